This is an optimization exercise on Yosys and OpenROAD, whose aim is small area, not a production implementation. Only simulation tests tie the RTL to the original design; equivalence was not proved. Order is by start time. A run may have started before the one above it ended, and the first run may already hold edits. Some runs may be left out. An edit can pass the tests and still lose a function that they never use. The flow treats the clock pin as an ideal source. Dropping or thinning the clock tree relies on that and would not hold on a real chip.

[flow/constraint.sdc]
create_clock -name core_clock -period 10.0 [get_ports {CLOCK_50}]
set_input_delay 2.0000 -clock core_clock [delete_from_list [all_inputs] [get_ports {CLOCK_50}]]
set_output_delay 2.0000 -clock core_clock [all_outputs]
set_load 0.01 [all_outputs]
[flow/design.v]
module lcd_component(
  input CLOCK_50,
  input rst_n,
  output LCD_ON,
  output LCD_BLON,
  output LCD_RW,
  output LCD_EN,
  output LCD_RS,
  output [7:0] LCD_DATA,
  input [2:0] mess,
  input [1:0] isServer
);
assign LCD_ON   = 1'b1;
assign LCD_BLON = 1'b1;
assign LCD_RW   = 1'b0;
reg [8:0] p;
reg [7:0] k;
reg       F, R;
reg       l1;
reg [2:0] l2;
wire act  = (k < 8'd38);
wire last = (F && k == 8'd0) ? (p == 9'd278) : (p == 9'd257);
wire ld   = (k == 8'd214 || k == 8'd255) && (p == (F ? 9'd62 : 9'd83));
always @(posedge CLOCK_50 or negedge rst_n)
begin
  if (!rst_n) begin
    p <= 9'd318;
    k <= 8'd254;
    F <= 1'b1;
    R <= 1'b0;
  end else begin
    R <= ld;
    if (ld && k == 8'd214) F <= 1'b0;
    if (R) begin
      p <= 9'd0;
      k <= 8'd0;
    end else if (act && last) begin
      p <= 9'd0;
      k <= k + 1'b1;
    end else begin
      p <= p + 1'b1;
      if (&p) k <= k + 1'b1;
    end
  end
end
always @(posedge CLOCK_50)
begin
  if (ld) begin
    if (!isServer[1]) l1 <= isServer[0];
    if (mess < 3'd6)  l2 <= mess;
  end
end
assign LCD_EN = act && p >= 9'd3 && p <= 9'd20;
reg [7:0] c1, c2;
wire [3:0] j1 = k - 8'd5;
wire [3:0] j2 = k - 8'd22;
always @(*) begin
  if (!l1)
    case (j1)
      0: c1 = 8'h67; 1: c1 = 8'h76; 2: c1 = 8'h73; 3: c1 = 8'h69;
      4: c1 = 8'h78; 5: c1 = 8'h84; 6: c1 = 8'h20; 7: c1 = 8'h53;
      8: c1 = 8'h54; 9: c1 = 8'h41; 10: c1 = 8'h54; 11: c1 = 8'h55;
      12: c1 = 8'h53; default: c1 = 8'h20;
    endcase
  else
    case (j1)
      0: c1 = 8'h53; 1: c1 = 8'h45; 2: c1 = 8'h52; 3: c1 = 8'h56;
      4: c1 = 8'h45; 5: c1 = 8'h52; 6: c1 = 8'h20; 7: c1 = 8'h53;
      8: c1 = 8'h54; 9: c1 = 8'h41; 10: c1 = 8'h54; 11: c1 = 8'h55;
      12: c1 = 8'h53; default: c1 = 8'h20;
    endcase
  case (l2)
    3'd0:
      case (j2)
        0: c2 = 8'h73; 1: c2 = 8'h68; 2: c2 = 8'h76; 3: c2 = 8'h69;
        4, 5, 6: c2 = 8'h46; default: c2 = 8'h20;
      endcase
    3'd4:
      case (j2)
        0: c2 = 8'h50; 1: c2 = 8'h61; 2: c2 = 8'h67; 3: c2 = 8'h65;
        5: c2 = 8'h52; 6: c2 = 8'h65; 7: c2 = 8'h63; 8: c2 = 8'h65;
        9: c2 = 8'h69; 10: c2 = 8'h76; 11: c2 = 8'h65; 12: c2 = 8'h64;
        default: c2 = 8'h20;
      endcase
    3'd5:
      case (j2)
        0: c2 = 8'h50; 1: c2 = 8'h61; 2: c2 = 8'h67; 3: c2 = 8'h65;
        5: c2 = 8'h4C; 6: c2 = 8'h6F; 7: c2 = 8'h61; 8: c2 = 8'h64;
        9: c2 = 8'h65; 10: c2 = 8'h64; default: c2 = 8'h20;
      endcase
    default:
      case (j2)
        0: c2 = 8'h50; 1: c2 = 8'h61; 2: c2 = 8'h67; 3: c2 = 8'h65;
        5: c2 = (l2 == 3'd1) ? 8'h49 : (l2 == 3'd2) ? 8'h50 : 8'h51;
        7: c2 = 8'h53; 8: c2 = 8'h65; 9: c2 = 8'h6E; 10: c2 = 8'h74;
        default: c2 = 8'h20;
      endcase
  endcase
end
reg [8:0] lut;
always @(*) begin
  if (k >= 8'd254)      lut = 9'h000;
  else if (k >= 8'd38)  lut = 9'h120;
  else if (k >= 8'd22)  lut = {1'b1, c2};
  else if (k == 8'd21)  lut = 9'h0C0;
  else if (k >= 8'd5)   lut = {1'b1, c1};
  else
    case (k[2:0])
      3'd0: lut = 9'h038; 3'd1: lut = 9'h00C; 3'd2: lut = 9'h001;
      3'd3: lut = 9'h006; default: lut = 9'h080;
    endcase
end
assign LCD_RS   = lut[8];
assign LCD_DATA = lut[7:0];
endmodule
[flow/config.mk]
export PLATFORM = sky130hd
export DESIGN_NAME = lcd_component
export DESIGN_NICKNAME = lcd_component
export VERILOG_FILES = /design/flow/design.v
export SDC_FILE = /design/flow/constraint.sdc
export NUM_CORES = 4
export LEC_CHECK = 0
export CAP_MARGIN = 20
export CORE_MARGIN = 2
export CORE_UTILIZATION = 40
export SLEW_MARGIN = 20
[flow/run.sh]
#!/bin/bash
# synth_recipe.tcl (not shown) runs the flow's synth.tcl, then flattens the netlist and writes it again
# the make line also repeats each setting of config.mk as NAME=value (left out here)
make -C /OpenROAD-flow-scripts/flow DESIGN_CONFIG=/design/flow/config.mk WORK_HOME=/design/flow/orfs CLKGATE_MAP_FILE= SYNTH_SCRIPT=/design/flow/synth_recipe.tcl finish
==> out/metrics.yaml, run 1 <==
outcome:
  run_status: "timing/DRC/antenna clean"
sta:
  holdWs_ps: 482
  drv_slew: 0
  tightest_slew_ps: 836
  setup_tns_ps: 0
  setup_viol: 0
  finClkSkew_ps: 3.44
  worst_slack_ps: 4190
  fin_crit_sh: 0.581
  maxClockFrequency_mhz: 172
  slew_headroom: 0.441
  min_period_ps: 5810
  final_hold_viol_count: 0
  rsz0062_at_grt: "no"
clocking:
  cts_tree: "yes"
  clock-sinks: 23
  cts_buffers: 3
  clk_pin_slew_ps: 80
  clockBufferDepth: 2
  cts_root_buf: "clkbuf_8"
  cts_setup_buffers: 0
  post_cts_resized: 0
  cts_htree_levels: 1
  cts_hold_buffers: 0
  clk_latency_ps: 260
worst_setup_path:
  cp_num_buf_inv: 1
  r2r-end: "k[5]"
  r2r_slack_ps: 7180
  required_ps: 8000
  r2r-start: "k[0]"
  cp_max_fo: 20
  crit_path_max_incr_delay_ps: 810
  crit_path_start_kind: "flip-flop"
  r2r_cells: 7
  worstSetupPathType: "reg -> out"
  worstSetupEndpointType: "output port"
  slowest_stage: "dfstp_2"
  critical_path.top_delay_family: "flip-flops"
  crit_chain: "ha_1, xor2_2, nand2_1, or3_1, a32oi_1, nor2_1, o32ai_1, clkdlybuf4s50_1"
  cp.arrival_ps: 3810
finish:
  antenna_cells: 0
  syn_to_final_growth_pct: 7.59
  finalNetCount: 357
  drive_gt1_frac: 0.0955
  num-fill-cells: 657
place:
  gp_congestion: 0.944
  io_buffer_count: 16
  dp_slack_ps: 4540
  dp.final_hpwl_um: 5050
global_routing:
  grt_max_degree: 23
  grt_pass1_vias: 2244
  grt_pass1_wl_um: 11300
  grt_usage: 0.193
  antenna_found_initial: 0
  grt-ovfl-total: 0
die:
  die_h_um: 83.7
  start_util: 0.407
  design.core.area_um2: 6240
  num_io_pins: 20
  rows: 29
  die_w_um: 83.7
  die-area_um2: 7000
yosys:
  ys_types: 62
  synth_edf_count: 4
  synthCells: 340
  ys_ff_latch: 23
  async_flop_share: 0.826
  syn_avg_cell_area_um2: 7.47
  synth_area_um2: 2540
  ys.flop_type: "dfstp_2"
  synth_seq_area_share: 0.241
  ys_warn_count: 1
route:
  viasPerCell: 6.27
  first_pass_iters: 6
  drt_iter0_markers: 222
  drc: 0
  routed-via-count: 2583
  final_antenna_net_count: 0
  wire_per_inst_um: 16.9
  routed_wl_um: 6970
min_path:
  worstHoldPathType: "reg -> reg"
  hp-start: "F"
  worstHoldEndpoint: "F"
  whs_path_depth: 1
job:
  maxCapViolations: 0
[through the flow]
step / area [um2] / instances / util
after global routing: 2730 / 412 / 0.438
after detailed placement: 2690 / 408 / 0.430
after floorplan: 2540 / 341 / -
after global placement: 2690 / 408 / 0.430
final: 2730 / 412 / 0.438
after CTS: 2730 / 412 / 0.438
[logic make-up (layout without fill, tap and decap cells)]
kind of cell	count (synthesis)	after routing	share of synthesized area
simple gates	137	137	0.267
compound gates	103	103	0.268
buf+inv	41	35	0.0685
flops	23	23	0.241
xor+xnor	15	15	0.0576
fa+ha+maj	14	14	0.0690
mux	5	5	0.0261
other cells	2	3	0.00296
[Yosys cell counts (3+ instances only)]
library cell,n,share of area
nand2_1,36,0.053
nor2_1,36,0.053
a21oi_1,24,0.047
o21ai_0,20,0.039
clkbuf_1,19,0.028
nor3_1,15,0.030
dfstp_2,14,0.14
ha_1,14,0.069
a31oi_1,13,0.032
inv_1,11,0.016
nand3_1,11,0.022
nand4_1,9,0.022
o211ai_1,8,0.024
xor2_1,8,0.028
nor2b_1,7,0.017
or3_1,6,0.015
a211oi_1,5,0.015
and3_1,5,0.012
dfrtp_1,5,0.049
xnor2_1,5,0.017
buf_2,4,0.0079
buf_4,4,0.012
edfxtp_1,4,0.047
a311o_1,3,0.012
inv_2,3,0.0044
mux2i_1,3,0.012
o31ai_1,3,0.0089
[cell usage in the layout, fill, tap and decap left out, types with 4 or more instances in the layout]
cell type        instances
nor2_1                  36
nand2_1                 36
a21oi_1                 24
o21ai_0                 20
clkdlybuf4s50_1         16
nor3_1                  15
dfstp_2                 14
ha_1                    14
a31oi_1                 13
inv_1                   11
nand3_1                 11
nand4_1                  9
xor2_1                   8
o211ai_1                 8
nor2b_1                  7
or3_1                    6
dfrtp_1                  5
a211oi_1                 5
xnor2_1                  5
and3_1                   5
edfxtp_1                 4
[flip-flops by register name, summed over array words and instances, names as in the netlist]
name / flops
F: 1
R: 1
k: 8
l1: 1
l2: 3
p: 9
[area by class of cell]
cell class | instances | area [um2] | share of cell area
inverters | 14 | 52.6 | 0.0192
clock inverters | 1 | 5.00 | 0.00183
clock buffers | 3 | 41.3 | 0.0151
multi-input cells | 277 | 1760 | 0.643
flip-flops and latches | 23 | 613 | 0.224
well taps | 77 | 96.3 | 0.0353
repair buffers | 17 | 168 | 0.0614
[worst max-delay path by stage]
stage	slack, ps	to	start	cells after the start
2_1_floorplan	5570	LCD_DATA[3]	k[1]	8
3_3_place_gp	4500	LCD_DATA[3]	k[2]	8
3_5_place_dp	4540	LCD_DATA[3]	k[2]	8
4_1_cts	4230	LCD_DATA[3]	k[2]	8
5_1_grt	4040	LCD_DATA[3]	k[2]	8
6_report	4190	LCD_DATA[3]	k[2]	8
[layer usage]
metal | GRT usage | share of wire | up-vias
met5 | 0 | 0 | -
met4 | 0.0528 | 0.016 | 0
met3 | 0.0158 | 0.049 | 12
met2 | 0.315 | 0.47 | 113
met1 | 0.275 | 0.47 | 1226
li1 | - | - | 1232
Power of run 1 is not shown: the default activity estimate is doubtful for this run.
==> run 2, diff against run 1 <==
==> flow/design.v (replaced) <==
module lcd_component(
  input CLOCK_50,
  input rst_n,
  output LCD_ON,
  output LCD_BLON,
  output LCD_RW,
  output LCD_EN,
  output LCD_RS,
  output [7:0] LCD_DATA,
  input [2:0] mess,
  input [1:0] isServer
);
assign LCD_ON   = 1'b1;
assign LCD_BLON = 1'b1;
assign LCD_RW   = 1'b0;
reg [8:0] p;
reg [7:0] k;
reg       F;
reg       l1;
reg [2:0] l2;
wire act  = (k[7:6] == 2'd0) && (k[5:4] != 2'd0 || k[3:0] >= 4'd11);
wire last = (F && k[5:0] == 6'd11) ? (p == 9'd278) : (p == 9'd257);
wire ld   = (k == 8'd10) && (p == 9'd510);
always @(posedge CLOCK_50 or negedge rst_n)
begin
  if (!rst_n) begin
    p <= 9'd254;
    k <= 8'd10;
    F <= 1'b1;
  end else begin
    if (act && last) begin
      p <= 9'd0;
      if (k[5:0] == 6'd63) begin
        p <= F ? 9'd448 : 9'd427;
        k <= 8'd90;
        F <= 1'b0;
      end else if (k[5:0] == 6'd31)
        k <= 8'd47;
      else
        k <= k + 1'b1;
    end else begin
      p <= p + 1'b1;
      if (&p) k <= k + 1'b1;
    end
  end
end
always @(posedge CLOCK_50)
begin
  if (ld) begin
    if (!isServer[1]) l1 <= isServer[0];
    if (mess < 3'd6)  l2 <= mess;
  end
end
assign LCD_EN = act && p >= 9'd3 && p <= 9'd20;
reg [7:0] c1, c2;
wire [3:0] j = k[3:0];
always @(*) begin
  if (!l1)
    case (j)
      0: c1 = 8'h67; 1: c1 = 8'h76; 2: c1 = 8'h73; 3: c1 = 8'h69;
      4: c1 = 8'h78; 5: c1 = 8'h84; 6: c1 = 8'h20; 7: c1 = 8'h53;
      8: c1 = 8'h54; 9: c1 = 8'h41; 10: c1 = 8'h54; 11: c1 = 8'h55;
      12: c1 = 8'h53; default: c1 = 8'h20;
    endcase
  else
    case (j)
      0: c1 = 8'h53; 1: c1 = 8'h45; 2: c1 = 8'h52; 3: c1 = 8'h56;
      4: c1 = 8'h45; 5: c1 = 8'h52; 6: c1 = 8'h20; 7: c1 = 8'h53;
      8: c1 = 8'h54; 9: c1 = 8'h41; 10: c1 = 8'h54; 11: c1 = 8'h55;
      12: c1 = 8'h53; default: c1 = 8'h20;
    endcase
  case (l2)
    3'd0:
      case (j)
        0: c2 = 8'h73; 1: c2 = 8'h68; 2: c2 = 8'h76; 3: c2 = 8'h69;
        4, 5, 6: c2 = 8'h46; default: c2 = 8'h20;
      endcase
    3'd4:
      case (j)
        0: c2 = 8'h50; 1: c2 = 8'h61; 2: c2 = 8'h67; 3: c2 = 8'h65;
        5: c2 = 8'h52; 6: c2 = 8'h65; 7: c2 = 8'h63; 8: c2 = 8'h65;
        9: c2 = 8'h69; 10: c2 = 8'h76; 11: c2 = 8'h65; 12: c2 = 8'h64;
        default: c2 = 8'h20;
      endcase
    3'd5:
      case (j)
        0: c2 = 8'h50; 1: c2 = 8'h61; 2: c2 = 8'h67; 3: c2 = 8'h65;
        5: c2 = 8'h4C; 6: c2 = 8'h6F; 7: c2 = 8'h61; 8: c2 = 8'h64;
        9: c2 = 8'h65; 10: c2 = 8'h64; default: c2 = 8'h20;
      endcase
    default:
      case (j)
        0: c2 = 8'h50; 1: c2 = 8'h61; 2: c2 = 8'h67; 3: c2 = 8'h65;
        5: c2 = (l2 == 3'd1) ? 8'h49 : (l2 == 3'd2) ? 8'h50 : 8'h51;
        7: c2 = 8'h53; 8: c2 = 8'h65; 9: c2 = 8'h6E; 10: c2 = 8'h74;
        default: c2 = 8'h20;
      endcase
  endcase
end
reg [8:0] lut;
always @(*) begin
  if (!act)             lut = F ? 9'h000 : 9'h120;
  else
    case (k[5:4])
      2'd3: lut = {1'b1, c2};
      2'd2: lut = 9'h0C0;
      2'd1: lut = {1'b1, c1};
      default:
        case (k[2:0])
          3'd3: lut = 9'h038; 3'd4: lut = 9'h00C; 3'd5: lut = 9'h001;
          3'd6: lut = 9'h006; default: lut = 9'h080;
        endcase
    endcase
end
assign LCD_RS   = lut[8];
assign LCD_DATA = lut[7:0];
endmodule
==> run 2 against run 1 <==
  * Still clean
  * Sequential share of layout area up 0.95 points
  * Worst hold slack worse by 6.6 ps
  * Largest cell class unchanged
  * Design area down 8.7%
==> out/metrics.yaml, run 2 <==
sta:
  setup_tns_ps: 0  # unchanged
  final_hold_viol_count: 0  # unchanged
  setup_viol: 0  # unchanged
  slew_headroom: 0.324  # -0.117
  drv_slew: 0  # unchanged
  rsz0062_at_grt: "no"
  tightest_slew_ps: 989  # +153 ps
  finClkSkew_ps: 6.60  # +3.16 ps
  min_period_ps: 5370  # -434 ps
  fin_crit_sh: 0.537  # -0.0434
  maxClockFrequency_mhz: 186  # +8.1%
yosys:
  synthCells: 306  # -10%
  synth_edf_count: 4  # unchanged
  syn_avg_cell_area_um2: 7.56  # +1.2%
  synth_area_um2: 2310  # -8.9%
  synth_top_area_frac: 0.114  # -0.0313
  async_flop_share: 0.818  # -0.00791
  ys.flop_type: "dfstp_2"
  ys_warn_count: 1  # unchanged
  ys_ff_latch: 22  # -4.3%
  netlist_top_cells_count: "33 x nand2_1, 25 x nor2_1, 24 x a21oi_1, 20 x o21ai_0, 17 x clkbuf_1"
  synth_seq_area_share: 0.252  # +0.0106
  ys_types: 62  # unchanged
  synth_top_area_cell: "dfstp_2"
  synthTopCellsByArea: "dfstp_2 11%, dfrtp_1 8.7%, ha_1 6.5%, nand2_1 5.4%, a21oi_1 5.2%"
  synth.most_common_cell: "nand2_1"
worst_setup_path:
  worstSetupEndpointType: "output port"
  cp.arrival_ps: 3370  # -440 ps
  crit_path_start_kind: "flip-flop"
  required_ps: 8000  # about the same
  cp_max_fo: 17  # -15%
  worstSetupPathType: "reg -> out"
route:
  first_pass_iters: 5  # -1
  final_antenna_net_count: 0  # unchanged
  drt_iter0_markers: 280  # +26%
  wire_per_inst_um: 16.6  # -2.0%
  drc: 0  # unchanged
  viasPerCell: 6.15  # -1.9%
  routed-via-count: 2293  # -11%
  routed_wl_um: 6190  # -11%
finish:
  syn_to_final_growth_pct: 7.79
  biggestRegsByFlops: "p x9, k x8, l2 x3"
  final_common_cell: "nand2_1"
  antenna_cells: 0  # unchanged
  finalNetCount: 321  # -10%
  drive_gt1_frac: 0.0731  # -0.0224
  top_register: "p"
  final_cell_mix: "33 x nand2_1, 25 x nor2_1, 24 x a21oi_1"
  largest_reg_flops: 9  # unchanged
die:
  die_h_um: 80.1  # -4.3%
  num_io_pins: 20  # unchanged
  rows: 27  # -6.9%
  design.core.area_um2: 5540  # -11%
  die-area_um2: 6410  # -8.5%
  start_util: 0.418  # +0.0106
  die_w_um: 80.1  # -4.3%
global_routing:
  grt_usage: 0.205  # +0.0118
  grt_max_degree: 38  # +65%
  grt_pass1_wl_um: 10500  # -7.1%
  grt_pass1_vias: 2102  # -6.3%
  antenna_found_initial: 0  # unchanged
  grt-ovfl-total: 0  # unchanged
clocking:
  clk_pin_slew_ps: 70  # about the same
  cts_buffers: 3  # unchanged
  cts_htree_levels: 1  # unchanged
  clock-sinks: 22  # -4.3%
  cts_tree: "yes"
  cts_root_buf: "clkbuf_8"
  post_cts_resized: 0  # unchanged
  cts_hold_buffers: 0  # unchanged
  cts_setup_buffers: 0  # unchanged
  clk_latency_ps: 260  # about the same
  clockBufferDepth: 2  # unchanged
place:
  dp.final_hpwl_um: 4500  # -11%
  io_buffer_count: 16  # unchanged
  gp_congestion: 0.881  # -6.7%
outcome:
  run_status: "timing/DRC/antenna clean"
min_path:
  worstHoldPathType: "reg -> reg"
job:
  maxCapViolations: 0  # unchanged
run 2: cell count changes in the layout (fill, tap and decap cells not counted), moves of 4 or more:
cell      before  now
nor2_1        36   25
nand4_1        9    4
nand2b_1       2    8
nor3_1        15    9
dfstp_2       14   10
a31oi_1       13    6
a21boi_0       0    4
o21ai_1        1    6
o211ai_1       8    3
run 2: per-stage QoR:
| stage | worst slack, ps | util | instance area (um2) | instances | hold WS, ps |
|---|---|---|---|---|---|
| 3_3_place_gp | 5010 | 0.442 | 2450 | 369 | 463 |
| 5_1_grt | 4350 | 0.450 | 2490 | 373 | 508 |
| 2_1_floorplan | 5610 | - | 2320 | 307 | 446 |
| 6_report | 4630 | 0.450 | 2490 | 373 | 475 |
| 4_1_cts | 4680 | 0.450 | 2490 | 373 | 479 |
| 3_5_place_dp | 4970 | 0.442 | 2450 | 369 | 468 |
run 2: cell families after synthesis:
group | Yosys count | share of synthesized area
and+or+nand+nor | 115 | 0.253
AOI/OAI and AO/OA | 103 | 0.299
buffers and inverters | 40 | 0.0757
DFF | 22 | 0.252
adders and majority gates | 12 | 0.0649
xor gates and xnor gates | 8 | 0.0303
muxes | 4 | 0.0227
other | 2 | 0.00325
run 2: area by class of cell:
cell class	count	area, um2
fill	571	3050
multi-input combinational	245	1560
sequential	22	583
timing repair buffer	17	168
tap	72	90.1
inverter	13	48.8
clock buffer	3	41.3
clock inverter	1	3.75
run 2: final timing paths:
| check | startpoint | to | slack, ps | depth (start not counted) |
|---|---|---|---|---|
| worst max-delay path | k[1] | LCD_DATA[5] | 4630 | 9 |
| worst min-delay path | k[7] | k[7] | 480 | 1 |
| worst max register to register | k[3] | k[0] | 6980 | 6 |
| worst min register to register | k[7] | k[7] | 480 | 1 |
| max in group asynchronous | rst_n | k[2] | 7280 | 1 |
| min in group asynchronous | rst_n | p[0] | 2210 | 1 |
run 2: routing by layer:
metal | vias to the layer above | part of all wire | GRT usage
li1 | 1101 | - | -
met1 | 1084 | 0.45 | 0.288
met2 | 96 | 0.47 | 0.333
met3 | 12 | 0.067 | 0.0270
met4 | 0 | 0.015 | 0.0475
met5 | - | 0 | 0
run 2: critical path, stage by stage, from the launching register on:
cell and delay (ps):
dfstp_2 660, inv_1 140, ha_1 420, nor3_1 460, nor2_1 150, o21ai_0 290, o21ai_0 150, o32ai_1 170
o21a_1 150, clkdlybuf4s50_1 520
Power of run 2 is not shown: the default activity estimate is doubtful for this run.
==> run 3, diff against run 2 <==
==> flow/flow/run.sh (new file) <==
#!/bin/bash
# Own flow: the standard layout, with an area-oriented ABC mapping in synthesis
# and the smallest buffer on the ports.
set -euo pipefail
W=$(pwd)
export FLOW_ABC_SCRIPT=$W/flow/abc_min_area.script
export FLOW_STD_SYNTH=$W/synth_recipe.tcl
bash standard.sh synth SYNTH_SCRIPT=$W/flow/synth_area.tcl > $W/synth.log 2>&1
bash standard.sh finish SYNTH_SCRIPT=$W/flow/synth_area.tcl \
  "BUFFER_PORTS_ARGS=-buffer_cell sky130_fd_sc_hd__buf_1" > $W/layout.log 2>&1
==> flow/flow/abc_min_area.script (new file) <==
strash
&get -n
&deepsyn -T 40
&put
dch -f
map -a
==> flow/flow/synth_area.tcl (new file) <==
# The standard synthesis (synth_recipe.tcl), with the final technology mapping
# done by an area-oriented ABC script instead of ORFS's speed script.
proc abc {args} {
  set i [lsearch -exact $args -script]
  if { $i >= 0 } {
    set args [lreplace $args $i [expr { $i + 1 }] -script $::env(FLOW_ABC_SCRIPT)]
  }
  set j [lsearch -exact $args -D]
  if { $j >= 0 } {
    set args [lreplace $args $j [expr { $j + 1 }]]
  }
  yosys abc {*}$args
}
source $::env(FLOW_STD_SYNTH)
==> flow/standard.sh (new file) <==
#!/bin/bash
# synth_recipe.tcl (not shown) runs the flow's synth.tcl, then flattens the netlist and writes it again
# the make line also repeats each setting of config.mk as NAME=value (left out here)
make -C /OpenROAD-flow-scripts/flow DESIGN_CONFIG=/design/flow/config.mk WORK_HOME=/design/flow/orfs CLKGATE_MAP_FILE= SYNTH_SCRIPT=/design/flow/synth_recipe.tcl "${@:-finish}"
removed: flow/run.sh
==> run 3 against run 2 <==
  * Worst hold slack got worse by 1.5 ps
  * Global-route usage increased by 1.5 points
  * Non-clock buffer count fell by 1
  * Die area down 16%
  * First-iteration DRC count down 17%
  * Wire length down 10%
  * Cell count fell by 5.6%
  * Still clean
  * Critical path depth unchanged
  * Design area is 16% lower
  * Register-to-register slack worse by 350 ps
==> out/metrics.yaml, run 3 <==
sta:
  rsz0062_at_grt: "no"
  setup_tns_ps: 0  # unchanged
  fin_crit_sh: 0.516  # -0.0218
  slew_headroom: 0.560  # +0.237
  maxClockFrequency_mhz: 194  # +4.2%
  min_period_ps: 5160  # -218 ps
  final_hold_viol_count: 0  # unchanged
  drv_slew: 0  # unchanged
  finClkSkew_ps: 1.76  # -4.84 ps
  setup_viol: 0  # unchanged
  tightest_slew_ps: 643  # -346 ps
yosys:
  synth_seq_area_share: 0.301  # +0.0490
  synthCells: 280  # -8.5%
  ys.flop_type: "dfstp_2"
  syn_avg_cell_area_um2: 6.92  # -8.5%
  ys_ff_latch: 22  # unchanged
  synth_area_um2: 1940  # -16%
  synth_top_area_frac: 0.136  # +0.0221
  ys_types: 33  # -47%
  synthTopCellsByArea: "dfstp_2 14%, dfrtp_1 10%, clkinv_1 8.7%, nor2_1 8.7%, ha_1 7.8%"
  async_flop_share: 0.818  # unchanged
  synth_top_area_cell: "dfstp_2"
  ys_warn_count: 1  # unchanged
  netlist_top_cells_count: "45 x clkinv_1, 45 x nor2_1, 39 x nand2_1, 26 x o21ai_0, 14 x nand3_1"
  synth_edf_count: 4  # unchanged
clocking:
  clockBufferDepth: 2  # unchanged
  clock-sinks: 22  # unchanged
  cts_tree: "yes"
  clk_pin_slew_ps: 70  # about the same
  cts_hold_buffers: 0  # unchanged
  post_cts_resized: 0  # unchanged
  cts_root_buf: "clkbuf_8"
  cts_setup_buffers: 0  # unchanged
  cts_buffers: 3  # unchanged
  cts_htree_levels: 1  # unchanged
  clk_latency_ps: 260  # about the same
die:
  die_w_um: 73.6  # -8.1%
  die-area_um2: 5410  # -16%
  rows: 25  # -7.4%
  design.core.area_um2: 4690  # -15%
  num_io_pins: 20  # unchanged
  die_h_um: 73.6  # -8.1%
  start_util: 0.413  # -0.00477
global_routing:
  grt_pass1_wl_um: 9160  # -13%
  grt_usage: 0.220  # +0.0154
  grt_pass1_vias: 1941  # -7.7%
  grt_max_degree: 19  # -50%
  antenna_found_initial: 0  # unchanged
  grt-ovfl-total: 0  # unchanged
route:
  viasPerCell: 5.88  # -4.4%
  drc: 0  # unchanged
  wire_per_inst_um: 15.8  # -4.8%
  first_pass_iters: 5  # unchanged
  routed-via-count: 2068  # -9.8%
  drt_iter0_markers: 232  # -17%
  final_antenna_net_count: 0  # unchanged
  routed_wl_um: 5560  # -10%
min_path:
  whs_path_depth: 1  # unchanged
  worstHoldPathType: "reg -> reg"
  worstHoldEndpoint: "k[7]"
  hp-start: "k[7]"
worst_setup_path:
  r2r_slack_ps: 6630  # -350 ps
  crit_path_max_incr_delay_ps: 660  # about the same
  required_ps: 8000  # about the same
  critPathLaunch: "k[2]"
  r2r-start: "k[3]"
  worstSetupPathType: "reg -> out"
  worstSetupEndpointType: "output port"
  cp_max_fo: 15  # -2
  cpMostUsedCell: "clkinv_1"
  cp_num_buf_inv: 3  # +1
  critical_path.top_delay_family: "buffers and inverters"
  slowest_stage: "dfrtp_1"
  crit_chain: "clkinv_1, nor2_1, clkinv_1, a2111oi_0, a31oi_1, o211ai_1, nand4_1, o311ai_0, buf_1"
  r2r-end: "k[7]"
  cp.arrival_ps: 3160  # -210 ps
  crit_path_start_kind: "flip-flop"
  r2r_cells: 12  # +6
finish:
  syn_to_final_growth_pct: 8.01
  num-fill-cells: 497  # -13%
  final_area_um2: 2090  # -16%
  finalNetCount: 318  # -0.93%
  final_cell_mix: "46 x clkinv_1, 45 x nor2_1, 39 x nand2_1"
  top_register: "p"
  antenna_cells: 0  # unchanged
  largest_reg_flops: 9  # unchanged
  drive_gt1_frac: 0.0671  # -0.00598
  biggestRegsByFlops: "p x9, k x8, l2 x3"
  final_common_cell: "clkinv_1"
place:
  dp.final_hpwl_um: 4360  # -3.1%
  placed_cell_area_um2: 2050  # -16%
  gp_congestion: 0.956  # +8.6%
  io_buffer_count: 16  # unchanged
outcome:
  run_status: "timing/DRC/antenna clean"
job:
  maxCapViolations: 0  # unchanged
## run 3: cell types whose count changed after synthesis, sizes merged, moves of 5 or more
cell    before  now
clkinv       0   45
nor2        25   45
clkbuf      17    0
a21oi       25   12
inv         13    0
nand2b       8    0
nor2b        8    0
buf         10    3
nand2       34   39
## run 3: layout make-up
type / count / area [um2] / share of cell area
repair buffers: 16 / 61.3 / 0.0293
flip-flops and latches: 22 / 583 / 0.279
clock buffers: 3 / 41.3 / 0.0197
well taps: 54 / 67.6 / 0.0323
clock inverters: 1 / 3.75 / 0.00179
inverters: 45 / 169 / 0.0807
multi-input cells: 211 / 1170 / 0.557
## run 3: worst max path at each step
stage,end,slack (ps),cells past startpoint
final,LCD_DATA[2],4840,9
after global routing,LCD_DATA[2],4630,9
after CTS,LCD_DATA[2],4960,9
after detailed placement,LCD_DATA[2],5250,9
after global placement,LCD_DATA[6],5230,12
after floorplan,LCD_DATA[6],5930,11
## run 3: kinds of logic after synthesis
family	synth area share
compound gates	0.227
xor+xnor	0.0226
fa+ha+maj	0.0775
buf+inv	0.0988
flops	0.301
other cells	0.00388
simple gates	0.269
## run 3: stage by stage
stage	hold slack [ps]	cells	worst slack, ps	util
floorplan	442	281	5930	-
global placement	459	348	5230	0.436
detailed placement	461	348	5250	0.436
CTS	476	352	4960	0.446
global route	494	352	4630	0.446
finish	474	352	4840	0.446
## run 3: metal layers
metal,vias up,share of wire,global-route usage
li1,1006,-,-
met1,946,0.42,0.269
met2,95,0.49,0.386
met3,21,0.064,0.0261
met4,0,0.033,0.0970
met5,-,0,0
Power of run 3 is not shown: the default activity estimate is doubtful for this run.
==> run 4, diff against run 3 <==
==> flow/flow/run.sh (replaced) <==
#!/bin/bash
# Own flow: the standard layout, with an area-oriented ABC mapping in synthesis
# (adders left to ABC instead of fixed half-adder cells) and the smallest
# buffer on the ports.
set -euo pipefail
W=$(pwd)
export FLOW_ABC_SCRIPT=$W/flow/abc_min_area.script
export FLOW_STD_SYNTH=$W/synth_recipe.tcl
SYN=(SYNTH_SCRIPT=$W/flow/synth_area.tcl ADDER_MAP_FILE=)
bash standard.sh synth "${SYN[@]}" > $W/synth.log 2>&1
bash standard.sh finish "${SYN[@]}" \
  "BUFFER_PORTS_ARGS=-buffer_cell sky130_fd_sc_hd__buf_1" > $W/layout.log 2>&1
==> flow/flow/abc_min_area.script (replaced) <==
strash
&get -n
&deepsyn -T 40
&put
&get -n
&dch -f
&nf -a -R 1000
&put
==> run 4 against run 3 <==
  * Worst setup slack gained 260 ps
  * Critical path depth increased by 3
  * Design area down 15%
  * Highest routed layer unchanged
  * Global-route usage up 0.33 points
  * Sequential share of layout area rose by 4.8 points
  * Non-clock buffer count increased by 1
  * Worst hold slack gained 9.9 ps
  * Via count down 19%
  * Maximum frequency grew 5.3%
  * Register-to-register slack lost 200 ps
  * Cell count shrank 21%
==> out/metrics.yaml, run 4 <==
yosys:
  async_flop_share: 0.818  # unchanged
  synth_area_um2: 1620  # -16%
  synthMuxAreaShare: 0  # unchanged
  syn_avg_cell_area_um2: 7.80  # +13%
  ys_warn_count: 1  # unchanged
  ys_ff_latch: 22  # unchanged
  synthSimpleGateAreaFrac: 0.306  # +0.0367
  synth_compound_area_frac: 0.256  # +0.0292
  synth.most_common_cell: "nand2_1"
  synthTopCellsByArea: "dfstp_2 16%, dfrtp_1 12%, a21oi_1 7.7%, edfxtp_1 7.4%, nand2_1 6.0%"
  synth_seq_area_share: 0.359  # +0.0583
  synthCells: 208  # -26%
  synth_top_area_frac: 0.162  # +0.0263
  ys_types: 44  # +33%
  synth_top_family_by_area: "simple AND/OR/NAND/NOR gates"
  ys.flop_type: "dfstp_2"
  synth_edf_count: 4  # unchanged
  netlist_top_cells_count: "26 x nand2_1, 25 x a21oi_1, 25 x nor2_1, 13 x o21ai_0, 10 x dfstp_2"
  yosys.area_share.adder: 0  # -0.0775
  synth_top_area_cell: "dfstp_2"
  synth_xor_area_frac: 0.0486  # +0.0260
place:
  dp.final_hpwl_um: 3420  # -22%
  io_buffer_count: 16  # unchanged
  gp_congestion: 0.886  # -7.3%
  dp_slack_ps: 5460  # +208 ps
die:
  die_h_um: 67.7  # -8.0%
  start_util: 0.412  # -0.00118
  die_w_um: 67.7  # -8.0%
  design.core.area_um2: 3940  # -16%
  rows: 23  # -8.0%
  die-area_um2: 4580  # -15%
  num_io_pins: 20  # unchanged
sta:
  finClkSkew_ps: 10.1  # +8.37 ps
  maxClockFrequency_mhz: 204  # +5.3%
  setup_viol: 0  # unchanged
  fin_crit_sh: 0.489  # -0.0261
  worst_slack_ps: 5110  # +261 ps
  final_hold_viol_count: 0  # unchanged
  slew_headroom: 0.346  # -0.214
  rsz0062_at_grt: "no"
  setup_tns_ps: 0  # unchanged
  tightest_slew_ps: 973  # +330 ps
  min_period_ps: 4890  # -261 ps
  drv_slew: 0  # unchanged
worst_setup_path:
  crit_path_start_kind: "flip-flop"
  worstSetupPathType: "reg -> out"
  r2r-start: "k[2]"
  r2r_cells: 11  # -1
  r2r_slack_ps: 6430  # -200 ps
  cp.arrival_ps: 2890  # -270 ps
  cp_max_fo: 6  # -9
  r2r-end: "k[7]"
  critPathLaunch: "l2[2]"
  crit_path_end: "LCD_DATA[1]"
  required_ps: 8000  # about the same
  worstSetupEndpointType: "output port"
clocking:
  cts_setup_buffers: 0  # unchanged
  post_cts_resized: 0  # unchanged
  cts_root_buf: "clkbuf_8"
  cts_buffers: 3  # unchanged
  clockBufferDepth: 2  # unchanged
  clk_pin_slew_ps: 90  # +20 ps
  clk_latency_ps: 260  # about the same
  cts_hold_buffers: 0  # unchanged
  clock-sinks: 22  # unchanged
  cts_htree_levels: 1  # unchanged
  cts_tree: "yes"
global_routing:
  grt_pass1_wl_um: 7730  # -16%
  antenna_found_initial: 0  # unchanged
  grt-ovfl-total: 0  # unchanged
  grt_usage: 0.224  # +0.00331
  grt_max_degree: 22  # +3
  grt_pass1_vias: 1592  # -18%
route:
  final_antenna_net_count: 0  # unchanged
  wire_per_inst_um: 16.7  # +5.6%
  drt_iter0_markers: 250  # +7.8%
  viasPerCell: 6.08  # +3.5%
  first_pass_iters: 5  # unchanged
  routed_wl_um: 4620  # -17%
  routed-via-count: 1684  # -19%
  drc: 0  # unchanged
finish:
  final_cell_mix: "26 x nand2_1, 25 x nor2_1, 25 x a21oi_1"
  syn_to_final_growth_pct: 9.87
  largest_reg_flops: 9  # unchanged
  top_register: "p"
  biggestRegsByFlops: "p x9, k x8, l2 x3"
  finalNetCount: 235  # -26%
  drive_gt1_frac: 0.0617  # -0.00544
  antenna_cells: 0  # unchanged
  num-fill-cells: 398  # -20%
  final_common_cell: "nand2_1"
min_path:
  worstHoldPathType: "reg -> reg"
  whs_path_depth: 1  # unchanged
job:
  maxCapViolations: 0  # unchanged
outcome:
  run_status: "timing/DRC/antenna clean"
[run 4: changes by cell type in the layout (fill, tap and decap cells not counted), moves of 9 or more]
cell / delta
clkinv_1: -40
nor2_1: -20
a21oi_1: +13
nand2_1: -13
o21ai_0: -13
ha_1: -12
nand2b_1: +9
[run 4: routing by layer]
layer	track usage	vias to the layer above	wire [um]
li1	-	808	-
met5	0	-	0
met3	0.0267	10	305
met1	0.311	789	2010
met2	0.362	77	2190
met4	0.0689	0	111
[run 4: metrics by stage]
step	instance area, um2	cells	hold slack, ps	utilization
after floorplan	1630	209	447	-
after global placement	1730	272	469	0.438
after detailed placement	1730	272	467	0.438
after CTS	1770	276	482	0.449
after global routing	1780	277	494	0.452
final	1780	277	484	0.452
[run 4: area by class of cell]
class	count	area, um2	area share
multi-input combinational	179	1000	0.562
sequential	22	583	0.327
timing repair buffer	17	71.3	0.0400
tap	50	62.6	0.0351
clock buffer	3	41.3	0.0232
inverter	5	18.8	0.0105
clock inverter	1	3.75	0.00211
[run 4: logic make-up after synthesis]
group,count (synthesis)
AND/OR/NAND/NOR,100
AO/OA/AOI/OAI,67
flip-flops,22
XOR/XNOR,9
buffers and inverters,8
other,2
[run 4: worst min-delay path by stage]
stage               slack (ps)  start   end
floorplan                  450   k[7]  k[7]
global placement           470   k[7]  k[7]
detailed placement         470   k[7]  k[7]
CTS                        480   k[7]  k[7]
global route               490   k[7]  k[7]
finish                     480   k[7]  k[7]
[run 4: worst max-delay path: stages (launching register included)]
cell and delay [ps]:
edfxtp_1 440, clkinv_1 130, nor2_1 90, nor2_1 220, o21ai_0 190, nand3b_1 270
o22ai_1 420, o21a_1 240, nor3_1 60, nor3_1 180, a21oi_1 50, a31oi_1 150
buf_1 170
Power of run 4 is not shown: the default activity estimate is doubtful for this run.
==> run 5, diff against run 4 <==
--- a/flow/design.v
+++ b/flow/design.v
@@ -48,7 +48,15 @@
 begin
   if (ld) begin
     if (!isServer[1]) l1 <= isServer[0];
-    if (mess < 3'd6)  l2 <= mess;
+    case (mess)
+      3'd0: l2 <= 3'd0;
+      3'd1: l2 <= 3'd7;
+      3'd2: l2 <= 3'd3;
+      3'd3: l2 <= 3'd5;
+      3'd4: l2 <= 3'd1;
+      3'd5: l2 <= 3'd6;
+      default: ;
+    endcase
   end
 end
 assign LCD_EN = act && p >= 9'd3 && p <= 9'd20;
@@ -69,32 +77,104 @@
       8: c1 = 8'h54; 9: c1 = 8'h41; 10: c1 = 8'h54; 11: c1 = 8'h55;
       12: c1 = 8'h53; default: c1 = 8'h20;
     endcase
-  case (l2)
-    3'd0:
-      case (j)
-        0: c2 = 8'h73; 1: c2 = 8'h68; 2: c2 = 8'h76; 3: c2 = 8'h69;
-        4, 5, 6: c2 = 8'h46; default: c2 = 8'h20;
-      endcase
-    3'd4:
-      case (j)
-        0: c2 = 8'h50; 1: c2 = 8'h61; 2: c2 = 8'h67; 3: c2 = 8'h65;
-        5: c2 = 8'h52; 6: c2 = 8'h65; 7: c2 = 8'h63; 8: c2 = 8'h65;
-        9: c2 = 8'h69; 10: c2 = 8'h76; 11: c2 = 8'h65; 12: c2 = 8'h64;
-        default: c2 = 8'h20;
-      endcase
-    3'd5:
-      case (j)
-        0: c2 = 8'h50; 1: c2 = 8'h61; 2: c2 = 8'h67; 3: c2 = 8'h65;
-        5: c2 = 8'h4C; 6: c2 = 8'h6F; 7: c2 = 8'h61; 8: c2 = 8'h64;
-        9: c2 = 8'h65; 10: c2 = 8'h64; default: c2 = 8'h20;
-      endcase
-    default:
-      case (j)
-        0: c2 = 8'h50; 1: c2 = 8'h61; 2: c2 = 8'h67; 3: c2 = 8'h65;
-        5: c2 = (l2 == 3'd1) ? 8'h49 : (l2 == 3'd2) ? 8'h50 : 8'h51;
-        7: c2 = 8'h53; 8: c2 = 8'h65; 9: c2 = 8'h6E; 10: c2 = 8'h74;
-        default: c2 = 8'h20;
-      endcase
+  case ({l2, j})
+    7'd0: c2 = 8'h73;
+    7'd1: c2 = 8'h68;
+    7'd2: c2 = 8'h76;
+    7'd3: c2 = 8'h69;
+    7'd4: c2 = 8'h46;
+    7'd5: c2 = 8'h46;
+    7'd6: c2 = 8'h46;
+    7'd7: c2 = 8'h20;
+    7'd8: c2 = 8'h20;
+    7'd9: c2 = 8'h20;
+    7'd10: c2 = 8'h20;
+    7'd11: c2 = 8'h20;
+    7'd12: c2 = 8'h20;
+    7'd13: c2 = 8'h20;
+    7'd14: c2 = 8'h20;
+    7'd15: c2 = 8'h20;
+    7'd112: c2 = 8'h50;
+    7'd113: c2 = 8'h61;
+    7'd114: c2 = 8'h67;
+    7'd115: c2 = 8'h65;
+    7'd116: c2 = 8'h20;
+    7'd117: c2 = 8'h49;
+    7'd118: c2 = 8'h20;
+    7'd119: c2 = 8'h53;
+    7'd120: c2 = 8'h65;
+    7'd121: c2 = 8'h6E;
+    7'd122: c2 = 8'h74;
+    7'd123: c2 = 8'h20;
+    7'd124: c2 = 8'h20;
+    7'd125: c2 = 8'h20;
+    7'd126: c2 = 8'h20;
+    7'd127: c2 = 8'h20;
+    7'd48: c2 = 8'h50;
+    7'd49: c2 = 8'h61;
+    7'd50: c2 = 8'h67;
+    7'd51: c2 = 8'h65;
+    7'd52: c2 = 8'h20;
+    7'd53: c2 = 8'h50;
+    7'd54: c2 = 8'h20;
+    7'd55: c2 = 8'h53;
+    7'd56: c2 = 8'h65;
+    7'd57: c2 = 8'h6E;
+    7'd58: c2 = 8'h74;
+    7'd59: c2 = 8'h20;
+    7'd60: c2 = 8'h20;
+    7'd61: c2 = 8'h20;
+    7'd62: c2 = 8'h20;
+    7'd63: c2 = 8'h20;
+    7'd80: c2 = 8'h50;
+    7'd81: c2 = 8'h61;
+    7'd82: c2 = 8'h67;
+    7'd83: c2 = 8'h65;
+    7'd84: c2 = 8'h20;
+    7'd85: c2 = 8'h51;
+    7'd86: c2 = 8'h20;
+    7'd87: c2 = 8'h53;
+    7'd88: c2 = 8'h65;
+    7'd89: c2 = 8'h6E;
+    7'd90: c2 = 8'h74;
+    7'd91: c2 = 8'h20;
+    7'd92: c2 = 8'h20;
+    7'd93: c2 = 8'h20;
+    7'd94: c2 = 8'h20;
+    7'd95: c2 = 8'h20;
+    7'd16: c2 = 8'h50;
+    7'd17: c2 = 8'h61;
+    7'd18: c2 = 8'h67;
+    7'd19: c2 = 8'h65;
+    7'd20: c2 = 8'h20;
+    7'd21: c2 = 8'h52;
+    7'd22: c2 = 8'h65;
+    7'd23: c2 = 8'h63;
+    7'd24: c2 = 8'h65;
+    7'd25: c2 = 8'h69;
+    7'd26: c2 = 8'h76;
+    7'd27: c2 = 8'h65;
+    7'd28: c2 = 8'h64;
+    7'd29: c2 = 8'h20;
+    7'd30: c2 = 8'h20;
+    7'd31: c2 = 8'h20;
+    7'd96: c2 = 8'h50;
+    7'd97: c2 = 8'h61;
+    7'd98: c2 = 8'h67;
+    7'd99: c2 = 8'h65;
+    7'd100: c2 = 8'h20;
+    7'd101: c2 = 8'h4C;
+    7'd102: c2 = 8'h6F;
+    7'd103: c2 = 8'h61;
+    7'd104: c2 = 8'h64;
+    7'd105: c2 = 8'h65;
+    7'd106: c2 = 8'h64;
+    7'd107: c2 = 8'h20;
+    7'd108: c2 = 8'h20;
+    7'd109: c2 = 8'h20;
+    7'd110: c2 = 8'h20;
+    7'd111: c2 = 8'h20;
+    default: c2 = 8'h20;
   endcase
 end
 reg [8:0] lut;
==> flow/flow/abc_min_area.script (replaced) <==
strash
&get -n
&deepsyn -T 90
&put
&get -n
&dch -f
&nf -a -R 1000
&put
==> run 5 against run 4 <==
  * Maximum frequency fell by 8.8%
  * Cell count rose by 2.9%
  * Critical path depth rose by 1
  * Synthesized cell count rose by 3.8%
  * Wire length fell by 12%
  * Non-clock buffer count did not move
  * Count of clock-buffer cells in the layout rose by 1
  * Worst hold slack improved by 22 ps
  * Register-to-register slack improved by 710 ps
==> out/metrics.yaml, run 5 <==
yosys:
  ys_types: 39  # -11%
  synth_seq_area_share: 0.360  # +0.000833
  synthTopCellsByArea: "dfstp_2 16%, dfrtp_1 12%, o21ai_0 8.0%, edfxtp_1 7.4%, nor2_1 7.4%"
  ys_ff_latch: 22  # unchanged
  ys_warn_count: 1  # unchanged
  synthCells: 216  # +3.8%
  synth.most_common_cell: "nor2_1"
  synth_top_area_frac: 0.162  # +0.000375
  syn_avg_cell_area_um2: 7.50  # -3.9%
  synth_edf_count: 4  # unchanged
  async_flop_share: 0.818  # unchanged
  synth_area_um2: 1620  # -0.23%
  ys.flop_type: "dfstp_2"
  netlist_top_cells_count: "32 x nor2_1, 27 x nand2_1, 26 x o21ai_0, 18 x a21oi_1, 10 x dfstp_2"
  synth_top_area_cell: "dfstp_2"
finish:
  top_register: "p"
  final_common_cell: "nor2_1"
  biggestRegsByFlops: "p x9, k x8, l2 x3"
  num-fill-cells: 403  # +1.3%
  final_cell_mix: "32 x nor2_1, 27 x nand2_1, 26 x o21ai_0"
  final_area_um2: 1780  # -0.21%
  antenna_cells: 0  # unchanged
  syn_to_final_growth_pct: 9.89  # about the same
  finalNetCount: 243  # +3.4%
  largest_reg_flops: 9  # unchanged
  drive_gt1_frac: 0.0596  # -0.00210
worst_setup_path:
  r2r-start: "k[2]"
  critPathLaunch: "k[1]"
  r2r-end: "k[4]"
  cp_max_fo: 22  # +16
  crit_path_start_kind: "flip-flop"
  required_ps: 8000  # about the same
  cp.arrival_ps: 3360  # +470 ps
  r2r_slack_ps: 7140  # +710 ps
  worstSetupPathType: "reg -> out"
  worstSetupEndpointType: "output port"
  r2r_cells: 11  # unchanged
clocking:
  cts_htree_levels: 1  # unchanged
  clk_latency_ps: 260  # about the same
  cts_setup_buffers: 0  # unchanged
  cts_tree: "yes"
  cts_root_buf: "clkbuf_8"
  post_cts_resized: 0  # unchanged
  cts_hold_buffers: 0  # unchanged
  clock-sinks: 22  # unchanged
  clk_pin_slew_ps: 80  # about the same
  cts_buffers: 3  # unchanged
  clockBufferDepth: 2  # unchanged
die:
  die_h_um: 67.6  # -0.11%
  rows: 23  # unchanged
  num_io_pins: 20  # unchanged
  die_w_um: 67.6  # -0.11%
  start_util: 0.411  # -0.000952
  design.core.area_um2: 3940  # unchanged
  die-area_um2: 4570  # -0.22%
route:
  final_antenna_net_count: 0  # unchanged
  drc: 0  # unchanged
  drt_iter0_markers: 171  # -32%
  viasPerCell: 5.76  # -5.2%
  wire_per_inst_um: 14.3  # -14%
  routed_wl_um: 4070  # -12%
  first_pass_iters: 5  # unchanged
  routed-via-count: 1643  # -2.4%
min_path:
  hp-start: "k[7]"
  whs_path_depth: 1  # unchanged
  worstHoldEndpoint: "k[7]"
  worstHoldPathType: "reg -> reg"
sta:
  finClkSkew_ps: 3.16  # -6.96 ps
  fin_crit_sh: 0.536  # +0.0470
  rsz0062_at_grt: "no"
  setup_tns_ps: 0  # unchanged
  min_period_ps: 5360  # +470 ps
  tightest_slew_ps: 606  # -367 ps
  final_hold_viol_count: 0  # unchanged
  maxClockFrequency_mhz: 186  # -8.8%
  slew_headroom: 0.593  # +0.247
  drv_slew: 0  # unchanged
  setup_viol: 0  # unchanged
global_routing:
  grt_pass1_wl_um: 6810  # -12%
  grt_max_degree: 23  # +4.5%
  grt_pass1_vias: 1485  # -6.7%
  grt-ovfl-total: 0  # unchanged
  antenna_found_initial: 0  # unchanged
  grt_usage: 0.194  # -0.0293
place:
  dp.final_hpwl_um: 3070  # -10%
  gp_congestion: 0.853  # -3.8%
  placed_cell_area_um2: 1720  # -0.22%
  io_buffer_count: 16  # unchanged
job:
  maxCapViolations: 0  # unchanged
outcome:
  run_status: "timing/DRC/antenna clean"
[run 5: cell types whose count changed after synthesis, moves of 3 or more]
cell      before  now
and2_0         0    3
nand2b_1       9    2
a21oi_1       25   18
nor2_1        25   32
o21ai_0       13   26
[run 5: worst max path at each step]
stage               slack (ps)  cells after the start          end
global placement          5180                     13  LCD_DATA[5]
global route              4410                     13  LCD_DATA[5]
detailed placement        5060                     13  LCD_DATA[0]
floorplan                 5490                     12  LCD_DATA[5]
finish                    4640                     13  LCD_DATA[5]
CTS                       4740                     13  LCD_DATA[5]
[run 5: cells by family after synthesis]
logic type	after synthesis	synth area share
compound gates	70	0.254
buf+inv	9	0.0278
other cells	2	0.00464
simple gates	103	0.298
mux	1	0.00618
flops	22	0.360
xor+xnor	9	0.0487
[run 5: final cells by class]
class	instances	area (um2)	share of cell area
timing repair buffer	17	71.3	0.0401
tap	50	62.6	0.0352
inverter	6	22.5	0.0127
clock buffer	4	45.0	0.0253
multi-input combinational	186	995	0.559
sequential	22	583	0.328
[run 5: per-layer routing]
layer,GRT usage,up-vias,routed length [um]
li1,-,816,-
met1,0.255,757,1880
met4,0.0842,0,102
met5,0,-,0
met3,0.0250,10,178
met2,0.319,60,1920
[run 5: critical path, cell delays in order (launching register included)]
cell and delay [ps]:
dfstp_2 750, nand3_1 220, nand3_1 140, nand2_1 140, nor2_1 260, nand2_1 150
nor2b_1 210, a31o_1 200, or2_0 160, nor2_1 80, nor3b_1 380, nor2_1 80
o211ai_1 170, buf_1 170
[run 5: through the flow]
step	instances	worst slack [ps]	utilization	hold slack (ps)
3_3_place_gp	280	5180	0.437	490
2_1_floorplan	217	5490	-	468
5_1_grt	285	4410	0.451	537
4_1_cts	284	4740	0.448	502
6_report	285	4640	0.451	505
3_5_place_dp	280	5060	0.437	494
Power of run 5 is not shown: the default activity estimate is doubtful for this run.
==> run 6, diff against run 5 <==
==> flow/design.v: back to that of run 2 <==
==> flow/flow/abc_min_area.script (replaced) <==
strash
&get -n
&deepsyn -T 10
&put
&get -n
&dch -f
&nf -a -R 1000
&put
--- a/flow/config.mk
+++ b/flow/config.mk
@@ -8,4 +8,6 @@
 export CAP_MARGIN = 20
 export CORE_MARGIN = 2
 export CORE_UTILIZATION = 40
+export CTS_CLUSTER_DIAMETER = 200
+export CTS_CLUSTER_SIZE = 30
 export SLEW_MARGIN = 20
==> run 6 against run 5 <==
  * Wire length up 2.7%
  * Maximum frequency increased by 0.74%
  * Sequential cell count did not move
  * First-iteration DRC count increased by 33%
  * Utilization rose by 0.30 points
  * Via count grew 2.5%
  * Synthesized cell count down 1.9%
  * Critical path type unchanged
  * Worst setup slack better by 39 ps
  * Die area rose by 0.87%
  * Cell count shrank 1.4%
  * Area after synthesis increased by 0.93%
  * Largest cell class unchanged
  * Register-to-register slack worse by 400 ps
==> out/metrics.yaml, run 6 <==
sta:
  min_period_ps: 5320  # -39.5 ps
  slew_headroom: 0.364  # -0.229
  maxClockFrequency_mhz: 188  # +0.74%
  final_hold_viol_count: 0  # unchanged
  setup_viol: 0  # unchanged
  drv_slew: 0  # unchanged
  tightest_slew_ps: 944  # +338 ps
  fin_crit_sh: 0.532  # -0.00395
  finClkSkew_ps: 3.20  # +0.0443 ps
  setup_tns_ps: 0  # unchanged
  rsz0062_at_grt: "no"
yosys:
  synthCells: 212  # -1.9%
  synth_top_area_cell: "dfstp_2"
  synth_top_family_by_area: "simple AND/OR/NAND/NOR gates"
  yosys.area_share.adder: 0  # unchanged
  ys_types: 41  # +5.1%
  synth_xor_area_frac: 0.0429  # -0.00581
  ys_ff_latch: 22  # unchanged
  synth_edf_count: 4  # unchanged
  synth_area_um2: 1630  # +0.93%
  synth_seq_area_share: 0.357  # -0.00331
  synth_compound_area_frac: 0.257  # +0.00302
  synthSimpleGateAreaFrac: 0.307  # +0.00874
  ys_warn_count: 1  # unchanged
  synthTopCellsByArea: "dfstp_2 16%, dfrtp_1 12%, o21ai_0 8.0%, edfxtp_1 7.4%, nor2_1 6.4%"
  syn_avg_cell_area_um2: 7.71  # +2.8%
  ys.flop_type: "dfstp_2"
  netlist_top_cells_count: "28 x nor2_1, 26 x o21ai_0, 19 x nand2_1, 18 x a21oi_1, 11 x nor3_1"
  async_flop_share: 0.818  # unchanged
  synth_top_area_frac: 0.161  # -0.00149
  synthMuxAreaShare: 0.00613  # -0.0000568
  synth.most_common_cell: "nor2_1"
worst_setup_path:
  cp.arrival_ps: 3320  # -40 ps
  r2r_cells: 9  # -2
  slowest_stage: "dfrtp_1"
  crit_path_start_kind: "flip-flop"
  cpMostUsedCell: "nand2_1"
  worstSetupPathType: "reg -> out"
  crit_chain: "clkinv_1, nor2_1, mux2i_1, nor3_1, o21ai_0, a21o_1, a31oi_1, nand2_1, nand2_1, nand2_1, or3_1, nor3b_1, buf_1"
  required_ps: 8000  # about the same
  worstSetupEndpointType: "output port"
  cp_max_fo: 17  # -23%
  r2r_slack_ps: 6740  # -400 ps
  r2r-start: "k[3]"
  r2r-end: "k[7]"
  crit_path_max_incr_delay_ps: 640  # -110 ps
die:
  num_io_pins: 20  # unchanged
  die_w_um: 67.9  # +0.44%
  design.core.area_um2: 3970  # +0.73%
  start_util: 0.411  # +0.000805
  die-area_um2: 4610  # +0.87%
  die_h_um: 67.9  # +0.44%
  rows: 23  # unchanged
finish:
  biggestRegsByFlops: "p x9, k x8, l2 x3"
  final_common_cell: "nor2_1"
  largest_reg_flops: 9  # unchanged
  finalNetCount: 239  # -1.6%
  syn_to_final_growth_pct: 10.4
  drive_gt1_frac: 0.0649  # +0.00536
  top_register: "p"
  final_cell_mix: "28 x nor2_1, 26 x o21ai_0, 19 x nand2_1"
  antenna_cells: 0  # unchanged
  num-fill-cells: 415  # +3.0%
place:
  io_buffer_count: 16  # unchanged
  dp.final_hpwl_um: 3160  # +3.0%
  gp_congestion: 0.959  # +12%
route:
  drc: 0  # unchanged
  viasPerCell: 5.99  # +4.0%
  wire_per_inst_um: 14.9  # +4.2%
  first_pass_iters: 5  # unchanged
  drt_iter0_markers: 228  # +33%
  final_antenna_net_count: 0  # unchanged
  wl_met3_um: 234  # +31%
  met2WireLength_um: 1900  # -0.78%
  routed_wl_um: 4190  # +2.7%
  dr.max_layer_used: "met4"
  routed-via-count: 1684  # +2.5%
  drt-met1-wl_um: 1930  # +2.8%
clocking:
  cts_htree_levels: 1  # unchanged
  cts_buffers: 3  # unchanged
  cts_root_buf: "clkbuf_8"
  clock-sinks: 22  # unchanged
  cts_hold_buffers: 0  # unchanged
  cts_setup_buffers: 0  # unchanged
  post_cts_resized: 0  # unchanged
  clockBufferDepth: 2  # unchanged
  cts_tree: "yes"
  clk_pin_slew_ps: 70  # about the same
  clk_latency_ps: 260  # about the same
min_path:
  hp-start: "F"
  whs_path_depth: 2  # +1
  worstHoldPathType: "reg -> reg"
  worstHoldEndpoint: "F"
global_routing:
  grt_pass1_vias: 1524  # +2.6%
  grt_max_degree: 22  # -4.3%
  grt_pass1_wl_um: 6970  # +2.3%
  grt-ovfl-total: 0  # unchanged
  grt_usage: 0.200  # +0.00511
  antenna_found_initial: 0  # unchanged
outcome:
  run_status: "timing/DRC/antenna clean"
job:
  maxCapViolations: 0  # unchanged
[run 6: changes by cell type in the layout (fill, tap and decap cells not counted), moves of 4 or more]
cell and delta:
a31oi_1 +4, nor3_1 +4, nor2b_1 -4, nor2_1 -4
and3_1 +6, a21o_1 +4, o22ai_1 -5, nand2_1 -8
[run 6: cell families after synthesis]
kind of cell	Yosys count
AOI/OAI and AO/OA	71
xor gates and xnor gates	8
buffers and inverters	8
DFF	22
muxes	1
other	2
and+or+nand+nor	100
[run 6: critical path, delay by kind of cell, from the launching register on]
family	cells	cell delay (ps)
AND/OR/NAND/NOR	7	1170
multiplexers	1	150
buffers and inverters	2	520
flip-flops	1	640
AO/OA/AOI/OAI	3	590
[run 6: routing by layer]
| layer | GRT usage | up-vias |
|---|---|---|
| met5 | 0 | - |
| met4 | 0.105 | 0 |
| met3 | 0.0214 | 13 |
| met2 | 0.309 | 67 |
| met1 | 0.275 | 781 |
| li1 | - | 823 |
[run 6: per-stage QoR]
step / cell area [um2] / cells / worst slack (ps) / util / hold slack (ps)
floorplan: 1640 / 213 / 5460 / - / 450
global placement: 1740 / 276 / 4920 / 0.438 / 488
detailed placement: 1740 / 276 / 5010 / 0.438 / 488
CTS: 1790 / 280 / 4710 / 0.451 / 501
global route: 1800 / 281 / 4300 / 0.454 / 531
finish: 1800 / 281 / 4680 / 0.454 / 498
[run 6: worst max-delay path by stage]
stage / startpoint / to
after global placement: k[2] / LCD_DATA[3]
after global routing: k[2] / LCD_DATA[3]
after floorplan: k[2] / LCD_DATA[3]
after CTS: k[2] / LCD_DATA[1]
after detailed placement: k[2] / LCD_DATA[3]
final: k[2] / LCD_DATA[1]
[run 6: cell type report]
class | count | area (um2) | area share
Multi-Input combinational cell | 183 | 1010 | 0.562
Sequential cell | 22 | 583 | 0.323
Timing Repair Buffer | 17 | 71.3 | 0.0395
Tap cell | 50 | 62.6 | 0.0347
Inverter | 5 | 18.8 | 0.0104
Clock buffer | 4 | 55.1 | 0.0305
Power of run 6 is not shown: the default activity estimate is doubtful for this run.
==> run 7, diff against run 6 <==
--- a/flow/config.mk
+++ b/flow/config.mk
@@ -8,6 +8,7 @@
 export CAP_MARGIN = 20
 export CORE_MARGIN = 2
 export CORE_UTILIZATION = 40
+export CTS_BUF_LIST = sky130_fd_sc_hd__clkbuf_16
 export CTS_CLUSTER_DIAMETER = 200
 export CTS_CLUSTER_SIZE = 30
 export SLEW_MARGIN = 20
==> run 7 against run 6 <==
  * Still clean
  * Worst setup slack better by 180 ps
  * First-iteration DRC count is 35% lower
  * Die area is 0.35% higher
  * Clock skew is 1.2 ps lower
  * Global-route usage is 0.35 points higher
  * Via count is 1.0% higher
  * Register-to-register slack better by 80 ps
  * Wire length is 5.9% higher
  * Count of clock-buffer cells in the layout stayed put
  * Maximum frequency is 3.6% higher
  * Sequential cell count stayed put
  * Critical path type unchanged
==> out/metrics.yaml, run 7 <==
worst_setup_path:
  crit_chain: "nor2b_1, or2_0, a32oi_1, nand2_1, nand2_1, nand2_1, nor3_1, nor2_1, o31a_1, a21oi_1, o21ai_0, o21ai_0, buf_1"
  cpMostUsedCell: "nand2_1"
  crit_path_start_kind: "flip-flop"
  r2r_slack_ps: 6820  # +80 ps
  crit_path_max_incr_delay_ps: 740  # +100 ps
  required_ps: 8000  # about the same
  worstSetupEndpointType: "output port"
  worstSetupPathType: "reg -> out"
  cp.arrival_ps: 3140  # -180 ps
  cp_max_fo: 21  # +4
  r2r-end: "k[7]"
  slowest_stage: "dfrtp_1"
  r2r-start: "k[0]"
  r2r_cells: 11  # +2
finish:
  largest_reg_flops: 9  # unchanged
  drive_gt1_frac: 0.0641  # -0.000833
  num-fill-cells: 403  # -2.9%
  top_register: "p"
  final_common_cell: "nor2_1"
  final_cell_mix: "31 x nor2_1, 28 x nand2_1, 21 x o21ai_0"
  biggestRegsByFlops: "p x9, k x8, l2 x3"
  syn_to_final_growth_pct: 12.5
  antenna_cells: 0  # unchanged
  finalNetCount: 242  # +1.3%
global_routing:
  grt_max_degree: 25  # +14%
  grt-ovfl-total: 0  # unchanged
  met2_usage: 0.294  # -0.0151
  grt_pass1_wl_um: 7130  # +2.3%
  grt_usage: 0.203  # +0.00354
  use_met1: 0.309  # +0.0342
  antenna_found_initial: 0  # unchanged
  use_met3: 0.0313  # +0.00987
  grt_pass1_vias: 1512  # -0.79%
  grt.busiest_layer: "met1"
die:
  die_w_um: 68.0  # +0.18%
  rows: 23  # unchanged
  start_util: 0.413  # +0.00158
  design.core.area_um2: 3970  # unchanged
  die-area_um2: 4630  # +0.35%
  num_io_pins: 20  # unchanged
  die_h_um: 68.0  # +0.18%
clocking:
  clock-sinks: 22  # unchanged
  cts_htree_levels: 1  # unchanged
  clk_pin_slew_ps: 60  # about the same
  cts_hold_buffers: 0  # unchanged
  cts_root_buf: "clkbuf_16"
  cts_setup_buffers: 0  # unchanged
  cts_buffers: 3  # unchanged
  clk_latency_ps: 260  # about the same
  cts_tree: "yes"
  clockBufferDepth: 2  # unchanged
  post_cts_resized: 0  # unchanged
route:
  final_antenna_net_count: 0  # unchanged
  viasPerCell: 5.99  # about the same
  routed-via-count: 1701  # +1.0%
  drt_iter0_markers: 149  # -35%
  drc: 0  # unchanged
  routed_wl_um: 4430  # +5.9%
  first_pass_iters: 5  # unchanged
  wire_per_inst_um: 15.6  # +4.8%
sta:
  min_period_ps: 5140  # -183 ps
  rsz0062_at_grt: "no"
  final_hold_viol_count: 0  # unchanged
  finClkSkew_ps: 2.00  # -1.21 ps
  setup_tns_ps: 0  # unchanged
  drv_slew: 0  # unchanged
  setup_viol: 0  # unchanged
  slew_headroom: 0.422  # +0.0581
  maxClockFrequency_mhz: 195  # +3.6%
  holdWs_ps: 504  # +5.48 ps
  tightest_slew_ps: 860  # -83.7 ps
  fin_crit_sh: 0.514  # -0.0183
yosys:
  yosys.area_share.adder: 0  # unchanged
  synthTopCellsByArea: "dfstp_2 16%, dfrtp_1 12%, edfxtp_1 7.3%, nor2_1 7.1%, nand2_1 6.4%"
  ys_warn_count: 1  # unchanged
  ys.flop_type: "dfstp_2"
  synth_xor_area_frac: 0.0374  # -0.00550
  synth_seq_area_share: 0.355  # -0.00136
  synthSimpleGateAreaFrac: 0.325  # +0.0179
  synthCells: 216  # +1.9%
  synth_compound_area_frac: 0.255  # -0.00251
  synth_edf_count: 4  # unchanged
  synth_top_area_frac: 0.160  # -0.000613
  synth_top_area_cell: "dfstp_2"
  async_flop_share: 0.818  # unchanged
  synth_area_um2: 1640  # +0.38%
  synth_top_family_by_area: "simple AND/OR/NAND/NOR gates"
  synthMuxAreaShare: 0  # -0.00613
  synth.most_common_cell: "nor2_1"
  ys_types: 41  # unchanged
  ys_ff_latch: 22  # unchanged
  netlist_top_cells_count: "31 x nor2_1, 28 x nand2_1, 21 x o21ai_0, 20 x a21oi_1, 12 x nor3_1"
  syn_avg_cell_area_um2: 7.59  # -1.5%
min_path:
  worstHoldPathType: "reg -> reg"
  worstHoldEndpoint: "k[7]"
  hp-start: "k[7]"
  whs_path_depth: 1  # -1
place:
  io_buffer_count: 16  # unchanged
  dp.final_hpwl_um: 3220  # +1.9%
  gp_congestion: 1.03  # +7.3%
outcome:
  run_status: "timing/DRC/antenna clean"
job:
  maxCapViolations: 0  # unchanged
==> run 7: worst max path at each step <==
stage               slack [ps]     endpoint  start  cells past startpoint
finish                    4860  LCD_DATA[5]   k[0]                     13
CTS                       4940  LCD_DATA[5]   k[0]                     13
detailed placement        5240  LCD_DATA[5]   k[0]                     13
global placement          5230  LCD_DATA[5]   k[0]                     13
global route              4700  LCD_DATA[5]   k[0]                     13
floorplan                 5840  LCD_DATA[5]   k[1]                     12
==> run 7: per-stage QoR <==
stage,std cells,area [um2],util,setup slack [ps]
floorplan,217,1640,-,5840
finish,284,1850,0.465,4860
detailed placement,280,1740,0.439,5240
global route,284,1850,0.465,4700
CTS,284,1840,0.464,4940
global placement,280,1740,0.439,5230
==> run 7: per-layer routing <==
metal | wire length (um) | share of wire | up-vias
met5 | 0 | 0 | -
met4 | 51 | 0.012 | 0
met3 | 388 | 0.088 | 10
met2 | 1920 | 0.43 | 106
met1 | 2070 | 0.47 | 757
li1 | - | - | 828
==> run 7: layout make-up <==
cell class / instances / area (um2) / share of cell area
clock buffer: 4 / 100 / 0.0542
inverter: 4 / 15.0 / 0.00814
multi-input combinational: 188 / 1020 / 0.555
sequential: 22 / 583 / 0.316
timing repair buffer: 16 / 61.3 / 0.0332
tap: 50 / 62.6 / 0.0339
==> run 7: kinds of logic after synthesis <==
group           count (synthesis)
buf+inv                         7
compound gates                 68
other cells                     2
xor+xnor                        7
flops                          22
simple gates                  110
==> run 7: critical path: cells and delay by family, from the launching register on <==
| family | cells | cell delay (ps) |
|---|---|---|
| simple gates | 7 | 1280 |
| flops | 1 | 740 |
| compound gates | 5 | 710 |
| buf+inv | 1 | 140 |
Power of run 7 is not shown: the default activity estimate is doubtful for this run.
==> run 8, diff against run 7 <==
==> flow/design.v: back to that of run 5 <==
--- a/flow/flow/run.sh
+++ b/flow/flow/run.sh
@@ -5,6 +5,7 @@
 set -euo pipefail
 W=$(pwd)
 export FLOW_ABC_SCRIPT=$W/flow/abc_min_area.script
+export FLOW_ABC_SEEDS="0 1 2 3 4 5 6 7"
 export FLOW_STD_SYNTH=$W/synth_recipe.tcl
 SYN=(SYNTH_SCRIPT=$W/flow/synth_area.tcl ADDER_MAP_FILE=)
 bash standard.sh synth "${SYN[@]}" > $W/synth.log 2>&1
==> flow/flow/abc_min_area.script (replaced) <==
strash
&get -n
&deepsyn -T 30 -S @SEED@
&put
&get -n
&dch -f
&nf -a -R 1000
&put
==> flow/flow/synth_area.tcl (replaced) <==
# The standard synthesis (synth_recipe.tcl), with the final technology mapping
# done by an area-oriented ABC script instead of ORFS's speed script. The
# mapping is tried with several random seeds of ABC's &deepsyn and the
# smallest result is kept.
proc abc {args} {
  set i [lsearch -exact $args -script]
  if { $i >= 0 } {
    set args [lreplace $args $i [expr { $i + 1 }]]
  }
  set j [lsearch -exact $args -D]
  if { $j >= 0 } {
    set args [lreplace $args $j [expr { $j + 1 }]]
  }
  set lib [lindex $args [expr { [lsearch -exact $args -liberty] + 1 }]]
  set tmpl [read [open $::env(FLOW_ABC_SCRIPT)]]
  yosys design -save my_pre_abc
  set best -1
  foreach seed $::env(FLOW_ABC_SEEDS) {
    yosys design -load my_pre_abc
    set f $::env(RESULTS_DIR)/abc_seed_$seed.script
    set fh [open $f w]
    puts -nonewline $fh [string map [list @SEED@ $seed] $tmpl]
    close $fh
    yosys abc {*}$args -script $f
    set st $::env(RESULTS_DIR)/abc_seed_$seed.stat
    yosys tee -q -o $st stat -liberty $lib
    set area 0
    regexp {Chip area for module [^:]*:\s*([0-9.]+)} [read [open $st]] -> area
    puts "abc seed $seed: area $area"
    if { $best < 0 || $area < $best } {
      set best $area
      yosys design -save my_best_abc
    }
  }
  puts "abc best area $best"
  yosys design -load my_best_abc
}
source $::env(FLOW_STD_SYNTH)
--- a/flow/config.mk
+++ b/flow/config.mk
@@ -8,7 +8,4 @@
 export CAP_MARGIN = 20
 export CORE_MARGIN = 2
 export CORE_UTILIZATION = 40
-export CTS_BUF_LIST = sky130_fd_sc_hd__clkbuf_16
-export CTS_CLUSTER_DIAMETER = 200
-export CTS_CLUSTER_SIZE = 30
 export SLEW_MARGIN = 20
==> run 8 against run 7 <==
  * Still clean on timing, DRC and antenna
  * Via count down 3.1%
  * Count of clock-buffer cells in the layout unchanged
  * Global-route usage is 0.14 points lower
  * Die area decreased by 2.4%
  * Critical path depth is 4 lower
==> out/metrics.yaml, run 8 <==
sta:
  slew_headroom: 0.353  # -0.0688
  tightest_slew_ps: 970  # +110 ps
  setup_viol: 0  # unchanged
  setup_tns_ps: 0  # unchanged
  finClkSkew_ps: 6.15  # +4.15 ps
  final_hold_viol_count: 0  # unchanged
  min_period_ps: 4690  # -451 ps
  rsz0062_at_grt: "no"
  fin_crit_sh: 0.469  # -0.0451
  maxClockFrequency_mhz: 213  # +9.6%
  drv_slew: 0  # unchanged
  holdWs_ps: 474  # -29.8 ps
clocking:
  post_cts_resized: 0  # unchanged
  clockBufferDepth: 2  # unchanged
  cts_setup_buffers: 0  # unchanged
  clock-sinks: 22  # unchanged
  cts_htree_levels: 1  # unchanged
  clk_pin_slew_ps: 80  # +20 ps
  clk_latency_ps: 270  # about the same
  cts_buffers: 3  # unchanged
  cts_tree: "yes"
  cts_root_buf: "clkbuf_8"
  cts_hold_buffers: 0  # unchanged
yosys:
  synth_edf_count: 4  # unchanged
  async_flop_share: 0.818  # unchanged
  ys.flop_type: "dfstp_2"
  synthTopCellsByArea: "dfstp_2 16%, dfrtp_1 13%, a21oi_1 7.5%, edfxtp_1 7.5%, nand2_1 6.6%"
  synth_compound_area_frac: 0.286  # +0.0316
  synth_top_area_frac: 0.164  # +0.00414
  synth.most_common_cell: "nand2_1"
  synth_seq_area_share: 0.365  # +0.00918
  ys_warn_count: 1  # unchanged
  synth_top_family_by_area: "compound AO/OA/AOI/OAI gates"
  syn_avg_cell_area_um2: 7.84  # +3.2%
  synthMuxAreaShare: 0  # unchanged
  synth_area_um2: 1600  # -2.5%
  synthSimpleGateAreaFrac: 0.271  # -0.0542
  synthCells: 204  # -5.6%
  ys_types: 43  # +4.9%
  yosys.area_share.adder: 0  # unchanged
  synth_top_area_cell: "dfstp_2"
  synth_xor_area_frac: 0.0548  # +0.0174
  netlist_top_cells_count: "28 x nand2_1, 24 x a21oi_1, 22 x nor2_1, 21 x o21ai_0, 10 x dfstp_2"
  ys_ff_latch: 22  # unchanged
global_routing:
  grt_max_degree: 26  # +4.0%
  use_met1: 0.287  # -0.0224
  grt_usage: 0.202  # -0.00136
  grt_pass1_vias: 1502  # -0.66%
  grt-ovfl-total: 0  # unchanged
  grt.busiest_layer: "met2"
  use_met3: 0.0383  # +0.00708
  met2_usage: 0.316  # +0.0219
  antenna_found_initial: 0  # unchanged
  grt_pass1_wl_um: 7010  # -1.6%
worst_setup_path:
  crit_path_max_incr_delay_ps: 560  # -180 ps
  required_ps: 8000  # about the same
  cpMostUsedCell: "a21oi_1"
  slowest_stage: "dfrtp_1"
  critPathLaunch: "k[0]"
  crit_path_start_kind: "flip-flop"
  critical_path.top_delay_family: "compound AO/OA/AOI/OAI gates"
  worstSetupPathType: "reg -> out"
  cp.arrival_ps: 2690  # -450 ps
  cp_num_buf_inv: 1  # unchanged
  cp_max_fo: 17  # -19%
  crit_chain: "and2_0, o21ai_0, a21oi_1, a21oi_1, nand2b_1, nor3_1, o21bai_1, a21oi_1, buf_1"
  r2r-start: "k[1]"
  worstSetupEndpointType: "output port"
route:
  routed-via-count: 1648  # -3.1%
  routed_wl_um: 4170  # -6.0%
  final_antenna_net_count: 0  # unchanged
  wire_per_inst_um: 15.4  # -1.5%
  viasPerCell: 6.08  # +1.5%
  first_pass_iters: 5  # unchanged
  drc: 0  # unchanged
  drt_iter0_markers: 188  # +26%
finish:
  largest_reg_flops: 9  # unchanged
  antenna_cells: 0  # unchanged
  drive_gt1_frac: 0.0673  # +0.00316
  syn_to_final_growth_pct: 11.0
  finalNetCount: 231  # -4.5%
  final_common_cell: "nand2_1"
  num-fill-cells: 383  # -5.0%
  top_register: "p"
  biggestRegsByFlops: "p x9, k x8, l2 x3"
  multiInputGateArea_um2: 990  # -3.3%
  final_cell_mix: "28 x nand2_1, 24 x a21oi_1, 22 x nor2_1"
  seqCellArea_um2: 583  # unchanged
min_path:
  hp-start: "k[7]"
  worstHoldPathType: "reg -> reg"
job:
  maxCapViolations: 0  # unchanged
outcome:
  run_status: "timing/DRC/antenna clean"
place:
  io_buffer_count: 16  # unchanged
  gp_congestion: 0.912  # -11%
  dp.final_hpwl_um: 3040  # -5.5%
die:
  rows: 22  # -4.3%
  num_io_pins: 20  # unchanged
  die_w_um: 67.2  # -1.2%
  die-area_um2: 4520  # -2.4%
  start_util: 0.427  # +0.0141
  design.core.area_um2: 3740  # -5.7%
  die_h_um: 67.2  # -1.2%
[run 8: cell types whose count changed after synthesis, moves of 4 or more]
cell	delta
nor2b_1	-5
nor3_1	-5
nor2_1	-9
a21oi_1	+4
[run 8: area by class of cell]
class,instances,area share
clock buffers,4,0.0374
inverters,2,0.00423
multi-input cells,178,0.558
flip-flops and latches,22,0.329
well taps,48,0.0339
repair buffers,17,0.0381
[run 8: worst reg2reg max path: stages (launching register included)]
cell       delay [ps]
dfstp_2           690
and2_0            360
o21ai_0           210
nand2_1           130
nand2_1           160
a2111oi_0         350
buf_4             220
a21o_1            150
and3_1            270
nand2_1           110
nor2_1            250
nand2_1           110
xnor2_1           130
[run 8: kinds of logic after synthesis]
logic type | Yosys count
compound gates | 75
flops | 22
buf+inv | 5
other cells | 2
xor+xnor | 10
simple gates | 90
[run 8: metal layers]
metal	vias to the layer above	wire (um)
met1	748	1960
met3	12	307
met2	89	1850
met5	-	0
li1	799	-
met4	0	51
[run 8: final timing paths]
check	endpoint	slack, ps	cells after the start
max	LCD_DATA[4]	5310	9
min	k[7]	470	1
max reg2reg	k[7]	6750	12
min reg2reg	k[7]	470	1
max in group asynchronous	k[5]	7550	1
min in group asynchronous	k[0]	1860	1
[run 8: through the flow]
stage	cell area [um2]	std cells	utilization	setup WS, ps
5_1_grt	1770	271	0.474	5120
6_report	1770	271	0.474	5310
3_5_place_dp	1710	267	0.456	5720
2_1_floorplan	1600	205	-	6060
4_1_cts	1770	271	0.474	5410
3_3_place_gp	1710	267	0.456	5690
Power of run 8 is not shown: the default activity estimate is doubtful for this run.
==> run 9, diff against run 8 <==
--- a/flow/config.mk
+++ b/flow/config.mk
@@ -5,7 +5,7 @@
 export SDC_FILE = /design/flow/constraint.sdc
 export NUM_CORES = 4
 export LEC_CHECK = 0
-export CAP_MARGIN = 20
+export CAP_MARGIN = 0
 export CORE_MARGIN = 2
 export CORE_UTILIZATION = 40
-export SLEW_MARGIN = 20
+export SLEW_MARGIN = 0
==> run 9 against run 8 <==
  * Sequential share of layout area unchanged
  * Register-to-register slack barely moved
  * First-iteration DRC count unchanged
  * Critical path depth stayed put
  * Area after synthesis is the same
  * Maximum frequency stayed put
  * Global-route usage unchanged
  * Clock skew unchanged
  * Largest cell class unchanged
  * Wire length is the same
  * Critical path type unchanged
  * Worst hold slack stayed put
  * Critical endpoint unchanged
==> out/metrics.yaml, run 9 <==
yosys:
  ys_types: 43  # unchanged
  syn_avg_cell_area_um2: 7.84  # unchanged
  synth_top_area_cell: "dfstp_2"
  ys_warn_count: 1  # unchanged
  ys_ff_latch: 22  # unchanged
  synth_top_area_frac: 0.164  # unchanged
  synth.most_common_cell: "nand2_1"
  synth_edf_count: 4  # unchanged
  ys.flop_type: "dfstp_2"
  synthTopCellsByArea: "dfstp_2 16%, dfrtp_1 13%, a21oi_1 7.5%, edfxtp_1 7.5%, nand2_1 6.6%"
  netlist_top_cells_count: "28 x nand2_1, 24 x a21oi_1, 22 x nor2_1, 21 x o21ai_0, 10 x dfstp_2"
  synth_area_um2: 1600  # unchanged
  async_flop_share: 0.818  # unchanged
  synthCells: 204  # unchanged
  synth_seq_area_share: 0.365  # unchanged
finish:
  final_area_um2: 1770  # unchanged
  drive_gt1_frac: 0.0673  # unchanged
  final_cell_count_no_fill: 271  # unchanged
  largest_reg_flops: 9  # unchanged
  antenna_cells: 0  # unchanged
  syn_to_final_growth_pct: 11.0  # unchanged
  biggestRegsByFlops: "p x9, k x8, l2 x3"
  final_cell_mix: "28 x nand2_1, 24 x a21oi_1, 22 x nor2_1"
  finalNetCount: 231  # unchanged
  final_common_cell: "nand2_1"
  top_register: "p"
worst_setup_path:
  crit_path_end: "LCD_DATA[4]"
  worstSetupPathType: "reg -> out"
  worstSetupEndpointType: "output port"
  r2r-start: "k[1]"
  required_ps: 8000  # about the same
  critPathLaunch: "k[0]"
  r2r-end: "k[7]"
  r2r_slack_ps: 6750  # about the same
  cp_max_fo: 17  # unchanged
  crit_path_start_kind: "flip-flop"
  r2r_cells: 12  # unchanged
  cp.arrival_ps: 2690  # about the same
place:
  io_buffer_count: 16  # unchanged
  gp_congestion: 0.912  # unchanged
  dp.final_hpwl_um: 3040  # unchanged
  dpl.cell_count: 267  # unchanged
  placed_cell_area_um2: 1710  # unchanged
clocking:
  clk_latency_ps: 270  # about the same
  cts_buffers: 3  # unchanged
  cts_htree_levels: 1  # unchanged
  clk_pin_slew_ps: 80  # about the same
  clockBufferDepth: 2  # unchanged
  cts_root_buf: "clkbuf_8"
  cts_tree: "yes"
  cts_setup_buffers: 0  # unchanged
  clock-sinks: 22  # unchanged
  cts_hold_buffers: 0  # unchanged
  post_cts_resized: 0  # unchanged
global_routing:
  antenna_found_initial: 0  # unchanged
  grt_pass1_wl_um: 7010  # unchanged
  grt_usage: 0.202  # unchanged
  grt-ovfl-total: 0  # unchanged
  grt_max_degree: 26  # unchanged
  grt_pass1_vias: 1502  # unchanged
route:
  viasPerCell: 6.08  # unchanged
  routed-via-count: 1648  # unchanged
  routed_wl_um: 4170  # unchanged
  drt_iter0_markers: 188  # unchanged
  wire_per_inst_um: 15.4  # unchanged
  drc: 0  # unchanged
  final_antenna_net_count: 0  # unchanged
  first_pass_iters: 5  # unchanged
sta:
  maxClockFrequency_mhz: 213  # unchanged
  rsz0062_at_grt: "no"
  final_hold_viol_count: 0  # unchanged
  fin_crit_sh: 0.469  # unchanged
  holdWs_ps: 474  # unchanged
  drv_slew: 0  # unchanged
  finClkSkew_ps: 6.15  # unchanged
  setup_viol: 0  # unchanged
  setup_tns_ps: 0  # unchanged
  slew_headroom: 0.353  # unchanged
  tightest_slew_ps: 970  # unchanged
  min_period_ps: 4690  # unchanged
die:
  rows: 22  # unchanged
  num_io_pins: 20  # unchanged
  die_h_um: 67.2  # unchanged
  design.core.area_um2: 3740  # unchanged
  start_util: 0.427  # unchanged
  die_w_um: 67.2  # unchanged
  die-area_um2: 4520  # unchanged
min_path:
  worstHoldPathType: "reg -> reg"
job:
  maxCapViolations: 0  # unchanged
outcome:
  run_status: "timing/DRC/antenna clean"
## run 9: cell counts in the layout (fill, tap and decap cells not counted)
No cell type changed its count.
## run 9: kinds of logic (layout without fill, tap and decap cells)
group / count (synthesis) / after routing / synth area share
buf+inv: 5 / 23 / 0.0188
flops: 22 / 22 / 0.365
xor+xnor: 10 / 10 / 0.0548
compound gates: 75 / 75 / 0.286
simple gates: 90 / 90 / 0.271
other cells: 2 / 3 / 0.00470
## run 9: worst min path at each step
| stage | cells after the start | slack (ps) | startpoint | end |
|---|---|---|---|---|
| after global routing | 1 | 490 | k[7] | k[7] |
| final | 1 | 470 | k[7] | k[7] |
| after CTS | 1 | 480 | k[7] | k[7] |
| after global placement | 1 | 460 | k[7] | k[7] |
| after floorplan | 1 | 450 | k[7] | k[7] |
| after detailed placement | 1 | 460 | k[7] | k[7] |
## run 9: per-layer routing
layer  up-vias  wire (um)  track usage
li1        799          -            -
met4         0         51       0.0510
met1       748       1960        0.287
met2        89       1850        0.316
met5         -          0            0
met3        12        307       0.0383
## run 9: layout make-up
| type | count | area [um2] |
|---|---|---|
| Clock buffer | 4 | 66.3 |
| Fill cell | 383 | 1970 |
| Inverter | 2 | 7.51 |
| Multi-Input combinational cell | 178 | 990 |
| Sequential cell | 22 | 583 |
| Tap cell | 48 | 60.1 |
| Timing Repair Buffer | 17 | 67.6 |
## run 9: per-stage QoR
step	setup WS, ps	util
after floorplan	6060	-
after global placement	5690	0.456
after detailed placement	5720	0.456
after CTS	5410	0.474
after global routing	5120	0.474
final	5310	0.474
## run 9: critical path: stages, from the launching register on
cell      delay (ps)
dfrtp_1          560
and2_0           350
o21ai_0          360
a21oi_1          170
a21oi_1          280
nand2b_1         110
nor3_1           190
o21bai_1          90
a21oi_1          140
buf_1            160
Power of run 9 is not shown: the default activity estimate is doubtful for this run.
==> run 10, diff against run 9 <==
==> flow/flow/run.sh (replaced) <==
#!/bin/bash
# Own flow: the standard layout, with an area-oriented ABC mapping in synthesis
# (adders left to ABC instead of fixed half-adder cells) and the smallest
# buffer on the ports; the clock tree is built without dummy loads.
set -euo pipefail
W=$(pwd)
export FLOW_ABC_SCRIPT=$W/flow/abc_min_area.script
export FLOW_ABC_SEEDS="0 1 2 3 4 5 6 7 8 9 10 11 12 13 14 15"
export FLOW_STD_SYNTH=$W/synth_recipe.tcl
SYN=(SYNTH_SCRIPT=$W/flow/synth_area.tcl ADDER_MAP_FILE=)
bash standard.sh synth "${SYN[@]}" > $W/synth.log 2>&1
bash standard.sh finish "${SYN[@]}" \
  "BUFFER_PORTS_ARGS=-buffer_cell sky130_fd_sc_hd__buf_1" \
  "CTS_ARGS=-sink_clustering_enable -repair_clock_nets -dont_use_dummy_load" > $W/layout.log 2>&1
--- a/flow/config.mk
+++ b/flow/config.mk
@@ -5,7 +5,7 @@
 export SDC_FILE = /design/flow/constraint.sdc
 export NUM_CORES = 4
 export LEC_CHECK = 0
-export CAP_MARGIN = 0
+export CAP_MARGIN = 20
 export CORE_MARGIN = 2
 export CORE_UTILIZATION = 40
-export SLEW_MARGIN = 0
+export SLEW_MARGIN = 20
==> run 10 against run 9 <==
  * Clock skew grew 13 ps
  * Design area shrank 2.1%
  * Still clean on timing, DRC and antenna
  * First-iteration DRC count shrank 4.3%
  * Maximum frequency shrank 10%
  * Die area shrank 0.37%
  * Worst hold slack gained 47 ps
  * Wire length shrank 2.2%
  * Highest routed layer unchanged
  * Synthesized cell count is the same
  * Sequential share of layout area grew 0.71 points
  * Largest cell class unchanged
==> out/metrics.yaml, run 10 <==
sta:
  final_hold_viol_count: 0  # unchanged
  tightest_slew_ps: 843  # -127 ps
  setup_tns_ps: 0  # unchanged
  finClkSkew_ps: 18.8  # +12.6 ps
  fin_crit_sh: 0.523  # +0.0535
  slew_headroom: 0.433  # +0.0796
  drv_slew: 0  # unchanged
  maxClockFrequency_mhz: 191  # -10%
  min_period_ps: 5230  # +535 ps
  worst_slack_ps: 4770  # -535 ps
  setup_viol: 0  # unchanged
  rsz0062_at_grt: "no"
global_routing:
  grt_pass1_vias: 1424  # -5.2%
  grt-ovfl-total: 0  # unchanged
  grt_pass1_wl_um: 7030  # +0.30%
  antenna_found_initial: 0  # unchanged
  grt_usage: 0.203  # +0.00164
  grt_max_degree: 20  # -23%
job:
  maxCapViolations: 0  # unchanged
route:
  first_pass_iters: 8  # +3
  drt_iter0_markers: 180  # -4.3%
  routed-via-count: 1663  # +0.91%
  wire_per_inst_um: 15.1  # -1.5%
  viasPerCell: 6.18  # +1.7%
  final_antenna_net_count: 0  # unchanged
  drc: 0  # unchanged
  routed_wl_um: 4080  # -2.2%
clocking:
  cts_buffers: 3  # unchanged
  clk_pin_slew_ps: 80  # about the same
  clk_latency_ps: 270  # about the same
  clock-sinks: 22  # unchanged
  post_cts_resized: 0  # unchanged
  cts_htree_levels: 1  # unchanged
  cts_hold_buffers: 0  # unchanged
  clockBufferDepth: 2  # unchanged
  cts_setup_buffers: 0  # unchanged
  cts_root_buf: "clkbuf_8"
  cts_tree: "yes"
yosys:
  synth_edf_count: 4  # unchanged
  synth_seq_area_share: 0.366  # +0.00143
  async_flop_share: 0.818  # unchanged
  netlist_top_cells_count: "32 x nor2_1, 21 x nand2_1, 20 x a21oi_1, 15 x o21ai_0, 10 x dfstp_2"
  synth_top_area_cell: "dfstp_2"
  syn_avg_cell_area_um2: 7.81  # -0.39%
  ys_ff_latch: 22  # unchanged
  synthTopCellsByArea: "dfstp_2 16%, dfrtp_1 13%, edfxtp_1 7.5%, nor2_1 7.5%, a21oi_1 6.3%"
  synth_area_um2: 1590  # -0.39%
  synth.most_common_cell: "nor2_1"
  ys_warn_count: 1  # unchanged
  ys_types: 45  # +4.7%
  synth_top_area_frac: 0.165  # +0.000645
  synthCells: 204  # unchanged
  ys.flop_type: "dfstp_2"
place:
  io_buffer_count: 16  # unchanged
  dp_slack_ps: 5150  # -567 ps
  dp.final_hpwl_um: 3050  # +0.24%
  gp_congestion: 0.963  # +5.6%
worst_setup_path:
  r2r_slack_ps: 6450  # -300 ps
  crit_path_max_incr_delay_ps: 570  # about the same
  r2r-end: "k[7]"
  crit_path_start_kind: "flip-flop"
  crit_path_end: "LCD_DATA[1]"
  r2r-start: "k[5]"
  slowest_stage: "dfrtp_1"
  cp_num_buf_inv: 2  # +1
  crit_chain: "clkinv_1, nor2_1, o21bai_1, nor2b_1, or3_1, mux2_1, o32ai_1, o211ai_1, o21ai_0, buf_1"
  path_depth: 10  # +1
  r2r_cells: 10  # -2
  critPathLaunch: "k[0]"
  required_ps: 8000  # about the same
  cp.arrival_ps: 3230  # +540 ps
  cp_max_fo: 12  # -5
  worstSetupPathType: "reg -> out"
  worstSetupEndpointType: "output port"
  critical_path.top_delay_family: "simple AND/OR/NAND/NOR gates"
finish:
  final_common_cell: "nor2_1"
  syn_to_final_growth_pct: 9.03
  antenna_cells: 0  # unchanged
  drive_gt1_frac: 0.0633  # -0.00392
  largest_reg_flops: 9  # unchanged
  biggestRegsByFlops: "p x9, k x8, l2 x3"
  final_cell_mix: "32 x nor2_1, 21 x nand2_1, 20 x a21oi_1"
  top_register: "p"
  utilization: 0.464  # -0.0100
  finalNetCount: 230  # -0.43%
outcome:
  run_status: "timing/DRC/antenna clean"
die:
  design.core.area_um2: 3740  # unchanged
  die-area_um2: 4500  # -0.37%
  die_w_um: 67.1  # -0.19%
  start_util: 0.425  # -0.00167
  num_io_pins: 20  # unchanged
  die_h_um: 67.1  # -0.19%
  rows: 22  # unchanged
min_path:
  whs_path_depth: 1  # unchanged
  worstHoldPathType: "reg -> reg"
==> run 10: worst min-delay path by stage <==
stage | from | to | slack [ps]
after floorplan | k[7] | k[7] | 470
after global placement | k[7] | k[7] | 500
after detailed placement | k[7] | k[7] | 500
after CTS | k[7] | k[7] | 520
after global routing | k[7] | k[7] | 540
final | k[7] | k[7] | 520
==> run 10: per-layer routing <==
layer,share of wire,vias to the layer above,global-route usage
li1,-,803,-
met1,0.46,749,0.317
met2,0.42,96,0.281
met3,0.092,15,0.0287
met4,0.023,0,0.0740
met5,0,-,0
==> run 10: cell families after synthesis <==
group                  after synthesis  synth area share
flip-flops                          22             0.366
other                                2           0.00472
multiplexers                         1           0.00707
buffers and inverters                8            0.0259
XOR/XNOR                             7            0.0385
AND/OR/NAND/NOR                     94             0.278
AO/OA/AOI/OAI                       70             0.280
==> run 10: metrics by stage <==
step	cell area (um2)	hold WS, ps	std cells
global route	1740	539	269
detailed placement	1690	498	266
CTS	1740	516	269
finish	1740	521	269
global placement	1690	505	266
floorplan	1600	469	205
==> run 10: layout make-up <==
cell class | count | area (um2)
Fill cell | 390 | 2010
Multi-Input combinational cell | 175 | 972
Sequential cell | 22 | 583
Timing Repair Buffer | 16 | 61.3
Tap cell | 48 | 60.1
Clock buffer | 3 | 41.3
Inverter | 5 | 18.8
Power of run 10 is not shown: the default activity estimate is doubtful for this run.
==> run 11, diff against run 10 <==
==> flow/flow/run.sh (replaced) <==
#!/bin/bash
# Own flow: the standard layout, with an area-oriented ABC mapping in synthesis
# (adders left to ABC instead of fixed half-adder cells) and the smallest
# buffer on the ports; the clock tree is built without dummy loads.
set -euo pipefail
W=$(pwd)
export FLOW_ABC_SCRIPT=$W/flow/abc_min_area.script
export FLOW_ABC_SEEDS="5"
export FLOW_STD_SYNTH=$W/synth_recipe.tcl
SYN=(SYNTH_SCRIPT=$W/flow/synth_area.tcl ADDER_MAP_FILE=)
bash standard.sh synth "${SYN[@]}" > $W/synth.log 2>&1
bash standard.sh finish "${SYN[@]}" \
  "BUFFER_PORTS_ARGS=-buffer_cell sky130_fd_sc_hd__buf_1" \
  "CTS_ARGS=-repair_clock_nets -dont_use_dummy_load -buf_list sky130_fd_sc_hd__clkbuf_8" > $W/layout.log 2>&1
==> run 11 against run 10 <==
  * Register-to-register slack better by 300 ps
  * Via count shrank 2.7%
  * Design area rose by 0.72%
  * Maximum frequency rose by 11%
  * Area after synthesis rose by 0.39%
  * Critical path type unchanged
==> out/metrics.yaml, run 11 <==
outcome:
  run_status: "timing/DRC/antenna clean"
clocking:
  cts_setup_buffers: 0  # unchanged
  post_cts_resized: 0  # unchanged
  cts_root_buf: "clkbuf_8"
  clockBufferDepth: 2  # unchanged
  cts_buffers: 3  # unchanged
  clk_latency_ps: 270  # about the same
  cts_tree: "yes"
  cts_htree_levels: 1  # unchanged
  clock-sinks: 22  # unchanged
  clk_pin_slew_ps: 90  # about the same
  cts_hold_buffers: 0  # unchanged
worst_setup_path:
  required_ps: 8000  # about the same
  cp_max_fo: 17  # +5
  r2r_cells: 12  # +2
  worstSetupEndpointType: "output port"
  worstSetupPathType: "reg -> out"
  cp.arrival_ps: 2690  # -540 ps
  crit_path_start_kind: "flip-flop"
sta:
  finClkSkew_ps: 20.7  # +2.00 ps
  tightest_slew_ps: 953  # +110 ps
  final_hold_viol_count: 0  # unchanged
  rsz0062_at_grt: "no"
  setup_viol: 0  # unchanged
  setup_tns_ps: 0  # unchanged
  min_period_ps: 4690  # -535 ps
  fin_crit_sh: 0.469  # -0.0535
  slew_headroom: 0.365  # -0.0681
  drv_slew: 0  # unchanged
  maxClockFrequency_mhz: 213  # +11%
yosys:
  ys_warn_count: 1  # unchanged
  async_flop_share: 0.818  # unchanged
  synth.most_common_cell: "nand2_1"
  ys_ff_latch: 22  # unchanged
  synthTopCellsByArea: "dfstp_2 16%, dfrtp_1 13%, a21oi_1 7.5%, edfxtp_1 7.5%, nand2_1 6.6%"
  synth_top_area_frac: 0.164  # -0.000645
  ys.flop_type: "dfstp_2"
  synthCells: 204  # unchanged
  synth_edf_count: 4  # unchanged
  synth_area_um2: 1600  # +0.39%
  synth_seq_area_share: 0.365  # -0.00143
  synth_top_area_cell: "dfstp_2"
  ys_types: 43  # -4.4%
  syn_avg_cell_area_um2: 7.84  # +0.39%
  netlist_top_cells_count: "28 x nand2_1, 24 x a21oi_1, 22 x nor2_1, 21 x o21ai_0, 10 x dfstp_2"
die:
  start_util: 0.427  # +0.00167
  num_io_pins: 20  # unchanged
  die_h_um: 67.2  # +0.19%
  die_w_um: 67.2  # +0.19%
  rows: 22  # unchanged
  die-area_um2: 4520  # +0.37%
  design.core.area_um2: 3740  # unchanged
finish:
  syn_to_final_growth_pct: 9.39
  drive_gt1_frac: 0.0631  # -0.000285
  final_common_cell: "nand2_1"
  top_register: "p"
  final_cell_mix: "28 x nand2_1, 24 x a21oi_1, 22 x nor2_1"
  finalNetCount: 231  # +0.43%
  antenna_cells: 0  # unchanged
  largest_reg_flops: 9  # unchanged
  biggestRegsByFlops: "p x9, k x8, l2 x3"
global_routing:
  grt-ovfl-total: 0  # unchanged
  grt_max_degree: 26  # +30%
  grt_usage: 0.201  # -0.00213
  grt_pass1_vias: 1501  # +5.4%
  grt_pass1_wl_um: 6960  # -0.98%
  antenna_found_initial: 0  # unchanged
place:
  io_buffer_count: 16  # unchanged
  gp_congestion: 0.912  # -5.3%
  dp.final_hpwl_um: 3040  # -0.24%
route:
  routed_wl_um: 4130  # +1.3%
  routed-via-count: 1618  # -2.7%
  first_pass_iters: 4  # -4
  wire_per_inst_um: 15.3  # +0.95%
  drt_iter0_markers: 185  # +2.8%
  drc: 0  # unchanged
  final_antenna_net_count: 0  # unchanged
  viasPerCell: 5.99  # -3.1%
min_path:
  whs_path_depth: 1  # unchanged
  worstHoldPathType: "reg -> reg"
job:
  maxCapViolations: 0  # unchanged
-- run 11: worst max-delay path: stages, from the launching register on --
cell and delay, ps:
dfrtp_1 550, and2_0 340, o21ai_0 360, a21oi_1 170, a21oi_1 280, nand2b_1 110, nor3_1 190, o21bai_1 90
a21oi_1 140, buf_1 160
-- run 11: stage by stage --
step	utilization	worst slack (ps)	instances	hold WS, ps	area [um2]
after floorplan	-	6060	205	446	1600
after global placement	0.456	5690	267	461	1710
after detailed placement	0.456	5720	267	465	1710
after CTS	0.467	5410	270	476	1750
after global routing	0.467	5120	270	484	1750
final	0.467	5310	270	472	1750
-- run 11: layout make-up --
| class | count | area, um2 |
|---|---|---|
| fill | 384 | 1990 |
| multi-input combinational | 178 | 990 |
| sequential | 22 | 583 |
| timing repair buffer | 17 | 67.6 |
| tap | 48 | 60.1 |
| clock buffer | 3 | 41.3 |
| inverter | 2 | 7.51 |
-- run 11: cell families (layout without fill, tap and decap cells) --
logic type,Yosys count,after routing,share of synthesized area
buffers and inverters,5,22,0.0188
XOR/XNOR,10,10,0.0548
AO/OA/AOI/OAI,75,75,0.286
flip-flops,22,22,0.365
other,2,3,0.00470
AND/OR/NAND/NOR,90,90,0.271
-- run 11: final timing paths --
| check | startpoint | slack (ps) | to |
|---|---|---|---|
| worst max-delay path | k[0] | 5310 | LCD_DATA[4] |
| worst min-delay path | k[7] | 470 | k[7] |
| worst max register to register | k[1] | 6750 | k[7] |
| worst min register to register | k[7] | 470 | k[7] |
| max in group asynchronous | rst_n | 7550 | k[5] |
| min in group asynchronous | rst_n | 1850 | k[0] |
-- run 11: routing by layer --
layer	wire length, um	GRT usage	vias to the layer above
li1	-	-	797
met1	1970	0.282	737
met2	1820	0.308	78
met3	300	0.0483	6
met4	37	0.0587	0
met5	0	0	-
Power of run 11 is not shown: the default activity estimate is doubtful for this run.
==> run 12, diff against run 11 <==
--- a/flow/flow/run.sh
+++ b/flow/flow/run.sh
@@ -11,4 +11,4 @@
 bash standard.sh synth "${SYN[@]}" > $W/synth.log 2>&1
 bash standard.sh finish "${SYN[@]}" \
   "BUFFER_PORTS_ARGS=-buffer_cell sky130_fd_sc_hd__buf_1" \
-  "CTS_ARGS=-repair_clock_nets -dont_use_dummy_load -buf_list sky130_fd_sc_hd__clkbuf_8" > $W/layout.log 2>&1
+  "CTS_ARGS=-sink_clustering_enable -sink_clustering_size 32 -sink_clustering_max_diameter 1000 -sink_clustering_levels 1 -repair_clock_nets -dont_use_dummy_load -buf_list sky130_fd_sc_hd__clkbuf_8" > $W/layout.log 2>&1
==> run 12 against run 11 <==
  * Worst hold slack stayed put
  * Global-route usage unchanged
  * Still clean
  * Critical path type unchanged
  * Cell count unchanged
  * Largest cell class unchanged
==> out/metrics.yaml, run 12 <==
worst_setup_path:
  cpMostUsedCell: "a21oi_1"
  crit_chain: "and2_0, o21ai_0, a21oi_1, a21oi_1, nand2b_1, nor3_1, o21bai_1, a21oi_1, buf_1"
  crit_path_start_kind: "flip-flop"
  required_ps: 8000  # about the same
  critPathLaunch: "k[0]"
  worstSetupEndpointType: "output port"
  cp_num_buf_inv: 1  # unchanged
  critical_path.top_delay_family: "compound AO/OA/AOI/OAI gates"
  r2r-start: "k[1]"
  slowest_stage: "dfrtp_1"
  worstSetupPathType: "reg -> out"
  cp.arrival_ps: 2690  # about the same
  cp_max_fo: 17  # unchanged
  crit_path_max_incr_delay_ps: 550  # about the same
global_routing:
  grt_max_degree: 26  # unchanged
  grt_pass1_vias: 1501  # unchanged
  grt_usage: 0.201  # unchanged
  grt_pass1_wl_um: 6960  # unchanged
  grt-ovfl-total: 0  # unchanged
  antenna_found_initial: 0  # unchanged
yosys:
  synth_top_area_cell: "dfstp_2"
  synth.most_common_cell: "nand2_1"
  synthCells: 204  # unchanged
  ys_types: 43  # unchanged
  ys.flop_type: "dfstp_2"
  synthTopCellsByArea: "dfstp_2 16%, dfrtp_1 13%, a21oi_1 7.5%, edfxtp_1 7.5%, nand2_1 6.6%"
  synth_top_area_frac: 0.164  # unchanged
  ys_ff_latch: 22  # unchanged
  synth_seq_area_share: 0.365  # unchanged
  syn_avg_cell_area_um2: 7.84  # unchanged
  synth_edf_count: 4  # unchanged
  async_flop_share: 0.818  # unchanged
  synth_area_um2: 1600  # unchanged
  ys_warn_count: 1  # unchanged
  netlist_top_cells_count: "28 x nand2_1, 24 x a21oi_1, 22 x nor2_1, 21 x o21ai_0, 10 x dfstp_2"
finish:
  finalNetCount: 231  # unchanged
  num-fill-cells: 384  # unchanged
  drive_gt1_frac: 0.0631  # unchanged
  biggestRegsByFlops: "p x9, k x8, l2 x3"
  antenna_cells: 0  # unchanged
  final_common_cell: "nand2_1"
  largest_reg_flops: 9  # unchanged
  top_register: "p"
  syn_to_final_growth_pct: 9.39  # unchanged
  final_cell_mix: "28 x nand2_1, 24 x a21oi_1, 22 x nor2_1"
sta:
  min_period_ps: 4690  # unchanged
  rsz0062_at_grt: "no"
  maxClockFrequency_mhz: 213  # unchanged
  setup_viol: 0  # unchanged
  tightest_slew_ps: 953  # unchanged
  drv_slew: 0  # unchanged
  fin_crit_sh: 0.469  # unchanged
  finClkSkew_ps: 20.7  # unchanged
  final_hold_viol_count: 0  # unchanged
  setup_tns_ps: 0  # unchanged
  holdWs_ps: 472  # unchanged
  slew_headroom: 0.365  # unchanged
clocking:
  clk_pin_slew_ps: 90  # about the same
  clock-sinks: 22  # unchanged
  post_cts_resized: 0  # unchanged
  cts_buffers: 3  # unchanged
  cts_tree: "yes"
  clockBufferDepth: 2  # unchanged
  cts_setup_buffers: 0  # unchanged
  cts_hold_buffers: 0  # unchanged
  clk_latency_ps: 270  # about the same
  cts_htree_levels: 1  # unchanged
  cts_root_buf: "clkbuf_8"
die:
  num_io_pins: 20  # unchanged
  die-area_um2: 4520  # unchanged
  start_util: 0.427  # unchanged
  design.core.area_um2: 3740  # unchanged
  die_w_um: 67.2  # unchanged
  rows: 22  # unchanged
  die_h_um: 67.2  # unchanged
route:
  final_antenna_net_count: 0  # unchanged
  drt_iter0_markers: 185  # unchanged
  viasPerCell: 5.99  # unchanged
  routed_wl_um: 4130  # unchanged
  routed-via-count: 1618  # unchanged
  first_pass_iters: 4  # unchanged
  drc: 0  # unchanged
  wire_per_inst_um: 15.3  # unchanged
min_path:
  worstHoldPathType: "reg -> reg"
  hp-start: "k[7]"
place:
  dp.final_hpwl_um: 3040  # unchanged
  io_buffer_count: 16  # unchanged
  gp_congestion: 0.912  # unchanged
job:
  maxCapViolations: 0  # unchanged
outcome:
  run_status: "timing/DRC/antenna clean"
[run 12: cell counts after synthesis]
No cell type changed its count.
[run 12: worst paths after layout]
kind                            slack, ps          end  cells past startpoint
worst min-delay path                  470         k[7]                      1
min in group asynchronous            1850         k[0]                      1
worst max-delay path                 5310  LCD_DATA[4]                      9
worst min register to register        470         k[7]                      1
worst max register to register       6750         k[7]                     12
max in group asynchronous            7550         k[5]                      1
[run 12: area by class of cell]
class | instances | area [um2] | share of cell area
clock buffers | 3 | 41.3 | 0.0236
inverters | 2 | 7.51 | 0.00429
multi-input cells | 178 | 990 | 0.566
flip-flops and latches | 22 | 583 | 0.333
well taps | 48 | 60.1 | 0.0343
repair buffers | 17 | 67.6 | 0.0386
[run 12: through the flow]
step | cell area (um2) | std cells | setup slack (ps) | utilization
after global placement | 1710 | 267 | 5690 | 0.456
final | 1750 | 270 | 5310 | 0.467
after detailed placement | 1710 | 267 | 5720 | 0.456
after CTS | 1750 | 270 | 5410 | 0.467
after floorplan | 1600 | 205 | 6060 | -
after global routing | 1750 | 270 | 5120 | 0.467
[run 12: cells by family (layout without fill, tap and decap cells)]
family | Yosys count | after routing | synth area share
XOR/XNOR | 10 | 10 | 0.0548
flip-flops | 22 | 22 | 0.365
AO/OA/AOI/OAI | 75 | 75 | 0.286
buffers and inverters | 5 | 22 | 0.0188
AND/OR/NAND/NOR | 90 | 90 | 0.271
other | 2 | 3 | 0.00470
[run 12: metal layers]
layer	vias to the layer above	global-route usage	wire length, um
met1	737	0.282	1970
met2	78	0.308	1820
met4	0	0.0587	37
met5	-	0	0
met3	6	0.0483	300
li1	797	-	-
Power of run 12 is not shown: the default activity estimate is doubtful for this run.
==> run 13, diff against run 12 <==
==> flow/flow/run.sh (replaced) <==
#!/bin/bash
# Own flow: the standard layout, with an area-oriented ABC mapping in synthesis
# (adders left to ABC instead of fixed half-adder cells) and the smallest
# buffer on the ports; the clock tree is collapsed to one buffer (its root)
# after CTS, without dummy loads.
set -euo pipefail
W=$(pwd)
export FLOW_ABC_SCRIPT=$W/flow/abc_min_area.script
export FLOW_ABC_SEEDS="5"
export FLOW_STD_SYNTH=$W/synth_recipe.tcl
SYN=(SYNTH_SCRIPT=$W/flow/synth_area.tcl ADDER_MAP_FILE=)
bash standard.sh synth "${SYN[@]}" > $W/synth.log 2>&1
LAY=("${SYN[@]}" "BUFFER_PORTS_ARGS=-buffer_cell sky130_fd_sc_hd__buf_1"
  "CTS_ARGS=-sink_clustering_enable -repair_clock_nets -dont_use_dummy_load")
bash standard.sh cts "${LAY[@]}" > $W/layout.log 2>&1
CTS_DB=$W/orfs/results/$FLOW_PLATFORM/lcd_component/base/4_cts.odb CLOCK_PORT=CLOCK_50 \
  openroad -no_init -exit $W/flow/flatten_clock.tcl > $W/flatten_clock.log 2>&1
bash standard.sh finish "${LAY[@]}" > $W/layout_finish.log 2>&1
==> flow/flow/flatten_clock.tcl (new file) <==
# Collapse the clock tree to its root buffer: every clock buffer driven by the
# root buffer is removed and its sinks are moved onto the root buffer's net.
read_db $::env(CTS_DB)
set block [ord::get_db_block]
set root ""
foreach it [[$block findNet $::env(CLOCK_PORT)] getITerms] {
  if { [$it isInputSignal] && [string match "*clkbuf*" [[[$it getInst] getMaster] getName]] } {
    set root [$it getInst]
  }
}
if { $root eq "" } { error "no root clock buffer" }
set rootnet [[$root findITerm X] getNet]
set n 0
foreach it [$rootnet getITerms] {
  set inst [$it getInst]
  if { $inst eq $root || ![string match "*clkbuf*" [[$inst getMaster] getName]] } { continue }
  if { [[$it getMTerm] getName] ne "A" } { continue }
  set leafnet [[$inst findITerm X] getNet]
  foreach sink [$leafnet getITerms] {
    if { [$sink getInst] eq $inst } { continue }
    $sink disconnect
    $sink connect $rootnet
  }
  $it disconnect
  [$inst findITerm X] disconnect
  odb::dbInst_destroy $inst
  odb::dbNet_destroy $leafnet
  incr n
}
puts "removed $n clock buffers below [$root getName]"
write_db $::env(CTS_DB)
==> run 13 against run 12 <==
  * Still clean
  * Sequential share of layout area increased by 0.53 points
  * Design area decreased by 1.6%
  * Worst hold slack improved by 10 ps
  * Largest cell class unchanged
==> out/metrics.yaml, run 13 <==
clocking:
  clk_pin_slew_ps: 130  # +40 ps
  cts_hold_buffers: 0  # unchanged
  clk_latency_ps: 180  # -90 ps
  clock-sinks: 22  # unchanged
  post_cts_resized: 0  # unchanged
  cts_setup_buffers: 0  # unchanged
global_routing:
  grt.busiest_layer: "met2"
  grt_pass1_vias: 1489  # -0.80%
  use_met3: 0.0333  # -0.0150
  grt_usage: 0.215  # +0.0137
  grt_max_degree: 26  # unchanged
  antenna_found_initial: 0  # unchanged
  met2_usage: 0.340  # +0.0322
  grt-ovfl-total: 0  # unchanged
  use_met1: 0.314  # +0.0324
  grt_pass1_wl_um: 6930  # -0.40%
finish:
  final_cell_mix: "28 x nand2_1, 24 x a21oi_1, 22 x nor2_1"
  final_cell_count_no_fill: 268  # -0.74%
  finalNetCount: 229  # -0.87%
  seqCellArea_um2: 583  # unchanged
  final_area_um2: 1720  # -1.6%
  biggestRegsByFlops: "p x9, k x8, l2 x3"
  multiInputGateArea_um2: 990  # unchanged
  antenna_cells: 0  # unchanged
  num-fill-cells: 385  # +0.26%
  top_register: "p"
  largest_reg_flops: 9  # unchanged
  syn_to_final_growth_pct: 7.67
  final_common_cell: "nand2_1"
  drive_gt1_frac: 0.0545  # -0.00852
yosys:
  syn_avg_cell_area_um2: 7.84  # unchanged
  synthCells: 204  # unchanged
  ys_warn_count: 1  # unchanged
  synth_top_area_frac: 0.164  # unchanged
  ys_ff_latch: 22  # unchanged
  synth_edf_count: 4  # unchanged
  synth_top_area_cell: "dfstp_2"
  synth_area_um2: 1600  # unchanged
  ys_types: 43  # unchanged
  async_flop_share: 0.818  # unchanged
  synth_seq_area_share: 0.365  # unchanged
  ys.flop_type: "dfstp_2"
  synthTopCellsByArea: "dfstp_2 16%, dfrtp_1 13%, a21oi_1 7.5%, edfxtp_1 7.5%, nand2_1 6.6%"
  netlist_top_cells_count: "28 x nand2_1, 24 x a21oi_1, 22 x nor2_1, 21 x o21ai_0, 10 x dfstp_2"
  synth.most_common_cell: "nand2_1"
worst_setup_path:
  r2r_slack_ps: 6770  # +20 ps
  required_ps: 8000  # about the same
  r2r-end: "k[7]"
  cp_max_fo: 17  # unchanged
  worstSetupEndpointType: "output port"
  r2r-start: "k[1]"
  crit_path_start_kind: "flip-flop"
  worstSetupPathType: "reg -> out"
  r2r_cells: 12  # unchanged
  cp.arrival_ps: 2610  # -80 ps
place:
  io_buffer_count: 16  # unchanged
  gp_congestion: 0.912  # unchanged
  placed_cell_area_um2: 1710  # unchanged
  dpl.cell_count: 267  # unchanged
  dp.final_hpwl_um: 3040  # unchanged
die:
  die_w_um: 67.2  # unchanged
  rows: 22  # unchanged
  num_io_pins: 20  # unchanged
  die-area_um2: 4520  # unchanged
  die_h_um: 67.2  # unchanged
  start_util: 0.427  # unchanged
  design.core.area_um2: 3740  # unchanged
sta:
  tightest_slew_ps: 942  # -10.1 ps
  holdWs_ps: 482  # +10.1 ps
  slew_headroom: 0.372  # +0.00676
  final_hold_viol_count: 0  # unchanged
  fin_crit_sh: 0.461  # -0.00765
  min_period_ps: 4610  # -76.5 ps
  rsz0062_at_grt: "no"
  drv_slew: 0  # unchanged
  setup_viol: 0  # unchanged
  setup_tns_ps: 0  # unchanged
  maxClockFrequency_mhz: 217  # +1.7%
  finClkSkew_ps: 1.47  # -19.3 ps
route:
  drc: 0  # unchanged
  wire_per_inst_um: 15.5  # +1.6%
  routed_wl_um: 4160  # +0.82%
  routed-via-count: 1642  # +1.5%
  drt_iter0_markers: 233  # +26%
  first_pass_iters: 7  # +3
  final_antenna_net_count: 0  # unchanged
  viasPerCell: 6.13  # +2.2%
min_path:
  hp-start: "k[7]"
  worstHoldPathType: "reg -> reg"
  whs_path_depth: 1  # unchanged
  worstHoldEndpoint: "k[7]"
outcome:
  run_status: "timing/DRC/antenna clean"
job:
  maxCapViolations: 0  # unchanged
==> run 13: worst max-delay path by stage <==
stage,startpoint,to,slack (ps),depth (start not counted)
2_1_floorplan,l2[0],LCD_DATA[4],6060,8
3_5_place_dp,k[0],LCD_DATA[4],5720,9
6_report,k[0],LCD_DATA[4],5390,9
4_1_cts,k[0],LCD_DATA[4],5410,9
3_3_place_gp,k[1],LCD_DATA[4],5690,9
5_1_grt,k[0],LCD_DATA[4],5180,9
==> run 13: cells by family after synthesis <==
kind of cell	Yosys count	synth area share
XOR/XNOR	10	0.0548
buffers and inverters	5	0.0188
flip-flops	22	0.365
other	2	0.00470
AND/OR/NAND/NOR	90	0.271
AO/OA/AOI/OAI	75	0.286
==> run 13: layout make-up <==
type	count	share of cell area
tap	48	0.0349
clock buffer	1	0.00799
multi-input combinational	178	0.575
timing repair buffer	17	0.0392
inverter	2	0.00436
sequential	22	0.339
==> run 13: per-layer routing <==
metal	share of wire	vias up
li1	-	795
met4	0.0065	0
met3	0.086	4
met1	0.46	745
met5	0	-
met2	0.45	98
==> run 13: critical path, cell delays in order, from the launching register on <==
cell and delay, ps:
dfrtp_1 570, and2_0 340, o21ai_0 350, a21oi_1 170, a21oi_1 290, nand2b_1 120, nor3_1 190, o21bai_1 90
a21oi_1 140, buf_1 160
==> run 13: through the flow <==
stage | worst slack, ps | util
after global routing | 5180 | 0.460
after global placement | 5690 | 0.456
final | 5390 | 0.460
after floorplan | 6060 | -
after CTS | 5410 | 0.467
after detailed placement | 5720 | 0.456
Power of run 13 is not shown: the default activity estimate is doubtful for this run.
==> run 14, diff against run 13 <==
--- a/flow/flow/run.sh
+++ b/flow/flow/run.sh
@@ -11,7 +11,7 @@
 SYN=(SYNTH_SCRIPT=$W/flow/synth_area.tcl ADDER_MAP_FILE=)
 bash standard.sh synth "${SYN[@]}" > $W/synth.log 2>&1
 LAY=("${SYN[@]}" "BUFFER_PORTS_ARGS=-buffer_cell sky130_fd_sc_hd__buf_1"
-  "CTS_ARGS=-sink_clustering_enable -repair_clock_nets -dont_use_dummy_load")
+  "CTS_ARGS=-sink_clustering_enable -repair_clock_nets -dont_use_dummy_load -root_buf sky130_fd_sc_hd__clkbuf_16")
 bash standard.sh cts "${LAY[@]}" > $W/layout.log 2>&1
 CTS_DB=$W/orfs/results/$FLOW_PLATFORM/lcd_component/base/4_cts.odb CLOCK_PORT=CLOCK_50 \
   openroad -no_init -exit $W/flow/flatten_clock.tcl > $W/flatten_clock.log 2>&1
==> run 14 against run 13 <==
  * Worst hold slack got worse by 6.2 ps
  * Design area rose by 0.65%
  * Sequential share of layout area fell by 0.22 points
  * Sequential cell count did not move
  * Area after synthesis did not move
  * Utilization rose by 0.30 points
  * Worst setup slack improved by 50 ps
  * Count of clock-buffer cells in the layout did not move
  * Register-to-register slack barely moved
  * Clock skew rose by 3.9 ps
  * Critical endpoint unchanged
==> out/metrics.yaml, run 14 <==
die:
  num_io_pins: 20  # unchanged
  die_h_um: 67.2  # unchanged
  rows: 22  # unchanged
  start_util: 0.427  # unchanged
  die-area_um2: 4520  # unchanged
  die_w_um: 67.2  # unchanged
  design.core.area_um2: 3740  # unchanged
sta:
  maxClockFrequency_mhz: 219  # +1.1%
  setup_viol: 0  # unchanged
  slew_headroom: 0.365  # -0.00654
  final_hold_viol_count: 0  # unchanged
  fin_crit_sh: 0.456  # -0.00499
  rsz0062_at_grt: "no"
  tightest_slew_ps: 952  # +9.81 ps
  drv_slew: 0  # unchanged
  setup_tns_ps: 0  # unchanged
  min_period_ps: 4560  # -49.9 ps
  finClkSkew_ps: 5.36  # +3.89 ps
worst_setup_path:
  worstSetupPathType: "reg -> out"
  cp_max_fo: 17  # unchanged
  cpMostUsedCell: "a21oi_1"
  required_ps: 8000  # about the same
  crit_chain: "and2_0, o21ai_0, a21oi_1, a21oi_1, nand2b_1, nor3_1, o21bai_1, a21oi_1, buf_1"
  slowest_stage: "dfrtp_1"
  worstSetupEndpointType: "output port"
  crit_path_start_kind: "flip-flop"
  crit_path_max_incr_delay_ps: 560  # about the same
  cp.arrival_ps: 2560  # -50 ps
place:
  io_buffer_count: 16  # unchanged
  dp.final_hpwl_um: 3040  # unchanged
  gp_congestion: 0.912  # unchanged
global_routing:
  grt-ovfl-total: 0  # unchanged
  grt_pass1_wl_um: 6960  # +0.40%
  grt_usage: 0.216  # +0.000705
  antenna_found_initial: 0  # unchanged
  grt_pass1_vias: 1501  # +0.81%
  grt_max_degree: 26  # unchanged
route:
  routed_wl_um: 4170  # about the same
  drt_iter0_markers: 203  # -13%
  wire_per_inst_um: 15.5  # about the same
  drc: 0  # unchanged
  first_pass_iters: 5  # -2
  viasPerCell: 6.16  # +0.49%
  routed-via-count: 1650  # +0.49%
  final_antenna_net_count: 0  # unchanged
finish:
  syn_to_final_growth_pct: 8.37
  num-fill-cells: 383  # -0.52%
  final_cell_mix: "28 x nand2_1, 24 x a21oi_1, 22 x nor2_1"
  final_common_cell: "nand2_1"
  top_register: "p"
  largest_reg_flops: 9  # unchanged
  finalNetCount: 229  # unchanged
  drive_gt1_frac: 0.0545  # unchanged
  antenna_cells: 0  # unchanged
  biggestRegsByFlops: "p x9, k x8, l2 x3"
yosys:
  ys.flop_type: "dfstp_2"
  synth_seq_area_share: 0.365  # unchanged
  synthCells: 204  # unchanged
  synthTopCellsByArea: "dfstp_2 16%, dfrtp_1 13%, a21oi_1 7.5%, edfxtp_1 7.5%, nand2_1 6.6%"
  synth.most_common_cell: "nand2_1"
  synth_edf_count: 4  # unchanged
  ys_warn_count: 1  # unchanged
  syn_avg_cell_area_um2: 7.84  # unchanged
  ys_types: 43  # unchanged
  ys_ff_latch: 22  # unchanged
  netlist_top_cells_count: "28 x nand2_1, 24 x a21oi_1, 22 x nor2_1, 21 x o21ai_0, 10 x dfstp_2"
  synth_top_area_cell: "dfstp_2"
  synth_top_area_frac: 0.164  # unchanged
  synth_area_um2: 1600  # unchanged
  async_flop_share: 0.818  # unchanged
min_path:
  worstHoldPathType: "reg -> reg"
outcome:
  run_status: "timing/DRC/antenna clean"
clocking:
  clk_pin_slew_ps: 90  # -40 ps
  cts_setup_buffers: 0  # unchanged
  clock-sinks: 22  # unchanged
  post_cts_resized: 0  # unchanged
  clk_latency_ps: 150  # -30 ps
  cts_hold_buffers: 0  # unchanged
job:
  maxCapViolations: 0  # unchanged
## run 14: kinds of logic after synthesis
group | synth area share
other cells | 0.00470
flops | 0.365
xor+xnor | 0.0548
buf+inv | 0.0188
simple gates | 0.271
compound gates | 0.286
## run 14: worst paths after layout
check | from | to | slack, ps | cells past startpoint
max | k[0] | LCD_DATA[4] | 5440 | 9
max in group asynchronous | rst_n | k[0] | 7460 | 1
max reg2reg | k[1] | k[7] | 6770 | 12
min | k[7] | k[7] | 480 | 1
min reg2reg | k[7] | k[7] | 480 | 1
min in group asynchronous | rst_n | k[6] | 1970 | 1
## run 14: metrics by stage
step / hold WS, ps / cells / area (um2) / utilization / setup slack (ps)
CTS: 474 / 270 / 1780 / 0.476 / 5430
global placement: 461 / 267 / 1710 / 0.456 / 5690
finish: 475 / 268 / 1730 / 0.463 / 5440
detailed placement: 465 / 267 / 1710 / 0.456 / 5720
global route: 488 / 268 / 1730 / 0.463 / 5240
floorplan: 446 / 205 / 1600 / - / 6060
## run 14: routing by layer
layer / GRT usage / wire length, um / vias up
li1: - / - / 797
met1: 0.311 / 1920 / 755
met2: 0.342 / 1870 / 88
met3: 0.0367 / 316 / 10
met4: 0.0408 / 53 / 0
met5: 0 / 0 / -
## run 14: worst max-delay path, delay by kind of cell, from the launching register on
| family | cells | cell delay, ps |
|---|---|---|
| compound gates | 5 | 1040 |
| buf+inv | 1 | 160 |
| flops | 1 | 560 |
| simple gates | 3 | 640 |
## run 14: final cells by class
type,count,area [um2],area share
Timing Repair Buffer,17,67.6,0.0390
Inverter,2,7.51,0.00433
Sequential cell,22,583,0.336
Multi-Input combinational cell,178,990,0.571
Clock buffer,1,25.0,0.0144
Tap cell,48,60.1,0.0347
Power of run 14 is not shown: the default activity estimate is doubtful for this run.
==> run 15, diff against run 14 <==
--- a/flow/flow/run.sh
+++ b/flow/flow/run.sh
@@ -5,8 +5,8 @@
 # after CTS, without dummy loads.
 set -euo pipefail
 W=$(pwd)
-export FLOW_ABC_SCRIPT=$W/flow/abc_min_area.script
-export FLOW_ABC_SEEDS="5"
+export FLOW_ABC_SCRIPTS="$W/flow/abc_nf.script $W/flow/abc_amap.script"
+export FLOW_ABC_SEEDS="0 1 2 3 4 5 6 7 8 9 10 11"
 export FLOW_STD_SYNTH=$W/synth_recipe.tcl
 SYN=(SYNTH_SCRIPT=$W/flow/synth_area.tcl ADDER_MAP_FILE=)
 bash standard.sh synth "${SYN[@]}" > $W/synth.log 2>&1
==> flow/flow/abc_amap.script (new file) <==
strash
&get -n
&deepsyn -T 30 -S @SEED@
&put
dch -f
amap
==> flow/flow/abc_nf.script (new file) <==
strash
&get -n
&deepsyn -T 30 -S @SEED@
&put
&get -n
&dch -f
&nf -a -R 1000
&put
==> flow/flow/synth_area.tcl (replaced) <==
# The standard synthesis (synth_recipe.tcl), with the final technology mapping
# done by an area-oriented ABC script instead of ORFS's speed script. The
# mapping is tried with several scripts and random seeds of ABC's &deepsyn,
# and the smallest result is kept.
proc abc {args} {
  set i [lsearch -exact $args -script]
  if { $i >= 0 } {
    set args [lreplace $args $i [expr { $i + 1 }]]
  }
  set j [lsearch -exact $args -D]
  if { $j >= 0 } {
    set args [lreplace $args $j [expr { $j + 1 }]]
  }
  set lib [lindex $args [expr { [lsearch -exact $args -liberty] + 1 }]]
  yosys design -save my_pre_abc
  set best -1
  foreach script $::env(FLOW_ABC_SCRIPTS) {
    set tmpl [read [open $script]]
    set name [file rootname [file tail $script]]
    foreach seed $::env(FLOW_ABC_SEEDS) {
      yosys design -load my_pre_abc
      set f $::env(RESULTS_DIR)/${name}_$seed.script
      set fh [open $f w]
      puts -nonewline $fh [string map [list @SEED@ $seed] $tmpl]
      close $fh
      yosys abc {*}$args -script $f
      set st $::env(RESULTS_DIR)/${name}_$seed.stat
      yosys tee -q -o $st stat -liberty $lib
      set area 0
      regexp {Chip area for module [^:]*:\s*([0-9.]+)} [read [open $st]] -> area
      puts "abc $name seed $seed: area $area"
      if { $best < 0 || $area < $best } {
        set best $area
        yosys design -save my_best_abc
      }
    }
  }
  puts "abc best area $best"
  yosys design -load my_best_abc
}
source $::env(FLOW_STD_SYNTH)
removed: flow/flow/abc_min_area.script
==> run 15 against run 14 <==
  * Sequential share of layout area grew 0.097 points
  * Register-to-register slack lost 820 ps
  * Cell count grew 10%
  * Area after synthesis shrank 0.55%
  * Via count grew 7.4%
  * First-iteration DRC count grew 62%
  * Sequential cell count is the same
  * Maximum frequency shrank 19%
  * Non-clock buffer count is the same
  * Utilization shrank 0.13 points
  * Highest routed layer unchanged
  * Global-route usage grew 1.4 points
  * Worst setup slack lost 1100 ps
  * Critical path type unchanged
==> out/metrics.yaml, run 15 <==
yosys:
  ys_warn_count: 1  # unchanged
  synth_edf_count: 4  # unchanged
  syn_avg_cell_area_um2: 6.85  # -13%
  ys_types: 34  # -21%
  ys_ff_latch: 22  # unchanged
  synthCells: 232  # +14%
  synthTopCellsByArea: "dfstp_2 17%, nor2_1 14%, dfrtp_1 13%, edfxtp_1 7.6%, o21ai_0 7.2%"
  async_flop_share: 0.818  # unchanged
  synth_seq_area_share: 0.367  # +0.00201
  synth_area_um2: 1590  # -0.55%
  synth_top_area_cell: "dfstp_2"
  synth_top_area_frac: 0.165  # +0.000905
  netlist_top_cells_count: "58 x nor2_1, 30 x clkinv_1, 23 x nand2_1, 23 x o21ai_0, 15 x a21oi_1"
  synth.most_common_cell: "nor2_1"
  ys.flop_type: "dfstp_2"
sta:
  fin_crit_sh: 0.567  # +0.110
  rsz0062_at_grt: "no"
  drv_slew: 0  # unchanged
  setup_viol: 0  # unchanged
  final_hold_viol_count: 0  # unchanged
  slew_headroom: 0.309  # -0.0558
  maxClockFrequency_mhz: 177  # -19%
  tightest_slew_ps: 1030  # +74.2 ps
  setup_tns_ps: 0  # unchanged
  finClkSkew_ps: 7.01  # +1.66 ps
  min_period_ps: 5670  # +1100 ps
worst_setup_path:
  r2r_cells: 13  # +1
  cp_max_fo: 8  # -9
  cp.arrival_ps: 3670  # +1110 ps
  slowest_stage: "o31ai_1"
  r2r_slack_ps: 5950  # -820 ps
  worstSetupEndpointType: "output port"
  crit_path_end: "LCD_DATA[4]"
  crit_path_max_incr_delay_ps: 650  # +90 ps
  r2r-end: "k[7]"
  worstSetupPathType: "reg -> out"
  required_ps: 8000  # about the same
  r2r-start: "k[1]"
  crit_path_start_kind: "flip-flop"
  crit_chain: "clkinv_1, nor2_1, a21oi_1, o31ai_1, nand2_1, a21oi_1, o211ai_1, o21ai_0, or2_0, a31o_1, nor2_1, o311ai_0, buf_1"
  critPathLaunch: "k[1]"
place:
  dp.final_hpwl_um: 3480  # +14%
  gp_congestion: 0.907  # -0.54%
  io_buffer_count: 16  # unchanged
min_path:
  hp-start: "k[7]"
  worstHoldPathType: "reg -> reg"
die:
  start_util: 0.425  # -0.00234
  num_io_pins: 20  # unchanged
  rows: 22  # unchanged
  die-area_um2: 4500  # -0.51%
  die_w_um: 67.1  # -0.25%
  design.core.area_um2: 3740  # unchanged
  die_h_um: 67.1  # -0.25%
clocking:
  clk_latency_ps: 160  # about the same
  clock-sinks: 22  # unchanged
  clk_pin_slew_ps: 90  # about the same
  cts_setup_buffers: 0  # unchanged
  post_cts_resized: 0  # unchanged
  cts_hold_buffers: 0  # unchanged
finish:
  seqCellArea_um2: 583  # unchanged
  biggestRegsByFlops: "p x9, k x8, l2 x3"
  drive_gt1_frac: 0.0484  # -0.00616
  multiInputGateArea_um2: 876  # -12%
  antenna_cells: 0  # unchanged
  num-fill-cells: 414  # +8.1%
  final_common_cell: "nor2_1"
  top_register: "p"
  final_cell_mix: "58 x nor2_1, 30 x clkinv_1, 23 x nand2_1, 23 x o21ai_0, 16 x buf_1"
  finalNetCount: 257  # +12%
  syn_to_final_growth_pct: 8.65
  largest_reg_flops: 9  # unchanged
outcome:
  run_status: "timing/DRC/antenna clean"
route:
  routed_wl_um: 4380  # +5.1%
  wire_per_inst_um: 14.8  # -4.9%
  drc: 0  # unchanged
  first_pass_iters: 8  # +3
  routed-via-count: 1772  # +7.4%
  final_antenna_net_count: 0  # unchanged
  viasPerCell: 5.99  # -2.8%
  drt_iter0_markers: 329  # +62%
global_routing:
  antenna_found_initial: 0  # unchanged
  grt_pass1_wl_um: 7280  # +4.6%
  grt-ovfl-total: 0  # unchanged
  grt_usage: 0.230  # +0.0142
  grt_pass1_vias: 1600  # +6.6%
  grt_max_degree: 23  # -12%
job:
  maxCapViolations: 0  # unchanged
==> run 15: changes by cell type after synthesis, moves of 4 or more <==
| cell | before | now |
|---|---|---|
| nor2_1 | 22 | 58 |
| clkinv_1 | 2 | 30 |
| a21oi_1 | 24 | 15 |
| xnor2_1 | 7 | 0 |
| nand2_1 | 28 | 23 |
| nand2b_1 | 4 | 0 |
| nand3_1 | 8 | 4 |
| nor4_1 | 1 | 5 |
| o21a_1 | 4 | 0 |
| o22ai_1 | 2 | 6 |
==> run 15: critical path, delay by kind of cell, from the launching register on <==
kind                   cells  cell delay (ps)
AND/OR/NAND/NOR            4              720
flip-flops                 1              610
buffers and inverters      2              410
AO/OA/AOI/OAI              7             1780
==> run 15: logic make-up after synthesis <==
logic type             share of synthesized area
buffers and inverters                     0.0850
AND/OR/NAND/NOR                            0.301
other                                    0.00472
flip-flops                                 0.367
AO/OA/AOI/OAI                              0.242
==> run 15: stage by stage <==
stage          setup WS [ps]   util  hold slack, ps  instances  area [um2]
2_1_floorplan           4910      -             441        233        1590
3_3_place_gp            4650  0.452             459        294        1690
3_5_place_dp            4560  0.452             468        294        1690
4_1_cts                 4280  0.472             475        297        1770
5_1_grt                 3900  0.462             498        296        1730
6_report                4330  0.462             476        296        1730
==> run 15: final cells by class <==
class,count,area share
tap,48,0.0348
inverter,30,0.0652
multi-input combinational,178,0.507
clock buffer,1,0.0145
timing repair buffer,17,0.0413
sequential,22,0.337
==> run 15: how the worst min path moves through the flow <==
stage / to / cells past startpoint
after CTS: k[7] / 1
after global routing: k[7] / 1
after detailed placement: k[7] / 1
after global placement: k[7] / 1
after floorplan: k[7] / 1
final: k[7] / 1
==> run 15: per-layer routing <==
metal	up-vias	wire [um]	part of all wire	global-route usage
met1	796	1990	0.45	0.337
met5	-	0	0	0
met4	0	125	0.029	0.0765
met2	108	1910	0.44	0.343
met3	16	355	0.081	0.0321
li1	852	-	-	-
Power of run 15 is not shown: the default activity estimate is doubtful for this run.
==> run 16, diff against run 15 <==
--- a/flow/flow/run.sh
+++ b/flow/flow/run.sh
@@ -6,7 +6,7 @@
 set -euo pipefail
 W=$(pwd)
 export FLOW_ABC_SCRIPTS="$W/flow/abc_nf.script $W/flow/abc_amap.script"
-export FLOW_ABC_SEEDS="0 1 2 3 4 5 6 7 8 9 10 11"
+export FLOW_ABC_SEEDS="0 1 2 3 4 5 6 7 8 9 10 11 12 13 14 15 16 17 18 19"
 export FLOW_STD_SYNTH=$W/synth_recipe.tcl
 SYN=(SYNTH_SCRIPT=$W/flow/synth_area.tcl ADDER_MAP_FILE=)
 bash standard.sh synth "${SYN[@]}" > $W/synth.log 2>&1
==> run 16 against run 15 <==
  * Synthesized cell count is 0.86% lower
  * Count of clock-buffer cells in the layout stayed put
  * Global-route usage is 1.1 points lower
  * Cell count is 1.0% lower
  * Worst setup slack worse by 110 ps
  * Non-clock buffer count is 1 lower
  * Maximum frequency is 1.8% lower
  * Sequential share of layout area is 0.37 points higher
  * Design area is 1.1% lower
  * First-iteration DRC count is 16% lower
  * Critical path depth is 4 higher
  * Still clean
==> out/metrics.yaml, run 16 <==
route:
  viasPerCell: 5.87  # -1.9%
  drc: 0  # unchanged
  drt_iter0_markers: 276  # -16%
  first_pass_iters: 5  # -3
  routed-via-count: 1720  # -2.9%
  final_antenna_net_count: 0  # unchanged
  wire_per_inst_um: 14.2  # -3.7%
  routed_wl_um: 4170  # -4.7%
yosys:
  netlist_top_cells_count: "45 x nor2_1, 31 x clkinv_1, 29 x o21ai_0, 24 x nand2_1, 17 x a21oi_1"
  synth_top_area_frac: 0.166  # +0.000784
  ys_warn_count: 1  # unchanged
  ys_types: 30  # -12%
  syn_avg_cell_area_um2: 6.88  # +0.39%
  synth_seq_area_share: 0.368  # +0.00174
  synth_top_area_cell: "dfstp_2"
  ys_ff_latch: 22  # unchanged
  async_flop_share: 0.818  # unchanged
  synth.most_common_cell: "nor2_1"
  synthCells: 230  # -0.86%
  synth_edf_count: 4  # unchanged
  ys.flop_type: "dfstp_2"
  synth_area_um2: 1580  # -0.47%
  synthTopCellsByArea: "dfstp_2 17%, dfrtp_1 13%, nor2_1 11%, o21ai_0 9.2%, edfxtp_1 7.6%"
worst_setup_path:
  cp_num_buf_inv: 3  # +1
  cp_max_fo: 10  # +2
  crit_path_max_incr_delay_ps: 650  # about the same
  critical_path.top_delay_family: "compound AO/OA/AOI/OAI gates"
  r2r_slack_ps: 6500  # +550 ps
  crit_path_start_kind: "flip-flop"
  slowest_stage: "dfstp_2"
  crit_chain: "clkinv_1, nor2_1, clkinv_1, a21oi_1, a211oi_1, a31oi_1, nor2_1, o21a_1, a31oi_1, nor2_1, a311oi_1, a21oi_1, a31oi_1, o2111a_1, o21ai_0, o21ai_0, buf_1"
  cp.arrival_ps: 3770  # +100 ps
  worstSetupPathType: "reg -> out"
  worstSetupEndpointType: "output port"
  required_ps: 8000  # about the same
finish:
  final_cell_mix: "45 x nor2_1, 31 x clkinv_1, 29 x o21ai_0"
  antenna_cells: 0  # unchanged
  top_register: "p"
  final_common_cell: "nor2_1"
  syn_to_final_growth_pct: 7.98
  drive_gt1_frac: 0.0449  # -0.00349
  final_area_um2: 1710  # -1.1%
  biggestRegsByFlops: "p x9, k x8, l2 x3"
  largest_reg_flops: 9  # unchanged
  finalNetCount: 254  # -1.2%
clocking:
  cts_hold_buffers: 0  # unchanged
  cts_setup_buffers: 0  # unchanged
  clk_pin_slew_ps: 90  # about the same
  post_cts_resized: 0  # unchanged
  clock-sinks: 22  # unchanged
  clk_latency_ps: 150  # about the same
die:
  die_w_um: 66.9  # -0.22%
  die-area_um2: 4480  # -0.45%
  rows: 22  # unchanged
  num_io_pins: 20  # unchanged
  design.core.area_um2: 3740  # unchanged
  start_util: 0.423  # -0.00201
  die_h_um: 66.9  # -0.22%
sta:
  slew_headroom: 0.386  # +0.0771
  drv_slew: 0  # unchanged
  tightest_slew_ps: 920  # -106 ps
  setup_viol: 0  # unchanged
  maxClockFrequency_mhz: 173  # -1.8%
  min_period_ps: 5770  # +106 ps
  rsz0062_at_grt: "no"
  fin_crit_sh: 0.577  # +0.0106
  finClkSkew_ps: 3.04  # -3.98 ps
  setup_tns_ps: 0  # unchanged
  final_hold_viol_count: 0  # unchanged
place:
  placed_cell_area_um2: 1680  # -0.44%
  io_buffer_count: 16  # unchanged
  gp_congestion: 0.970  # +7.0%
  dp.final_hpwl_um: 3250  # -6.8%
global_routing:
  grt_usage: 0.219  # -0.0110
  antenna_found_initial: 0  # unchanged
  grt_pass1_wl_um: 6980  # -4.1%
  grt_max_degree: 23  # unchanged
  grt-ovfl-total: 0  # unchanged
  grt_pass1_vias: 1492  # -6.8%
outcome:
  run_status: "timing/DRC/antenna clean"
job:
  maxCapViolations: 0  # unchanged
min_path:
  worstHoldPathType: "reg -> reg"
==> run 16: cell families after synthesis <==
family                 after synthesis  share of synthesized area
AOI/OAI and AO/OA                   70                      0.259
buffers and inverters               34                     0.0877
other                                2                    0.00474
and+or+nand+nor                    102                      0.280
DFF                                 22                      0.368
==> run 16: worst paths after layout <==
| path | from | endpoint | depth (start not counted) |
|---|---|---|---|
| setup / recovery | k[1] | LCD_DATA[1] | 17 |
| hold / removal | k[7] | k[7] | 1 |
| setup reg to reg | k[1] | k[7] | 14 |
| hold reg to reg | k[7] | k[7] | 1 |
| max in group asynchronous | rst_n | k[7] | 1 |
| min in group asynchronous | rst_n | k[0] | 1 |
==> run 16: layout make-up <==
cell class,instances,area (um2)
inverters,31,116
flip-flops and latches,22,583
well taps,48,60.1
repair buffers,16,60.1
fillers,394,2030
multi-input cells,175,865
clock buffers,1,25.0
==> run 16: worst reg2reg max path, cell delays in order, from the launching register on <==
cell	delay, ps
dfstp_2	650
clkinv_1	250
nor2_1	250
clkinv_1	220
a21oi_1	230
nor2_1	110
nor3_1	500
a21oi_1	200
nor2_1	240
nand2_1	110
nor2_1	200
nand2_1	120
nor2_1	180
nor2_1	60
a21oi_1	110
==> run 16: routing by layer <==
layer / global-route usage / vias up / wire length [um]
li1: - / 838 / -
met1: 0.323 / 773 / 1890
met2: 0.333 / 99 / 1850
met3: 0.0236 / 10 / 362
met4: 0.0689 / 0 / 63
met5: 0 / - / 0
==> run 16: metrics by stage <==
step | instances | util | setup slack, ps | hold slack (ps)
after floorplan | 231 | - | 5060 | 447
after global placement | 292 | 0.450 | 4680 | 464
after detailed placement | 292 | 0.450 | 4560 | 481
after CTS | 295 | 0.470 | 4270 | 489
after global routing | 293 | 0.457 | 3930 | 503
final | 293 | 0.457 | 4230 | 490
Power of run 16 is not shown: the default activity estimate is doubtful for this run.
==> run 17, diff against run 16 <==
==> flow/flow/run.sh (replaced) <==
#!/bin/bash
# Own flow: the standard layout, with an area-oriented ABC mapping in synthesis
# (adders left to ABC instead of fixed half-adder cells) and the smallest
# buffer on the ports; the clock tree is collapsed to one buffer (its root)
# after CTS, without dummy loads; the reset port's buffer is a stronger cell.
set -euo pipefail
W=$(pwd)
export FLOW_ABC_SCRIPTS="$W/flow/abc_nf.script $W/flow/abc_amap.script"
export FLOW_ABC_SEEDS="1"
export FLOW_STD_SYNTH=$W/synth_recipe.tcl
SYN=(SYNTH_SCRIPT=$W/flow/synth_area.tcl ADDER_MAP_FILE=)
bash standard.sh synth "${SYN[@]}" > $W/synth.log 2>&1
LAY=("${SYN[@]}" "BUFFER_PORTS_ARGS=-buffer_cell sky130_fd_sc_hd__buf_1"
  "CTS_ARGS=-sink_clustering_enable -repair_clock_nets -dont_use_dummy_load -root_buf sky130_fd_sc_hd__clkbuf_16")
R=$W/orfs/results/$FLOW_PLATFORM/lcd_component/base
bash standard.sh 3_3_place_gp "${LAY[@]}" > $W/layout.log 2>&1
PLACE_DB=$R/3_3_place_gp.odb RESET_PORT=rst_n PORT_BUF_CELL=sky130_fd_sc_hd__buf_4 \
  openroad -no_init -exit $W/flow/size_port_buffer.tcl > $W/size_port_buffer.log 2>&1
bash standard.sh cts "${LAY[@]}" > $W/layout_cts.log 2>&1
CTS_DB=$R/4_cts.odb CLOCK_PORT=CLOCK_50 \
  openroad -no_init -exit $W/flow/flatten_clock.tcl > $W/flatten_clock.log 2>&1
bash standard.sh finish "${LAY[@]}" > $W/layout_finish.log 2>&1
==> flow/flow/size_port_buffer.tcl (new file) <==
# Give the input port buffer on the reset net (which fans out to every
# register's reset pin) a stronger cell, instead of the buffer that repair
# would otherwise add after it. Run after global placement, before
# resizing and detailed placement legalize the cells.
read_db $::env(PLACE_DB)
set block [ord::get_db_block]
set master [[ord::get_db] findMaster $::env(PORT_BUF_CELL)]
set n 0
foreach it [[$block findNet $::env(RESET_PORT)] getITerms] {
  set inst [$it getInst]
  if { [string match "*__buf_*" [[$inst getMaster] getName]] } {
    $inst swapMaster $master
    incr n
  }
}
puts "resized $n port buffers on $::env(RESET_PORT) to $::env(PORT_BUF_CELL)"
write_db $::env(PLACE_DB)
==> run 17 against run 16 <==
  * Design area is 2.7% higher
  * Still clean on timing, DRC and antenna
  * Wire length is 6.1% higher
  * Largest cell class unchanged
  * Sequential cell count is the same
  * Highest routed layer unchanged
  * Die area up 2.4%
==> out/metrics.yaml, run 17 <==
outcome:
  run_status: "timing/DRC/antenna clean"
sta:
  min_period_ps: 4940  # -831 ps
  tightest_slew_ps: 742  # -178 ps
  fin_crit_sh: 0.494  # -0.0831
  drv_slew: 0  # unchanged
  setup_viol: 0  # unchanged
  setup_tns_ps: 0  # unchanged
  final_hold_viol_count: 0  # unchanged
  finClkSkew_ps: 3.19  # +0.158 ps
  slew_headroom: 0.505  # +0.119
  rsz0062_at_grt: "no"
  maxClockFrequency_mhz: 202  # +17%
place:
  gp_congestion: 0.975  # +0.47%
  io_buffer_count: 16  # unchanged
  dp.final_hpwl_um: 3490  # +7.5%
yosys:
  synth_area_um2: 1620  # +2.5%
  async_flop_share: 0.818  # unchanged
  synth.most_common_cell: "nor2_1"
  synthTopCellsByArea: "dfstp_2 16%, nor2_1 14%, dfrtp_1 12%, edfxtp_1 7.4%, clkinv_1 6.9%"
  ys_ff_latch: 22  # unchanged
  ys.flop_type: "dfstp_2"
  synth_seq_area_share: 0.359  # -0.00909
  synthCells: 236  # +2.6%
  synth_edf_count: 4  # unchanged
  ys_types: 34  # +13%
  ys_warn_count: 1  # unchanged
  synth_top_area_frac: 0.162  # -0.00410
  syn_avg_cell_area_um2: 6.88  # about the same
  synth_top_area_cell: "dfstp_2"
  netlist_top_cells_count: "61 x nor2_1, 30 x clkinv_1, 21 x nand2_1, 20 x o21ai_0, 14 x nor3_1"
worst_setup_path:
  cp_num_buf_inv: 2  # -1
  cp.arrival_ps: 2940  # -830 ps
  crit_path_max_incr_delay_ps: 480  # -170 ps
  cp_max_fo: 9  # -1
  crit_path_start_kind: "flip-flop"
  critical_path.top_delay_family: "simple AND/OR/NAND/NOR gates"
  required_ps: 8000  # about the same
  slowest_stage: "dfrtp_1"
  crit_chain: "clkinv_1, nor2_1, nor2_1, o22ai_1, o32ai_1, nor2_1, nor2_1, nand3_1, nor2b_1, a21oi_1, or3_1, a31oi_1, buf_1"
  worstSetupPathType: "reg -> out"
  cpMostUsedCell: "nor2_1"
  worstSetupEndpointType: "output port"
die:
  rows: 23  # +4.5%
  die-area_um2: 4580  # +2.4%
  design.core.area_um2: 3940  # +5.3%
  start_util: 0.412  # -0.0112
  die_h_um: 67.7  # +1.2%
  die_w_um: 67.7  # +1.2%
  num_io_pins: 20  # unchanged
clocking:
  clk_pin_slew_ps: 90  # about the same
  cts_setup_buffers: 0  # unchanged
  clock-sinks: 22  # unchanged
  clk_latency_ps: 150  # about the same
  post_cts_resized: 0  # unchanged
  cts_hold_buffers: 0  # unchanged
finish:
  final_common_cell: "nor2_1"
  antenna_cells: 0  # unchanged
  final_cell_mix: "61 x nor2_1, 30 x clkinv_1, 21 x nand2_1"
  largest_reg_flops: 9  # unchanged
  top_register: "p"
  drive_gt1_frac: 0.0478  # +0.00291
  biggestRegsByFlops: "p x9, k x8, l2 x3"
  syn_to_final_growth_pct: 8.17
  finalNetCount: 260  # +2.4%
route:
  routed_wl_um: 4430  # +6.1%
  final_antenna_net_count: 0  # unchanged
  wire_per_inst_um: 14.7  # +3.3%
  routed-via-count: 1788  # +4.0%
  first_pass_iters: 5  # unchanged
  drt_iter0_markers: 258  # -6.5%
  viasPerCell: 5.94  # +1.2%
  drc: 0  # unchanged
global_routing:
  grt-ovfl-total: 0  # unchanged
  grt_pass1_wl_um: 7360  # +5.3%
  grt_max_degree: 23  # unchanged
  grt_pass1_vias: 1602  # +7.4%
  antenna_found_initial: 0  # unchanged
  grt_usage: 0.228  # +0.00881
min_path:
  worstHoldPathType: "reg -> reg"
job:
  maxCapViolations: 0  # unchanged
==> run 17: logic make-up after synthesis <==
logic type,synth area share
flip-flops,0.359
AO/OA/AOI/OAI,0.251
other,0.00463
AND/OR/NAND/NOR,0.301
buffers and inverters,0.0833
==> run 17: routing by layer <==
| layer | GRT usage | share of wire | up-vias |
|---|---|---|---|
| li1 | - | - | 859 |
| met1 | 0.319 | 0.45 | 824 |
| met2 | 0.369 | 0.46 | 97 |
| met3 | 0.0183 | 0.073 | 8 |
| met4 | 0.0765 | 0.016 | 0 |
| met5 | 0 | 0 | - |
==> run 17: worst paths after layout <==
path                       cells past startpoint     endpoint  start  slack (ps)
min in group asynchronous                      1         p[0]  rst_n        1690
setup reg to reg                              13         k[7]   k[0]        6610
hold / removal                                 1         k[7]   k[7]         500
setup / recovery                              13  LCD_DATA[3]   k[0]        5060
hold reg to reg                                1         k[7]   k[7]         500
max in group asynchronous                      1         k[1]  rst_n        8050
==> run 17: area by class of cell <==
| class | instances | area, um2 |
|---|---|---|
| clock buffers | 1 | 25.0 |
| fillers | 401 | 2190 |
| inverters | 30 | 113 |
| multi-input cells | 182 | 908 |
| flip-flops and latches | 22 | 583 |
| well taps | 50 | 62.6 |
| repair buffers | 16 | 63.8 |
==> run 17: through the flow <==
step	cell area [um2]	utilization	hold slack [ps]	setup slack (ps)	std cells
4_1_cts	1810	0.458	498	5010	303
2_1_floorplan	1630	-	459	5570	237
5_1_grt	1760	0.445	531	4740	301
3_3_place_gp	1730	0.438	483	5410	300
6_report	1760	0.445	496	5060	301
3_5_place_dp	1730	0.439	486	5290	300
==> run 17: worst reg2reg max path, cell delays in order (launching register included) <==
cell,delay [ps]
dfrtp_1,510
clkinv_1,300
nor2_1,240
nor2_1,100
nor2_1,120
o21ai_0,240
a221oi_1,680
a21oi_1,190
nor2_1,290
nand2_1,140
nor2_1,190
nand2_1,110
nand2_1,70
o21ai_0,70
Power of run 17 is not shown: the default activity estimate is doubtful for this run.
==> run 18, diff against run 17 <==
--- a/flow/flow/run.sh
+++ b/flow/flow/run.sh
@@ -6,7 +6,7 @@
 set -euo pipefail
 W=$(pwd)
 export FLOW_ABC_SCRIPTS="$W/flow/abc_nf.script $W/flow/abc_amap.script"
-export FLOW_ABC_SEEDS="1"
+export FLOW_ABC_SEEDS="0 1 2 3 4 5 6 7 8 9 10 11 12 13 14 15 16 17 18 19"
 export FLOW_STD_SYNTH=$W/synth_recipe.tcl
 SYN=(SYNTH_SCRIPT=$W/flow/synth_area.tcl ADDER_MAP_FILE=)
 bash standard.sh synth "${SYN[@]}" > $W/synth.log 2>&1
==> run 18 against run 17 <==
  * Clock skew about the same
  * Via count down 3.8%
  * First-iteration DRC count up 7.0%
  * Sequential cell count unchanged
  * Maximum frequency down 14%
  * Design area down 2.4%
  * Wire length down 5.8%
  * Die area down 2.3%
  * Critical endpoint is now LCD_DATA[1]
  * Largest cell class unchanged
==> out/metrics.yaml, run 18 <==
outcome:
  run_status: "timing/DRC/antenna clean"
finish:
  finalNetCount: 254  # -2.3%
  final_cell_mix: "45 x nor2_1, 31 x clkinv_1, 29 x o21ai_0"
  utilization: 0.458  # +0.0123
  drive_gt1_frac: 0.0490  # +0.00117
  antenna_cells: 0  # unchanged
  top_register: "p"
  biggestRegsByFlops: "p x9, k x8, l2 x3"
  final_cell_count_no_fill: 293  # -2.7%
  largest_reg_flops: 9  # unchanged
  final_common_cell: "nor2_1"
  syn_to_final_growth_pct: 8.22  # about the same
  num-fill-cells: 392  # -2.2%
sta:
  setup_tns_ps: 0  # unchanged
  rsz0062_at_grt: "no"
  maxClockFrequency_mhz: 173  # -14%
  final_hold_viol_count: 0  # unchanged
  slew_headroom: 0.595  # +0.0897
  setup_viol: 0  # unchanged
  drv_slew: 0  # unchanged
  tightest_slew_ps: 602  # -140 ps
  min_period_ps: 5770  # +831 ps
  fin_crit_sh: 0.577  # +0.0831
  finClkSkew_ps: 3.04  # -0.158 ps
die:
  die-area_um2: 4480  # -2.3%
  die_h_um: 66.9  # -1.2%
  die_w_um: 66.9  # -1.2%
  rows: 22  # -4.3%
  design.core.area_um2: 3740  # -5.0%
  num_io_pins: 20  # unchanged
  start_util: 0.423  # +0.0112
global_routing:
  grt_pass1_wl_um: 6980  # -5.1%
  grt_usage: 0.219  # -0.00881
  antenna_found_initial: 0  # unchanged
  grt_pass1_vias: 1492  # -6.9%
  grt_max_degree: 23  # unchanged
  grt-ovfl-total: 0  # unchanged
min_path:
  worstHoldPathType: "reg -> reg"
  hp-start: "k[7]"
  whs_path_depth: 1  # unchanged
  worstHoldEndpoint: "k[7]"
worst_setup_path:
  cp.arrival_ps: 3770  # +830 ps
  r2r-start: "k[1]"
  cp_max_fo: 10  # +1
  r2r_cells: 14  # +1
  r2r-end: "k[7]"
  crit_path_start_kind: "flip-flop"
  r2r_slack_ps: 6500  # -110 ps
  worstSetupPathType: "reg -> out"
  worstSetupEndpointType: "output port"
  required_ps: 8000  # about the same
yosys:
  netlist_top_cells_count: "45 x nor2_1, 31 x clkinv_1, 29 x o21ai_0, 24 x nand2_1, 17 x a21oi_1"
  synthCells: 230  # -2.5%
  synth_area_um2: 1580  # -2.5%
  async_flop_share: 0.818  # unchanged
  ys_ff_latch: 22  # unchanged
  syn_avg_cell_area_um2: 6.88  # about the same
  synth_top_area_cell: "dfstp_2"
  synthTopCellsByArea: "dfstp_2 17%, dfrtp_1 13%, nor2_1 11%, o21ai_0 9.2%, edfxtp_1 7.6%"
  ys.flop_type: "dfstp_2"
  synth.most_common_cell: "nor2_1"
  ys_types: 30  # -12%
  synth_top_area_frac: 0.166  # +0.00410
  synth_edf_count: 4  # unchanged
  synth_seq_area_share: 0.368  # +0.00909
  ys_warn_count: 1  # unchanged
route:
  drc: 0  # unchanged
  dr.max_layer_used: "met4"
  routed-via-count: 1720  # -3.8%
  drt-met1-wl_um: 1890  # -4.1%
  met2WireLength_um: 1850  # -9.9%
  wire_per_inst_um: 14.2  # -3.2%
  drt_iter0_markers: 276  # +7.0%
  first_pass_iters: 5  # unchanged
  final_antenna_net_count: 0  # unchanged
  routed_wl_um: 4170  # -5.8%
  viasPerCell: 5.87  # -1.2%
  wl_met3_um: 362  # +11%
clocking:
  clk_latency_ps: 150  # about the same
  post_cts_resized: 0  # unchanged
  clk_pin_slew_ps: 90  # about the same
  cts_setup_buffers: 0  # unchanged
  clock-sinks: 22  # unchanged
  cts_hold_buffers: 0  # unchanged
place:
  dp.final_hpwl_um: 3250  # -6.9%
  dpl.cell_count: 292  # -2.7%
  gp_congestion: 0.970  # -0.47%
  io_buffer_count: 16  # unchanged
job:
  maxCapViolations: 0  # unchanged
[run 18: worst max-delay path, cell delays in order (launching register included)]
cell and delay [ps]:
dfstp_2 650, clkinv_1 250, nor2_1 250, clkinv_1 220, a21oi_1 230, a211oi_1 120
a31oi_1 210, nor2_1 100, o21a_1 120, a31oi_1 250, nor2_1 70, a311oi_1 310
a21oi_1 70, a31oi_1 260, o2111a_1 210, o21ai_0 70, o21ai_0 70, buf_1 170
[run 18: layout make-up]
type                    instances  area (um2)  share of cell area
repair buffers                 16        63.8              0.0373
inverters                      31         116              0.0679
multi-input cells             175         865               0.505
well taps                      48        60.1              0.0351
clock buffers                   1        25.0              0.0146
flip-flops and latches         22         583               0.340
[run 18: per-layer routing]
metal  global-route usage  vias to the layer above
li1                     -                      838
met1                0.323                      773
met2                0.333                       99
met3               0.0236                       10
met4               0.0689                        0
met5                    0                        -
[run 18: cells by family (layout without fill, tap and decap cells)]
kind of cell,after synthesis,count (layout),synth area share
AO/OA/AOI/OAI,70,70,0.259
flip-flops,22,22,0.368
AND/OR/NAND/NOR,102,102,0.280
other,2,3,0.00474
buffers and inverters,34,48,0.0877
[run 18: worst max path at each step]
stage / depth (start not counted) / from / slack, ps / endpoint
finish: 17 / k[1] / 4230 / LCD_DATA[1]
global route: 17 / k[1] / 3930 / LCD_DATA[1]
detailed placement: 17 / k[1] / 4560 / LCD_DATA[1]
CTS: 17 / k[1] / 4270 / LCD_DATA[1]
global placement: 17 / k[1] / 4680 / LCD_DATA[1]
floorplan: 17 / k[1] / 5060 / LCD_DATA[1]
[run 18: per-stage QoR]
stage | setup slack (ps) | instance area, um2 | hold slack (ps)
floorplan | 5060 | 1590 | 447
global placement | 4680 | 1680 | 464
detailed placement | 4560 | 1690 | 481
CTS | 4270 | 1760 | 489
global route | 3930 | 1710 | 503
finish | 4230 | 1710 | 490
Power of run 18 is not shown: the default activity estimate is doubtful for this run.

-- separate check: timing with driven ports --
No port has a modelled driver above. Below, the same layouts with a new extraction and two added sets of constraints.
Step 1, drivers: a clkbuf_16 drives CLOCK_50 and a buf_2 each remaining input, both assumed.
Step 2 moves the port delays by t, midway between the first and last clock arrival at a register: inputs arrive t later, outputs are due t later. That takes back most of the time a late clock gives input paths.
Three values: ideal ports, drivers, drivers and shift; two values: the first two.
run | shift t [ns] | setup WS [ns] | worst setup path after step 2 | worst data-port slew with drivers (ns)
run 1 | 0.286 | 4.192 / 4.166 / 4.453 | register to output | 0.03
run 2 | 0.285 | 4.626 / 4.600 / 4.885 | register to output | 0.03
run 3 | 0.285 | 4.844 / 4.818 / 5.103 | register to output | 0.03
run 4 | 0.283 | 5.106 / 5.078 / 5.361 | register to output | 0.03
run 5 | 0.279 | 4.636 / 4.611 / 4.890 | register to output | 0.03
run 6 | 0.284 | 4.675 / 4.650 / 4.935 | register to output | 0.03
run 7 | 0.284 | 4.859 / 4.832 / 5.116 | register to output | 0.03
run 8 | 0.284 | 5.310 / 5.289 / 5.573 | register to output | 0.03
run 9 | 0.284 | 5.310 / 5.289 / 5.573 | register to output | 0.03
run 10 | 0.280 | 4.775 / 4.750 / 5.031 | register to output | 0.03
run 11 | 0.279 | 5.310 / 5.288 / 5.568 | register to output | 0.03
run 12 | 0.279 | 5.310 / 5.288 / 5.568 | register to output | 0.03
run 13 | 0.198 | 5.387 / 5.366 / 5.563 | register to output | 0.03
run 14 | 0.175 | 5.437 / 5.410 / 5.585 | register to output | 0.03
run 15 | 0.182 | 4.334 / 4.305 / 4.488 | register to output | 0.03
run 16 | 0.180 | 4.228 / 4.198 / 4.378 | register to output | 0.03
run 17 | 0.177 | 5.059 / 5.031 / 5.209 | register to output | 0.03
run 18 | 0.180 | 4.228 / 4.198 / 4.378 | register to output | 0.03
After both steps every run listed still meets setup and hold.
